This design comes from an exercise in tuning for small area on the open sky130 flow, not from production work. In this exercise RTL edits were held to simulation tests only and were not proved equivalent to the original. Runs are listed by start time; runs that overlapped did not see each other's results, and the first one shown may already differ from the original design. Some runs may be left out. An edit can pass the tests and still lose a function that they never use. Power is estimated from default activity; no workload was simulated.

--- config.mk ---
export PLATFORM = sky130hd
export DESIGN_NAME = usb_top_level
export DESIGN_NICKNAME = usb_top_level
export VERILOG_FILES = /design/flow/design.v
export SDC_FILE = /design/flow/constraint.sdc
export NUM_CORES = 4
export LEC_CHECK = 0
export CAP_MARGIN = 20
export CORE_MARGIN = 2
export CORE_UTILIZATION = 45
export SLEW_MARGIN = 20
--- constraint.sdc ---
create_clock -name core_clock -period 10.0 [get_ports {clk}]
set_input_delay 2.0000 -clock core_clock [delete_from_list [all_inputs] [get_ports {clk}]]
set_output_delay 2.0000 -clock core_clock [all_outputs]
set_load 0.01 [all_outputs]
--- design.v ---
module sync_high (
    input wire clk,
    input wire n_rst,
    input wire async_in,
    output reg sync_out
);
reg meta;
always_ff @( posedge clk, negedge n_rst ) 
begin : RESET_HIGH_SYNCHRONIZER
    if(n_rst == 1'b0)
    begin
        meta <= 1'b1;
        sync_out <= 1'b1;
    end
    else
    begin
        meta <= async_in;
        sync_out <= meta;
    end
end
endmodule
module sync_low (
    input wire clk,
    input wire n_rst,
    input wire async_in,
    output reg sync_out
);
reg meta;
always_ff @( posedge clk, negedge n_rst ) 
begin : RESET_LOW_SYNCHRONIZER
    if(n_rst == 1'b0)
    begin
        meta <= 1'b0;
        sync_out <= 1'b0;
    end
    else
    begin
        meta <= async_in;
        sync_out <= meta;
    end
end
endmodule
module eop_detect
(
    input wire clk,
    input wire n_rst,
    input wire d_plus_sync,
    input wire d_minus_sync,
    input wire shift_enable,
    output reg eop
);
reg pmand;
reg nxt_eop;
always_comb begin: NXT_EOP
    if(shift_enable) begin
        nxt_eop = pmand;
    end
    else begin
        nxt_eop = eop;
    end
end
always_ff @(posedge clk, negedge n_rst) begin: REGISTER
    if(!n_rst) begin
        eop <= 1'b0;
    end
    else begin
        eop <= nxt_eop;
    end
end
assign pmand = ~(d_plus_sync | d_minus_sync);
endmodule
module decoder
(
    input wire clk,
    input wire n_rst,
    input wire d_plus_sync,
    input wire shift_enable,
    output reg d_orig
);
reg old_data;
reg new_data;
reg nxt_old;
reg nxt_new;
always_comb begin : NEXT_VALUE
    nxt_old = old_data;
    nxt_new = new_data;
    if(shift_enable) begin
       nxt_new = d_plus_sync;
       nxt_old = new_data; 
    end
end
always_ff @(posedge clk, negedge n_rst) begin
    if(!n_rst) begin
       new_data <= 1'b1;
       old_data <= 1'b1; 
    end
    else begin
        new_data <= nxt_new;
        old_data <= nxt_old; 
    end
end
assign d_orig = ~(new_data ^ old_data);
endmodule
module edge_detector
(
    input wire clk,
    input wire n_rst,
    input wire d_plus_sync,
    output reg d_edge
);
reg old_d_plus;
always_ff @(posedge clk, negedge n_rst) begin
    if(!n_rst) begin
        old_d_plus <= 1'b1;
    end
    else begin
        old_d_plus <= d_plus_sync;
    end
end
assign d_edge = (old_d_plus & (!d_plus_sync)) | ((!old_d_plus) & d_plus_sync);
endmodule
module flex_counter_rx #(
    NUM_CNT_BITS = 4
) (
    input reg clk,
    input reg n_rst,
    input reg clear,
    input reg count_enable,
    input reg [NUM_CNT_BITS-1:0] rollover_val,
    output reg [NUM_CNT_BITS-1:0] count_out,
    output reg rollover_flag
);
reg [NUM_CNT_BITS-1:0] next_output;
reg next_rollover_flag;
always_ff @(posedge clk, negedge n_rst) 
begin : OUTPUT
    if(n_rst == 0)  
    begin
        count_out <= 0;
        rollover_flag <= 0;
    end
    else
    begin
        count_out <= next_output;
        rollover_flag <= next_rollover_flag;
    end
end
always_comb 
begin : NEXT_STATE
    if(clear == 1)
    begin
      next_output = 0;
      next_rollover_flag = 0;
    end
    else if(count_enable == 1'b1)
    begin
        if(count_out == rollover_val)
        begin
            next_output = 1;
            next_rollover_flag = 0;
        end
        else if(count_out == rollover_val-1)
        begin
            next_output = count_out + 1;
            next_rollover_flag = 1;
        end
        else
        begin
            next_output = count_out + 1;
            next_rollover_flag = 0;
        end
    end
    else
    begin
        next_output = count_out;
        next_rollover_flag = rollover_flag;
    end
end
endmodule
module timer
(
    input wire clk,
    input wire n_rst,
    input wire d_edge,
    input wire disable_timer,
    output reg shift_enable,
    output reg byte_received
);
typedef enum logic [1:0] { STROBE_CLEAR, COUNT_TO_4, COUNT_TO_8 } statetype1;
typedef enum logic [2:0] { BYTE_IDLE, BYTE_CLEAR, BYTE_WAIT_ONE_BIT, BYTE_COUNT, BYTE_RESET } statetype2;
statetype1 state1;
statetype1 nxt_state1;
statetype2 state2;
statetype2 nxt_state2;
reg strobe_clear;
reg strobe_enable;
reg [3:0] strobe_rollovervalue;
reg [3:0] strobe_count;
reg shift_enable1;
reg byte_disable;
reg byte_enable;
reg byte_clear;
reg [3:0] byte_rollovervalue;
reg [3:0] byte_count;
always_comb begin: SHIFT_ENABLE_NEXT_STATE
    nxt_state1 = state1;
    case(state1)
        STROBE_CLEAR: begin
            nxt_state1 = COUNT_TO_4;
        end
        COUNT_TO_4: begin
            if(shift_enable)
                nxt_state1 = COUNT_TO_8;
        end
        COUNT_TO_8: begin
            if(d_edge)
                nxt_state1 = COUNT_TO_4;
        end
    endcase
end
always_ff @(posedge clk, negedge n_rst) begin: SHIFT_ENABLE_REGISTER
    if(!n_rst) begin
        state1 <= STROBE_CLEAR;
    end
    else begin
        state1 <= nxt_state1;
    end
end
always_comb begin:  SHIFT_ENABLE_OUTPUT_LOGIC
    strobe_clear = 1'b0;
    strobe_enable = 1'b0;
    strobe_rollovervalue = '0;
    case(state1)
        STROBE_CLEAR: begin
            strobe_clear = 1'b1;
        end
        COUNT_TO_4: begin
            strobe_enable = 1'b1;
            strobe_rollovervalue = 4'd1;
        end
        COUNT_TO_8: begin
            strobe_enable = 1'b1;
            strobe_rollovervalue = 4'd8;
        end
    endcase
    if(d_edge)
        strobe_clear = 1'b1;
end
flex_counter_rx
CORE1(
    .clk(clk),
    .n_rst(n_rst),
    .clear(strobe_clear),
    .count_enable(strobe_enable),
    .rollover_val(strobe_rollovervalue),
    .count_out(strobe_count),
    .rollover_flag(shift_enable1)
);
always_comb begin: SHIFT_ENABLE
    if(d_edge)
        shift_enable = 1'b0;
    else
        shift_enable = shift_enable1;
end
always_comb begin: BYTE_RECEIVED_NEXT_STATE
    nxt_state2 = state2;
    case(state2)
        BYTE_IDLE: begin
            if(d_edge)
                nxt_state2 = BYTE_CLEAR;
        end
        BYTE_CLEAR: begin
            nxt_state2 = BYTE_WAIT_ONE_BIT;
        end
        BYTE_WAIT_ONE_BIT: begin
            if(shift_enable)
                nxt_state2 = BYTE_COUNT;
        end
        BYTE_COUNT: begin
            if(disable_timer)
                nxt_state2 = BYTE_IDLE;
            else if(byte_received)
                nxt_state2 = BYTE_RESET;
        end
        BYTE_RESET: begin
            nxt_state2 = BYTE_COUNT;
        end
    endcase
end
always_ff @(posedge clk, negedge n_rst) begin: BYTE_RECEIVED_REGISTER
    if(!n_rst) begin
        state2 <= BYTE_IDLE;
    end
    else begin
        state2 <= nxt_state2;
    end
end
always_comb begin:  BYTE_RECEIVED_OUTPUT_LOGIC
    byte_disable = 1'b0;
    byte_clear = 1'b0;
    byte_rollovervalue = '0;
    case(state2)
        BYTE_IDLE: begin
            byte_disable = 1'b1;
        end
        BYTE_CLEAR: begin
            byte_clear = 1'b1;
        end
        BYTE_WAIT_ONE_BIT: begin
            byte_disable = 1'b1;
        end
        BYTE_COUNT: begin
            byte_rollovervalue = 4'd8;
        end
        BYTE_RESET: begin
            byte_clear = 1'b1;
        end
    endcase
end
always_comb begin: BYTE_TIMER_ENABLE_LOGIC
    byte_enable = 1'b0;
    if(byte_disable)
        byte_enable = 1'b0;
    else if(shift_enable)
        byte_enable = 1'b1;
end
flex_counter_rx
CORE2(
    .clk(clk),
    .n_rst(n_rst),
    .clear(byte_clear),
    .count_enable(byte_enable),
    .rollover_val(byte_rollovervalue),
    .count_out(byte_count),
    .rollover_flag(byte_received)
);
endmodule
module rcu
(
    input wire clk,
    input wire n_rst,
    input wire d_edge,
    input wire shift_enable,
    input wire byte_received,
    input wire [7:0] p_out,
    input wire [7:0] old_2_byte,
    input wire [7:0] new_2_byte,
    input wire eop,
    input wire done_2,
    input wire done_64,
    output reg disable_timer,
    output reg rcving,
    output reg flush,
    output reg r_error,
    output reg store_pid,
    output reg load_buf,
    output reg w_enable,
    output reg ready
);
typedef enum logic [4:0] { IDLE, EIDLE, RESET, READING_SYNC, CHECKING_SYNC, READ_PID, CHECKSTORE_PID,
                            READ_DATA, RECEIVED_DATA, STORE_DATA, WAIT_FOR_EOP, READ_ADRESS, RECEIVED_ADRESS,
                            ADRESS_DONE, ADRESS_CHECK, ADRESS_CORRECT, WAIT, EOP1, ERROR, ERROR_EOP1  
                            } statetype;
statetype state;
statetype nxt_state;
always_comb begin: NEXT_STATE
    nxt_state = state;
    case(state)
        IDLE: begin
            if(d_edge)
                nxt_state = RESET;
        end
        EIDLE: begin
            if(d_edge)
                nxt_state = RESET;
        end
        RESET: begin
            nxt_state = READING_SYNC;
        end
        READING_SYNC: begin
            if(byte_received)
                nxt_state = CHECKING_SYNC;
        end
        CHECKING_SYNC: begin
            if(p_out == 8'b10000000)
                nxt_state = READ_PID;
            else
                nxt_state = ERROR;
        end
        READ_PID: begin
            if(byte_received)
                nxt_state = CHECKSTORE_PID;
        end
        CHECKSTORE_PID: begin
            if((p_out == 8'b11010010) || (p_out == 8'b01011010) || (p_out == 8'b00011110))
                nxt_state = WAIT;
            else if((p_out == 8'b11100001) || (p_out == 8'b01101001))
                nxt_state = READ_ADRESS;
            else if((p_out == 8'b11000011) || (p_out == 8'b01001011))
                nxt_state = READ_DATA;
            else
                nxt_state = ERROR;
        end
        WAIT: begin
            if(eop && shift_enable)
                nxt_state = EOP1;
        end
        READ_ADRESS: begin
            if(byte_received)
                nxt_state = RECEIVED_ADRESS;
            else if(eop && shift_enable)
                nxt_state = ERROR_EOP1;
        end
        RECEIVED_ADRESS: begin
            nxt_state = ADRESS_DONE;
        end
        ADRESS_DONE: begin
            if(!done_2)
                nxt_state = READ_ADRESS;
            else
                nxt_state = ADRESS_CHECK;
        end
        ADRESS_CHECK: begin
            if((old_2_byte[6:0] == 7'b0000001) && ({new_2_byte[2:0], old_2_byte[7]} == 4'b0001))
                nxt_state = ADRESS_CORRECT;
            else
                nxt_state = ERROR;
        end
        ADRESS_CORRECT: begin
            if(eop && shift_enable)
                nxt_state = EOP1;
        end
        READ_DATA: begin
            if(byte_received)
                nxt_state = RECEIVED_DATA;
            else if(eop && shift_enable)
                nxt_state = ERROR_EOP1;
        end
        RECEIVED_DATA: begin
            if(!done_2)
                nxt_state = WAIT_FOR_EOP;
            else
                nxt_state = STORE_DATA;
        end
        STORE_DATA: begin
            if(!done_64)
                nxt_state = WAIT_FOR_EOP;
            else
                nxt_state = ERROR;
        end
        WAIT_FOR_EOP: begin
            if(!eop && shift_enable)
                nxt_state = READ_DATA;
            else if(eop && shift_enable && done_2)
                nxt_state = EOP1;
            else if(eop && shift_enable && !done_2)
                nxt_state = ERROR_EOP1;
        end
        EOP1: begin
            if(eop && shift_enable)
                nxt_state = IDLE;
        end
        ERROR: begin
            if(eop && shift_enable)
                nxt_state = ERROR_EOP1;
        end
        ERROR_EOP1: begin
            if(eop && shift_enable)
                nxt_state = EIDLE;
        end
    endcase
end
always_ff @(posedge clk, negedge n_rst) begin: STATE_REGISTER
    if(!n_rst)
        state <= IDLE;
    else
        state <= nxt_state;
end
always_comb begin: OUTPUT_LOGIC
    disable_timer = 1'b0;
    rcving = 1'b0;
    flush = 1'b0;
    r_error = 1'b0;
    store_pid = 1'b0;
    load_buf = 1'b0;
    w_enable = 1'b0;
    ready = 1'b0;
    case(state)
        IDLE: begin
            disable_timer = 1'b1;
        end
        EIDLE: begin
            r_error = 1'b1;
            disable_timer = 1'b1;
        end
        RESET: begin
            rcving = 1'b1;
            flush = 1'b1;
        end
        READING_SYNC: begin
            rcving = 1'b1;
        end
        CHECKING_SYNC: begin
            rcving = 1'b1;
        end
        READ_PID: begin
            rcving = 1'b1;
        end
        CHECKSTORE_PID: begin
            rcving = 1'b1;
            store_pid = 1'b1;
        end
        WAIT: begin
            rcving = 1'b1;
        end
        READ_ADRESS: begin
            rcving = 1'b1;
        end
        RECEIVED_ADRESS: begin
            rcving = 1'b1;
            load_buf = 1'b1;
        end
        ADRESS_DONE: begin
            rcving = 1'b1;
        end
        ADRESS_CHECK: begin
            rcving = 1'b1;
        end
        ADRESS_CORRECT: begin
            rcving = 1'b1;
        end
        READ_DATA: begin
            rcving = 1'b1;
        end
        RECEIVED_DATA: begin
            rcving = 1'b1;
            load_buf = 1'b1;
        end
        STORE_DATA: begin
            rcving = 1'b1;
            w_enable = 1'b1;
            ready = 1'b1;
        end
        WAIT_FOR_EOP: begin
            rcving = 1'b1;
        end
        ERROR: begin
            r_error = 1'b1;
            rcving = 1'b1;
        end
        ERROR_EOP1: begin
            r_error = 1'b1;
        end
    endcase
end
endmodule
module flex_stp_sr # (
    NUM_BITS = 4,
    SHIFT_MSB = 1
) (
    input wire clk,
    input wire n_rst,
    input wire shift_enable,
    input wire serial_in,
    output reg [NUM_BITS-1:0] parallel_out
);
reg [NUM_BITS-1:0] next_output;
always_ff @(posedge clk, negedge n_rst) 
begin : SHIFT_REG_FLIPFLOP
    if(n_rst == 0)
    begin
        parallel_out <= '1;
    end
    else
    begin
        parallel_out <= next_output;
    end
end
always_comb begin : NEXT_OUTPUT
    if(shift_enable)
    begin
        if(SHIFT_MSB)
        begin
            next_output = { parallel_out [NUM_BITS-2:0], serial_in};
        end
        else
        begin
            next_output = {serial_in,  parallel_out[NUM_BITS-1:1]};
        end
    end
    else
    begin
        next_output = parallel_out;
    end
end
endmodule
module stp_sr_8_lsb
(
  input wire clk,
  input wire n_rst,
  input wire d_orig,
  input wire shift_enable,
  output wire [7:0] p_out 
);
  flex_stp_sr #(
    .SHIFT_MSB(0),
    .NUM_BITS(8)
    )
  CORE(
    .clk(clk),
    .n_rst(n_rst),
    .serial_in(d_orig),
    .shift_enable(shift_enable),
    .parallel_out(p_out)
  );
endmodule
module rx_data_ready_reg
(
    input wire clk,
    input wire n_rst,
    input wire ready,
    input wire [6:0] buffer_occupancy,
    output reg rx_data_ready
);
typedef enum logic  { RIDLE, READY } statetype;
statetype nxt_state;
statetype state;
always_comb begin: NEXT_STATE_LOGIC
    nxt_state = state;
    case(state)
        RIDLE: begin
            if(ready)
                nxt_state = READY;
        end
        READY: begin
            if(buffer_occupancy == '0)
                nxt_state = RIDLE;
        end
    endcase
end
always_comb begin: OUTPUT_LOGIC
    rx_data_ready = 0;
    if(state == READY)
        rx_data_ready = 1;
end
always_ff @(posedge clk, negedge n_rst) begin : REGISTER
    if(!n_rst)
    begin
        state <= RIDLE;
    end
    else
    begin
        state <= nxt_state;
    end
end
endmodule
module rx_packet_reg
(
    input wire clk,
    input wire n_rst,
    input wire store_pid,
    input wire [7:0] p_out,
    output reg [3:0] rx_packet
);
reg [3:0] nxt_rx_packet;
always_comb begin : NXT_RX_PACKET
    nxt_rx_packet = rx_packet;
    if(store_pid) begin
        case (p_out)
        8'b11100001: begin  
            nxt_rx_packet = 4'b0001;
        end
        8'b01101001: begin  
            nxt_rx_packet = 4'b1001;
        end
        8'b11000011: begin  
            nxt_rx_packet = 4'b0011;
        end
        8'b01001011: begin  
            nxt_rx_packet = 4'b1011;
        end
        8'b11010010: begin  
            nxt_rx_packet = 4'b0010;
        end
        8'b01011010: begin  
            nxt_rx_packet = 4'b1010;
        end
        8'b00011110: begin  
            nxt_rx_packet = 4'b1110;
        end  
        endcase
    end
end
always_ff @(posedge clk, negedge n_rst) begin : REGISTER
    if(!n_rst)
    begin
        rx_packet <= '0;
    end
    else
    begin
        rx_packet <= nxt_rx_packet;
    end
end
endmodule
module store_2_byte_buffer
(
    input wire clk,
    input wire n_rst,
    input wire load_buf,
    input wire flush,
    input wire [7:0] p_out,
    output reg [7:0] new_2_byte,
    output reg [7:0] old_2_byte,
    output reg [7:0] rcv_data
);
reg [7:0] nxt_new_2_byte;
reg [7:0] nxt_old_2_byte;
reg [7:0] nxt_rcv_data;
always_comb begin: NXT_VALUE
    nxt_new_2_byte = new_2_byte;
    nxt_old_2_byte = old_2_byte;
    nxt_rcv_data = rcv_data;
    if(flush) begin
        nxt_new_2_byte = '0;
        nxt_old_2_byte = '0;
        nxt_rcv_data = '0;
    end
    else if(load_buf) begin
        nxt_new_2_byte = p_out;
        nxt_old_2_byte = new_2_byte;
        nxt_rcv_data = old_2_byte;
    end
end
always_ff @(posedge clk, negedge n_rst) begin: REGISTER
    if(!n_rst) begin
        new_2_byte <= '0;
        old_2_byte <= '0;
        rcv_data <= '0;
    end
    else begin
        new_2_byte <= nxt_new_2_byte;
        old_2_byte <= nxt_old_2_byte;
        rcv_data <= nxt_rcv_data;
    end
end
endmodule
module count_to_2
(
    input wire clk,
    input wire n_rst,
    input wire flush, 
    input wire load_buf,
    output reg done_2
);
reg [1:0] count;
reg [1:0] nxt_count;
always_comb begin: NEXT_COUNT
    nxt_count = count;
    if(flush)
        nxt_count = '0;
    else if(load_buf) begin
        if(count == 2'b10)
            nxt_count = count;
        else
            nxt_count = count + 1;
    end
end
always_ff @(posedge clk, negedge n_rst) begin: REGISTER
    if(!n_rst)
        count <= '0;
    else
        count <= nxt_count;
end
always_comb begin: OUTPUT_LOGIC
    if(count == 2'b10)
        done_2 = 1'b1;
    else
        done_2 = 1'b0;
end
endmodule
module count_to_64
(
    input wire clk,
    input wire n_rst,
    input wire flush,
    input wire w_enable,
    output reg done_64
);
reg [6:0] count;
reg [6:0] nxt_count;
always_comb begin: NEXT_COUNT
    nxt_count = count;
    if(flush)
        nxt_count = '0;
    else if(w_enable) begin
        if(count == 7'd64)
            nxt_count = count;
        else
            nxt_count = count + 1;
    end
end
always_ff @(posedge clk, negedge n_rst) begin: REGISTER
    if(!n_rst)
        count <= '0;
    else
        count <= nxt_count;
end
always_comb begin: OUTPUT_LOGIC
    if(count == 7'd64)
        done_64 = 1'b1;
    else
        done_64 = 1'b0;
end
endmodule
module rcv_block
(
    input wire clk,
    input wire n_rst,
    input wire d_plus,
    input wire d_minus,
    input wire [6:0] buffer_occupancy,
    output reg rx_error,
    output reg rx_transfer_active,
    output reg flush,
    output reg rx_data_ready,
    output reg [3:0] rx_packet,
    output reg w_enable,
    output reg [7:0] rcv_data
);
reg d_plus_sync;
reg d_minus_sync;
reg eop;
reg shift_enable;
reg byte_received;
reg d_orig;
reg d_edge;
reg disable_timer;
reg [7:0] p_out;
reg [7:0] new_2_byte;
reg [7:0] old_2_byte;
reg done_2;
reg done_64;
reg store_pid;
reg load_buf;
reg ready;
sync_high SYNC_HIGH(
    .clk(clk),
    .n_rst(n_rst),
    .async_in(d_plus),
    .sync_out(d_plus_sync)
);
sync_low SYNC_LOW(
    .clk(clk),
    .n_rst(n_rst),
    .async_in(d_minus),
    .sync_out(d_minus_sync)
);
eop_detect EOP_DETECTOR(
    .clk(clk),
    .n_rst(n_rst),
    .d_plus_sync(d_plus_sync),
    .d_minus_sync(d_minus_sync),
    .shift_enable(shift_enable),
    .eop(eop)
);
decoder DECODER(
    .clk(clk),
    .n_rst(n_rst),
    .d_plus_sync(d_plus_sync),
    .shift_enable(shift_enable),
    .d_orig(d_orig)
);
edge_detector EDGE_DETECTOR(
    .clk(clk),
    .n_rst(n_rst),
    .d_plus_sync(d_plus_sync),
    .d_edge(d_edge)
);
timer TIMER(
    .clk(clk),
    .n_rst(n_rst),
    .d_edge(d_edge),
    .disable_timer(disable_timer),
    .shift_enable(shift_enable),
    .byte_received(byte_received)
);
rcu RCU(
    .clk(clk),
    .n_rst(n_rst),
    .d_edge(d_edge),
    .shift_enable(shift_enable),
    .byte_received(byte_received),
    .p_out(p_out),
    .old_2_byte(old_2_byte),
    .new_2_byte(new_2_byte),
    .eop(eop),
    .done_2(done_2),
    .done_64(done_64),
    .disable_timer(disable_timer),
    .rcving(rx_transfer_active),
    .flush(flush),
    .r_error(rx_error),
    .store_pid(store_pid),
    .load_buf(load_buf),
    .w_enable(w_enable),
    .ready(ready)
);
stp_sr_8_lsb SHIFT_REGISTER(
    .clk(clk),
    .n_rst(n_rst),
    .d_orig(d_orig),
    .shift_enable(shift_enable),
    .p_out(p_out)
);
rx_data_ready_reg READY(
    .clk(clk),
    .n_rst(n_rst),
    .ready(ready),
    .buffer_occupancy(buffer_occupancy),
    .rx_data_ready(rx_data_ready)
);
rx_packet_reg PACKET(
    .clk(clk),
    .n_rst(n_rst),
    .store_pid(store_pid),
    .p_out(p_out),
    .rx_packet(rx_packet)
);
store_2_byte_buffer STORE_2_BYTE(
    .clk(clk),
    .n_rst(n_rst),
    .load_buf(load_buf),
    .flush(flush),
    .p_out(p_out),
    .new_2_byte(new_2_byte),
    .old_2_byte(old_2_byte),
    .rcv_data(rcv_data)
);
count_to_2 COUNT_TO_2(
    .clk(clk),
    .n_rst(n_rst),
    .flush(flush),
    .load_buf(load_buf),
    .done_2(done_2)
);
count_to_64 COUNT_TO_64(
    .clk(clk),
    .n_rst(n_rst),
    .flush(flush),
    .w_enable(w_enable),
    .done_64(done_64)
);
endmodule
module flex_counter #(
    parameter NUM_CNT_BITS = 4
)
(
    input logic clk,
    input logic n_rst,
    input logic clear,
    input logic count_enable,
    input logic [NUM_CNT_BITS - 1:0] rollover_val,
    output logic [NUM_CNT_BITS - 1:0] count_out,
    output logic rollover_flag
);
logic [NUM_CNT_BITS - 1:0] count_next;
logic rollover_flag_next;
always_ff @( posedge clk, negedge n_rst ) begin
    if (!n_rst) begin
        count_out <= '0;
        rollover_flag <= '0;
    end
    else begin
        count_out <= count_next;
        rollover_flag <= rollover_flag_next;
    end
end
always_comb begin
    if(clear) begin
        count_next = '0;
    end
    else if (count_enable) begin
        if (rollover_val == count_out) begin
            count_next = 4'b1;               
        end
        else begin
            count_next = count_out + 1;
        end
    end
    else begin
        count_next = count_out;
    end
    if (clear) begin
        rollover_flag_next = 0;
    end
    else if (rollover_val == count_next) begin
        rollover_flag_next = 1;  
    end          
    else begin
        rollover_flag_next = 0;
    end
end
endmodule
module flex_pts_sr #(
    parameter NUM_BITS = 4,
    parameter SHIFT_MSB = 1
) (
    input logic clk,
    input logic n_rst,
    input logic shift_enable,
    input logic load_enable,
    input logic [NUM_BITS - 1:0] parallel_in,
    output logic serial_out
);
    logic [NUM_BITS - 1:0] next_parallel_out;
    logic [NUM_BITS - 1:0] parallel_out;
    always_ff @( posedge clk, negedge n_rst ) begin
        if(!n_rst) begin
            parallel_out <= '1;
        end
        else begin
            parallel_out <= next_parallel_out;
        end
    end
    always_comb begin
        if (load_enable) begin
            next_parallel_out = parallel_in;
        end
        else if (shift_enable) begin
            if (SHIFT_MSB) begin
                next_parallel_out = {parallel_out[NUM_BITS - 2:0], 1'b1};
            end
            else begin
                next_parallel_out = {1'b1, parallel_out[NUM_BITS - 1:1]};
            end
        end
        else begin
            next_parallel_out = parallel_out;
        end
    end
    always_comb begin
        if(!n_rst) begin
            serial_out = '1;
        end
        else begin
            if (SHIFT_MSB) begin
                serial_out = parallel_out[NUM_BITS - 1];
            end
            else begin
                serial_out = parallel_out[0];
            end
        end
    end
endmodule
module pts_sr_8_lsb
(
  input logic clk,
  input logic n_rst,
  input logic strobe,
  input logic strobe_middle,
  input logic [7:0] d_par,
  input logic pts_load_enable,
  input logic pts_shift_enable,
  output logic d_orig 
);
  flex_pts_sr #(
    .NUM_BITS(8),
    .SHIFT_MSB(0)
  )
  CORE(
    .clk(clk),
    .n_rst(n_rst),
    .parallel_in(d_par),
    .load_enable(pts_load_enable),
    .shift_enable(strobe),
    .serial_out(d_orig)
  );
endmodule
module packet_selecter (
    input logic sync_start,
    input logic pid_start,
    input logic [7:0] tx_packet_data,
    input logic [3:0] tx_packet,
    input logic crc_start,
    output logic [7:0] d_par
);
always_comb begin : selecter
    d_par = tx_packet_data;
    if (pid_start) begin
        case (tx_packet)
            4'b0001: begin
                d_par = 8'b11100001;
            end
            4'b1001: begin
                d_par = 8'b01101001;
            end
            4'b0010: begin
                d_par = 8'b11010010;
            end
            4'b1010: begin
                d_par = 8'b01011010;
            end
            4'b1110: begin
                d_par = 8'b00011110;
            end
            4'b0011: begin
                d_par = 8'b11000011;
            end
        endcase
    end
    if (sync_start) begin
        d_par = 8'b10000000;
    end
    if (crc_start) begin
        d_par = 8'b00000000;
    end
end
endmodule
module encoder (
    input logic clk,
    input logic strobe_middle,
    input logic strobe,
    input logic n_rst,
    input logic d_orig,
    output logic d_encoded
);
logic next_d_encoded;
always_ff @( posedge clk, negedge n_rst ) begin
    if (!n_rst) begin
        d_encoded <= '1;
    end
    else begin
        d_encoded <= next_d_encoded;
    end
end
always_comb begin
    if(strobe_middle) begin
        if (d_orig) begin
            next_d_encoded = d_encoded;       
        end
        else begin
            next_d_encoded = !d_encoded;        
        end
    end
    else begin
        next_d_encoded = d_encoded;  
    end
end
endmodule
module d_plus_selecter (
    input logic d_encoded,
    input logic eop,
    input logic idle,
    output logic d_plus_out
);
always_comb begin
    if (eop) begin
        d_plus_out = 0;
    end
    else if (idle) begin
        d_plus_out = 1;
    end
    else begin
        d_plus_out = d_encoded;
    end
end
endmodule
module d_minus_selecter (
    input logic d_encoded,
    input logic eop,
    input logic idle,
    output logic d_minus_out
);
always_comb begin
    if (eop) begin
        d_minus_out = 0;
    end
    else if (idle) begin
        d_minus_out = 0;
    end
    else begin
        d_minus_out = !d_encoded;
    end
end
endmodule
module timer_transmit(
  input logic clk,
  input logic n_rst,
  input logic timer_enable,
  input logic timer_clear,
  input logic tx_transfer_active,
  output logic byte_transmitted,
  output logic strobe,
  output logic strobe_middle
);
logic rollover_flag_8;
logic rollover_flag_9;
logic timer1_enable;
logic timer2_enable;
logic timer_inner_clear;
logic [3:0] count_out_bit;
typedef enum bit [3:0] { IDLE, CT8_1, CT8_1_CLEAR, CT8_2, CT8_2_CLEAR, CT9, CT9_CLEAR } stateType;
stateType state;
stateType next_state;
always_ff @( posedge clk, negedge n_rst ) begin
    if (!n_rst) begin
        state <= IDLE;
    end
    else begin
        state <= next_state;
    end
end
assign byte_transmitted = (rollover_flag_8 || rollover_flag_9);
always_comb begin : NXT_LOGIC
    next_state = state;
      case (state)
          IDLE: begin
              next_state = CT8_1;
          end
          CT8_1: begin
              if (rollover_flag_8) begin
                  next_state = CT8_1_CLEAR;
              end
          end
          CT8_1_CLEAR: begin
            next_state = CT8_2;
          end
          CT8_2: begin
              if (rollover_flag_8) begin
                  next_state = CT8_2_CLEAR;
              end
          end
          CT8_2_CLEAR: begin
            next_state = CT9;
          end
          CT9: begin
              if (rollover_flag_9) begin
                  next_state = CT9_CLEAR;
              end
          end
          CT9_CLEAR: begin
            next_state = CT8_1;
          end
      endcase
end
always_comb begin : OUTPUT
  timer1_enable = 0;
  timer2_enable = 0;
  timer_inner_clear = 0;
  case (state)
      CT8_1: begin
          timer1_enable = 1;
      end
      CT8_1_CLEAR: begin
          timer_inner_clear = 1;
      end
      CT8_2: begin
          timer1_enable = 1;
      end
      CT8_2_CLEAR: begin
          timer_inner_clear = 1;
      end
      CT9: begin
          timer2_enable = 1;
      end
      CT9_CLEAR: begin
          timer_inner_clear = 1;
      end
  endcase
end
assign strobe_middle = tx_transfer_active ? (count_out_bit == 4'd4) : 0;
flex_counter #(
  .NUM_CNT_BITS(4)
) bit_counter_bit(
  .clk(clk),
  .n_rst(n_rst),
  .clear(timer_clear),
  .count_enable(timer1_enable || timer2_enable),
  .rollover_val(4'd8),
  .count_out(count_out_bit),
  .rollover_flag(strobe)
);
flex_counter #(
  .NUM_CNT_BITS(4)
) bit_counter_byte_8(
  .clk(clk),
  .n_rst(n_rst),
  .clear(timer_clear || timer_inner_clear),
  .count_enable(timer1_enable && strobe),
  .rollover_val(4'd8),
  .count_out(),
  .rollover_flag(rollover_flag_8)
);
flex_counter #(
  .NUM_CNT_BITS(4)
) bit_counter_byte_9(
  .clk(clk),
  .n_rst(n_rst),
  .clear(timer_clear || timer_inner_clear),
  .count_enable(timer2_enable && strobe),
  .rollover_val(4'd9),
  .count_out(),
  .rollover_flag(rollover_flag_9)
);
endmodule
module tmu (
    input logic clk,
    input logic n_rst,
    input logic strobe,
    input logic byte_transmitted,
    input logic [6:0] buffer_occupancy,
    input logic [3:0] tx_packet,
    output logic get_tx_packet_data,
    output logic tx_transfer_active,
    output logic tx_error,
    output logic timer_enable,
    output logic pid_start,
    output logic sync_start,
    output logic idle,
    output logic pts_load_enable,
    output logic pts_shift_enable,
    output logic timer_clear,
    output logic eop,
    output logic crc_start
);
    typedef enum bit [4:0] { IDLE, SYNC_load, SYNC, PID_load, PID, DATA_load, DATA, DATA_check, CRC_load_1, CRC_1, CRC_load_2, CRC_2, EOP_1, EOP_2, ERROR, IDLE_d_1, IDLE_d_2, IDLE_d_3} stateType;
    stateType state;
    stateType next_state;
    always_ff @( posedge clk, negedge n_rst ) begin
        if (!n_rst) begin
            state <= IDLE;
        end
        else begin
            state <= next_state;
        end
    end
    always_comb begin : NXT_LOGIC
    next_state = state;
        case (state)
            IDLE: begin
                if (tx_packet != 0) begin
                    if ((tx_packet == 4'b0011) && (!buffer_occupancy)) begin
                        next_state = ERROR;
                    end                    
                    else begin
                        next_state = SYNC_load; 
                    end 
                end
            end
            SYNC_load: begin
                next_state = SYNC;
            end
            SYNC: begin
                if (byte_transmitted) begin
                    next_state = PID_load;  
                end
            end
            PID_load: begin
                next_state = PID;
            end
            PID: begin
                if (byte_transmitted) begin
                    if ((tx_packet == 4'b0011) || (tx_packet == 4'b1011)) begin
                        next_state = DATA_load;
                    end
                    else if ((tx_packet == 4'b0001) || (tx_packet == 4'b1001)) begin
                        next_state = CRC_load_1;
                    end
                    else begin
                        next_state = EOP_1;
                    end
                end
            end
            DATA_load: begin
                next_state = DATA;
            end
            DATA: begin
                if (byte_transmitted) begin
                    next_state = DATA_check;
                end
            end
            DATA_check: begin
                if (buffer_occupancy) begin
                    next_state = DATA_load;
                end
                else begin
                    next_state = CRC_load_1;
                end
            end
            CRC_load_1: begin
                next_state = CRC_1;
            end
            CRC_1: begin
                if (byte_transmitted) begin
                    next_state = CRC_load_2;
                end
            end
            CRC_load_2: begin
                next_state = CRC_2;
            end
            CRC_2: begin
                if (byte_transmitted) begin
                    next_state = EOP_1;
                end
            end
            EOP_1: begin
                if (strobe) begin
                    next_state = EOP_2;
                end
            end
            EOP_2: begin
                if (strobe) begin
                    next_state = IDLE_d_1;
                end
            end
            IDLE_d_1: begin
                next_state = IDLE_d_2;
            end
            IDLE_d_2: begin
                next_state = IDLE_d_3;
            end
            IDLE_d_3: begin
                next_state = IDLE;
            end
            ERROR: begin
                if (byte_transmitted) begin
                    next_state = IDLE;
                end
            end
        endcase
    end
    always_comb begin : OUTPUT
        timer_enable = 0;
        timer_clear = 0;
        sync_start = 0;
        pid_start = 0;
        get_tx_packet_data = 0;
        tx_error = 0;
        eop = 0;
        tx_transfer_active = 0;
        pts_load_enable = 0;
        pts_shift_enable = 0;
        idle = 0;
        crc_start = 0;
        case (state)
            IDLE: begin
                timer_clear = 1;
                idle = 1;
            end
            SYNC_load: begin
                tx_transfer_active = 1;
                pts_load_enable = 1;
                sync_start = 1;
            end
            SYNC: begin
                timer_enable = 1;
                tx_transfer_active = 1;
                pts_shift_enable = 1;
            end
            PID_load: begin
                tx_transfer_active = 1;
                pts_load_enable = 1;
                pid_start = 1;
            end
            PID: begin
                timer_enable = 1;
                tx_transfer_active = 1;
                pts_shift_enable = 1;
            end
            DATA_load: begin
                tx_transfer_active = 1;
                pts_load_enable = 1;
            end
            DATA: begin
                tx_transfer_active = 1;
                pts_shift_enable = 1;
                timer_enable = 1;
            end
            DATA_check: begin
                get_tx_packet_data = 1;
                tx_transfer_active = 1;
            end
            CRC_load_1: begin
                tx_transfer_active = 1;
                pts_load_enable = 1;
                crc_start = 1;
            end
            CRC_1: begin
                timer_enable = 1;
                tx_transfer_active = 1;
                pts_shift_enable = 1;
            end
            CRC_load_2: begin
                tx_transfer_active = 1;
                pts_load_enable = 1;
                crc_start = 1;
            end
            CRC_2: begin
                timer_enable = 1;
                tx_transfer_active = 1;
                pts_shift_enable = 1;
            end
            EOP_1: begin
                eop = 1;
                tx_transfer_active = 1;
            end
            EOP_2: begin
                eop = 1;
                tx_transfer_active = 1;
            end
            ERROR: begin
                tx_error = 1;
                tx_transfer_active = 1;
                pts_load_enable = 1;
            end
            IDLE_d_1: begin
                idle = 1;
            end
            IDLE_d_2: begin
                idle = 1;
            end
            IDLE_d_3: begin
                idle = 1;
            end
        endcase
    end
endmodule
module usb_transmitter (
  input logic clk,
  input logic n_rst,
  input logic [6:0] buffer_occupancy,
  input logic [3:0] tx_packet,
  input logic [7:0] tx_packet_data,
  output logic get_tx_packet_data,
  output logic tx_transfer_active,
  output logic tx_error,
  output logic d_plus_out,
  output logic d_minus_out
);
  logic [7:0] d_par;
  logic d_orig;
  logic d_encoded;
  logic eop;
  logic timer_clear;
  logic timer_enable;
  logic byte_transmitted;
  logic strobe;
  logic sync_start;
  logic pid_start;
  logic idle;
  logic pts_load_enable;
  logic pts_shift_enable;
  logic crc_start;
  logic strobe_middle;
  packet_selecter packet_selecter (
    .sync_start(sync_start),
    .pid_start(pid_start),
    .tx_packet_data(tx_packet_data),
    .tx_packet(tx_packet),
    .d_par(d_par),
    .crc_start(crc_start)
  );
  pts_sr_8_lsb pts_sr_8_lsb (
    .clk(clk),
    .n_rst(n_rst),
    .strobe(strobe),
    .strobe_middle(strobe_middle),
    .pts_load_enable(pts_load_enable),
    .pts_shift_enable(pts_shift_enable),
    .d_par(d_par),
    .d_orig(d_orig)
  );
  encoder encoder (
    .clk(clk),
    .strobe(strobe),
    .strobe_middle(strobe_middle),
    .n_rst(n_rst),
    .d_orig(d_orig),
    .d_encoded(d_encoded)
  );
  d_plus_selecter d_plus_selecter (
    .eop(eop),
    .d_encoded(d_encoded),
    .d_plus_out(d_plus_out),
    .idle(idle)
  );
  d_minus_selecter d_minus_selecter (
    .eop(eop),
    .d_encoded(d_encoded),
    .d_minus_out(d_minus_out),
    .idle(idle)
  );
  timer_transmit timer(
    .clk(clk),
    .n_rst(n_rst),
    .timer_enable(timer_enable),
    .timer_clear(timer_clear),
    .tx_transfer_active(tx_transfer_active),
    .byte_transmitted(byte_transmitted),
    .strobe(strobe),
    .strobe_middle(strobe_middle)
  );
  tmu tmu(
    .clk(clk),
    .n_rst(n_rst),
    .byte_transmitted(byte_transmitted),
    .pts_load_enable(pts_load_enable),
    .pts_shift_enable(pts_shift_enable),
    .strobe(strobe),
    .buffer_occupancy(buffer_occupancy),
    .sync_start(sync_start),
    .pid_start(pid_start),
    .timer_enable(timer_enable),
    .timer_clear(timer_clear),
    .get_tx_packet_data(get_tx_packet_data),
    .tx_transfer_active(tx_transfer_active),
    .tx_error(tx_error),
    .eop(eop),
    .tx_packet(tx_packet),
    .idle(idle),
    .crc_start(crc_start)
  );
endmodule
module get_ptr_controller (
    input logic clk,
    input logic n_rst,
    input logic clr,
    input logic get_rx_data,
    input logic get_tx_packet_data,
    input logic [6:0] buffer_occupancy,
    output logic [6:0] get_ptr
);
    logic [6:0] next_get_ptr;
    always_ff @( posedge clk, negedge n_rst ) begin
        if (!n_rst) begin
            get_ptr <= 0;
        end
        else begin
            get_ptr <= next_get_ptr;
        end
    end
    always_comb begin
        if (clr) begin
            next_get_ptr = 0;
        end
        else if ((get_rx_data || get_tx_packet_data) && (get_ptr < 64) && (buffer_occupancy)) begin
            next_get_ptr = get_ptr + 1;
        end
        else begin
            next_get_ptr = get_ptr;
        end
    end
endmodule
module store_ptr_controller (
    input logic clk,
    input logic n_rst,
    input logic clr,
    input logic store_rx_packet_data,
    input logic store_tx_data,
    input logic [6:0] buffer_occupancy,
    output logic [6:0] store_ptr
);
    logic [6:0] next_store_ptr;
    always_ff @( posedge clk, negedge n_rst ) begin
        if (!n_rst) begin
            store_ptr <= 0;
        end
        else begin
            store_ptr <= next_store_ptr;
        end
    end
    always_comb begin
        if (clr) begin
            next_store_ptr = 0;
        end
        else if ((store_tx_data || store_rx_packet_data) && (store_ptr < 64)) begin
            next_store_ptr = store_ptr + 1;
        end
        else begin
            next_store_ptr = store_ptr;
        end
    end
endmodule
module fifo_ram (
    input logic clk,
    input logic n_rst,
    input logic [7:0] tx_data,
    input logic [7:0] rx_packet_data,
    input logic [6:0] store_ptr,
    input logic [6:0] get_ptr,
    input logic store_rx_packet_data,
    input logic store_tx_data,
    output logic [6:0] buffer_occupancy,
    output logic [7:0] tx_packet_data,
    output logic [7:0] rx_data
);
logic [7:0] FIFO_reg [63:0];
logic [7:0] next_FIFO_reg [63:0];
logic [6:0] buffer_count;
genvar i;
generate
    for (i = 0; i < 64; i++)
        always_ff @( posedge clk, negedge n_rst ) begin
            if (!n_rst) begin
                FIFO_reg[i] <= 0;
            end
            else begin
                FIFO_reg[i] <= next_FIFO_reg[i];
            end 
        end
endgenerate
generate
    for(i = 0; i< 64; i++)
        always_comb begin
            if ((store_rx_packet_data || store_tx_data) && (store_ptr[5:0] == i)) begin
                if (store_tx_data) begin
                    next_FIFO_reg[i] = tx_data;
                end
                else begin
                    next_FIFO_reg[i] = rx_packet_data;
                end
            end
            else begin
                next_FIFO_reg[i] = FIFO_reg[i];
            end
        end
endgenerate
always_comb begin
    rx_data = FIFO_reg[get_ptr[5:0]];
    tx_packet_data = FIFO_reg[get_ptr[5:0]];
    buffer_count = store_ptr - get_ptr;
    if (buffer_count == 64 || buffer_count == -64) begin
        buffer_occupancy = 64;
    end
    else begin
        buffer_occupancy = buffer_count % 64;
    end
end
endmodule
module buffer (
    input logic clk,
    input logic n_rst,
    input logic store_tx_data,
    input logic store_rx_packet_data,
    input logic get_rx_data,
    input logic get_tx_packet_data,
    input logic [7:0] tx_data,
    input logic [7:0] rx_packet_data,
    input logic clear,
    input logic flush,
    output logic [6:0] buffer_occupancy,
    output logic [7:0] rx_data,
    output logic [7:0] tx_packet_data
);
logic [6:0] store_ptr;
logic [6:0] get_ptr;
logic clr;
assign clr = (flush || clear);
store_ptr_controller store_ptr_controller (
    .clk(clk),
    .n_rst(n_rst),
    .clr(clr),
    .store_rx_packet_data(store_rx_packet_data),
    .store_tx_data(store_tx_data),
    .store_ptr(store_ptr),
    .buffer_occupancy(buffer_occupancy)
);
get_ptr_controller get_ptr_controller (
    .clk(clk),
    .n_rst(n_rst),
    .clr(clr),
    .get_rx_data(get_rx_data),
    .get_tx_packet_data(get_tx_packet_data),
    .get_ptr(get_ptr),
    .buffer_occupancy(buffer_occupancy)
);
fifo_ram fifo_ram (
    .clk(clk),
    .n_rst(n_rst),
    .tx_data(tx_data),
    .rx_packet_data(rx_packet_data),
    .store_ptr(store_ptr),
    .get_ptr(get_ptr),
    .store_rx_packet_data(store_rx_packet_data),
    .store_tx_data(store_tx_data),
    .buffer_occupancy(buffer_occupancy),
    .tx_packet_data(tx_packet_data),
    .rx_data(rx_data)
);
endmodule
module ahb_slave
(
  input logic clk,
  input logic n_rst,
  input  logic hsel,
  input  logic [3:0] haddr,
  input  logic [1:0] htrans,
  input  logic [1:0] hsize,
  input  logic hwrite,
  input  logic [31:0] hwdata,
  output logic [31:0] hrdata,
  output logic hresp,
  output logic hready,
  input  logic [3:0] rx_packet,
  input  logic rx_data_ready,
  input  logic rx_transfer_active,
  input  logic rx_error,
  output logic dmode,
  input  logic [6:0] buffer_occupancy,
  input  logic [7:0] rx_data,
  output logic get_rx_data,
  output logic store_tx_data,
  output logic [7:0] tx_data,
  output logic clear,
  output logic [3:0] tx_packet,
  input logic tx_transfer_active,
  input logic tx_error
);
  localparam OUT   = 4'b0001;  
  localparam IN    = 4'b1001;  
  localparam DATA0 = 4'b0011;  
  localparam DATA1 = 4'b1011;  
  localparam ACK   = 4'b0010;  
  localparam NAK   = 4'b1010;  
  localparam STALL = 4'b1110;  
  logic [13:0] [7:0] slavedata, next_slavedata;
  logic [31:0] next_hrdata;
  logic [3:0]  next_haddr;
  logic [3:0] next_address;
  logic [3:0] addr;
  logic next_hwrite;
  logic next_hsize;
  logic read, write;
  logic next_read, next_write;
  typedef enum {DATA_IDLE, READ, DATA_WRITE, BYTE1, BYTE2, BYTE3, BYTE4} stateTYPE;
  stateTYPE data_state, next_data_state;
  typedef enum {IDLE, WRITE, CHECK, CLEAR} state;
  state tx_state, next_state_tx;
  state flush_state, next_state_flush;
  assign hready = (hresp) ? 1'b0: 1'b1;
  always_comb begin : D_MODE
    dmode = 1'b0;
    if (rx_transfer_active) begin
      dmode = 1'b1;
    end
  end
  always_comb begin : FLUSH_BUFFER_CONTROL_REGISTER
      next_state_flush = flush_state;
      case (flush_state)
          IDLE: begin
            if (haddr == 13 && hwrite && hsel && !hresp) begin 
              next_state_flush = WRITE;
            end
          end
          WRITE: begin
            next_state_flush = CHECK;
          end
          CHECK: begin
            if (buffer_occupancy == '0) begin
              next_state_flush = CLEAR;
            end
          end
          CLEAR: begin 
            next_state_flush = IDLE;
          end
      endcase
  end
  assign clear = slavedata[13][0];
  always_comb begin : TX_PACKET_CONTROL_REGISTER
      next_state_tx = tx_state;
      case (tx_state)
          IDLE  : if (hsel && hwrite && !hresp && haddr == 12) next_state_tx = WRITE;
          WRITE : if (tx_transfer_active) next_state_tx = CHECK;
          CHECK: if (!tx_transfer_active) next_state_tx = CLEAR;
          CLEAR : next_state_tx = IDLE;
      endcase
  end
  always_comb begin : TX_PACKET_OUTPUT
    tx_packet = 0;
    if(slavedata[12] == 1) begin  
      tx_packet = DATA0;
    end else if(slavedata[12] == 2) begin
      tx_packet = ACK;
    end else if(slavedata[12] == 3) begin
      tx_packet = NAK;
    end else if(slavedata[12] == 4) begin
      tx_packet = STALL; 
    end else begin
      tx_packet = '0;
    end
  end
    always_comb begin : DB_STATE
      next_data_state = data_state;
      next_read = read;
      next_write = write;
      case (data_state)
        DATA_IDLE : begin 
          if (next_slavedata[10][0]) begin
            next_data_state = READ;
          end else if (!hresp && hsel && hwrite && (next_address == 0)) begin
            next_data_state = DATA_WRITE;
          end
        end
        DATA_WRITE : begin
          next_data_state = BYTE1;
          next_write = 1;
        end
        READ  : begin
          next_data_state = BYTE1;
          next_read = 1;
        end
        BYTE1 : begin 
            next_data_state = (slavedata[11][0]) ? DATA_IDLE:BYTE2;
            next_read = (slavedata[11][0])? 0:read;
            next_write = (slavedata[11][0])? 0:write;
        end
        BYTE2 : begin 
            next_data_state = (slavedata[11][1]) ? DATA_IDLE:BYTE3;
            next_read = (slavedata[11][1])? 0:read;
            next_write = (slavedata[11][1])? 0:write;
        end
        BYTE3 : next_data_state = BYTE4;
        BYTE4 : begin 
            next_data_state = DATA_IDLE;
            next_read = 0;
            next_write = 0;
        end
        default: next_data_state = DATA_IDLE;
      endcase
    end
  always_comb begin : WRITE_DATA_OUTPUT
    tx_data       = '0;
    store_tx_data = '0;
    if (write)
      store_tx_data = 1'b1;
    if(write) begin
      case (data_state)
        BYTE1 : tx_data = slavedata[0];
        BYTE2 : tx_data = slavedata[1];
        BYTE3 : tx_data = slavedata[2];
        BYTE4 : tx_data = slavedata[3];
      endcase
    end
  end
  assign get_rx_data = read;
  always_comb begin : ADDRESS_MAPPING
    hresp = 0;
    next_address = addr;
    if (hsel) begin
      if ((hwrite && (haddr < 10) && (haddr > 3)) || (haddr > 13) || (hsize == 3))  
        hresp = 1; 
      else
        case (hsize)
          2'd0 : next_address = haddr;  
          2'd1 : next_address = haddr & ~2'd1;  
          2'd2 : next_address = haddr & ~2'd3;  
        endcase
    end
  end
  always_comb begin : RECEIVE_DATA  
    next_hrdata = hrdata;
    if (hsel && !hwrite && !hresp) begin  
      if ((!hwrite && next_hwrite) && (next_haddr == haddr))  
        next_hrdata = hwdata;  
      else begin
        case (hsize)
          0: begin  
            case (haddr[1:0])
              2'd0: next_hrdata = {24'd0, slavedata[next_address]};
              2'd1: next_hrdata = {16'd0, slavedata[next_address],  8'd0};
              2'd2: next_hrdata = { 8'd0, slavedata[next_address], 16'd0};
              2'd3: next_hrdata = {slavedata[next_address], 24'd0};
            endcase
          end 
          1: begin  
            case (haddr[1:0])
              2'd0, 2'd1: next_hrdata = {16'd0, slavedata[next_address + 4'd1], slavedata[next_address]};
              2'd2, 2'd3: next_hrdata = {slavedata[next_address + 4'd1], slavedata[next_address], 16'd0};
            endcase
          end
          2: begin
          next_hrdata = {(next_address < 4'd12) ? slavedata[next_address + 4'd3] : 8'h00,
                         (next_address < 4'd12) ? slavedata[next_address + 4'd2] : 8'h00,
                         slavedata[next_address + 4'd1], slavedata[next_address]};  
          end
        endcase
      end
    end
  end
  always_comb begin : WRITE_FROM_AHB
    next_slavedata[8]  = {1'b0,buffer_occupancy};  
    next_slavedata[13:9] = slavedata[13:9];  
    if (tx_state == CLEAR) begin 
      next_slavedata[12] = '0; 
    end
    if (flush_state == CLEAR) begin
      next_slavedata[13] = '0;  
    end
    next_slavedata[7:6] = '0;  
    if (rx_error) begin
      next_slavedata[6] = 1;
    end
    if (tx_error) begin
      next_slavedata[7] = 1;
    end
    next_slavedata[5:4] = '0;  
    if (rx_transfer_active) begin
      next_slavedata[5][0] = 1'b1;
    end
    if (tx_transfer_active) begin
      next_slavedata[5][1] = 1'b1;
    end
    if (rx_data_ready) begin
      next_slavedata[4][0] = 1'b1;
    end
    case (rx_packet)
      IN: begin
        next_slavedata[4][1] = 1'b1;
      end
      OUT: begin
        next_slavedata[4][2] = 1'b1;
      end
      ACK: begin
        next_slavedata[4][3] = 1'b1;
      end
      NAK: begin
        next_slavedata[4][4] = 1'b1;
      end
    endcase
  next_slavedata[3:0]= slavedata[3:0];  
    if(write)begin
      case (data_state)
        DATA_WRITE, BYTE1, BYTE2, BYTE3: next_slavedata[9] = 8'h1;
        BYTE4: next_slavedata[9] = 8'h0;
      endcase
    end
    if (data_state == DATA_WRITE)
      next_slavedata[3:0] = hwdata;
    if(read) begin
    case (data_state)
      BYTE1 : begin
        next_slavedata[0] = rx_data;
        if (slavedata[11][0]) begin
          next_slavedata[10] = '0;
        end
      end
      BYTE2 : 
      begin
        next_slavedata[1] = rx_data;
        if (slavedata[11][1]) begin
          next_slavedata[10] = '0;
        end
      end
      BYTE3 : next_slavedata[2] = rx_data;
      BYTE4 : 
        begin 
          next_slavedata[3] = rx_data;
          next_slavedata[10] = '0;
        end
    endcase
    end
    if (hsel && (htrans != 2'b00)) begin
      case (hsize)
        0 : next_slavedata[11] = 1;
        1 : next_slavedata[11] = 2;
        2 : next_slavedata[11] = 4;
      endcase
    end
    if (hsel & next_hwrite && (addr > 9)) begin  
      case (next_hsize)
        0: begin
          case (addr[1:0])
            2'd0 : next_slavedata[addr] = hwdata[7:0];
            2'd1 : next_slavedata[addr] = hwdata[15:8];
            2'd2 : next_slavedata[addr] = hwdata[23:16];
            2'd3 : next_slavedata[addr] = hwdata[31:24];
          endcase
        end 
        1: begin
          case (addr[1:0])
            2'd0, 2'd1: begin
              if (addr < 4'd13) next_slavedata[addr + 4'd1] = hwdata[15:8];
              next_slavedata[addr] = hwdata[7:0];
            end
            2'd2: begin
              next_slavedata[addr + 4'd1] = hwdata[31:24];
              next_slavedata[addr] = hwdata[23:16];
            end
          endcase
        end
        2: begin
          {next_slavedata[addr+3],next_slavedata[addr+2],next_slavedata[addr+1],next_slavedata[addr]} = hwdata;
        end
      endcase
    end
  end
  always_ff @( posedge clk, negedge n_rst ) begin : FLIP_FLOPS_FOR_ALL
      if (!n_rst) begin
        tx_state <= IDLE;
        flush_state <= IDLE;
        data_state <= DATA_IDLE;
        slavedata <= '0;
        read  <= '0;
        write <= '0;
        addr <= '0;
        hrdata <= '0;
        next_haddr  <= '0;
        next_hwrite <= '0;
        next_hsize <= '0;
      end else begin
        data_state <= next_data_state;
        tx_state <= next_state_tx;
        flush_state <= next_state_flush;
        slavedata <= next_slavedata;
        read  <= next_read;
        write <= next_write;
        addr <= next_address;
        hrdata <= next_hrdata;
        next_haddr  <= haddr;
        next_hwrite <= hwrite;
        next_hsize <= hsize;
      end
  end
endmodule
module usb_top_level(
    input logic clk,
    input logic n_rst,
    input logic hsel,
    input logic [3:0] haddr,
    input logic [1:0] htrans,
    input logic  [1:0] hsize,
    input logic hwrite,
    input logic [31:0] hwdata,
    output logic [31:0] hrdata,
    output logic hresp,
    output logic hready,
    output logic d_mode,
    input logic d_plus_in,
    input logic d_minus_in,
    output logic d_plus_out,
    output logic d_minus_out,
    output logic [6:0] buffer_occupancy,
    output logic get_rx_data,
    output logic [3:0] tx_packet,
    output logic tx_transfer_active
);
logic [3:0] rx_packet;
logic rx_data_ready;
logic rx_transfer_active;
logic rx_error;
logic store_rx_packet_data;
logic [7:0] rx_packet_data;
logic flush;
logic [7:0] rx_data;
logic store_tx_data;
logic [7:0] tx_data;
logic clear;
logic tx_error;
logic get_tx_packet_data;
logic [7:0] tx_packet_data;
ahb_slave AHB_SLAVE(
    .clk(clk),
    .n_rst(n_rst),
    .hsel(hsel),
    .hwrite(hwrite),
    .hsize(hsize),
    .haddr(haddr),
    .htrans(htrans),
    .hwdata(hwdata),
    .hrdata(hrdata),
    .hresp(hresp),
    .hready(hready),
    .dmode(d_mode),
    .rx_packet(rx_packet),
    .rx_data_ready(rx_data_ready),
    .rx_transfer_active(rx_transfer_active),
    .rx_error(rx_error),
    .buffer_occupancy(buffer_occupancy),
    .rx_data(rx_data),
    .get_rx_data(get_rx_data),
    .store_tx_data(store_tx_data),
    .tx_data(tx_data),
    .clear(clear),
    .tx_packet(tx_packet),
    .tx_transfer_active(tx_transfer_active),
    .tx_error(tx_error)
);
buffer BUFFER(
    .clk(clk),
    .n_rst(n_rst),
    .store_tx_data(store_tx_data),
    .store_rx_packet_data(store_rx_packet_data),
    .get_rx_data(get_rx_data),
    .get_tx_packet_data(get_tx_packet_data),
    .tx_data(tx_data),
    .rx_packet_data(rx_packet_data),
    .clear(clear),
    .flush(flush),
    .buffer_occupancy(buffer_occupancy),
    .rx_data(rx_data),
    .tx_packet_data(tx_packet_data)
);
usb_transmitter TRANSMITTER(
    .clk(clk),
    .n_rst(n_rst),
    .buffer_occupancy(buffer_occupancy),
    .tx_packet(tx_packet),
    .tx_packet_data(tx_packet_data),
    .get_tx_packet_data(get_tx_packet_data),
    .tx_transfer_active(tx_transfer_active),
    .tx_error(tx_error),
    .d_plus_out(d_plus_out),
    .d_minus_out(d_minus_out)
);
rcv_block RECEIVER(
    .clk(clk),
    .n_rst(n_rst),
    .d_plus(d_plus_in),
    .d_minus(d_minus_in),
    .buffer_occupancy(buffer_occupancy),
    .rx_error(rx_error),
    .rx_transfer_active(rx_transfer_active),
    .flush(flush),
    .rx_data_ready(rx_data_ready),
    .rx_packet(rx_packet),
    .w_enable(store_rx_packet_data),
    .rcv_data(rx_packet_data)
);
endmodule
--- run.sh ---
#!/bin/bash
# synth_recipe.tcl (not shown) runs the flow's synth.tcl, then flattens the netlist and writes it again
# the make line also repeats each setting of config.mk as NAME=value (left out here)
make -C /OpenROAD-flow-scripts/flow DESIGN_CONFIG=/design/flow/config.mk WORK_HOME=/design/flow/orfs CLKGATE_MAP_FILE= SYNTH_SCRIPT=/design/flow/synth_recipe.tcl finish
==> metrics.cfg, run 1 <==
[setup_path]
crit_arrival_ns=4.57
criticalPathCategory=in2out
critPathSlowestCell=clkdlybuf4s50_1
worstSetupStartpointType=input port
endpoint_kind=output port
cp_cell_sequence=clkdlybuf4s50_1 -> and4bb_4 -> a311o_2 -> o21ai_0 -> clkdlybuf4s50_1
critPathMaxFanout=23
slowest_delay_ns=0.73
cp.required_ns=8.00
cpMostUsedCell=clkdlybuf4s50_1

[drt]
wl_per_cell_um=29.3
avgViaCountPerCell=6.40
drt_first_pass_iters=6
ant_nets=0
drc_errors=0
dr.first_iter.drc_count=5406
routed_wl_mm=183
num_vias=39896

[cts]
postCtsSetupBuffers=0
cts_buffer_depth=3
cts-root-buf=clkbuf_16
numCtsBuffers=91
holdBufCountCts=0
clk_latency_ns=0.70
cts_resized=0
path_clk_slew_ns=0.06
htreeDepth=3
cts_sinks=795
cts_tree=yes

[global_route]
grt_max_degree=173
grt-busiest-layer=met2
grt_util_met1_pct=49.2
grt_pass1_wl_mm=265
grtUsageMet2_pct=56.3
grt_pass1_vias=37289
gr-total-overflow=0
track_usage_pct=37.8
antenna_found_initial=4
grt_use_met3_pct=7.74

[timing]
fin_skew_ns=0.0387
tightestPinTransition_ns=1.23
relSlewSlack_pct=17.6
finalHoldViolCount=0
finalCriticalPeriod_ns=6.57
fmax_ghz=0.152
finalWorstSetupSlack_ns=3.43
slew_violations=0
tns_ns=0
setup_viol=0
fin_crit_sh_pct=65.7
rsz0062_at_grt=no

[pwr]
peakVddDrop_v=0.000238
power_density_nw_per_um2=253
p_leak_uw=0.0202

[synth]
synth.cells.most_frequent=dfrtp_1 (773), nand2_1 (615), nand3_1 (509), a21oi_1 (476)
yosysUniqueCellTypes=100
synthTopCellsByArea=dfrtp_1 (46%), nand3_1 (6.0%), a21oi_1 (5.6%)
synth_top_area_share_pct=45.8
yosysTopAreaCell=dfrtp_1
synth_edf_count=0
yosysSeqAreaShare_pct=47.2
yosys_warnings=31
ys.flop_type=dfrtp_1
ys_ff_latch=795
synthArstFlopShare_pct=100
synthesis.area_um2=42200
syn_inst=4979
synth.most_common_cell=dfrtp_1
syn-mean-instance-area_um2=8.48

[min_path]
hp-class=reg2reg

[floorplanning]
die_h_um=310
die-area_um2=96300
ioPinCount=96
fp.coreArea_um2=93200
row_count=112
start_util_pct=45.3
die_w_um=310

[run]
drv_cap=0

[final_layout]
finalNetCount=4987
area_growth_pct=12.9
drive_gt1_share_pct=8.71
largest_reg_flops=512
final_cell_area_um2=47600

[placed_design]
dpl.hpwl_mm=121
io_buffers=95
placed_area_um2=44500
dp_slack_ns=3.06
gp_congestion=1.02

[status]
status=complete, no violations

[through the flow]
| stage | hold slack (ns) | util (%) | power, uW | instances |
|---|---|---|---|---|
| final | 0.388 | 51.1 | 12100 | 6229 |
| after floorplan | 0.331 | - | 6630 | 5002 |
| after detailed placement | 0.377 | 47.7 | 8510 | 6056 |
| after global placement | 0.369 | 47.7 | 8470 | 6055 |
| after CTS | 0.391 | 51.0 | 12000 | 6222 |
| after global routing | 0.394 | 51.1 | 12600 | 6226 |
[power breakdown]
| part | switching [uW] | internal [uW] | total, uW | leakage (uW) |
|---|---|---|---|---|
| clock network | 1460 | 2000 | 3470 | 0.00151 |
| registers | 726 | 3720 | 4450 | 0.0106 |
| logic | 2750 | 1410 | 4150 | 0.00806 |
[routing by layer]
metal  routed length, um  share of wire, %
met1               71600                39
met2               79300                43
met3               16000               8.8
met4               15600               8.6
met5                   0                 0
[worst max-delay path: cells and delay by family]
kind / cells / cell delay (ns)
AND/OR/NAND/NOR: 1 / 0.31
AO/OA/AOI/OAI: 2 / 0.93
buffers and inverters: 2 / 1.32
[final cells by class]
cell class / instances / area (um^2)
tap: 1254 / 1570
inverter: 77 / 290
multi-input combinational: 3713 / 20800
fill: 8914 / 45500
clock buffer: 140 / 2700
timing repair buffer: 220 / 1970
sequential: 795 / 19900
clock inverter: 26 / 374
antenna: 4 / 10.0
[layout by cell type, fill, tap and decap left out, types with 23 or more instances in the layout]
master and instances:
nand3_1 506, nand2b_1 33, and2_1 27, nand4_1 125, mux2i_1 53, a211oi_1 52, a32oi_1 51, nand2_1 615
or3_1 24, o211ai_1 23, inv_1 67, o22ai_1 23, a21oi_1 468, nor4_1 32, buf_4 116, clkbuf_16 92
and3_1 68, a22oi_1 31, a311oi_1 28, ha_1 42, nor2b_1 35, mux2_2 39, a31oi_1 41, nor2_1 427
clkdlybuf4s50_1 94, conb_1 24, clkbuf_1 26, dfrtp_1 773, nor3_1 73, o21ai_0 455
[logic make-up after synthesis]
family,count (synthesis),synth area share [%]
AND/OR/NAND/NOR,2091,23.3
AO/OA/AOI/OAI,1429,20.7
flip-flops,795,47.2
buffers and inverters,494,4.54
multiplexers,92,2.30
adder cells (fa/ha/maj),43,1.29
XOR/XNOR,34,0.705
other,1,0.00888
[worst paths after layout]
kind                                                                       start                                                   endpoint  slack [ns]  depth (start not counted)
worst min-delay path                              RECEIVER.READY.state$_DFF_PN0_                          AHB_SLAVE.slavedata[32]$_DFF_PN0_        0.39                          0
max in group asynchronous                                                  n_rst                BUFFER.fifo_ram.FIFO_reg[30][4]$_DFFE_PN0P_        6.60                          3
min in group asynchronous                                                  n_rst                          AHB_SLAVE.next_haddr[1]$_DFF_PN0_        1.30                          1
worst min register to register                    RECEIVER.READY.state$_DFF_PN0_                          AHB_SLAVE.slavedata[32]$_DFF_PN0_        0.39                          0
worst max-delay path                                                    haddr[1]                                                     hready        3.43                          5
worst max register to register  BUFFER.get_ptr_controller.get_ptr[1]$_DFFE_PN0P_  TRANSMITTER.pts_sr_8_lsb.CORE.parallel_out[4]$_DFFE_PN1P_        5.26                         11
==> run 2: changes to the inputs <==
--- a/design.v
+++ b/design.v
@@ -1621,122 +1621,6 @@
     .crc_start(crc_start)
   );
 endmodule
-module get_ptr_controller (
-    input logic clk,
-    input logic n_rst,
-    input logic clr,
-    input logic get_rx_data,
-    input logic get_tx_packet_data,
-    input logic [6:0] buffer_occupancy,
-    output logic [6:0] get_ptr
-);
-    logic [6:0] next_get_ptr;
-    always_ff @( posedge clk, negedge n_rst ) begin
-        if (!n_rst) begin
-            get_ptr <= 0;
-        end
-        else begin
-            get_ptr <= next_get_ptr;
-        end
-    end
-    always_comb begin
-        if (clr) begin
-            next_get_ptr = 0;
-        end
-        else if ((get_rx_data || get_tx_packet_data) && (get_ptr < 64) && (buffer_occupancy)) begin
-            next_get_ptr = get_ptr + 1;
-        end
-        else begin
-            next_get_ptr = get_ptr;
-        end
-    end
-endmodule
-module store_ptr_controller (
-    input logic clk,
-    input logic n_rst,
-    input logic clr,
-    input logic store_rx_packet_data,
-    input logic store_tx_data,
-    input logic [6:0] buffer_occupancy,
-    output logic [6:0] store_ptr
-);
-    logic [6:0] next_store_ptr;
-    always_ff @( posedge clk, negedge n_rst ) begin
-        if (!n_rst) begin
-            store_ptr <= 0;
-        end
-        else begin
-            store_ptr <= next_store_ptr;
-        end
-    end
-    always_comb begin
-        if (clr) begin
-            next_store_ptr = 0;
-        end
-        else if ((store_tx_data || store_rx_packet_data) && (store_ptr < 64)) begin
-            next_store_ptr = store_ptr + 1;
-        end
-        else begin
-            next_store_ptr = store_ptr;
-        end
-    end
-endmodule
-module fifo_ram (
-    input logic clk,
-    input logic n_rst,
-    input logic [7:0] tx_data,
-    input logic [7:0] rx_packet_data,
-    input logic [6:0] store_ptr,
-    input logic [6:0] get_ptr,
-    input logic store_rx_packet_data,
-    input logic store_tx_data,
-    output logic [6:0] buffer_occupancy,
-    output logic [7:0] tx_packet_data,
-    output logic [7:0] rx_data
-);
-logic [7:0] FIFO_reg [63:0];
-logic [7:0] next_FIFO_reg [63:0];
-logic [6:0] buffer_count;
-genvar i;
-generate
-    for (i = 0; i < 64; i++)
-        always_ff @( posedge clk, negedge n_rst ) begin
-            if (!n_rst) begin
-                FIFO_reg[i] <= 0;
-            end
-            else begin
-                FIFO_reg[i] <= next_FIFO_reg[i];
-            end 
-        end
-endgenerate
-generate
-    for(i = 0; i< 64; i++)
-        always_comb begin
-            if ((store_rx_packet_data || store_tx_data) && (store_ptr[5:0] == i)) begin
-                if (store_tx_data) begin
-                    next_FIFO_reg[i] = tx_data;
-                end
-                else begin
-                    next_FIFO_reg[i] = rx_packet_data;
-                end
-            end
-            else begin
-                next_FIFO_reg[i] = FIFO_reg[i];
-            end
-        end
-endgenerate
-always_comb begin
-    rx_data = FIFO_reg[get_ptr[5:0]];
-    tx_packet_data = FIFO_reg[get_ptr[5:0]];
-    buffer_count = store_ptr - get_ptr;
-    if (buffer_count == 64 || buffer_count == -64) begin
-        buffer_occupancy = 64;
-    end
-    else begin
-        buffer_occupancy = buffer_count % 64;
-    end
-end
-endmodule
 module buffer (
     input logic clk,
     input logic n_rst,
@@ -1752,46 +1636,55 @@
     output logic [7:0] rx_data,
     output logic [7:0] tx_packet_data
 );
-logic [6:0] store_ptr;
-logic [6:0] get_ptr;
-logic clr;
-assign clr = (flush || clear);
-store_ptr_controller store_ptr_controller (
-    .clk(clk),
-    .n_rst(n_rst),
-    .clr(clr),
-    .store_rx_packet_data(store_rx_packet_data),
-    .store_tx_data(store_tx_data),
-    .store_ptr(store_ptr),
-    .buffer_occupancy(buffer_occupancy)
-);
-get_ptr_controller get_ptr_controller (
-    .clk(clk),
-    .n_rst(n_rst),
-    .clr(clr),
-    .get_rx_data(get_rx_data),
-    .get_tx_packet_data(get_tx_packet_data),
-    .get_ptr(get_ptr),
-    .buffer_occupancy(buffer_occupancy)
-);
-fifo_ram fifo_ram (
-    .clk(clk),
-    .n_rst(n_rst),
-    .tx_data(tx_data),
-    .rx_packet_data(rx_packet_data),
-    .store_ptr(store_ptr),
-    .get_ptr(get_ptr),
-    .store_rx_packet_data(store_rx_packet_data),
-    .store_tx_data(store_tx_data),
-    .buffer_occupancy(buffer_occupancy),
-    .tx_packet_data(tx_packet_data),
-    .rx_data(rx_data)
-);
+logic [6:0] store_ptr, get_ptr;
+logic [6:0] hw;           
+logic [7:0] mem [63:0];   
+logic clr, we;
+logic [7:0] wd;
+assign clr = flush | clear;
+assign we  = store_rx_packet_data | store_tx_data;
+assign wd  = store_tx_data ? tx_data : rx_packet_data;
+always_ff @(posedge clk, negedge n_rst) begin
+    if (!n_rst) begin
+        store_ptr <= '0;
+        get_ptr <= '0;
+        hw <= '0;
+    end else begin
+        if (clr)
+            store_ptr <= '0;
+        else if (we && !store_ptr[6])
+            store_ptr <= store_ptr + 7'd1;
+        if (clr)
+            get_ptr <= '0;
+        else if ((get_rx_data || get_tx_packet_data) && !get_ptr[6] && buffer_occupancy != 7'd0)
+            get_ptr <= get_ptr + 7'd1;
+        if (we && !hw[6] && store_ptr[5:0] == hw[5:0])
+            hw <= hw + 7'd1;
+    end
+end
+always_ff @(posedge clk) begin
+    if (we)
+        mem[store_ptr[5:0]] <= wd;
+end
+logic [63:0] sel;
+always_comb begin
+    sel = '0;
+    sel[get_ptr[5:0]] = (get_ptr[5:0] != hw[5:0]) | hw[6];
+end
+always_comb begin
+    rx_data = '0;
+    for (int i = 0; i < 64; i++)
+        rx_data = rx_data | ({8{sel[i]}} & mem[i]);
+end
+assign tx_packet_data = rx_data;
+logic [6:0] diff;
+assign diff = store_ptr - get_ptr;
+assign buffer_occupancy = (diff == 7'd64) ? 7'd64 : {1'b0, diff[5:0]};
 endmodule
 module ahb_slave
 (
-  input logic clk,
-  input logic n_rst,
+  input  logic clk,
+  input  logic n_rst,
   input  logic hsel,
   input  logic [3:0] haddr,
   input  logic [1:0] htrans,
@@ -1813,313 +1706,170 @@
   output logic [7:0] tx_data,
   output logic clear,
   output logic [3:0] tx_packet,
-  input logic tx_transfer_active,
-  input logic tx_error
+  input  logic tx_transfer_active,
+  input  logic tx_error
 );
-  localparam OUT   = 4'b0001;  
-  localparam IN    = 4'b1001;  
-  localparam DATA0 = 4'b0011;  
-  localparam DATA1 = 4'b1011;  
-  localparam ACK   = 4'b0010;  
-  localparam NAK   = 4'b1010;  
-  localparam STALL = 4'b1110;  
-  logic [13:0] [7:0] slavedata, next_slavedata;
-  logic [31:0] next_hrdata;
-  logic [3:0]  next_haddr;
-  logic [3:0] next_address;
-  logic [3:0] addr;
-  logic next_hwrite;
-  logic next_hsize;
-  logic read, write;
-  logic next_read, next_write;
-  typedef enum {DATA_IDLE, READ, DATA_WRITE, BYTE1, BYTE2, BYTE3, BYTE4} stateTYPE;
-  stateTYPE data_state, next_data_state;
-  typedef enum {IDLE, WRITE, CHECK, CLEAR} state;
-  state tx_state, next_state_tx;
-  state flush_state, next_state_flush;
-  assign hready = (hresp) ? 1'b0: 1'b1;
-  always_comb begin : D_MODE
-    dmode = 1'b0;
-    if (rx_transfer_active) begin
-      dmode = 1'b1;
-    end
-  end
-  always_comb begin : FLUSH_BUFFER_CONTROL_REGISTER
-      next_state_flush = flush_state;
-      case (flush_state)
-          IDLE: begin
-            if (haddr == 13 && hwrite && hsel && !hresp) begin 
-              next_state_flush = WRITE;
-            end
-          end
-          WRITE: begin
-            next_state_flush = CHECK;
-          end
-          CHECK: begin
-            if (buffer_occupancy == '0) begin
-              next_state_flush = CLEAR;
-            end
-          end
-          CLEAR: begin 
-            next_state_flush = IDLE;
-          end
-      endcase
-  end
-  assign clear = slavedata[13][0];
-  always_comb begin : TX_PACKET_CONTROL_REGISTER
-      next_state_tx = tx_state;
-      case (tx_state)
-          IDLE  : if (hsel && hwrite && !hresp && haddr == 12) next_state_tx = WRITE;
-          WRITE : if (tx_transfer_active) next_state_tx = CHECK;
-          CHECK: if (!tx_transfer_active) next_state_tx = CLEAR;
-          CLEAR : next_state_tx = IDLE;
-      endcase
+  localparam logic [2:0] D_IDLE = 3'b000, D_WR = 3'b001, D_RD = 3'b010,
+                         D_B1 = 3'b100, D_B2 = 3'b101, D_B3 = 3'b110, D_B4 = 3'b111;
+  logic [7:0] sd0, sd1, sd2, sd3;      
+  logic [4:0] st4;                     
+  logic [1:0] st5;                     
+  logic       er6, er7;                
+  logic [6:0] oc8;                     
+  logic       ws9;                     
+  logic [7:0] sd10, sd11, sd12, sd13;
+  logic [2:0] ds;
+  logic       read, write;
+  logic [1:0] txs, fls;                
+  logic       a_hi;                    
+  logic [1:0] a_lo;                    
+  logic [3:0] p_haddr;
+  logic       p_hwrite, p_hsize;
+  assign hresp  = hsel & ((hwrite & (haddr[3:2] == 2'b01 | haddr[3:1] == 3'b100)) |
+                          (haddr[3:1] == 3'b111) | (hsize == 2'b11));
+  assign hready = ~hresp;
+  assign dmode  = rx_transfer_active;
+  assign clear  = sd13[0];
+  assign get_rx_data   = read;
+  assign store_tx_data = write;
+  always_comb begin
+    case (sd12)
+      8'd1:    tx_packet = 4'b0011;
+      8'd2:    tx_packet = 4'b0010;
+      8'd3:    tx_packet = 4'b1010;
+      8'd4:    tx_packet = 4'b1110;
+      default: tx_packet = 4'b0000;
+    endcase
   end
-  always_comb begin : TX_PACKET_OUTPUT
-    tx_packet = 0;
-    if(slavedata[12] == 1) begin  
-      tx_packet = DATA0;
-    end else if(slavedata[12] == 2) begin
-      tx_packet = ACK;
-    end else if(slavedata[12] == 3) begin
-      tx_packet = NAK;
-    end else if(slavedata[12] == 4) begin
-      tx_packet = STALL; 
-    end else begin
-      tx_packet = '0;
-    end
+  always_comb begin
+    case (ds[1:0])
+      2'd0: tx_data = sd0;
+      2'd1: tx_data = sd1;
+      2'd2: tx_data = sd2;
+      default: tx_data = sd3;
+    endcase
   end
-    always_comb begin : DB_STATE
-      next_data_state = data_state;
-      next_read = read;
-      next_write = write;
-      case (data_state)
-        DATA_IDLE : begin 
-          if (next_slavedata[10][0]) begin
-            next_data_state = READ;
-          end else if (!hresp && hsel && hwrite && (next_address == 0)) begin
-            next_data_state = DATA_WRITE;
-          end
-        end
-        DATA_WRITE : begin
-          next_data_state = BYTE1;
-          next_write = 1;
-        end
-        READ  : begin
-          next_data_state = BYTE1;
-          next_read = 1;
-        end
-        BYTE1 : begin 
-            next_data_state = (slavedata[11][0]) ? DATA_IDLE:BYTE2;
-            next_read = (slavedata[11][0])? 0:read;
-            next_write = (slavedata[11][0])? 0:write;
-        end
-        BYTE2 : begin 
-            next_data_state = (slavedata[11][1]) ? DATA_IDLE:BYTE3;
-            next_read = (slavedata[11][1])? 0:read;
-            next_write = (slavedata[11][1])? 0:write;
-        end
-        BYTE3 : next_data_state = BYTE4;
-        BYTE4 : begin 
-            next_data_state = DATA_IDLE;
-            next_read = 0;
-            next_write = 0;
-        end
-        default: next_data_state = DATA_IDLE;
-      endcase
-    end
-  always_comb begin : WRITE_DATA_OUTPUT
-    tx_data       = '0;
-    store_tx_data = '0;
-    if (write)
-      store_tx_data = 1'b1;
-    if(write) begin
-      case (data_state)
-        BYTE1 : tx_data = slavedata[0];
-        BYTE2 : tx_data = slavedata[1];
-        BYTE3 : tx_data = slavedata[2];
-        BYTE4 : tx_data = slavedata[3];
-      endcase
-    end
+  logic ok;           
+  logic [3:0] na;     
+  assign ok = hsel & ~hresp;
+  always_comb begin
+    na = haddr;
+    if (hsize[0]) na[0] = 1'b0;
+    if (hsize[1]) na[1:0] = 2'b00;
+  end
+  logic wr;
+  logic w10, w11, w12, w13;
+  logic [7:0] d13;
+  assign wr  = hsel & p_hwrite & a_hi;
+  assign w10 = wr & (a_lo == 2'd2);
+  assign w11 = wr & (a_lo == 2'd3) & ~p_hsize | wr & (a_lo == 2'd2) & p_hsize;
+  assign w12 = wr & (a_lo == 2'd0);
+  assign w13 = wr & (a_lo == 2'd1) | wr & (a_lo == 2'd0) & p_hsize;
+  assign d13 = (p_hsize & (a_lo == 2'd1)) ? hwdata[7:0] : hwdata[15:8];
+  logic [7:0] n10;
+  always_comb begin
+    n10 = sd10;
+    if (read && ((ds == D_B1 && sd11[0]) || (ds == D_B2 && sd11[1]) || ds == D_B4))
+      n10 = '0;
+    if (w10) n10 = hwdata[23:16];
+  end
+  logic [7:0] l0, l1, l2, l3;
+  always_comb begin
+    case (haddr[3:2])
+      2'd0: begin l0 = sd0; l1 = sd1; l2 = sd2; l3 = sd3; end
+      2'd1: begin l0 = {3'b0, st4}; l1 = {6'b0, st5}; l2 = {7'b0, er6}; l3 = {7'b0, er7}; end
+      2'd2: begin l0 = {1'b0, oc8}; l1 = {7'b0, ws9}; l2 = sd10; l3 = sd11; end
+      default: begin l0 = sd12; l1 = sd13; l2 = 8'd0; l3 = 8'd0; end
+    endcase
   end
-  assign get_rx_data = read;
-  always_comb begin : ADDRESS_MAPPING
-    hresp = 0;
-    next_address = addr;
-    if (hsel) begin
-      if ((hwrite && (haddr < 10) && (haddr > 3)) || (haddr > 13) || (hsize == 3))  
-        hresp = 1; 
-      else
-        case (hsize)
-          2'd0 : next_address = haddr;  
-          2'd1 : next_address = haddr & ~2'd1;  
-          2'd2 : next_address = haddr & ~2'd3;  
-        endcase
-    end
+  logic [3:0] len;
+  always_comb begin
+    case (hsize)
+      2'd0: len = 4'b0001 << haddr[1:0];
+      2'd1: len = haddr[1] ? 4'b1100 : 4'b0011;
+      default: len = 4'b1111;
+    endcase
   end
-  always_comb begin : RECEIVE_DATA  
-    next_hrdata = hrdata;
-    if (hsel && !hwrite && !hresp) begin  
-      if ((!hwrite && next_hwrite) && (next_haddr == haddr))  
-        next_hrdata = hwdata;  
-      else begin
-        case (hsize)
-          0: begin  
-            case (haddr[1:0])
-              2'd0: next_hrdata = {24'd0, slavedata[next_address]};
-              2'd1: next_hrdata = {16'd0, slavedata[next_address],  8'd0};
-              2'd2: next_hrdata = { 8'd0, slavedata[next_address], 16'd0};
-              2'd3: next_hrdata = {slavedata[next_address], 24'd0};
-            endcase
-          end 
-          1: begin  
-            case (haddr[1:0])
-              2'd0, 2'd1: next_hrdata = {16'd0, slavedata[next_address + 4'd1], slavedata[next_address]};
-              2'd2, 2'd3: next_hrdata = {slavedata[next_address + 4'd1], slavedata[next_address], 16'd0};
-            endcase
-          end
-          2: begin
-          next_hrdata = {(next_address < 4'd12) ? slavedata[next_address + 4'd3] : 8'h00,
-                         (next_address < 4'd12) ? slavedata[next_address + 4'd2] : 8'h00,
-                         slavedata[next_address + 4'd1], slavedata[next_address]};  
-          end
+  always_ff @(posedge clk, negedge n_rst) begin
+    if (!n_rst) begin
+      sd0 <= '0; sd1 <= '0; sd2 <= '0; sd3 <= '0;
+      st4 <= '0; st5 <= '0; er6 <= 1'b0; er7 <= 1'b0; oc8 <= '0; ws9 <= 1'b0;
+      sd10 <= '0; sd11 <= '0; sd12 <= '0; sd13 <= '0;
+      ds <= D_IDLE; read <= 1'b0; write <= 1'b0;
+      txs <= 2'd0; fls <= 2'd0;
+      a_hi <= 1'b0; a_lo <= 2'd0;
+      p_haddr <= '0; p_hwrite <= 1'b0; p_hsize <= 1'b0;
+      hrdata <= '0;
+    end else begin
+      p_haddr  <= haddr;
+      p_hwrite <= hwrite;
+      p_hsize  <= hsize[0];
+      if (ok) begin
+        a_hi <= (na > 4'd9);
+        a_lo <= na[1:0];
+      end
+      st4 <= {rx_packet == 4'b1010, rx_packet == 4'b0010, rx_packet == 4'b0001,
+              rx_packet == 4'b1001, rx_data_ready};
+      st5 <= {tx_transfer_active, rx_transfer_active};
+      er6 <= rx_error;
+      er7 <= tx_error;
+      oc8 <= buffer_occupancy;
+      if (write) ws9 <= (ds != D_B4);
+      if (ds == D_WR) begin
+        {sd3, sd2, sd1, sd0} <= hwdata;
+      end
+      if (read) begin
+        case (ds[1:0])
+          2'd0: sd0 <= rx_data;
+          2'd1: sd1 <= rx_data;
+          2'd2: sd2 <= rx_data;
+          default: sd3 <= rx_data;
         endcase
       end
-    end
-  end
-  always_comb begin : WRITE_FROM_AHB
-    next_slavedata[8]  = {1'b0,buffer_occupancy};  
-    next_slavedata[13:9] = slavedata[13:9];  
-    if (tx_state == CLEAR) begin 
-      next_slavedata[12] = '0; 
-    end
-    if (flush_state == CLEAR) begin
-      next_slavedata[13] = '0;  
-    end
-    next_slavedata[7:6] = '0;  
-    if (rx_error) begin
-      next_slavedata[6] = 1;
-    end
-    if (tx_error) begin
-      next_slavedata[7] = 1;
-    end
-    next_slavedata[5:4] = '0;  
-    if (rx_transfer_active) begin
-      next_slavedata[5][0] = 1'b1;
-    end
-    if (tx_transfer_active) begin
-      next_slavedata[5][1] = 1'b1;
-    end
-    if (rx_data_ready) begin
-      next_slavedata[4][0] = 1'b1;
-    end
-    case (rx_packet)
-      IN: begin
-        next_slavedata[4][1] = 1'b1;
-      end
-      OUT: begin
-        next_slavedata[4][2] = 1'b1;
-      end
-      ACK: begin
-        next_slavedata[4][3] = 1'b1;
-      end
-      NAK: begin
-        next_slavedata[4][4] = 1'b1;
-      end
-    endcase
-  next_slavedata[3:0]= slavedata[3:0];  
-    if(write)begin
-      case (data_state)
-        DATA_WRITE, BYTE1, BYTE2, BYTE3: next_slavedata[9] = 8'h1;
-        BYTE4: next_slavedata[9] = 8'h0;
-      endcase
-    end
-    if (data_state == DATA_WRITE)
-      next_slavedata[3:0] = hwdata;
-    if(read) begin
-    case (data_state)
-      BYTE1 : begin
-        next_slavedata[0] = rx_data;
-        if (slavedata[11][0]) begin
-          next_slavedata[10] = '0;
-        end
-      end
-      BYTE2 : 
-      begin
-        next_slavedata[1] = rx_data;
-        if (slavedata[11][1]) begin
-          next_slavedata[10] = '0;
-        end
+      sd10 <= n10;
+      if (w11) sd11 <= hwdata[31:24];
+      else if (hsel && htrans != 2'b00 && hsize != 2'b11) sd11 <= {5'b0, hsize == 2'd2, hsize == 2'd1, hsize == 2'd0};
+      if (w12) sd12 <= hwdata[7:0];
+      else if (txs == 2'd3) sd12 <= '0;
+      if (w13) sd13 <= d13;
+      else if (fls == 2'd3) sd13 <= '0;
+      case (txs)
+        2'd0: if (ok && hwrite && haddr == 4'd12) txs <= 2'd1;
+        2'd1: if (tx_transfer_active) txs <= 2'd2;
+        2'd2: if (!tx_transfer_active) txs <= 2'd3;
+        default: txs <= 2'd0;
+      endcase
+      case (fls)
+        2'd0: if (ok && hwrite && haddr == 4'd13) fls <= 2'd1;
+        2'd1: fls <= 2'd2;
+        2'd2: if (buffer_occupancy == 7'd0) fls <= 2'd3;
+        default: fls <= 2'd0;
+      endcase
+      case (ds)
+        D_IDLE: begin
+          if (n10[0]) ds <= D_RD;
+          else if (ok && hwrite && na == 4'd0) ds <= D_WR;
+        end
+        D_WR: begin ds <= D_B1; write <= 1'b1; end
+        D_RD: begin ds <= D_B1; read <= 1'b1; end
+        D_B1: begin
+          ds <= sd11[0] ? D_IDLE : D_B2;
+          if (sd11[0]) begin read <= 1'b0; write <= 1'b0; end
+        end
+        D_B2: begin
+          ds <= sd11[1] ? D_IDLE : D_B3;
+          if (sd11[1]) begin read <= 1'b0; write <= 1'b0; end
+        end
+        D_B3: ds <= D_B4;
+        default: begin ds <= D_IDLE; read <= 1'b0; write <= 1'b0; end
+      endcase
+      if (ok && !hwrite) begin
+        if (p_hwrite && p_haddr == haddr)
+          hrdata <= hwdata;
+        else
+          hrdata <= {len[3] ? l3 : 8'd0, len[2] ? l2 : 8'd0, len[1] ? l1 : 8'd0, len[0] ? l0 : 8'd0};
       end
-      BYTE3 : next_slavedata[2] = rx_data;
-      BYTE4 : 
-        begin 
-          next_slavedata[3] = rx_data;
-          next_slavedata[10] = '0;
-        end
-    endcase
-    end
-    if (hsel && (htrans != 2'b00)) begin
-      case (hsize)
-        0 : next_slavedata[11] = 1;
-        1 : next_slavedata[11] = 2;
-        2 : next_slavedata[11] = 4;
-      endcase
     end
-    if (hsel & next_hwrite && (addr > 9)) begin  
-      case (next_hsize)
-        0: begin
-          case (addr[1:0])
-            2'd0 : next_slavedata[addr] = hwdata[7:0];
-            2'd1 : next_slavedata[addr] = hwdata[15:8];
-            2'd2 : next_slavedata[addr] = hwdata[23:16];
-            2'd3 : next_slavedata[addr] = hwdata[31:24];
-          endcase
-        end 
-        1: begin
-          case (addr[1:0])
-            2'd0, 2'd1: begin
-              if (addr < 4'd13) next_slavedata[addr + 4'd1] = hwdata[15:8];
-              next_slavedata[addr] = hwdata[7:0];
-            end
-            2'd2: begin
-              next_slavedata[addr + 4'd1] = hwdata[31:24];
-              next_slavedata[addr] = hwdata[23:16];
-            end
-          endcase
-        end
-        2: begin
-          {next_slavedata[addr+3],next_slavedata[addr+2],next_slavedata[addr+1],next_slavedata[addr]} = hwdata;
-        end
-      endcase
-    end
-  end
-  always_ff @( posedge clk, negedge n_rst ) begin : FLIP_FLOPS_FOR_ALL
-      if (!n_rst) begin
-        tx_state <= IDLE;
-        flush_state <= IDLE;
-        data_state <= DATA_IDLE;
-        slavedata <= '0;
-        read  <= '0;
-        write <= '0;
-        addr <= '0;
-        hrdata <= '0;
-        next_haddr  <= '0;
-        next_hwrite <= '0;
-        next_hsize <= '0;
-      end else begin
-        data_state <= next_data_state;
-        tx_state <= next_state_tx;
-        flush_state <= next_state_flush;
-        slavedata <= next_slavedata;
-        read  <= next_read;
-        write <= next_write;
-        addr <= next_address;
-        hrdata <= next_hrdata;
-        next_haddr  <= haddr;
-        next_hwrite <= hwrite;
-        next_hsize <= hsize;
-      end
   end
 endmodule
 module usb_top_level(
==> metrics.cfg, run 2 <==
[status]
status=complete, no violations

[drt]
ant_nets=0
num_vias=27249
avgViaCountPerCell=6.54
dr.first_iter.drc_count=3813
wl_per_cell_um=31.4
drc_errors=0
routed_wl_mm=131
drt_first_pass_iters=6

[placed_design]
dp_slack_ns=3.98
dpl.cell_count=4006
dpl.hpwl_mm=87.2
io_buffers=95
gp_congestion=1.03

[synth]
synth_edf_count=512
syn_inst=2941
ys_ff_latch=770
synthArstFlopShare_pct=33.5
synth_top_area_share_pct=43.8
ys.flop_type=edfxtp_1
yosysSeqAreaShare_pct=62.3
synth.most_common_cell=edfxtp_1
yosys_warnings=27
yosysTopAreaCell=edfxtp_1
synth.cells.most_frequent=edfxtp_1 (512), nor2_1 (254), dfrtp_1 (236), a21oi_1 (204)
synthTopCellsByArea=edfxtp_1 (44%), dfrtp_1 (17%), a21oi_1 (2.9%)
yosysUniqueCellTypes=92
synthesis.area_um2=35100
syn-mean-instance-area_um2=11.9

[timing]
finalWorstSetupSlack_ns=3.23
finalCriticalPeriod_ns=6.77
fin_crit_sh_pct=67.7
setup_viol=0
finalHoldViolCount=0
tightestPinTransition_ns=1.26
rsz0062_at_grt=no
slew_violations=0
fin_skew_ns=0.0371
relSlewSlack_pct=15.7
fmax_ghz=0.148
tns_ns=0

[final_layout]
fillCellCount=6652
drive_gt1_share_pct=13.4
layout_common_cells=edfxtp_1 (512), dfrtp_1 (234), nor2_1 (233)
final_cells=4169
finalNetCount=3137
area_growth_pct=16.2
final_common_cell=edfxtp_1
final_core_utilization_pct=52.7
largest_reg_flops=512

[setup_path]
crit_arrival_ns=4.77
critPathMaxFanout=25
reg2reg_slack_ns=4.24
cp_num_buf_inv=2
slowest_delay_ns=0.84
criticalPathCategory=reg2out
endpoint_kind=output port
cp_cell_sequence=clkinv_1 -> ha_1 -> nor2b_1 -> o21ai_0 -> nor3b_1 -> nor2_1 -> nor4_1 -> o21ai_0 -> nor3_1 -> clkdlybuf4s50_1
critPathTopFamily=simple AND/OR/NAND/NOR gates
critPathSlowestCell=dfrtp_1
worstSetupStartpointType=flop
cp.required_ns=8.00
cpMostUsedCell=o21ai_0

[global_route]
grt_pass1_vias=26306
grt_max_degree=155
gr-total-overflow=0
antenna_found_initial=9
grt_pass1_wl_mm=188
track_usage_pct=32.1

[cts]
clk_latency_ns=0.66
postCtsSetupBuffers=0
cts_sinks=770
holdBufCountCts=0
cts-root-buf=clkbuf_16
numCtsBuffers=86
cts_tree=yes
htreeDepth=3
cts_resized=0
cts_buffer_depth=3
path_clk_slew_ns=0.06

[floorplanning]
start_util_pct=45.4
fp.coreArea_um2=77300
die_h_um=283
die_w_um=283
ioPinCount=96
die-area_um2=80200
row_count=102

[pwr]
peakVddDrop_v=0.000155
power_density_nw_per_um2=264
p_leak_uw=0.0146

[run]
drv_cap=0

[min_path]
hp-class=reg2reg

==> run 2: cell types whose count changed after synthesis, sizes merged, moves of 42 or more <==
cell    delta
a21oi    -274
a22o      +42
a22oi     +47
a32oi     -43
clkbuf   -216
dfrtp    -537
edfxtp   +512
nand2    -429
nand3    -446
nand4     -95
nor2     -202
o21ai    -277
==> run 2: layout make-up <==
| type | count | area, um^2 | area share, % |
|---|---|---|---|
| antenna | 1 | 2.50 | 0.00614 |
| clock buffer | 111 | 2380 | 5.84 |
| clock inverter | 48 | 608 | 1.49 |
| inverter | 64 | 240 | 0.590 |
| multi-input combinational | 1922 | 12500 | 30.6 |
| sequential | 770 | 21900 | 53.7 |
| tap | 1040 | 1300 | 3.19 |
| timing repair buffer | 213 | 1880 | 4.62 |
==> run 2: worst paths after layout <==
kind	start	end	depth (start not counted)
worst max-delay path	BUFFER.get_ptr[2]$_DFFE_PN0P_	buffer_occupancy[6]	10
worst min-delay path	RECEIVER.SYNC_HIGH.meta$_DFF_PN1_	RECEIVER.SYNC_HIGH.sync_out$_DFF_PN1_	0
worst max register to register	BUFFER.get_ptr[0]$_DFFE_PN0P_	AHB_SLAVE.sd2[1]$_DFF_PN0_	13
worst min register to register	RECEIVER.SYNC_HIGH.meta$_DFF_PN1_	RECEIVER.SYNC_HIGH.sync_out$_DFF_PN1_	0
max in group asynchronous	n_rst	RECEIVER.TIMER.CORE2.count_out[3]$_DFFE_PN0P_	2
min in group asynchronous	n_rst	TRANSMITTER.timer.state[1]$_DFFE_PN0P_	1
==> run 2: power by group <==
| part | total (uW) | internal, uW | switching, uW |
|---|---|---|---|
| Clock | 3350 | 2000 | 1350 |
| Combinational | 3050 | 1030 | 2030 |
| Sequential | 4360 | 3950 | 414 |
==> run 2: cell families after synthesis <==
logic type	synth area share (%)
mux	3.56
fa+ha+maj	1.23
xor+xnor	1.30
simple gates	13.0
flops	62.3
buf+inv	2.82
compound gates	15.8
==> run 2: layer usage <==
layer / track usage [%] / vias to the layer above / wire, um
li1: - / 11511 / -
met1: 43.0 / 13596 / 50800
met2: 49.0 / 1739 / 57900
met3: 7.87 / 391 / 14800
met4: 15.7 / 12 / 7450
met5: 0 / - / 71
==> run 2: metrics by stage <==
stage	hold WS (ns)	power, uW	instance area (um^2)
floorplan	0.331	6090	35100
global placement	0.332	7320	37600
detailed placement	0.346	7390	37700
CTS	0.355	10700	40700
global route	0.365	11200	40700
finish	0.355	10800	40700
==> run 3: changes to the inputs <==
==> design.v (replaced) <==
module rcv_block
(
    input  wire clk,
    input  wire n_rst,
    input  wire d_plus,
    input  wire d_minus,
    input  wire [6:0] buffer_occupancy,
    output reg  rx_error,
    output reg  rx_transfer_active,
    output reg  flush,
    output reg  rx_data_ready,
    output reg  [3:0] rx_packet,
    output reg  w_enable,
    output reg  [7:0] rcv_data
);
localparam logic [4:0]
    IDLE = 5'd0, EIDLE = 5'd1, RESET = 5'd2, READING_SYNC = 5'd3, CHECKING_SYNC = 5'd4,
    READ_PID = 5'd5, CHECKSTORE_PID = 5'd6, READ_DATA = 5'd7, RECEIVED_DATA = 5'd8,
    STORE_DATA = 5'd9, WAIT_FOR_EOP = 5'd10, READ_ADRESS = 5'd11, RECEIVED_ADRESS = 5'd12,
    ADRESS_DONE = 5'd13, ADRESS_CHECK = 5'd14, ADRESS_CORRECT = 5'd15, WAIT = 5'd16,
    EOP1 = 5'd17, ERROR = 5'd18, ERROR_EOP1 = 5'd19;
reg dp_meta, dp_sync, dm_meta, dm_sync, dp_old;
reg new_data, old_data, eop;
wire d_edge = dp_old ^ dp_sync;
wire shift_enable;
wire d_orig = ~(new_data ^ old_data);
always_ff @(posedge clk, negedge n_rst) begin
    if (!n_rst) begin
        dp_meta <= 1'b1; dp_sync <= 1'b1;
        dm_meta <= 1'b0; dm_sync <= 1'b0;
        dp_old <= 1'b1;
        new_data <= 1'b1; old_data <= 1'b1;
        eop <= 1'b0;
    end else begin
        dp_meta <= d_plus;  dp_sync <= dp_meta;
        dm_meta <= d_minus; dm_sync <= dm_meta;
        dp_old <= dp_sync;
        if (shift_enable) begin
            new_data <= dp_sync;
            old_data <= new_data;
            eop <= ~(dp_sync | dm_sync);
        end
    end
end
reg [1:0] s1;
reg [3:0] c1;
reg f1;
assign shift_enable = f1 & ~d_edge;
always_ff @(posedge clk, negedge n_rst) begin
    if (!n_rst) begin
        s1 <= 2'd0; c1 <= 4'd0; f1 <= 1'b0;
    end else begin
        case (s1)
            2'd0: s1 <= 2'd1;
            2'd1: if (shift_enable) s1 <= 2'd2;
            default: if (d_edge) s1 <= 2'd1;
        endcase
        if (s1 == 2'd0 || d_edge) begin
            c1 <= 4'd0; f1 <= 1'b0;
        end else if (s1 == 2'd1) begin
            if (c1 == 4'd1)      begin c1 <= 4'd1; f1 <= 1'b0; end
            else if (c1 == 4'd0) begin c1 <= 4'd1; f1 <= 1'b1; end
            else                 begin c1 <= c1 + 4'd1; f1 <= 1'b0; end
        end else begin
            if (c1 == 4'd8)      begin c1 <= 4'd1; f1 <= 1'b0; end
            else if (c1 == 4'd7) begin c1 <= 4'd8; f1 <= 1'b1; end
            else                 begin c1 <= c1 + 4'd1; f1 <= 1'b0; end
        end
    end
end
reg [2:0] s2;
reg [3:0] c2;
reg byte_received;
wire disable_timer;
always_ff @(posedge clk, negedge n_rst) begin
    if (!n_rst) begin
        s2 <= 3'd0; c2 <= 4'd0; byte_received <= 1'b0;
    end else begin
        case (s2)
            3'd0: if (d_edge) s2 <= 3'd1;
            3'd1: s2 <= 3'd2;
            3'd2: if (shift_enable) s2 <= 3'd3;
            3'd3: if (disable_timer) s2 <= 3'd0; else if (byte_received) s2 <= 3'd4;
            default: s2 <= 3'd3;
        endcase
        if (s2 == 3'd1 || s2 == 3'd4) begin
            c2 <= 4'd0; byte_received <= 1'b0;
        end else if (s2 == 3'd3 && shift_enable) begin
            if (c2 == 4'd8)      begin c2 <= 4'd1; byte_received <= 1'b0; end
            else if (c2 == 4'd7) begin c2 <= 4'd8; byte_received <= 1'b1; end
            else                 begin c2 <= c2 + 4'd1; byte_received <= 1'b0; end
        end
    end
end
reg [7:0] p_out;
always_ff @(posedge clk, negedge n_rst) begin
    if (!n_rst)
        p_out <= 8'hff;
    else if (shift_enable)
        p_out <= {d_orig, p_out[7:1]};
end
reg [4:0] state, nxt;
reg done_2, done_64;
reg [7:0] new_2_byte, old_2_byte;
wire es = eop & shift_enable;
always_comb begin
    nxt = state;
    case (state)
        IDLE, EIDLE:     if (d_edge) nxt = RESET;
        RESET:           nxt = READING_SYNC;
        READING_SYNC:    if (byte_received) nxt = CHECKING_SYNC;
        CHECKING_SYNC:   nxt = (p_out == 8'b10000000) ? READ_PID : ERROR;
        READ_PID:        if (byte_received) nxt = CHECKSTORE_PID;
        CHECKSTORE_PID: begin
            if (p_out == 8'b11010010 || p_out == 8'b01011010 || p_out == 8'b00011110)
                nxt = WAIT;
            else if (p_out == 8'b11100001 || p_out == 8'b01101001)
                nxt = READ_ADRESS;
            else if (p_out == 8'b11000011 || p_out == 8'b01001011)
                nxt = READ_DATA;
            else
                nxt = ERROR;
        end
        WAIT, ADRESS_CORRECT: if (es) nxt = EOP1;
        READ_ADRESS: begin
            if (byte_received) nxt = RECEIVED_ADRESS;
            else if (es) nxt = ERROR_EOP1;
        end
        RECEIVED_ADRESS: nxt = ADRESS_DONE;
        ADRESS_DONE:     nxt = done_2 ? ADRESS_CHECK : READ_ADRESS;
        ADRESS_CHECK:    nxt = (old_2_byte[6:0] == 7'b0000001 && {new_2_byte[2:0], old_2_byte[7]} == 4'b0001)
                               ? ADRESS_CORRECT : ERROR;
        READ_DATA: begin
            if (byte_received) nxt = RECEIVED_DATA;
            else if (es) nxt = ERROR_EOP1;
        end
        RECEIVED_DATA:   nxt = done_2 ? STORE_DATA : WAIT_FOR_EOP;
        STORE_DATA:      nxt = done_64 ? ERROR : WAIT_FOR_EOP;
        WAIT_FOR_EOP: begin
            if (!eop && shift_enable) nxt = READ_DATA;
            else if (es) nxt = done_2 ? EOP1 : ERROR_EOP1;
        end
        EOP1:            if (es) nxt = IDLE;
        ERROR:           if (es) nxt = ERROR_EOP1;
        ERROR_EOP1:      if (es) nxt = EIDLE;
        default: ;
    endcase
end
wire load_buf  = (state == RECEIVED_ADRESS) | (state == RECEIVED_DATA);
wire store_pid = (state == CHECKSTORE_PID);
assign disable_timer = (state == IDLE) | (state == EIDLE);
always_comb begin
    flush    = (state == RESET);
    w_enable = (state == STORE_DATA);
    rx_error = (state == EIDLE) | (state == ERROR) | (state == ERROR_EOP1);
    rx_transfer_active = (state >= RESET) & (state <= ERROR) & (state != EOP1);
end
reg [1:0] n2;
reg [6:0] n64;
assign done_2  = n2[1];
assign done_64 = n64[6];
reg rdy;
assign rx_data_ready = rdy;
always_ff @(posedge clk, negedge n_rst) begin
    if (!n_rst) begin
        state <= IDLE;
        n2 <= 2'd0;
        n64 <= 7'd0;
        rdy <= 1'b0;
        rx_packet <= 4'd0;
    end else begin
        state <= nxt;
        if (flush) n2 <= 2'd0;
        else if (load_buf && !n2[1]) n2 <= n2 + 2'd1;
        if (flush) n64 <= 7'd0;
        else if (w_enable && !n64[6]) n64 <= n64 + 7'd1;
        if (!rdy) begin
            if (w_enable) rdy <= 1'b1;
        end else if (buffer_occupancy == 7'd0)
            rdy <= 1'b0;
        if (store_pid) begin
            case (p_out)
                8'b11100001: rx_packet <= 4'b0001;
                8'b01101001: rx_packet <= 4'b1001;
                8'b11000011: rx_packet <= 4'b0011;
                8'b01001011: rx_packet <= 4'b1011;
                8'b11010010: rx_packet <= 4'b0010;
                8'b01011010: rx_packet <= 4'b1010;
                8'b00011110: rx_packet <= 4'b1110;
                default: ;
            endcase
        end
    end
end
always_ff @(posedge clk) begin
    if (load_buf) begin
        new_2_byte <= p_out;
        old_2_byte <= new_2_byte;
        rcv_data   <= old_2_byte;
    end
end
endmodule
module usb_transmitter (
  input  logic clk,
  input  logic n_rst,
  input  logic [6:0] buffer_occupancy,
  input  logic [3:0] tx_packet,
  input  logic [7:0] tx_packet_data,
  output logic get_tx_packet_data,
  output logic tx_transfer_active,
  output logic tx_error,
  output logic d_plus_out,
  output logic d_minus_out
);
  typedef enum logic [4:0] { IDLE, SYNC_load, SYNC, PID_load, PID, DATA_load, DATA, DATA_check,
                             CRC_load_1, CRC_1, CRC_load_2, CRC_2, EOP_1, EOP_2, ERROR,
                             IDLE_d_1, IDLE_d_2, IDLE_d_3 } stateType;
  stateType state, next_state;
  logic byte_transmitted, strobe;
  logic [3:0] cbit;           
  logic [3:0] cbyte;          
  logic [2:0] ts;             
  logic [7:0] sr;
  logic d_encoded;
  logic timer_clear, load, sync_start, pid_start, crc_start, eop, idle;
  always_comb begin
    timer_clear = (state == IDLE);
    load        = (state == SYNC_load) | (state == PID_load) | (state == DATA_load) |
                  (state == CRC_load_1) | (state == CRC_load_2) | (state == ERROR);
    sync_start  = (state == SYNC_load);
    pid_start   = (state == PID_load);
    crc_start   = (state == CRC_load_1) | (state == CRC_load_2);
    eop         = (state == EOP_1) | (state == EOP_2);
    idle        = (state == IDLE) | (state == IDLE_d_1) | (state == IDLE_d_2) | (state == IDLE_d_3);
    get_tx_packet_data = (state == DATA_check);
    tx_error    = (state == ERROR);
    tx_transfer_active = ~idle;
  end
  always_comb begin
    next_state = state;
    case (state)
      IDLE: begin
        if (tx_packet != 4'd0) begin
          if (tx_packet == 4'b0011 && buffer_occupancy == 7'd0) next_state = ERROR;
          else next_state = SYNC_load;
        end
      end
      SYNC_load:  next_state = SYNC;
      SYNC:       if (byte_transmitted) next_state = PID_load;
      PID_load:   next_state = PID;
      PID: begin
        if (byte_transmitted) begin
          if (tx_packet == 4'b0011 || tx_packet == 4'b1011) next_state = DATA_load;
          else if (tx_packet == 4'b0001 || tx_packet == 4'b1001) next_state = CRC_load_1;
          else next_state = EOP_1;
        end
      end
      DATA_load:  next_state = DATA;
      DATA:       if (byte_transmitted) next_state = DATA_check;
      DATA_check: next_state = (buffer_occupancy != 7'd0) ? DATA_load : CRC_load_1;
      CRC_load_1: next_state = CRC_1;
      CRC_1:      if (byte_transmitted) next_state = CRC_load_2;
      CRC_load_2: next_state = CRC_2;
      CRC_2:      if (byte_transmitted) next_state = EOP_1;
      EOP_1:      if (strobe) next_state = EOP_2;
      EOP_2:      if (strobe) next_state = IDLE_d_1;
      IDLE_d_1:   next_state = IDLE_d_2;
      IDLE_d_2:   next_state = IDLE_d_3;
      IDLE_d_3:   next_state = IDLE;
      ERROR:      if (byte_transmitted) next_state = IDLE;
      default: ;
    endcase
  end
  logic [7:0] d_par;
  always_comb begin
    d_par = tx_packet_data;
    if (pid_start) begin
      case (tx_packet)
        4'b0001: d_par = 8'b11100001;
        4'b1001: d_par = 8'b01101001;
        4'b0010: d_par = 8'b11010010;
        4'b1010: d_par = 8'b01011010;
        4'b1110: d_par = 8'b00011110;
        4'b0011: d_par = 8'b11000011;
        default: ;
      endcase
    end
    if (sync_start) d_par = 8'b10000000;
    if (crc_start)  d_par = 8'b00000000;
  end
  logic counting, ct9, tclr;
  assign counting = (ts == 3'd1) | (ts == 3'd3) | (ts == 3'd5);
  assign ct9  = (ts == 3'd5);
  assign tclr = (ts == 3'd2) | (ts == 3'd4) | (ts == 3'd6);
  logic [3:0] cbit_n, cbyte_n;
  always_comb begin
    if (timer_clear) cbit_n = 4'd0;
    else if (counting) cbit_n = (cbit == 4'd8) ? 4'd1 : cbit + 4'd1;
    else cbit_n = cbit;
    if (timer_clear || tclr) cbyte_n = 4'd0;
    else if (counting && strobe) cbyte_n = (cbyte == {1'b1, 2'b00, ct9}) ? 4'd1 : cbyte + 4'd1;
    else cbyte_n = cbyte;
  end
  always_ff @(posedge clk, negedge n_rst) begin
    if (!n_rst) begin
      state <= IDLE;
      ts <= 3'd0;
      cbit <= 4'd0;
      strobe <= 1'b0;
      cbyte <= 4'd0;
      byte_transmitted <= 1'b0;
      d_encoded <= 1'b1;
    end else begin
      state <= next_state;
      case (ts)
        3'd0: ts <= 3'd1;
        3'd1, 3'd3, 3'd5: if (byte_transmitted) ts <= ts + 3'd1;
        3'd2, 3'd4: ts <= ts + 3'd1;
        default: ts <= 3'd1;
      endcase
      cbit <= cbit_n;
      strobe <= ~timer_clear & (cbit_n == 4'd8);
      cbyte <= cbyte_n;
      byte_transmitted <= ~(timer_clear | tclr) & (cbyte_n == {1'b1, 2'b00, ct9});
      if (tx_transfer_active && cbit == 4'd4 && !sr[0])
        d_encoded <= ~d_encoded;
    end
  end
  always_ff @(posedge clk) begin
    if (load) sr <= d_par;
    else if (strobe) sr <= {1'b1, sr[7:1]};
  end
  assign d_plus_out  = ~eop & (idle | d_encoded);
  assign d_minus_out = ~eop & ~idle & ~d_encoded;
endmodule
module buffer (
    input logic clk,
    input logic n_rst,
    input logic store_tx_data,
    input logic store_rx_packet_data,
    input logic get_rx_data,
    input logic get_tx_packet_data,
    input logic [7:0] tx_data,
    input logic [7:0] rx_packet_data,
    input logic clear,
    input logic flush,
    output logic [6:0] buffer_occupancy,
    output logic [7:0] rx_data,
    output logic [7:0] tx_packet_data
);
logic [6:0] store_ptr, get_ptr;
logic [6:0] hw;           
logic [7:0] mem [63:0];   
logic clr, we;
logic [7:0] wd;
assign clr = flush | clear;
assign we  = store_rx_packet_data | store_tx_data;
assign wd  = store_tx_data ? tx_data : rx_packet_data;
always_ff @(posedge clk, negedge n_rst) begin
    if (!n_rst) begin
        store_ptr <= '0;
        get_ptr <= '0;
        hw <= '0;
    end else begin
        if (clr)
            store_ptr <= '0;
        else if (we && !store_ptr[6])
            store_ptr <= store_ptr + 7'd1;
        if (clr)
            get_ptr <= '0;
        else if ((get_rx_data || get_tx_packet_data) && !get_ptr[6] && buffer_occupancy != 7'd0)
            get_ptr <= get_ptr + 7'd1;
        if (we && !hw[6] && store_ptr[5:0] == hw[5:0])
            hw <= hw + 7'd1;
    end
end
always_ff @(posedge clk) begin
    if (we)
        mem[store_ptr[5:0]] <= wd;
end
logic [63:0] sel;
always_comb begin
    sel = '0;
    sel[get_ptr[5:0]] = (get_ptr[5:0] != hw[5:0]) | hw[6];
end
always_comb begin
    rx_data = '0;
    for (int i = 0; i < 64; i++)
        rx_data = rx_data | ({8{sel[i]}} & mem[i]);
end
assign tx_packet_data = rx_data;
logic [6:0] diff;
assign diff = store_ptr - get_ptr;
assign buffer_occupancy = (diff == 7'd64) ? 7'd64 : {1'b0, diff[5:0]};
endmodule
module ahb_slave
(
  input  logic clk,
  input  logic n_rst,
  input  logic hsel,
  input  logic [3:0] haddr,
  input  logic [1:0] htrans,
  input  logic [1:0] hsize,
  input  logic hwrite,
  input  logic [31:0] hwdata,
  output logic [31:0] hrdata,
  output logic hresp,
  output logic hready,
  input  logic [3:0] rx_packet,
  input  logic rx_data_ready,
  input  logic rx_transfer_active,
  input  logic rx_error,
  output logic dmode,
  input  logic [6:0] buffer_occupancy,
  input  logic [7:0] rx_data,
  output logic get_rx_data,
  output logic store_tx_data,
  output logic [7:0] tx_data,
  output logic clear,
  output logic [3:0] tx_packet,
  input  logic tx_transfer_active,
  input  logic tx_error
);
  localparam logic [2:0] D_IDLE = 3'b000, D_WR = 3'b001, D_RD = 3'b010,
                         D_B1 = 3'b100, D_B2 = 3'b101, D_B3 = 3'b110, D_B4 = 3'b111;
  logic [7:0] sd0, sd1, sd2, sd3;      
  logic [4:0] st4;                     
  logic [1:0] st5;                     
  logic       er6, er7;                
  logic [6:0] oc8;                     
  logic       ws9;                     
  logic [7:0] sd10, sd11, sd12, sd13;
  logic [2:0] ds;
  logic       read, write;
  logic [1:0] txs, fls;                
  logic       a_hi;                    
  logic [1:0] a_lo;                    
  logic [3:0] p_haddr;
  logic       p_hwrite, p_hsize;
  assign hresp  = hsel & ((hwrite & (haddr[3:2] == 2'b01 | haddr[3:1] == 3'b100)) |
                          (haddr[3:1] == 3'b111) | (hsize == 2'b11));
  assign hready = ~hresp;
  assign dmode  = rx_transfer_active;
  assign clear  = sd13[0];
  assign get_rx_data   = read;
  assign store_tx_data = write;
  always_comb begin
    case (sd12)
      8'd1:    tx_packet = 4'b0011;
      8'd2:    tx_packet = 4'b0010;
      8'd3:    tx_packet = 4'b1010;
      8'd4:    tx_packet = 4'b1110;
      default: tx_packet = 4'b0000;
    endcase
  end
  always_comb begin
    case (ds[1:0])
      2'd0: tx_data = sd0;
      2'd1: tx_data = sd1;
      2'd2: tx_data = sd2;
      default: tx_data = sd3;
    endcase
  end
  logic ok;           
  logic [3:0] na;     
  assign ok = hsel & ~hresp;
  always_comb begin
    na = haddr;
    if (hsize[0]) na[0] = 1'b0;
    if (hsize[1]) na[1:0] = 2'b00;
  end
  logic wr;
  logic w10, w11, w12, w13;
  logic [7:0] d13;
  assign wr  = hsel & p_hwrite & a_hi;
  assign w10 = wr & (a_lo == 2'd2);
  assign w11 = wr & (a_lo == 2'd3) & ~p_hsize | wr & (a_lo == 2'd2) & p_hsize;
  assign w12 = wr & (a_lo == 2'd0);
  assign w13 = wr & (a_lo == 2'd1) | wr & (a_lo == 2'd0) & p_hsize;
  assign d13 = (p_hsize & (a_lo == 2'd1)) ? hwdata[7:0] : hwdata[15:8];
  logic [7:0] n10;
  always_comb begin
    n10 = sd10;
    if (read && ((ds == D_B1 && sd11[0]) || (ds == D_B2 && sd11[1]) || ds == D_B4))
      n10 = '0;
    if (w10) n10 = hwdata[23:16];
  end
  logic [7:0] l0, l1, l2, l3;
  always_comb begin
    case (haddr[3:2])
      2'd0: begin l0 = sd0; l1 = sd1; l2 = sd2; l3 = sd3; end
      2'd1: begin l0 = {3'b0, st4}; l1 = {6'b0, st5}; l2 = {7'b0, er6}; l3 = {7'b0, er7}; end
      2'd2: begin l0 = {1'b0, oc8}; l1 = {7'b0, ws9}; l2 = sd10; l3 = sd11; end
      default: begin l0 = sd12; l1 = sd13; l2 = 8'd0; l3 = 8'd0; end
    endcase
  end
  logic [3:0] len;
  always_comb begin
    case (hsize)
      2'd0: len = 4'b0001 << haddr[1:0];
      2'd1: len = haddr[1] ? 4'b1100 : 4'b0011;
      default: len = 4'b1111;
    endcase
  end
  always_ff @(posedge clk, negedge n_rst) begin
    if (!n_rst) begin
      sd0 <= '0; sd1 <= '0; sd2 <= '0; sd3 <= '0;
      st4 <= '0; st5 <= '0; er6 <= 1'b0; er7 <= 1'b0; oc8 <= '0; ws9 <= 1'b0;
      sd10 <= '0; sd11 <= '0; sd12 <= '0; sd13 <= '0;
      ds <= D_IDLE; read <= 1'b0; write <= 1'b0;
      txs <= 2'd0; fls <= 2'd0;
      a_hi <= 1'b0; a_lo <= 2'd0;
      p_haddr <= '0; p_hwrite <= 1'b0; p_hsize <= 1'b0;
      hrdata <= '0;
    end else begin
      p_haddr  <= haddr;
      p_hwrite <= hwrite;
      p_hsize  <= hsize[0];
      if (ok) begin
        a_hi <= (na > 4'd9);
        a_lo <= na[1:0];
      end
      st4 <= {rx_packet == 4'b1010, rx_packet == 4'b0010, rx_packet == 4'b0001,
              rx_packet == 4'b1001, rx_data_ready};
      st5 <= {tx_transfer_active, rx_transfer_active};
      er6 <= rx_error;
      er7 <= tx_error;
      oc8 <= buffer_occupancy;
      if (write) ws9 <= (ds != D_B4);
      if (ds == D_WR) begin
        {sd3, sd2, sd1, sd0} <= hwdata;
      end
      if (read) begin
        case (ds[1:0])
          2'd0: sd0 <= rx_data;
          2'd1: sd1 <= rx_data;
          2'd2: sd2 <= rx_data;
          default: sd3 <= rx_data;
        endcase
      end
      sd10 <= n10;
      if (w11) sd11 <= hwdata[31:24];
      else if (hsel && htrans != 2'b00 && hsize != 2'b11) sd11 <= {5'b0, hsize == 2'd2, hsize == 2'd1, hsize == 2'd0};
      if (w12) sd12 <= hwdata[7:0];
      else if (txs == 2'd3) sd12 <= '0;
      if (w13) sd13 <= d13;
      else if (fls == 2'd3) sd13 <= '0;
      case (txs)
        2'd0: if (ok && hwrite && haddr == 4'd12) txs <= 2'd1;
        2'd1: if (tx_transfer_active) txs <= 2'd2;
        2'd2: if (!tx_transfer_active) txs <= 2'd3;
        default: txs <= 2'd0;
      endcase
      case (fls)
        2'd0: if (ok && hwrite && haddr == 4'd13) fls <= 2'd1;
        2'd1: fls <= 2'd2;
        2'd2: if (buffer_occupancy == 7'd0) fls <= 2'd3;
        default: fls <= 2'd0;
      endcase
      case (ds)
        D_IDLE: begin
          if (n10[0]) ds <= D_RD;
          else if (ok && hwrite && na == 4'd0) ds <= D_WR;
        end
        D_WR: begin ds <= D_B1; write <= 1'b1; end
        D_RD: begin ds <= D_B1; read <= 1'b1; end
        D_B1: begin
          ds <= sd11[0] ? D_IDLE : D_B2;
          if (sd11[0]) begin read <= 1'b0; write <= 1'b0; end
        end
        D_B2: begin
          ds <= sd11[1] ? D_IDLE : D_B3;
          if (sd11[1]) begin read <= 1'b0; write <= 1'b0; end
        end
        D_B3: ds <= D_B4;
        default: begin ds <= D_IDLE; read <= 1'b0; write <= 1'b0; end
      endcase
      if (ok && !hwrite) begin
        if (p_hwrite && p_haddr == haddr)
          hrdata <= hwdata;
        else
          hrdata <= {len[3] ? l3 : 8'd0, len[2] ? l2 : 8'd0, len[1] ? l1 : 8'd0, len[0] ? l0 : 8'd0};
      end
    end
  end
endmodule
module usb_top_level(
    input logic clk,
    input logic n_rst,
    input logic hsel,
    input logic [3:0] haddr,
    input logic [1:0] htrans,
    input logic  [1:0] hsize,
    input logic hwrite,
    input logic [31:0] hwdata,
    output logic [31:0] hrdata,
    output logic hresp,
    output logic hready,
    output logic d_mode,
    input logic d_plus_in,
    input logic d_minus_in,
    output logic d_plus_out,
    output logic d_minus_out,
    output logic [6:0] buffer_occupancy,
    output logic get_rx_data,
    output logic [3:0] tx_packet,
    output logic tx_transfer_active
);
logic [3:0] rx_packet;
logic rx_data_ready;
logic rx_transfer_active;
logic rx_error;
logic store_rx_packet_data;
logic [7:0] rx_packet_data;
logic flush;
logic [7:0] rx_data;
logic store_tx_data;
logic [7:0] tx_data;
logic clear;
logic tx_error;
logic get_tx_packet_data;
logic [7:0] tx_packet_data;
ahb_slave AHB_SLAVE(
    .clk(clk),
    .n_rst(n_rst),
    .hsel(hsel),
    .hwrite(hwrite),
    .hsize(hsize),
    .haddr(haddr),
    .htrans(htrans),
    .hwdata(hwdata),
    .hrdata(hrdata),
    .hresp(hresp),
    .hready(hready),
    .dmode(d_mode),
    .rx_packet(rx_packet),
    .rx_data_ready(rx_data_ready),
    .rx_transfer_active(rx_transfer_active),
    .rx_error(rx_error),
    .buffer_occupancy(buffer_occupancy),
    .rx_data(rx_data),
    .get_rx_data(get_rx_data),
    .store_tx_data(store_tx_data),
    .tx_data(tx_data),
    .clear(clear),
    .tx_packet(tx_packet),
    .tx_transfer_active(tx_transfer_active),
    .tx_error(tx_error)
);
buffer BUFFER(
    .clk(clk),
    .n_rst(n_rst),
    .store_tx_data(store_tx_data),
    .store_rx_packet_data(store_rx_packet_data),
    .get_rx_data(get_rx_data),
    .get_tx_packet_data(get_tx_packet_data),
    .tx_data(tx_data),
    .rx_packet_data(rx_packet_data),
    .clear(clear),
    .flush(flush),
    .buffer_occupancy(buffer_occupancy),
    .rx_data(rx_data),
    .tx_packet_data(tx_packet_data)
);
usb_transmitter TRANSMITTER(
    .clk(clk),
    .n_rst(n_rst),
    .buffer_occupancy(buffer_occupancy),
    .tx_packet(tx_packet),
    .tx_packet_data(tx_packet_data),
    .get_tx_packet_data(get_tx_packet_data),
    .tx_transfer_active(tx_transfer_active),
    .tx_error(tx_error),
    .d_plus_out(d_plus_out),
    .d_minus_out(d_minus_out)
);
rcv_block RECEIVER(
    .clk(clk),
    .n_rst(n_rst),
    .d_plus(d_plus_in),
    .d_minus(d_minus_in),
    .buffer_occupancy(buffer_occupancy),
    .rx_error(rx_error),
    .rx_transfer_active(rx_transfer_active),
    .flush(flush),
    .rx_data_ready(rx_data_ready),
    .rx_packet(rx_packet),
    .w_enable(store_rx_packet_data),
    .rcv_data(rx_packet_data)
);
endmodule
==> metrics.cfg, run 3 <==
[status]
status=complete, no violations

[synth]
synth.most_common_cell=edfxtp_1
synth_top_area_share_pct=47.8
syn-mean-instance-area_um2=12.4
yosysUniqueCellTypes=94
yosysSeqAreaShare_pct=64.0
synthesis.area_um2=34200
synth.cells.most_frequent=edfxtp_1 (544), nor2_1 (270), dfrtp_1 (207), nand2_1 (163), a21oi_1 (160)
yosys_warnings=7
ys.flop_type=edfxtp_1
synthArstFlopShare_pct=28.9
yosysTopAreaCell=edfxtp_1
synthTopCellsByArea=edfxtp_1 (48%), dfrtp_1 (15%), nor2_1 (3.0%)
synth_edf_count=544
syn_inst=2758
ys_ff_latch=765

[cts]
numCtsBuffers=84
cts_resized=0
cts-root-buf=clkbuf_16
postCtsSetupBuffers=0
path_clk_slew_ns=0.06
cts_tree=yes
htreeDepth=3
cts_sinks=765
cts_buffer_depth=3
clk_latency_ns=0.68
holdBufCountCts=0

[floorplanning]
fp.coreArea_um2=75600
die-area_um2=78200
ioPinCount=96
row_count=101
die_h_um=280
die_w_um=280
start_util_pct=45.3

[drt]
routed_wl_mm=120
wl_per_cell_um=30.8
drt_first_pass_iters=6
avgViaCountPerCell=6.57
drc_errors=0
num_vias=25627
ant_nets=0
dr.first_iter.drc_count=4108

[setup_path]
crit_arrival_ns=4.40
critPathMaxFanout=19
startpoint=BUFFER.get_ptr[2]$_DFFE_PN0P_
endpoint_kind=output port
cp.required_ns=8.00
criticalPathCategory=reg2out
r2r-start=BUFFER.get_ptr[0]$_DFFE_PN0P_
worstSetupStartpointType=flop
rr_worst_depth=12

[timing]
fin_crit_sh_pct=64.0
rsz0062_at_grt=no
finalHoldViolCount=0
setup_viol=0
relSlewSlack_pct=19.6
whs_ns=0.351
tns_ns=0
fmax_ghz=0.156
tightestPinTransition_ns=1.20
finalCriticalPeriod_ns=6.40
slew_violations=0
fin_skew_ns=0.0466

[global_route]
grt_pass1_wl_mm=173
gr-total-overflow=0
grt_max_degree=80
antenna_found_initial=0
grt_pass1_vias=24569
track_usage_pct=30.4

[final_layout]
final_common_cell=edfxtp_1
largest_reg_flops=512
area_growth_pct=14.9
drive_gt1_share_pct=12.2
finalNetCount=2934
layout_common_cells=edfxtp_1 (544), nor2_1 (252), dfrtp_1 (205)
final_cells=3899
n_antenna_cell=0

[pwr]
p_leak_uw=0.0136
peakVddDrop_v=0.000181
total_power_uw=12300
power_density_nw_per_um2=314

[min_path]
hold_depth=0
hp-start=RECEIVER.dm_meta$_DFF_PN0_
hp-class=reg2reg

[placed_design]
dpl.hpwl_mm=81.7
io_buffers=95
gp_congestion=1.02
dpl.cell_count=3747

[run]
drv_cap=0

## run 3: changes by cell type in the layout (fill, tap and decap cells not counted), moves of 24 or more
cell,change
nand2_1,-24
a21oi_1,-44
dfrtp_1,-29
o21ai_0,-56
nand3_1,+31
edfxtp_1,+32
buf_4,-43
a22oi_1,+38
## run 3: stage by stage
stage          setup WS [ns]  cell area, um^2  utilization, %
2_1_floorplan           5.22            34200               -
5_1_grt                 3.39            39300            52.0
6_report                3.60            39300            52.0
3_3_place_gp            3.93            36300            48.1
4_1_cts                 3.60            39200            51.9
3_5_place_dp            3.90            36400            48.1
## run 3: final timing paths
check / endpoint / slack [ns]
max in group asynchronous: RECEIVER.c2[0]$_DFFE_PN0P_ / 7.28
worst min register to register: RECEIVER.dm_sync$_DFF_PN0_ / 0.35
min in group asynchronous: TRANSMITTER.cbit[1]$_DFF_PN0_ / 1.30
worst min-delay path: RECEIVER.dm_sync$_DFF_PN0_ / 0.35
worst max-delay path: buffer_occupancy[6] / 3.60
worst max register to register: TRANSMITTER.sr[3]$_DFFE_PP_ / 3.89
## run 3: area by class of cell
class,instances,area [um^2]
repair buffers,169,1530
well taps,978,1220
clock buffers,103,2210
flip-flops and latches,765,21900
multi-input cells,1779,11600
inverters,57,214
clock inverters,48,639
fillers,6458,36300
## run 3: metal layers
metal	wire length, um	track usage [%]	vias up
met1	46400	40.8	12698
met4	6430	14.4	0
met3	13900	7.89	352
li1	-	-	10806
met5	0	0	-
met2	53400	46.1	1771
## run 3: logic make-up after synthesis
kind of cell             count (synthesis)  share of synthesized area [%]
AND/OR/NAND/NOR                        855                           12.3
flip-flops                             765                           64.0
AO/OA/AOI/OAI                          712                           14.2
buffers and inverters                  214                           2.55
multiplexers                           125                           4.35
XOR/XNOR                                54                           1.38
adder cells (fa/ha/maj)                 33                           1.22
## run 3: where the power goes
part           leakage, uW  switching, uW  internal, uW
sequential         0.00766            420          4140
combinational      0.00454           3230          1350
clock              0.00138           1340          1870
## run 3: critical path, stage by stage, from the launching register on
cell	delay [ns]
dfrtp_1	0.84
inv_1	0.35
ha_1	0.43
nor2b_1	0.13
o21ai_0	0.10
a21boi_0	0.29
nor2_1	0.17
nor4_1	0.35
o21ai_0	0.20
nor2_1	0.27
clkdlybuf4s50_1	0.59
==> run 4: changes to the inputs <==
==> flow/run.sh (new file) <==
#!/bin/bash
# Layout flow: the standard synthesis, then an area-oriented re-mapping of
# the combinational logic (registers untouched), then the standard ORFS flow
# with single-drive-strength port buffers and a clock tree built from larger
# sink clusters without dummy loads.
set -euo pipefail
W=$PWD
F=$W/flow
RES=$W/orfs/results/sky130hd/usb_top_level/base
LIB=$FLOW_HOME/platforms/sky130hd/lib/sky130_fd_sc_hd__tt_025C_1v80.lib
YOSYS=$(command -v yosys || echo $FLOW_HOME/../tools/install/yosys/bin/yosys)

bash standard.sh synth > $W/synth.log 2>&1
cp $RES/1_2_yosys.v $W/std_synth.v

DU=""
for c in $(awk '/^export DONT_USE_CELLS/{f=1} f{print} f&&!/\\$/{f=0}' $FLOW_HOME/platforms/sky130hd/config.mk | grep -o 'sky130_fd_sc_hd__[a-z0-9_]*'); do
  DU="$DU -dont_use $c"
done
cat > $W/remap.ys <<EOF
read_liberty -ignore_miss_func $LIB
read_verilog $W/std_synth.v
hierarchy -top usb_top_level
setattr -mod -set keep_hierarchy 1 sky130_fd_sc_hd__df* sky130_fd_sc_hd__edf*
flatten
opt_clean
setundef -zero
abc -liberty $LIB $DU -script $F/remap.abc
opt_clean -purge
hilomap -singleton -hicell sky130_fd_sc_hd__conb_1 HI -locell sky130_fd_sc_hd__conb_1 LO
insbuf -buf sky130_fd_sc_hd__buf_4 A X
splitnets
opt_clean -purge
select usb_top_level
write_verilog -noattr -noexpr -nohex -nodec -selected $W/remap.v
EOF
$YOSYS -l $W/remap.log -q $W/remap.ys > /dev/null 2>&1
cp $W/remap.v $RES/1_2_yosys.v
rm -f $RES/1_synth.odb $RES/1_synth.sdc

export BUFFER_PORTS_ARGS="-buffer_cell sky130_fd_sc_hd__buf_1"
export CTS_ARGS="-sink_clustering_enable -repair_clock_nets -dont_use_dummy_load -buf_list sky130_fd_sc_hd__clkbuf_16 -sink_clustering_size 20 -sink_clustering_max_diameter 100"
bash standard.sh > $W/layout.log 2>&1
==> flow/remap.abc (new file) <==
&get -n
&st
&deepsyn -T 60
&dch -f
&nf -a
&st
&deepsyn -T 60
&dch -f
&nf -a
&put
==> standard.sh (new file) <==
#!/bin/bash
# synth_recipe.tcl (not shown) runs the flow's synth.tcl, then flattens the netlist and writes it again
# the make line also repeats each setting of config.mk as NAME=value (left out here)
make -C /OpenROAD-flow-scripts/flow DESIGN_CONFIG=/design/flow/config.mk WORK_HOME=/design/flow/orfs CLKGATE_MAP_FILE= SYNTH_SCRIPT=/design/flow/synth_recipe.tcl "${@:-finish}"
removed: run.sh
==> metrics.cfg, run 4 <==
[pwr]
combPwrFrac_pct=24.1
p_seq_share_pct=53.8
peakVddDrop_v=0.000111
internal-power_uw=5310
netSwitchingFraction_pct=33.5
power_frac_clock_pct=22.1
p_leak_uw=0.0113
power_density_nw_per_um2=242
power.switching_uw=2680
total_power_uw=7990

[drt]
dr.first_iter.drc_count=2835
ant_nets=0
num_vias=20600
routed_wl_mm=91.3
drt_first_pass_iters=7
wl_per_cell_um=28.6
drc_errors=0
avgViaCountPerCell=6.44

[setup_path]
crit_arrival_ns=3.47
critPathSlowestCell=buf_1
cp.required_ns=8.00
critPathMaxFanout=14
criticalPathCategory=in2out
endpoint_kind=output port
slowest_delay_ns=0.42
cpMostUsedCell=buf_1
rr_worst_depth=11
worstSetupStartpointType=input port
cp_cell_sequence=buf_1 -> nand2b_1 -> o21ai_0 -> nand2_1 -> a21oi_1 -> clkinv_1 -> buf_1

[cts]
postCtsSetupBuffers=0
cts-root-buf=clkbuf_16
holdBufCountCts=0
cts_sinks=765
cts_tree=yes
cts_buffer_depth=3
numCtsBuffers=44
cts_resized=0
clk_latency_ns=0.63
htreeDepth=2
path_clk_slew_ns=0.08

[floorplanning]
die_w_um=263
start_util_pct=45.6
die_h_um=263
ioPinCount=96
fp.coreArea_um2=66000
row_count=94
die-area_um2=69000

[min_path]
hp-class=reg2reg
hold_depth=0

[placed_design]
dpl.hpwl_mm=61.0
io_buffers=95
gp_congestion=0.904

[global_route]
gr-total-overflow=0
track_usage_pct=26.1
grt_pass1_vias=20090
antenna_found_initial=1
grt_max_degree=65
grt_pass1_wl_mm=135

[final_layout]
layout_common_cells=edfxtp_1 (544), nor2_1 (229), dfrtp_1 (207)
finalNetCount=2380
drive_gt1_share_pct=7.03
final_core_utilization_pct=50.1
largest_reg_flops=512
fillCellCount=5606
area_growth_pct=9.82
final_common_cell=edfxtp_1

[timing]
relSlewSlack_pct=12.6
fin_skew_ns=0.0723
rsz0062_at_grt=no
fmax_ghz=0.183
finalHoldViolCount=0
fin_crit_sh_pct=54.7
tns_ns=0
slew_violations=0
setup_viol=0
tightestPinTransition_ns=1.30
finalCriticalPeriod_ns=5.47

[run]
drv_cap=0

[synth]
syn-mean-instance-area_um2=13.9
synthesis.area_um2=30100
syn_inst=2159
yosys_warnings=7

[status]
status=complete, no violations

==> run 4: cell types whose count changed in the layout (fill, tap and decap cells not counted), moves of 35 or more <==
cell	before	now
clkbuf_16	84	44
a222oi_1	16	94
o21ai_0	130	67
mux2i_1	61	0
inv_1	55	0
clkdlybuf4s50_1	93	0
mux2_2	48	0
a21oi_1	160	82
nand3_1	96	44
buf_1	0	94
nand2_1	163	198
==> run 4: worst max-delay path: cells and delay by family <==
family          cells  cell delay (ns)
buf+inv             3             0.64
compound gates      2             0.46
simple gates        2             0.36
==> run 4: cell type report <==
class / instances / area, um^2 / area share (%)
timing repair buffer: 161 / 860 / 2.60
antenna: 1 / 2.50 / 0.00757
inverter: 36 / 135 / 0.409
tap: 864 / 1080 / 3.27
clock buffer: 44 / 1100 / 3.33
multi-input combinational: 1326 / 8000 / 24.2
sequential: 765 / 21900 / 66.2
==> run 4: final timing paths <==
kind,from,endpoint,slack (ns)
max in group asynchronous,n_rst,AHB_SLAVE.a_lo[0]$_DFFE_PN0P_,6.66
worst min register to register,RECEIVER.dm_meta$_DFF_PN0_,RECEIVER.dm_sync$_DFF_PN0_,0.35
worst max register to register,BUFFER.get_ptr[3]$_DFFE_PN0P_,TRANSMITTER.sr[6]$_DFFE_PP_,4.87
worst min-delay path,RECEIVER.dm_meta$_DFF_PN0_,RECEIVER.dm_sync$_DFF_PN0_,0.35
min in group asynchronous,n_rst,TRANSMITTER.state[3]$_DFFE_PN0P_,1.53
worst max-delay path,haddr[3],hready,4.53
==> run 4: layer usage <==
| layer | global-route usage, % | wire (um) |
|---|---|---|
| met5 | 0 | 0 |
| met3 | 4.74 | 8570 |
| met1 | 36.8 | 37300 |
| met4 | 7.70 | 2500 |
| met2 | 41.6 | 43000 |
==> run 4: power by group through the flow <==
stage | Combinational, uW | Sequential, uW | Clock, uW
after floorplan | 1140 | 4230 | 0
after global placement | 1870 | 4350 | 0
after detailed placement | 1900 | 4360 | 0
after CTS | 1910 | 4290 | 1790
after global routing | 2080 | 4340 | 1890
final | 1930 | 4300 | 1760
==> run 4: metrics by stage <==
stage	hold WS, ns	cells	area, um^2	setup slack [ns]
floorplan	0.331	2159	30100	3.85
global placement	0.333	3148	31900	4.67
detailed placement	0.337	3151	31900	4.57
CTS	0.356	3195	33000	4.57
global route	0.356	3197	33100	4.39
finish	0.353	3197	33100	4.53
==> run 5: changes to the inputs <==
--- a/flow/run.sh
+++ b/flow/run.sh
@@ -25,7 +25,7 @@
 flatten
 opt_clean
 setundef -zero
-abc -liberty $LIB $DU -script $F/remap.abc
+abc -liberty $LIB $DU -script $F/remap.abc usb_top_level
 opt_clean -purge
 hilomap -singleton -hicell sky130_fd_sc_hd__conb_1 HI -locell sky130_fd_sc_hd__conb_1 LO
 insbuf -buf sky130_fd_sc_hd__buf_4 A X
@@ -39,5 +39,5 @@
 rm -f $RES/1_synth.odb $RES/1_synth.sdc
 
 export BUFFER_PORTS_ARGS="-buffer_cell sky130_fd_sc_hd__buf_1"
-export CTS_ARGS="-sink_clustering_enable -repair_clock_nets -dont_use_dummy_load -buf_list sky130_fd_sc_hd__clkbuf_16 -sink_clustering_size 20 -sink_clustering_max_diameter 100"
+export CTS_ARGS="-sink_clustering_enable -repair_clock_nets -dont_use_dummy_load -buf_list sky130_fd_sc_hd__clkbuf_4 -sink_clustering_size 10 -sink_clustering_max_diameter 40"
 bash standard.sh > $W/layout.log 2>&1
==> flow/remap.abc (replaced) <==
&get -n
&st
&deepsyn -T 60
&dch -f
&nf -a -R 20 -C 32
&st
&deepsyn -T 60
&dch -f
&nf -a -R 20 -C 32
&put
==> metrics.cfg, run 5 <==
[cts]
clk_latency_ns=0.92
path_clk_slew_ns=0.09
htreeDepth=3
numCtsBuffers=106
holdBufCountCts=0
cts_tree=yes
cts-root-buf=clkbuf_4
cts_sinks=765
cts_resized=0
cts_buffer_depth=3
postCtsSetupBuffers=0

[drt]
ant_nets=0
routed_wl_mm=89.7
drc_errors=0
dr.first_iter.drc_count=3266
drt_first_pass_iters=6
wl_per_cell_um=27.7
avgViaCountPerCell=6.46
num_vias=20895

[floorplanning]
fp.coreArea_um2=65900
ioPinCount=96
die_h_um=262
die_w_um=262
row_count=94
die-area_um2=68700
start_util_pct=45.5

[setup_path]
worstSetupStartpointType=flop
cpMostUsedCell=o21ai_0
crit_arrival_ns=3.68
criticalPathCategory=reg2out
critPathSlowestCell=nor4_1
rr_worst_depth=11
cp-endpoint=buffer_occupancy[6]
cp.required_ns=8.00
critPathMaxFanout=14
slowest_delay_ns=0.69
endpoint_kind=output port
startpoint=BUFFER.get_ptr[1]$_DFFE_PN0P_
r2r-end=AHB_SLAVE.sd1[5]$_DFF_PN0_
cp_cell_sequence=clkinv_1 -> o21ai_0 -> a311oi_1 -> o21ai_0 -> o21ai_0 -> xnor2_1 -> nor4_1 -> buf_1
reg2reg_slack_ns=4.91
r2r-start=BUFFER.get_ptr[5]$_DFFE_PN0P_

[placed_design]
gp_congestion=0.930
dpl.hpwl_mm=59.5
io_buffers=95

[timing]
setup_viol=0
relSlewSlack_pct=17.3
fin_skew_ns=0.0984
slew_violations=0
rsz0062_at_grt=no
whs_ns=0.364
finalCriticalPeriod_ns=5.68
fmax_ghz=0.176
tightestPinTransition_ns=1.24
fin_crit_sh_pct=56.8
tns_ns=0
finalHoldViolCount=0

[final_layout]
drive_gt1_share_pct=8.24
layout_common_cells=edfxtp_1 (544), nor2_1 (277), nand2_1 (209)
largest_reg_flops=512
area_growth_pct=8.21
finalNetCount=2415
final_common_cell=edfxtp_1

[global_route]
grt_use_met3_pct=4.95
antenna_found_initial=2
track_usage_pct=26.0
grt_util_met1_pct=36.7
grtUsageMet2_pct=40.2
grt_max_degree=85
gr-total-overflow=0
grt_pass1_vias=19819
grt_pass1_wl_mm=131
grt-busiest-layer=met2

[pwr]
peakVddDrop_v=0.0000825
p_leak_uw=0.0112
power_density_nw_per_um2=233

[run]
drv_cap=0

[synth]
syn_inst=2145
syn-mean-instance-area_um2=14.0
yosys_warnings=7
synthesis.area_um2=30000

[status]
status=complete, no violations

[min_path]
hp-class=reg2reg

run 5: metal layers:
metal  vias to the layer above  wire (um)
met4                         0       3500
met5                         -          0
met2                      1248      41300
met1                     10480      36100
li1                       8928          -
met3                       239       8860
run 5: how the worst min path moves through the flow:
stage,startpoint,end,slack (ns),cells after the start
finish,RECEIVER.dp_meta$_DFF_PN1_,RECEIVER.dp_sync$_DFF_PN1_,0.36,0
global route,RECEIVER.dp_meta$_DFF_PN1_,RECEIVER.dp_sync$_DFF_PN1_,0.37,0
CTS,RECEIVER.dp_meta$_DFF_PN1_,RECEIVER.dp_sync$_DFF_PN1_,0.37,0
detailed placement,RECEIVER.dm_meta$_DFF_PN0_,RECEIVER.dm_sync$_DFF_PN0_,0.33,0
global placement,RECEIVER.dm_meta$_DFF_PN0_,RECEIVER.dm_sync$_DFF_PN0_,0.33,0
floorplan,RECEIVER.dm_meta$_DFF_PN0_,RECEIVER.dm_sync$_DFF_PN0_,0.33,0
run 5: metrics by stage:
stage / setup WS (ns) / total power (uW) / utilization, % / area (um^2) / instances
2_1_floorplan: 5.09 / 5350 / - / 30000 / 2145
3_3_place_gp: 4.59 / 6070 / 48.0 / 31600 / 3124
3_5_place_dp: 4.50 / 6120 / 48.0 / 31600 / 3124
4_1_cts: 4.21 / 7550 / 49.2 / 32400 / 3230
5_1_grt: 4.10 / 7900 / 49.2 / 32400 / 3233
6_report: 4.32 / 7550 / 49.2 / 32400 / 3233
run 5: area by class of cell:
class,instances,area (um^2)
multi-input cells,1303,7740
clock buffers,106,796
flip-flops and latches,765,21900
fillers,5730,33400
repair buffers,148,766
inverters,45,169
well taps,864,1080
diodes,2,5.00
run 5: where the power goes:
| part | internal, uW | switching (uW) |
|---|---|---|
| registers | 3970 | 367 |
| logic | 526 | 1230 |
| clock network | 483 | 983 |
run 5: critical path, delay by kind of cell (launching register included):
kind	cells	cell delay, ns
AND/OR/NAND/NOR	1	0.69
XOR/XNOR	1	0.26
buffers and inverters	2	0.42
flip-flops	1	0.65
AO/OA/AOI/OAI	4	0.79
==> run 6: changes to the inputs <==
--- a/design.v
+++ b/design.v
@@ -378,21 +378,29 @@
     if (we)
         mem[store_ptr[5:0]] <= wd;
 end
-logic [63:0] sel;
-always_comb begin
-    sel = '0;
-    sel[get_ptr[5:0]] = (get_ptr[5:0] != hw[5:0]) | hw[6];
-end
-always_comb begin
-    rx_data = '0;
+logic [511:0] mflat;
+always_comb
     for (int i = 0; i < 64; i++)
-        rx_data = rx_data | ({8{sel[i]}} & mem[i]);
-end
+        mflat[i * 8 +: 8] = mem[i];
+buffer_rd RD (
+    .m(mflat),
+    .g(get_ptr[5:0]),
+    .v((get_ptr[5:0] != hw[5:0]) | hw[6]),
+    .rx(rx_data)
+);
 assign tx_packet_data = rx_data;
 logic [6:0] diff;
 assign diff = store_ptr - get_ptr;
 assign buffer_occupancy = (diff == 7'd64) ? 7'd64 : {1'b0, diff[5:0]};
 endmodule
+module buffer_rd (
+    input  logic [511:0] m,
+    input  logic [5:0] g,
+    input  logic v,
+    output logic [7:0] rx
+);
+assign rx = v ? m[g * 8 +: 8] : 8'd0;
+endmodule
 module ahb_slave
 (
   input  logic clk,
--- a/flow/run.sh
+++ b/flow/run.sh
@@ -13,14 +13,36 @@
 bash standard.sh synth > $W/synth.log 2>&1
 cp $RES/1_2_yosys.v $W/std_synth.v
 
+# Second synthesis of the same design with the buffer's read multiplexer
+# (buffer_rd, no registers) replaced by a hand-placed cell netlist. It is used
+# only if it keeps exactly the standard synthesis's registers.
+NET=$W/std_synth.v
+if python3 $F/gen_rd.py > $W/rd_gates.v 2> $W/gen_rd.log &&
+   python3 $F/swap_rd.py $W/design.v $W/rd_gates.v $W/design_rd.v > $W/swap_rd.log 2>&1; then
+  sed "s#$W/design.v#$W/design_rd.v#" $W/config.mk > $W/config_rd.mk
+  sed -e "s#DESIGN_CONFIG=$W/config.mk#DESIGN_CONFIG=$W/config_rd.mk#" -e "s#WORK_HOME=$W/orfs #WORK_HOME=$W/orfs_rd #" standard.sh > $W/standard_rd.sh
+  if bash $W/standard_rd.sh synth > $W/synth_rd.log 2>&1; then
+    RD=$W/orfs_rd/results/sky130hd/usb_top_level/base/1_2_yosys.v
+    python3 $F/regs.py $W/std_synth.v > $W/regs_std.txt
+    python3 $F/regs.py $RD > $W/regs_rd.txt
+    if cmp -s $W/regs_std.txt $W/regs_rd.txt && [ -s $W/regs_std.txt ]; then
+      cp $RD $W/rd_synth.v
+      NET=$W/rd_synth.v
+    fi
+  fi
+fi
+echo "remap input: $NET" > $W/remap_input.log
+
 DU=""
 for c in $(awk '/^export DONT_USE_CELLS/{f=1} f{print} f&&!/\\$/{f=0}' $FLOW_HOME/platforms/sky130hd/config.mk | grep -o 'sky130_fd_sc_hd__[a-z0-9_]*'); do
   DU="$DU -dont_use $c"
 done
 cat > $W/remap.ys <<EOF
 read_liberty -ignore_miss_func $LIB
-read_verilog $W/std_synth.v
+read_verilog -lib $F/keep_stubs.v
+read_verilog $NET
 hierarchy -top usb_top_level
+chtype -map sky130_fd_sc_hd__inv_1 KEEP_inv_1 -map sky130_fd_sc_hd__nand2_1 KEEP_nand2_1 -map sky130_fd_sc_hd__nand3_1 KEEP_nand3_1 -map sky130_fd_sc_hd__nand4_1 KEEP_nand4_1 -map sky130_fd_sc_hd__nor2_1 KEEP_nor2_1 -map sky130_fd_sc_hd__nor3_1 KEEP_nor3_1 -map sky130_fd_sc_hd__a222oi_1 KEEP_a222oi_1 usb_top_level/c:BUFFER.RD.rdg_*
 setattr -mod -set keep_hierarchy 1 sky130_fd_sc_hd__df* sky130_fd_sc_hd__edf*
 flatten
 opt_clean
@@ -31,6 +53,7 @@
 insbuf -buf sky130_fd_sc_hd__buf_4 A X
 splitnets
 opt_clean -purge
+chtype -map KEEP_inv_1 sky130_fd_sc_hd__inv_1 -map KEEP_nand2_1 sky130_fd_sc_hd__nand2_1 -map KEEP_nand3_1 sky130_fd_sc_hd__nand3_1 -map KEEP_nand4_1 sky130_fd_sc_hd__nand4_1 -map KEEP_nor2_1 sky130_fd_sc_hd__nor2_1 -map KEEP_nor3_1 sky130_fd_sc_hd__nor3_1 -map KEEP_a222oi_1 sky130_fd_sc_hd__a222oi_1 usb_top_level
 select usb_top_level
 write_verilog -noattr -noexpr -nohex -nodec -selected $W/remap.v
 EOF
==> flow/gen_rd.py (new file) <==
#!/usr/bin/env python3
"""Write a gate-level buffer_rd (the 64-to-1 byte read multiplexer) in
sky130_fd_sc_hd cells: one-hot select from predecoded pointer halves, then
per bit an AND-OR tree of a222oi cells.  Same function as the RTL module:
rx = v ? m[g*8 +: 8] : 0."""
import sys

P = 'sky130_fd_sc_hd__'
out = []
n = [0]


def cell(typ, pins):
    n[0] += 1
    conn = ', '.join('.%s(%s)' % (k, v) for k, v in pins)
    out.append('  %s%s rdg_%d (%s);' % (P, typ, n[0], conn))


def wire(name, width=None):
    out.append('  wire %s%s;' % ('[%d:0] ' % (width - 1) if width else '', name))


out.append('module buffer_rd (m, g, v, rx);')
out.append('  input [511:0] m;')
out.append('  input [5:0] g;')
out.append('  input v;')
out.append('  output [7:0] rx;')
wire('gn', 6)
wire('lo_n', 8)
wire('hi_n', 8)
wire('sel', 64)
for k in range(6):
    cell('inv_1', [('A', 'g[%d]' % k), ('Y', 'gn[%d]' % k)])


def lit(k, bit):
    return ('g[%d]' % k) if bit else ('gn[%d]' % k)


for j in range(8):
    cell('nand3_1', [('A', lit(0, j & 1)), ('B', lit(1, j >> 1 & 1)), ('C', lit(2, j >> 2 & 1)),
                     ('Y', 'lo_n[%d]' % j)])
    cell('nand4_1', [('A', lit(3, j & 1)), ('B', lit(4, j >> 1 & 1)), ('C', lit(5, j >> 2 & 1)),
                     ('D', 'v'), ('Y', 'hi_n[%d]' % j)])
for i in range(64):
    cell('nor2_1', [('A', 'lo_n[%d]' % (i % 8)), ('B', 'hi_n[%d]' % (i // 8)), ('Y', 'sel[%d]' % i)])

for b in range(8):
    y = 'y%d' % b
    z = 'z%d' % b
    wire(y, 22)
    wire(z, 6)
    wire('w%d' % b, 2)
    for k in range(21):
        e = [3 * k, 3 * k + 1, 3 * k + 2]
        cell('a222oi_1', [('A1', 'sel[%d]' % e[0]), ('A2', 'm[%d]' % (e[0] * 8 + b)),
                          ('B1', 'sel[%d]' % e[1]), ('B2', 'm[%d]' % (e[1] * 8 + b)),
                          ('C1', 'sel[%d]' % e[2]), ('C2', 'm[%d]' % (e[2] * 8 + b)),
                          ('Y', '%s[%d]' % (y, k))])
    cell('nand2_1', [('A', 'sel[63]'), ('B', 'm[%d]' % (63 * 8 + b)), ('Y', '%s[21]' % y)])
    for q in range(5):
        cell('nand4_1', [('A', '%s[%d]' % (y, 4 * q)), ('B', '%s[%d]' % (y, 4 * q + 1)),
                         ('C', '%s[%d]' % (y, 4 * q + 2)), ('D', '%s[%d]' % (y, 4 * q + 3)),
                         ('Y', '%s[%d]' % (z, q))])
    cell('nand2_1', [('A', '%s[20]' % y), ('B', '%s[21]' % y), ('Y', '%s[5]' % z)])
    cell('nor3_1', [('A', '%s[0]' % z), ('B', '%s[1]' % z), ('C', '%s[2]' % z), ('Y', 'w%d[0]' % b)])
    cell('nor3_1', [('A', '%s[3]' % z), ('B', '%s[4]' % z), ('C', '%s[5]' % z), ('Y', 'w%d[1]' % b)])
    cell('nand2_1', [('A', 'w%d[0]' % b), ('B', 'w%d[1]' % b), ('Y', 'rx[%d]' % b)])
out.append('endmodule')
sys.stdout.write('\n'.join(out) + '\n')
==> flow/keep_stubs.v (new file) <==
module KEEP_inv_1(input A, output Y); endmodule
module KEEP_nand2_1(input A, input B, output Y); endmodule
module KEEP_nand3_1(input A, input B, input C, output Y); endmodule
module KEEP_nand4_1(input A, input B, input C, input D, output Y); endmodule
module KEEP_nor2_1(input A, input B, output Y); endmodule
module KEEP_nor3_1(input A, input B, input C, output Y); endmodule
module KEEP_a222oi_1(input A1, input A2, input B1, input B2, input C1, input C2, output Y); endmodule
==> flow/regs.py (new file) <==
#!/usr/bin/env python3
"""List the flip-flops of a netlist as sorted 'type name' lines."""
import re, sys
t = open(sys.argv[1]).read()
regs = re.findall(r'^\s*(sky130_fd_sc_hd__(?:df|edf|sdf|dl)\w*)\s+(\S+(?: \S+)?)\s*\(', t, re.M)
for typ, name in sorted(set((a, b.strip()) for a, b in regs), key=lambda x: x[1]):
    print(typ, name)
==> flow/swap_rd.py (new file) <==
#!/usr/bin/env python3
"""Replace module buffer_rd in the design with the gate-level one."""
import re, sys
d = open(sys.argv[1]).read()
g = open(sys.argv[2]).read()
m = re.search(r'^module buffer_rd\b.*?^endmodule\b', d, re.S | re.M)
if not m:
    sys.exit('buffer_rd not found')
open(sys.argv[3], 'w').write(d[:m.start()] + g + d[m.end():])
print('swapped buffer_rd')
==> metrics.cfg, run 6 <==
[status]
status=complete, no violations

[cts]
htreeDepth=3
clk_latency_ns=0.93
cts_sinks=765
cts_buffer_depth=3
cts_tree=yes
postCtsSetupBuffers=0
cts_resized=0
numCtsBuffers=108
path_clk_slew_ns=0.11
cts-root-buf=clkbuf_4
holdBufCountCts=0

[final_layout]
area_growth_pct=7.52
largest_reg_flops=512
final_core_utilization_pct=48.7
drive_gt1_share_pct=6.77
final_cells=3095
finalNetCount=2278
fillCellCount=5719
layout_common_cells=edfxtp_1 (544), nor2_1 (289), a222oi_1 (219)
final_common_cell=edfxtp_1

[setup_path]
slowest_delay_ns=0.58
reg2reg_slack_ns=4.79
crit_cells=8
worstSetupStartpointType=flop
rr_worst_depth=11
critPathTopFamily=adder cells
cpMostUsedCell=maj3_1
endpoint_kind=output port
critPathMaxFanout=12
criticalPathCategory=reg2out
cp.required_ns=8.00
r2r-start=BUFFER.get_ptr[1]$_DFFE_PN0P_
startpoint=BUFFER.get_ptr[0]$_DFFE_PN0P_
cp_cell_sequence=nor2b_1 -> a21oi_1 -> maj3_1 -> maj3_1 -> maj3_1 -> xnor2_1 -> nor3b_1 -> buf_1
cp-endpoint=buffer_occupancy[6]
cp_num_buf_inv=1
crit_arrival_ns=4.00
critPathSlowestCell=dfrtp_1
r2r-end=TRANSMITTER.sr[3]$_DFFE_PP_

[global_route]
grtUsageMet2_pct=35.7
grt_max_degree=175
grt_pass1_wl_mm=118
grt_use_met3_pct=4.09
antenna_found_initial=2
grt_util_met1_pct=33.0
track_usage_pct=23.2
grt-busiest-layer=met2
grt_pass1_vias=18758
gr-total-overflow=0

[timing]
fin_crit_sh_pct=60.0
finalHoldViolCount=0
rsz0062_at_grt=no
setup_viol=0
tns_ns=0
slew_violations=0
relSlewSlack_pct=29.5
fin_skew_ns=0.111
tightestPinTransition_ns=1.06
finalCriticalPeriod_ns=6.00
fmax_ghz=0.167

[pwr]
power_density_nw_per_um2=259
total_power_uw=8250
peakVddDrop_v=0.000165
p_leak_uw=0.0109

[placed_design]
io_buffers=95
gp_congestion=0.904
dpl.cell_count=2986
dpl.hpwl_mm=51.8

[drt]
drt_first_pass_iters=9
drc_errors=0
wl_per_cell_um=25.8
routed_wl_mm=79.9
ant_nets=0
avgViaCountPerCell=6.39
dr.first_iter.drc_count=2961
num_vias=19762

[run]
drv_cap=0

[synth]
syn-mean-instance-area_um2=14.5
syn_inst=2041
synthesis.area_um2=29600
yosys_warnings=7

[floorplanning]
die_w_um=261
row_count=94
die-area_um2=67900
die_h_um=261
ioPinCount=96
start_util_pct=45.3
fp.coreArea_um2=65400

[min_path]
hp-class=reg2reg

## run 6: area by class of cell
type	instances	area (um^2)	area share [%]
Timing Repair Buffer	113	508	1.60
Multi-Input combinational cell	1204	7400	23.2
Tap cell	864	1080	3.40
Clock buffer	108	811	2.55
Sequential cell	765	21900	68.7
Antenna cell	1	2.50	0.00786
Inverter	40	150	0.472
## run 6: power breakdown
part	leakage, uW	switching [uW]	total [uW]	internal (uW)
clock network	0.000497	975	1470	491
registers	0.00766	424	4600	4170
logic	0.00275	1610	2190	584
total	0.0109	3000	8250	5250
## run 6: how the worst min path moves through the flow
| stage | startpoint | slack (ns) | cells after the start | endpoint |
|---|---|---|---|---|
| 2_1_floorplan | RECEIVER.dm_meta$_DFF_PN0_ | 0.33 | 0 | RECEIVER.dm_sync$_DFF_PN0_ |
| 3_3_place_gp | RECEIVER.dm_meta$_DFF_PN0_ | 0.34 | 0 | RECEIVER.dm_sync$_DFF_PN0_ |
| 3_5_place_dp | RECEIVER.dm_meta$_DFF_PN0_ | 0.34 | 0 | RECEIVER.dm_sync$_DFF_PN0_ |
| 4_1_cts | RECEIVER.dm_meta$_DFF_PN0_ | 0.36 | 0 | RECEIVER.dm_sync$_DFF_PN0_ |
| 5_1_grt | RECEIVER.dp_meta$_DFF_PN1_ | 0.37 | 0 | RECEIVER.dp_sync$_DFF_PN1_ |
| 6_report | RECEIVER.dp_meta$_DFF_PN1_ | 0.35 | 0 | RECEIVER.dp_sync$_DFF_PN1_ |
## run 6: layer usage
layer  share of wire, %  vias up  routed length [um]
met5              0.016        -                  13
met3                8.6      169                6910
met2                 47     1004               37300
met4                3.5        2                2780
met1                 41     9973               32900
li1                   -     8614                   -
## run 6: through the flow
step           hold WS (ns)  instance area [um^2]  worst slack, ns
2_1_floorplan         0.331                 29600             5.14
3_3_place_gp          0.336                 31000             4.43
3_5_place_dp          0.344                 31000             4.34
4_1_cts               0.365                 31800             3.88
5_1_grt               0.370                 31800             3.66
6_report              0.353                 31800             4.00
==> run 7: changes to the inputs <==
--- a/design.v
+++ b/design.v
@@ -192,13 +192,20 @@
         end
     end
 end
+reg pend;
+always_ff @(posedge clk, negedge n_rst) begin
+    if (!n_rst)
+        pend <= 1'b0;
+    else
+        pend <= load_buf;
+end
 always_ff @(posedge clk) begin
-    if (load_buf) begin
+    if (pend) begin
         new_2_byte <= p_out;
         old_2_byte <= new_2_byte;
-        rcv_data   <= old_2_byte;
     end
 end
+assign rcv_data = old_2_byte;
 endmodule
 module usb_transmitter (
   input  logic clk,
==> metrics.cfg, run 7 <==
[pwr]
p_leak_uw=0.0108
total_power_uw=7960
power_density_nw_per_um2=252
peakVddDrop_v=0.000156

[final_layout]
layout_common_cells=edfxtp_1 (536), nor2_1 (269), a222oi_1 (213)
area_growth_pct=7.59
final_core_utilization_pct=49.0
largest_reg_flops=512
fillCellCount=5575
final_cell_area_um2=31600
multi_input_area_um2=7320
ff_latch_area_um2=21700
finalNetCount=2265
drive_gt1_share_pct=6.77
final_common_cell=edfxtp_1

[timing]
fmax_ghz=0.174
fin_skew_ns=0.178
fin_crit_sh_pct=57.4
relSlewSlack_pct=29.3
slew_violations=0
tns_ns=0
finalHoldViolCount=0
tightestPinTransition_ns=1.03
finalCriticalPeriod_ns=5.74
rsz0062_at_grt=no
setup_viol=0

[setup_path]
cp.required_ns=8.00
criticalPathCategory=reg2out
worstSetupStartpointType=flop
crit_arrival_ns=3.74
endpoint_kind=output port
critPathMaxFanout=9

[placed_design]
placed_area_um2=30700
gp_congestion=0.928
io_buffers=95
dpl.hpwl_mm=52.8

[global_route]
grt_pass1_wl_mm=120
track_usage_pct=23.7
gr-total-overflow=0
grt_max_degree=173
antenna_found_initial=1
grt_pass1_vias=19265

[cts]
cts-root-buf=clkbuf_4
cts_resized=0
numCtsBuffers=111
cts_sinks=758
cts_tree=yes
path_clk_slew_ns=0.11
clk_latency_ns=0.98
htreeDepth=3
cts_buffer_depth=3
postCtsSetupBuffers=0
holdBufCountCts=0

[drt]
drc_errors=0
ant_nets=0
dr.first_iter.drc_count=3236
routed_wl_mm=80.6
avgViaCountPerCell=6.39
num_vias=19651
wl_per_cell_um=26.2
drt_first_pass_iters=13

[min_path]
hp-class=reg2reg

[floorplanning]
die_w_um=259
die-area_um2=67300
ioPinCount=96
fp.coreArea_um2=64500
row_count=93
start_util_pct=45.5
die_h_um=259

[synth]
yosys_warnings=8
syn_inst=2029
synthesis.area_um2=29300
syn-mean-instance-area_um2=14.5

[status]
status=complete, no violations

[run]
drv_cap=0

[run 7: changes by cell type in the layout (fill, tap and decap cells not counted), sizes merged, moves of 9 or more]
cell	delta
a21oi	-14
a31oi	+9
nand2	+12
clkinv	+12
nor2	-20
[run 7: final timing paths]
path	from	end	slack (ns)	depth (start not counted)
hold / removal	RECEIVER.new_2_byte[5]$_DFFE_PP_	RECEIVER.old_2_byte[5]$_DFFE_PP_	0.34	0
max in group asynchronous	n_rst	RECEIVER.n64[2]$_DFFE_PN0P_	7.35	2
setup reg to reg	BUFFER.get_ptr[0]$_DFFE_PN0P_	TRANSMITTER.sr[4]$_DFFE_PP_	5.20	10
hold reg to reg	RECEIVER.new_2_byte[5]$_DFFE_PP_	RECEIVER.old_2_byte[5]$_DFFE_PP_	0.34	0
setup / recovery	BUFFER.store_ptr[0]$_DFFE_PN0P_	buffer_occupancy[6]	4.26	8
min in group asynchronous	n_rst	TRANSMITTER.cbit[3]$_DFF_PN0_	1.15	1
[run 7: stage by stage]
stage / cells / setup slack (ns) / hold WS [ns]
global route: 3073 / 4.01 / 0.350
CTS: 3072 / 4.14 / 0.362
global placement: 2961 / 4.47 / 0.337
floorplan: 2029 / 5.10 / 0.331
detailed placement: 2961 / 4.46 / 0.339
finish: 3074 / 4.26 / 0.342
[run 7: layer usage]
| metal | global-route usage (%) | vias to the layer above | routed length [um] |
|---|---|---|---|
| met3 | 4.99 | 168 | 8550 |
| met4 | 8.29 | 0 | 2460 |
| met2 | 37.3 | 1081 | 37500 |
| li1 | - | 8564 | - |
| met1 | 32.9 | 9838 | 32100 |
| met5 | 0 | - | 0 |
[run 7: power breakdown]
part	leakage, uW	total (uW)	internal, uW	switching (uW)
Clock	0.000511	1480	504	974
Sequential	0.00763	4470	4080	391
Combinational	0.00269	2010	536	1470
Total	0.0108	7950	5120	2840
[run 7: cell type report]
type                            instances  share of cell area, %
Antenna cell                            2                 0.0159
Timing Repair Buffer                  109                   1.51
Inverter                               52                  0.618
Clock buffer                          111                   2.64
Tap cell                              855                   3.39
Sequential cell                       758                   68.6
Multi-Input combinational cell       1187                   23.2
[run 7: worst max-delay path, cell delays in order (launching register included)]
cell and delay (ns):
dfrtp_1 0.51, nand2b_1 0.25, o21ba_1 0.22, maj3_1 0.39
maj3_1 0.39, o21ai_0 0.21, xnor2_1 0.17, nor3b_1 0.47
buf_1 0.21
==> run 8: changes to the inputs <==
--- a/flow/run.sh
+++ b/flow/run.sh
@@ -37,7 +37,10 @@
 for c in $(awk '/^export DONT_USE_CELLS/{f=1} f{print} f&&!/\\$/{f=0}' $FLOW_HOME/platforms/sky130hd/config.mk | grep -o 'sky130_fd_sc_hd__[a-z0-9_]*'); do
   DU="$DU -dont_use $c"
 done
-cat > $W/remap.ys <<EOF
+remap() {
+  local K=$1
+  sed "s/-S 0/-S $K/" $F/remap.abc > $W/remap_$K.abc
+  cat > $W/remap_$K.ys <<EOF
 read_liberty -ignore_miss_func $LIB
 read_verilog -lib $F/keep_stubs.v
 read_verilog $NET
@@ -47,7 +50,7 @@
 flatten
 opt_clean
 setundef -zero
-abc -liberty $LIB $DU -script $F/remap.abc usb_top_level
+abc -liberty $LIB $DU -script $W/remap_$K.abc usb_top_level
 opt_clean -purge
 hilomap -singleton -hicell sky130_fd_sc_hd__conb_1 HI -locell sky130_fd_sc_hd__conb_1 LO
 insbuf -buf sky130_fd_sc_hd__buf_4 A X
@@ -55,9 +58,23 @@
 opt_clean -purge
 chtype -map KEEP_inv_1 sky130_fd_sc_hd__inv_1 -map KEEP_nand2_1 sky130_fd_sc_hd__nand2_1 -map KEEP_nand3_1 sky130_fd_sc_hd__nand3_1 -map KEEP_nand4_1 sky130_fd_sc_hd__nand4_1 -map KEEP_nor2_1 sky130_fd_sc_hd__nor2_1 -map KEEP_nor3_1 sky130_fd_sc_hd__nor3_1 -map KEEP_a222oi_1 sky130_fd_sc_hd__a222oi_1 usb_top_level
 select usb_top_level
-write_verilog -noattr -noexpr -nohex -nodec -selected $W/remap.v
+write_verilog -noattr -noexpr -nohex -nodec -selected $W/remap_$K.v
 EOF
-$YOSYS -l $W/remap.log -q $W/remap.ys > /dev/null 2>&1
+  $YOSYS -l $W/remap_$K.log -q $W/remap_$K.ys > /dev/null 2>&1
+}
+# three seeds of the area search in parallel; keep the smallest netlist
+for K in 1 2 3; do remap $K & done
+wait
+best=""; barea=""
+for K in 1 2 3; do
+  a=$(python3 $F/cellarea.py $LIB $W/remap_$K.v || echo none)
+  echo "seed $K area ${a:-none}" >> $W/remap_pick.log
+  if [ "$a" != none ] && [ -s $W/remap_$K.v ] && { [ -z "$barea" ] || python3 -c "import sys; sys.exit(0 if $a < $barea else 1)"; }; then
+    best=$K; barea=$a
+  fi
+done
+echo "picked seed $best" >> $W/remap_pick.log
+if [ -n "$best" ]; then cp $W/remap_$best.v $W/remap.v; else cp $NET $W/remap.v; fi
 cp $W/remap.v $RES/1_2_yosys.v
 rm -f $RES/1_synth.odb $RES/1_synth.sdc
 
==> flow/cellarea.py (new file) <==
#!/usr/bin/env python3
"""Print the total cell area of a mapped netlist (liberty areas)."""
import re, sys
lib = open(sys.argv[1]).read()
area = {m.group(1): float(m.group(2)) for m in
        re.finditer(r'cell\s*\(\s*"?(\w+)"?\s*\)\s*\{.*?area\s*:\s*([\d.]+)', lib, re.S)}
try:
    net = open(sys.argv[2]).read()
except OSError:
    print('none'); sys.exit(0)
tot = sum(area.get(t, 0.0) for t in re.findall(r'^\s*(sky130_fd_sc_hd__\w+)\s', net, re.M))
print('%.3f' % tot if tot > 0 else 'none')
==> flow/remap.abc (replaced) <==
&get -n
&st
&deepsyn -T 60 -S 0
&dch -f
&nf -a -R 20 -C 32
&st
&deepsyn -T 60 -S 0
&dch -f
&nf -a -R 20 -C 32
&put
==> metrics.cfg, run 8 <==
[status]
status=complete, no violations

[setup_path]
rr_worst_depth=11
cpMostUsedCell=maj3_1
worstSetupStartpointType=flop
critPathTopFamily=adder cells
cp_cell_sequence=nor2b_1 -> maj3_1 -> maj3_1 -> maj3_1 -> maj3_1 -> xnor2_1 -> nor3b_1 -> buf_1
cp_num_buf_inv=1
reg2reg_slack_ns=5.30
cp.required_ns=8.00
slowest_delay_ns=0.60
critPathSlowestCell=xnor2_1
r2r-end=AHB_SLAVE.sd1[1]$_DFF_PN0_
endpoint_kind=output port
crit_arrival_ns=4.16
r2r-start=BUFFER.get_ptr[3]$_DFFE_PN0P_
criticalPathCategory=reg2out
startpoint=BUFFER.get_ptr[0]$_DFFE_PN0P_
critPathMaxFanout=12

[placed_design]
gp_congestion=0.953
dpl.cell_count=2969
io_buffers=95
dpl.hpwl_mm=51.2

[final_layout]
area_growth_pct=7.20
final_common_cell=edfxtp_1
finalNetCount=2268
largest_reg_flops=512
final_cells=3076
layout_common_cells=edfxtp_1 (536), nor2_1 (299), a222oi_1 (217)
drive_gt1_share_pct=6.58

[drt]
avgViaCountPerCell=6.39
dr_wl_met2_mm=36.8
drc_errors=0
wl_per_cell_um=25.7
met1_length_mm=32.3
routed_wl_mm=79.0
num_vias=19665
top_layer_used=met4
wl_met3_mm=7.47
ant_nets=0
drt_first_pass_iters=13
dr.first_iter.drc_count=3075

[floorplanning]
row_count=93
die_w_um=259
start_util_pct=45.5
die-area_um2=67200
fp.coreArea_um2=64500
die_h_um=259
ioPinCount=96

[synth]
synthesis.area_um2=29300
syn-mean-instance-area_um2=14.4
syn_inst=2037
yosys_warnings=8

[cts]
clk_latency_ns=0.93
numCtsBuffers=106
cts_tree=yes
htreeDepth=3
holdBufCountCts=0
cts_resized=0
postCtsSetupBuffers=0
cts_sinks=758
path_clk_slew_ns=0.09
cts_buffer_depth=3
cts-root-buf=clkbuf_4

[pwr]
peakVddDrop_v=0.000151
p_leak_uw=0.0109
power_density_nw_per_um2=241

[global_route]
antenna_found_initial=1
grt_pass1_vias=19199
gr-total-overflow=0
grt_max_degree=67
track_usage_pct=23.3
grt_pass1_wl_mm=118

[timing]
slew_violations=0
rsz0062_at_grt=no
whs_ns=0.337
fin_skew_ns=0.167
relSlewSlack_pct=36.7
finalCriticalPeriod_ns=6.16
setup_viol=0
fmax_ghz=0.162
tns_ns=0
fin_crit_sh_pct=61.6
finalHoldViolCount=0
tightestPinTransition_ns=0.942

[run]
drv_cap=0

[min_path]
hp-start=RECEIVER.dm_meta$_DFF_PN0_
hp-class=reg2reg
hold_depth=0
min_to=RECEIVER.dm_sync$_DFF_PN0_

run 8: cell count changes in the layout (fill, tap and decap cells not counted), moves of 5 or more:
cell / previous run / this run
a22oi_1: 28 / 18
and2_0: 19 / 10
clkinv_1: 46 / 40
o21a_2: 3 / 8
a21oi_1: 42 / 48
nor2_1: 269 / 299
or3_1: 8 / 3
clkbuf_4: 112 / 107
nand3_1: 31 / 41
nand2_1: 182 / 170
a31oi_4: 5 / 0
run 8: how the worst max path moves through the flow:
stage,end,cells past startpoint
2_1_floorplan,AHB_SLAVE.hrdata[9]$_DFFE_PN0P_,8
6_report,buffer_occupancy[6],8
3_5_place_dp,AHB_SLAVE.hrdata[3]$_DFFE_PN0P_,12
5_1_grt,buffer_occupancy[6],8
3_3_place_gp,AHB_SLAVE.hrdata[4]$_DFFE_PN0P_,12
4_1_cts,buffer_occupancy[6],8
run 8: stage by stage:
stage / util [%] / power [uW] / worst slack, ns / area, um^2
2_1_floorplan: - / 5280 / 5.08 / 29300
3_3_place_gp: 47.5 / 6110 / 4.30 / 30600
3_5_place_dp: 47.5 / 6160 / 4.08 / 30600
4_1_cts: 48.8 / 7590 / 3.77 / 31400
5_1_grt: 48.8 / 7910 / 3.66 / 31400
6_report: 48.8 / 7570 / 3.84 / 31400
run 8: cell type report:
class	instances	area [um^2]
fill	5589	33000
sequential	758	21700
multi-input combinational	1201	7270
tap	855	1070
clock buffer	106	796
timing repair buffer	109	465
inverter	46	173
antenna	1	2.50
run 8: per-layer routing:
metal,vias to the layer above,track usage [%]
li1,8576,-
met1,9843,32.7
met2,1076,36.4
met3,170,4.54
met4,0,8.25
met5,-,0
run 8: where the power goes:
group / internal [uW] / total, uW / leakage [uW] / switching, uW
Clock: 482 / 1450 / 0.000488 / 967
Sequential: 3910 / 4270 / 0.00761 / 351
Combinational: 508 / 1860 / 0.00277 / 1350
==> run 9: changes to the inputs <==
--- a/design.v
+++ b/design.v
@@ -74,7 +74,7 @@
 wire disable_timer;
 always_ff @(posedge clk, negedge n_rst) begin
     if (!n_rst) begin
-        s2 <= 3'd0; c2 <= 4'd0; byte_received <= 1'b0;
+        s2 <= 3'd0;
     end else begin
         case (s2)
             3'd0: if (d_edge) s2 <= 3'd1;
@@ -83,13 +83,15 @@
             3'd3: if (disable_timer) s2 <= 3'd0; else if (byte_received) s2 <= 3'd4;
             default: s2 <= 3'd3;
         endcase
-        if (s2 == 3'd1 || s2 == 3'd4) begin
-            c2 <= 4'd0; byte_received <= 1'b0;
-        end else if (s2 == 3'd3 && shift_enable) begin
-            if (c2 == 4'd8)      begin c2 <= 4'd1; byte_received <= 1'b0; end
-            else if (c2 == 4'd7) begin c2 <= 4'd8; byte_received <= 1'b1; end
-            else                 begin c2 <= c2 + 4'd1; byte_received <= 1'b0; end
-        end
+    end
+end
+always_ff @(posedge clk) begin
+    if (s2 == 3'd1 || s2 == 3'd4) begin
+        c2 <= 4'd0; byte_received <= 1'b0;
+    end else if (s2 == 3'd3 && shift_enable) begin
+        if (c2 == 4'd8)      begin c2 <= 4'd1; byte_received <= 1'b0; end
+        else if (c2 == 4'd7) begin c2 <= 4'd8; byte_received <= 1'b1; end
+        else                 begin c2 <= c2 + 4'd1; byte_received <= 1'b0; end
     end
 end
 reg [7:0] p_out;
@@ -161,19 +163,19 @@
 assign done_64 = n64[6];
 reg rdy;
 assign rx_data_ready = rdy;
+always_ff @(posedge clk) begin
+    if (flush) n2 <= 2'd0;
+    else if (load_buf && !n2[1]) n2 <= n2 + 2'd1;
+    if (flush) n64 <= 7'd0;
+    else if (w_enable && !n64[6]) n64 <= n64 + 7'd1;
+end
 always_ff @(posedge clk, negedge n_rst) begin
     if (!n_rst) begin
         state <= IDLE;
-        n2 <= 2'd0;
-        n64 <= 7'd0;
         rdy <= 1'b0;
         rx_packet <= 4'd0;
     end else begin
         state <= nxt;
-        if (flush) n2 <= 2'd0;
-        else if (load_buf && !n2[1]) n2 <= n2 + 2'd1;
-        if (flush) n64 <= 7'd0;
-        else if (w_enable && !n64[6]) n64 <= n64 + 7'd1;
         if (!rdy) begin
             if (w_enable) rdy <= 1'b1;
         end else if (buffer_occupancy == 7'd0)
@@ -312,10 +314,6 @@
     if (!n_rst) begin
       state <= IDLE;
       ts <= 3'd0;
-      cbit <= 4'd0;
-      strobe <= 1'b0;
-      cbyte <= 4'd0;
-      byte_transmitted <= 1'b0;
       d_encoded <= 1'b1;
     end else begin
       state <= next_state;
@@ -325,15 +323,17 @@
         3'd2, 3'd4: ts <= ts + 3'd1;
         default: ts <= 3'd1;
       endcase
-      cbit <= cbit_n;
-      strobe <= ~timer_clear & (cbit_n == 4'd8);
-      cbyte <= cbyte_n;
-      byte_transmitted <= ~(timer_clear | tclr) & (cbyte_n == {1'b1, 2'b00, ct9});
       if (tx_transfer_active && cbit == 4'd4 && !sr[0])
         d_encoded <= ~d_encoded;
     end
   end
   always_ff @(posedge clk) begin
+    cbit <= cbit_n;
+    strobe <= ~timer_clear & (cbit_n == 4'd8);
+    cbyte <= cbyte_n;
+    byte_transmitted <= ~(timer_clear | tclr) & (cbyte_n == {1'b1, 2'b00, ct9});
+  end
+  always_ff @(posedge clk) begin
     if (load) sr <= d_par;
     else if (strobe) sr <= {1'b1, sr[7:1]};
   end
==> metrics.cfg, run 9 <==
[status]
status=complete, no violations

[final_layout]
final_cell_area_um2=31400
final_common_cell=edfxtp_1
largest_reg_flops=512
drive_gt1_share_pct=6.66
area_growth_pct=7.42
layout_common_cells=edfxtp_1 (536), nor2_1 (294), a222oi_1 (220)
ff_latch_area_um2=21500
fillCellCount=5588
final_cells=3080
finalNetCount=2271
multi_input_area_um2=7320

[drt]
dr_wl_met2_mm=36.2
wl_met3_mm=7.78
num_vias=19415
routed_wl_mm=77.8
top_layer_used=met4
met1_length_mm=31.4
avgViaCountPerCell=6.30
dr.first_iter.drc_count=2944
drc_errors=0
drt_first_pass_iters=12
ant_nets=0
wl_per_cell_um=25.3

[cts]
cts_buffer_depth=3
cts-root-buf=clkbuf_4
numCtsBuffers=109
cts_tree=yes
cts_resized=0
holdBufCountCts=0
postCtsSetupBuffers=0
htreeDepth=3
path_clk_slew_ns=0.10
clk_latency_ns=0.88
cts_sinks=758

[floorplanning]
die-area_um2=67100
ioPinCount=96
start_util_pct=45.5
row_count=93
die_h_um=259
fp.coreArea_um2=64300
die_w_um=259

[timing]
finalCriticalPeriod_ns=5.94
relSlewSlack_pct=30.9
fin_skew_ns=0.116
rsz0062_at_grt=no
fin_crit_sh_pct=59.4
tightestPinTransition_ns=1.03
tns_ns=0
fmax_ghz=0.168
slew_violations=0
setup_viol=0
finalHoldViolCount=0

[pwr]
internal-power_uw=5040
netSwitchingFraction_pct=34.5
peakVddDrop_v=0.000139
p_seq_share_pct=57.2
combPwrFrac_pct=23.9
power.switching_uw=2660
power_frac_clock_pct=19.0
power_density_nw_per_um2=245
p_leak_uw=0.0107

[setup_path]
cp.required_ns=8.00
reg2reg_slack_ns=5.20
critPathMaxFanout=10
rr_worst_depth=10
r2r-start=BUFFER.get_ptr[4]$_DFFE_PN0P_
criticalPathCategory=reg2out
r2r-end=TRANSMITTER.sr[3]$_DFFE_PP_
worstSetupStartpointType=flop
crit_arrival_ns=3.94
endpoint_kind=output port

[global_route]
gr-total-overflow=0
grt_max_degree=178
grt_pass1_vias=18959
antenna_found_initial=1
grt_pass1_wl_mm=116
track_usage_pct=22.9

[synth]
synthesis.area_um2=29300
yosys_warnings=8
syn_inst=2037
syn-mean-instance-area_um2=14.4

[min_path]
hold_depth=0
hp-start=RECEIVER.dp_meta$_DFF_PN1_
hp-class=reg2reg
min_to=RECEIVER.dp_sync$_DFF_PN1_

[placed_design]
placed_area_um2=30600
io_buffers=95
dpl.cell_count=2969
gp_congestion=0.925
dpl.hpwl_mm=50.6

[run]
drv_cap=0

-- run 9: worst max-delay path by stage --
stage                                  start                                to  slack (ns)  depth (start not counted)
2_1_floorplan                       haddr[2]                            hready        5.12                          4
3_3_place_gp                        haddr[2]  AHB_SLAVE.hrdata[23]$_DFFE_PN0P_        3.99                         11
3_5_place_dp                        haddr[2]  AHB_SLAVE.hrdata[19]$_DFFE_PN0P_        4.08                         11
4_1_cts        BUFFER.get_ptr[1]$_DFFE_PN0P_               buffer_occupancy[6]        4.00                          8
5_1_grt        BUFFER.get_ptr[1]$_DFFE_PN0P_               buffer_occupancy[6]        3.85                          8
6_report       BUFFER.get_ptr[1]$_DFFE_PN0P_               buffer_occupancy[6]        4.06                          8
-- run 9: metrics by stage --
step	hold WS (ns)	setup WS (ns)	utilization [%]	power, uW
after global routing	0.324	3.85	48.8	8080
after floorplan	0.331	5.12	-	5460
after global placement	0.346	3.99	47.6	6230
after detailed placement	0.343	4.08	47.6	6290
final	0.325	4.06	48.8	7700
after CTS	0.332	4.00	48.8	7720
-- run 9: worst max-delay path: stages (launching register included) --
cell and delay (ns):
dfrtp_1 0.51, xnor2_1 0.34, a21oi_1 0.16, maj3_1 0.41, maj3_1 0.41, maj3_1 0.38, xnor2_1 0.23, nor3b_1 0.42
buf_1 0.20
-- run 9: final cells by class --
| class | count | area share (%) |
|---|---|---|
| repair buffers | 109 | 1.52 |
| flip-flops and latches | 758 | 68.6 |
| inverters | 49 | 0.585 |
| multi-input cells | 1198 | 23.3 |
| clock buffers | 109 | 2.60 |
| diodes | 2 | 0.0159 |
| well taps | 855 | 3.40 |
-- run 9: power groups by stage --
stage | Sequential (uW) | Combinational (uW) | Clock (uW)
after detailed placement | 4460 | 1830 | 0
after global routing | 4440 | 2010 | 1630
final | 4400 | 1840 | 1460
after floorplan | 4320 | 1140 | 0
after global placement | 4450 | 1780 | 0
after CTS | 4390 | 1840 | 1500
-- run 9: metal layers --
layer	global-route usage, %	vias to the layer above
li1	-	8576
met1	32.1	9650
met2	35.8	1029
met3	4.40	160
met4	8.65	0
met5	0	-

-- static timing again, ports no longer ideal --
In the flow no input, the clock included, has a driving cell. The finished layouts below were timed again as built, in two steps. Step 1 (the two cells are an assumption about what drives the block):
set clk [get_ports {clk}]
set_driving_cell -lib_cell sky130_fd_sc_hd__clkbuf_16 $clk
set_driving_cell -lib_cell sky130_fd_sc_hd__buf_2 [delete_from_list [all_inputs] $clk]
Step 2 adds t to the input delays and takes it off the output delays; t is the mean of the earliest and latest rising clock arrival at the registers after step 1. Input paths then give back, and output paths get back, about the clock's delay inside the block. Slacks: ideal ports / drivers / drivers and shift; pairs: ideal ports / drivers.
| run | t (ns) | slack for setup (ns) | latest minus earliest clock arrival (ns) | worst register clock-pin slew, ns | worst data-port slew with drivers (ns) |
|---|---|---|---|---|---|
| run 1 | 0.754 | 3.425 / 3.402 / 2.922 | 0.050 / 0.049 | 0.07 / 0.07 | 0.08 |
| run 2 | 0.710 | 3.226 / 3.156 / 3.867 | 0.038 / 0.037 | 0.06 / 0.06 | 0.05 |
| run 3 | 0.722 | 3.596 / 3.530 / 3.858 | 0.048 / 0.047 | 0.07 / 0.07 | 0.06 |
| run 4 | 0.651 | 4.535 / 4.505 / 4.505 | 0.079 / 0.079 | 0.09 / 0.09 | 0.08 |
| run 5 | 0.919 | 4.322 / 4.265 / 4.562 | 0.115 / 0.115 | 0.11 / 0.11 | 0.03 |
| run 6 | 0.925 | 4.000 / 3.943 / 4.283 | 0.123 / 0.123 | 0.11 / 0.11 | 0.04 |
| run 7 | 0.931 | 4.259 / 4.201 / 4.457 | 0.215 / 0.216 | 0.11 / 0.11 | 0.04 |
| run 8 | 0.894 | 3.837 / 3.774 / 4.162 | 0.193 / 0.192 | 0.11 / 0.11 | 0.04 |
| run 9 | 0.891 | 4.061 / 4.005 / 3.981 | 0.144 / 0.144 | 0.11 / 0.11 | 0.04 |
After both steps every run listed still meets setup and hold. For run 1, which loses most, drivers alone change the setup slack by -0.023 ns; drivers and shift together by -0.503 ns.
